Background: an optimization exercise with open tools, aiming at small area. Do not read the settings as production practice. Only simulation tests tie the RTL to the original design; equivalence was not proved. Runs are listed by start time; runs that overlapped did not see each other's results, and the first one shown may already differ from the original design. The series may have gaps, and a smaller design here may also do less where the tests do not look. The flow treats the clock pin as an ideal source, which a real chip does not have. Power and IR drop assume default switching activity.

<file path="flow/config.mk">
export PLATFORM = sky130hd
export DESIGN_NAME = music_top
export DESIGN_NICKNAME = music_top
export VERILOG_FILES = /design/flow/design.v
export SDC_FILE = /design/flow/constraint.sdc
export NUM_CORES = 4
export LEC_CHECK = 0
export CAP_MARGIN = 20
export CORE_MARGIN = 2
export CORE_UTILIZATION = 40
export SLEW_MARGIN = 20
</file>
<file path="flow/constraint.sdc">
create_clock -name core_clock -period 150.0 [get_ports {clk}]
set_input_delay 30.0000 -clock core_clock [delete_from_list [all_inputs] [get_ports {clk}]]
set_output_delay 30.0000 -clock core_clock [all_outputs]
set_load 0.01 [all_outputs]
</file>
<file path="flow/design.v">
module clock_divider #(parameter n=25)(
    input clk,
    input rst,
    output clk_div,
    output clk_rise
);
    reg [n-1:0] num;
    wire [n-1:0] next_num;
    always @(posedge clk, posedge rst) begin
        if (rst)
            num <= 0;
        else
            num <= next_num;
    end
    assign next_num = num+1;
    assign clk_div = num[n-1];
    assign clk_rise = (num[n-2:0] == {(n-1){1'b1}}) & ~num[n-1];
endmodule
module debounce(pb_debounced, pb ,clk, rst);
    output pb_debounced;
    input pb;
    input clk;
    input rst;
    reg [6:0] shift_reg;
    always @(posedge clk, posedge rst) begin
        if (rst) begin
            shift_reg <= 7'b0;
        end else begin
            shift_reg[6:1] <= shift_reg[5:0];
            shift_reg[0] <= pb;
        end
    end
    assign pb_debounced = shift_reg == 7'b111_1111 ? 1'b1 : 1'b0;
endmodule
module onepulse(signal, clk, rst, op);
    input signal, clk, rst;
    output reg op;
    reg delay;
    always @(posedge clk, posedge rst) begin
        if (rst) begin
            op <= 0;
            delay <= 0;
        end else begin
            if((signal == 1) & (delay == 0)) op <= 1;
            else op <= 0; 
            delay <= signal;
        end
    end
endmodule
module LFSR (
    input clk,
    input rst,
    input [3:0] seed,
    output reg [3:0] random
);
always @(posedge clk, posedge rst) begin
    if (rst)
        random <= seed;
    else begin
        random[2:0] <= random[3:1];
        random[3] <= random[1] ^ random[0]; 
    end
end
endmodule
module KeyboardCtrl#(
   parameter SYSCLK_FREQUENCY_HZ = 100000000
)(
    output reg [7:0] key_in,
    output reg is_extend,
    output reg is_break,
	output reg valid,
    output err,
    input [7:0] rx_data,
    input rx_valid,
    input rst,
    input clk
);
    parameter RESET          = 3'd0;
	parameter SEND_CMD       = 3'd1;
	parameter WAIT_ACK       = 3'd2;
    parameter WAIT_KEYIN     = 3'd3;
	parameter GET_BREAK      = 3'd4;
	parameter GET_EXTEND     = 3'd5;
	parameter RESET_WAIT_BAT = 3'd6;
    parameter CMD_RESET           = 8'hFF; 
    parameter CMD_SET_STATUS_LEDS = 8'hED;
	parameter RSP_ACK             = 8'hFA;
	parameter RSP_BAT_PASS        = 8'hAA;
    parameter BREAK_CODE  = 8'hF0;
    parameter EXTEND_CODE = 8'hE0;
    parameter CAPS_LOCK   = 8'h58;
    parameter NUM_LOCK    = 8'h77;
    parameter SCR_LOCK    = 8'h7E;
	wire busy = 1'b0;
	assign err = 1'b0;
	reg [7:0] tx_data;
	reg tx_valid;
	reg [2:0] state;
	reg [2:0] lock_status;
	always @ (posedge clk, posedge rst)
	  if(rst)
	    key_in <= 0;
	  else if(rx_valid)
	    key_in <= rx_data;
	  else
	    key_in <= key_in;
	always @ (posedge clk, posedge rst)begin
	  if(rst)begin
	    state <= RESET;
        is_extend <= 1'b0;
        is_break <= 1'b1;
		valid <= 1'b0;
		lock_status <= 3'b0;
		tx_data <= 8'h00;
		tx_valid <= 1'b0;
	  end else begin
	    is_extend <= 1'b0;
	    is_break <= 1'b0;
	    valid <= 1'b0;
	    lock_status <= lock_status;
	    tx_data <= tx_data;
	    tx_valid <= 1'b0;
	    case(state)
	      RESET:begin
	          is_extend <= 1'b0;
              is_break <= 1'b1;
		      valid <= 1'b0;
		      lock_status <= 3'b0;
		      tx_data <= CMD_RESET;
		      tx_valid <= 1'b0;
			  state <= SEND_CMD;
	        end
		  SEND_CMD:begin
		      if(busy == 1'b0)begin
			    tx_valid <= 1'b1;
				state <= WAIT_ACK;
			  end else begin
			    tx_valid <= 1'b0;
				state <= SEND_CMD;
		      end
		    end
		  WAIT_ACK:begin
		      if(rx_valid == 1'b1)begin
			    if(rx_data == RSP_ACK && tx_data == CMD_RESET)begin
				  state <= RESET_WAIT_BAT;
				end else if(rx_data == RSP_ACK && tx_data == CMD_SET_STATUS_LEDS)begin
				  tx_data <= {5'b00000, lock_status};
				  state <= SEND_CMD;
				end else begin
				  state <= WAIT_KEYIN;
				end
			  end else if(err == 1'b1)begin
			    state <= RESET;
			  end else begin
			    state <= WAIT_ACK;
			  end
		    end
		  WAIT_KEYIN:begin
		      if(rx_valid == 1'b1 && rx_data == BREAK_CODE)begin
			    state <= GET_BREAK;
			  end else if(rx_valid == 1'b1 && rx_data == EXTEND_CODE)begin
			    state <= GET_EXTEND;
			  end else if(rx_valid == 1'b1)begin
			    state <= WAIT_KEYIN;
				valid <= 1'b1;
			  end else if(err == 1'b1)begin
			    state <= RESET;
			  end else begin
			    state <= WAIT_KEYIN;
			  end
		    end
		  GET_BREAK:begin
		      is_extend <= is_extend;
		      if(rx_valid == 1'b1)begin
			    state <= WAIT_KEYIN;
                valid <= 1'b1;
				is_break <= 1'b1;
			  end else if(err == 1'b1)begin
			    state <= RESET;
			  end else begin
			    state <= GET_BREAK;
			  end
		    end
		  GET_EXTEND:begin
		      if(rx_valid == 1'b1 && rx_data == BREAK_CODE)begin
		        state <= GET_BREAK;
		        is_extend <= 1'b1;
		      end else if(rx_valid == 1'b1)begin
		        state <= WAIT_KEYIN;
                valid <= 1'b1;
		        is_extend <= 1'b1;
			  end else if(err == 1'b1)begin
			    state <= RESET;
		      end else begin
		        state <= GET_EXTEND;
		      end
		    end
		  RESET_WAIT_BAT:begin
		      if(rx_valid == 1'b1 && rx_data == RSP_BAT_PASS)begin
			    state <= WAIT_KEYIN;
			  end else if(rx_valid == 1'b1)begin
			    state <= RESET;
			  end else if(err == 1'b1)begin
			    state <= RESET;
			  end else begin
			    state <= RESET_WAIT_BAT;
			  end
		    end
		  default:begin
		      state <= RESET;
		      valid <= 1'b0;
		    end
		endcase
	  end
	end
endmodule
module KeyboardDecoder(
	input wire rst,
	input wire clk,
	input wire [7:0] kb_data,
	input wire kb_data_valid,
	output reg [511:0] key_down,
	output wire [8:0] last_change,
	output reg key_valid
    );
    parameter [1:0] INIT			= 2'b00;
    parameter [1:0] WAIT_FOR_SIGNAL = 2'b01;
    parameter [1:0] GET_SIGNAL_DOWN = 2'b10;
    parameter [1:0] WAIT_RELEASE    = 2'b11;
	parameter [7:0] IS_INIT			= 8'hAA;
    parameter [7:0] IS_EXTEND		= 8'hE0;
    parameter [7:0] IS_BREAK		= 8'hF0;
    reg [9:0] key;		 
    reg [1:0] state;
    reg been_ready, been_extend, been_break;
    wire [7:0] key_in;
    wire is_extend;
    wire is_break;
    wire valid;
    wire err;
    wire pulse_been_ready;
    wire [511:0] key_decode = 1 << last_change;
    assign last_change = {key[9], key[7:0]};
    KeyboardCtrl inst (
		.key_in(key_in),
		.is_extend(is_extend),
		.is_break(is_break),
		.valid(valid),
		.err(err),
		.rx_data(kb_data),
		.rx_valid(kb_data_valid),
		.rst(rst),
		.clk(clk)
	);
	onepulse op (
		.signal(been_ready),
		.clk(clk),
		.rst(rst),
		.op(pulse_been_ready)
	);
    always @ (posedge clk, posedge rst) begin
    	if (rst) begin
    		state <= INIT;
    		been_ready  <= 1'b0;
    		been_extend <= 1'b0;
    		been_break  <= 1'b0;
    		key <= 10'b0_0_0000_0000;
    	end else begin
    		state <= state;
			been_ready  <= been_ready;
			been_extend <= (is_extend) ? 1'b1 : been_extend;
			been_break  <= (is_break ) ? 1'b1 : been_break;
			key <= key;
    		case (state)
    			INIT : begin
    					if (key_in == IS_INIT) begin
    						state <= WAIT_FOR_SIGNAL;
    						been_ready  <= 1'b0;
							been_extend <= 1'b0;
							been_break  <= 1'b0;
							key <= 10'b0_0_0000_0000;
    					end else begin
    						state <= INIT;
    					end
    				end
    			WAIT_FOR_SIGNAL : begin
    					if (valid == 0) begin
    						state <= WAIT_FOR_SIGNAL;
    						been_ready <= 1'b0;
    					end else begin
    						state <= GET_SIGNAL_DOWN;
    					end
    				end
    			GET_SIGNAL_DOWN : begin
						state <= WAIT_RELEASE;
						key <= {been_extend, been_break, key_in};
						been_ready  <= 1'b1;
    				end
    			WAIT_RELEASE : begin
    					if (valid == 1) begin
    						state <= WAIT_RELEASE;
    					end else begin
    						state <= WAIT_FOR_SIGNAL;
    						been_extend <= 1'b0;
    						been_break  <= 1'b0;
    					end
    				end
    			default : begin
    					state <= INIT;
						been_ready  <= 1'b0;
						been_extend <= 1'b0;
						been_break  <= 1'b0;
						key <= 10'b0_0_0000_0000;
    				end
    		endcase
    	end
    end
    always @ (posedge clk, posedge rst) begin
    	if (rst) begin
    		key_valid <= 1'b0;
    		key_down <= 511'b0;
    	end else if (key_decode[last_change] && pulse_been_ready) begin
    		key_valid <= 1'b1;
    		if (key[8] == 0) begin
    			key_down <= key_down | key_decode;
    		end else begin
    			key_down <= key_down & (~key_decode);
    		end
    	end else begin
    		key_valid <= 1'b0;
			key_down <= key_down;
    	end
    end
endmodule
module play_pause_controller(
    input clk,
    input rst,
    input play_1p,
    output reg play_or_pause
);
    reg play_pause_next;
    always @(posedge clk, posedge rst) begin
        if(rst) begin
            play_or_pause <= 0;
        end else begin
            play_or_pause <= play_pause_next;
        end
    end
    always @(*) begin
        play_pause_next = play_or_pause;
        if(play_1p) begin
            play_pause_next = ~play_or_pause;
        end
    end
endmodule
module speed_controller(
    input clk,
    input rst,
    input [511:0] key_down,
    input [8:0] last_change,
    input key_valid,
    output reg play_en,
    output reg [1:0] speed
);
    parameter [8:0] KEY_CODES_0 = 9'b0_0001_1010;	 
    parameter [8:0] KEY_CODES_1 = 9'b0_0010_0010;	 
    reg [1:0] key_num;
	always @ (*) begin
        case(last_change)
            KEY_CODES_0 : key_num = 2'b00;    
            KEY_CODES_1 : key_num = 2'b01;    
            default : key_num = 2'b11;
        endcase
    end
    parameter N_FAST = 11;
    parameter N_NORMAL = 12;
    wire clkDiv21, clkDiv22, riseDiv21, riseDiv22;
    clock_divider #(.n(N_FAST)) clock_21(.clk(clk), .rst(rst), .clk_div(clkDiv21), .clk_rise(riseDiv21));     
    clock_divider #(.n(N_NORMAL)) clock_22(.clk(clk), .rst(rst), .clk_div(clkDiv22), .clk_rise(riseDiv22));     
    reg [1:0] speed_next;     
    always @(posedge clk, posedge rst) begin
        if(rst) begin
            speed <= 1;
        end else begin
            speed <= speed_next;
        end
    end
    always @(*) begin
        speed_next = speed;
		if(key_valid && key_down[last_change]) begin
            if(key_num != 2'b11) begin
                if (key_num == 2'b00) begin	 
					speed_next = 1;
				end else if (key_num == 2'b01) begin	 
					speed_next = 2;
				end
			end
		end
	end
    always @(*) begin
        if(speed == 1) begin   
            play_en = riseDiv22;
        end else begin     
            play_en = riseDiv21;
        end
    end
endmodule
module loop_width_controller(
    input clk,
    input rst,
    input [511:0] key_down,
    input [8:0] last_change,
    input key_valid,
    output reg [2:0] loop_width
);
    parameter [8:0] KEY_CODES_0 = 9'b0_0111_0010;	 
    parameter [8:0] KEY_CODES_1 = 9'b0_0111_1010;	 
    parameter [8:0] KEY_CODES_2 = 9'b0_0110_1011;	 
    parameter [8:0] KEY_CODES_3 = 9'b0_0111_0011;	 
    parameter [8:0] KEY_CODES_4 = 9'b0_0111_0100;	 
    reg [2:0] key_num;
	always @ (*) begin
        case(last_change)
            KEY_CODES_0 : key_num = 3'b000;    
            KEY_CODES_1 : key_num = 3'b001;    
            KEY_CODES_2 : key_num = 3'b010;    
            KEY_CODES_3 : key_num = 3'b011;    
            KEY_CODES_4 : key_num = 3'b100;    
            default : key_num = 3'b111;
        endcase
    end
    reg [2:0] loop_width_next;
    always @(posedge clk, posedge rst) begin
		if (rst) begin
			loop_width <= 3;     
		end else begin
			loop_width <= loop_width_next;
		end
	end
    always @(*) begin
		loop_width_next = loop_width;
		if(key_valid && key_down[last_change]) begin
            if(key_num != 3'b111) begin
                if (key_num == 3'b000) begin	 
					loop_width_next = 2;
				end else if (key_num == 3'b001) begin	 
					loop_width_next = 3;
				end else if (key_num == 3'b010) begin	 
					loop_width_next = 4;
				end else if (key_num == 3'b011) begin	 
					loop_width_next = 5;
				end else if (key_num == 3'b100) begin	 
					loop_width_next = 6;
				end
			end
		end
	end
endmodule
module volume_octave_controller(
    input clk,
    input rst,
    input [511:0] key_down,
    input [8:0] last_change,
    input key_valid,
    output reg [2:0] volume,
    output reg [2:0] octave
);
    parameter [8:0] KEY_CODES_0 = 9'b0_0001_1100;	 
    parameter [8:0] KEY_CODES_1 = 9'b0_0010_0011;	 
    parameter [8:0] KEY_CODES_2 = 9'b0_0001_1101;	 
    parameter [8:0] KEY_CODES_3 = 9'b0_0001_1011;	 
    reg [2:0] key_num;
    always @ (*) begin
        case(last_change)
            KEY_CODES_0 : key_num = 3'b000;    
            KEY_CODES_1 : key_num = 3'b001;    
            KEY_CODES_2 : key_num = 3'b010;    
            KEY_CODES_3 : key_num = 3'b011;    
            default : key_num = 3'b111;
        endcase
    end
    reg [2:0] volume_next, octave_next;
    always @(posedge clk, posedge rst) begin
        if(rst) begin
            volume <= 3'd3;
            octave <= 3'd2;
        end else begin
            volume <= volume_next;
            octave <= octave_next;
        end
    end
    always @(*) begin
        volume_next = volume;
        octave_next = octave;
        if(key_valid && key_down[last_change]) begin
            if(key_num!=3'b111) begin
                if(key_num == 3'b000) begin    
                    if(volume==1) begin
                        volume_next = 1;
                    end else begin
                        volume_next = volume-1;
                    end
                end else if(key_num == 3'b001) begin   
                    if(volume==5) begin
                        volume_next = 5;
                    end else begin
                        volume_next = volume+1;
                    end
                end else if(key_num == 3'b010) begin   
                    if(octave==3) begin
                        octave_next = 3;
                    end else begin
                        octave_next = octave+1;
                    end
                end else if(key_num == 3'b011) begin   
                    if(octave==1) begin
                        octave_next = 1;
                    end else begin
                        octave_next = octave-1;
                    end
                end
            end
        end
    end
endmodule
module player_control (
	input clk, 
	input rst,
	input en,
	input play_pause,
	input loop_de,
	input [2:0] loop_width,
	input reverse,
	output reg [11:0] ibeat
);
	parameter LEN = 4095;
    reg [11:0] next_ibeat;
	reg [11:0] bound, bound_next;
	always @(posedge clk, posedge rst) begin
		if (rst) begin
			ibeat <= 0;
			bound <= 0;
		end else if (en) begin
            ibeat <= next_ibeat;
			bound <= bound_next;
		end
	end
    always @* begin
		next_ibeat = ibeat;
		bound_next = bound;
		if(play_pause) begin	 
			if(!loop_de) begin
				if(reverse) begin
					next_ibeat = (ibeat > 0) ? (ibeat - 1) : LEN-1;
					bound_next = (ibeat - 1 > 0) ? (ibeat - (ibeat%4)) : 0;
				end else begin
					next_ibeat = (ibeat + 1 < LEN) ? (ibeat + 1) : 0;
					bound_next = (ibeat + 1 < LEN) ? (ibeat + 3 - (ibeat%4)) : 0;
				end
			end else begin
				if(reverse) begin
					if(ibeat > 63 - 4*(loop_width-1) || ibeat != bound) begin
						next_ibeat = (ibeat > 0) ? (ibeat - 1) : LEN-1;
					end else begin
						next_ibeat = ibeat + (4*loop_width-1);
					end
				end else begin
					if(ibeat < 4*(loop_width-1) || ibeat != bound) begin	 
						next_ibeat = (ibeat + 1 < LEN) ? (ibeat + 1) : 0;
					end else begin	 
						next_ibeat = ibeat - (4*loop_width-1);	 
					end
				end
			end
		end
    end
endmodule
module music_example (
    input clk,
    input rst,
	input [11:0] ibeatNum,
	input en,
    input [15:0] switch,
    input left_button_de,
	output reg [31:0] toneL,
    output reg [31:0] toneR,
    output reg [15:0] led
);
    reg [15:0] led_next;
    always @(posedge clk, posedge rst) begin
        if(rst) begin
            led <= 16'b1000_0000_0000_0000;
        end else begin
            led <= led_next;
        end
    end
    always @* begin
        toneR = 32'd1_0000_0000;
        led_next = led;
        if(en) begin    
            if(0<=ibeatNum && ibeatNum<4) begin
                if(switch[15]) begin
                    toneR = 32'd130;
                end
                led_next = 1<<15;
            end else if(4<=ibeatNum && ibeatNum<8) begin
                if(switch[14] && !left_button_de) begin
                    toneR = 32'd311;
                end
                led_next = 1<<14;
            end else if(8<=ibeatNum && ibeatNum<12) begin
                if(switch[13] && !left_button_de) begin
                    toneR = 32'd330;
                end
                led_next = 1<<13;
            end else if(12<=ibeatNum && ibeatNum<16) begin
                if(switch[12] && !left_button_de) begin
                    toneR = 32'd130;
                end
                led_next = 1<<12;
            end else if(16<=ibeatNum && ibeatNum<20) begin
                if(switch[11] && !left_button_de) begin
                    toneR = 32'd147;
                end
                led_next = 1<<11;
            end else if(20<=ibeatNum && ibeatNum<24) begin
                if(switch[10] && !left_button_de) begin
                    toneR = 32'd247;
                end
                led_next = 1<<10;
            end else if(24<=ibeatNum && ibeatNum<28) begin
                if(switch[9]) begin
                    toneR = 32'd175;
                end
                led_next = 1<<9;
            end else if(28<=ibeatNum && ibeatNum<32) begin
                if(switch[8] && !left_button_de) begin
                    toneR = 32'd262;
                end
                led_next = 1<<8;
            end else if(32<=ibeatNum && ibeatNum<36) begin
                if(switch[7] && !left_button_de) begin
                    toneR = 32'd220;
                end
                led_next = 1<<7;
            end else if(36<=ibeatNum && ibeatNum<40) begin
                if(switch[6] && !left_button_de) begin
                    toneR = 32'd147;
                end
                led_next = 1<<6;
            end else if(40<=ibeatNum && ibeatNum<44) begin
                if(switch[5]) begin
                    toneR = 32'd130;
                end
                led_next = 1<<5;
            end else if(44<=ibeatNum && ibeatNum<48) begin
                if(switch[4] && !left_button_de) begin
                    toneR = 32'd130;
                end
                led_next = 1<<4;
            end else if(48<=ibeatNum && ibeatNum<52) begin
                if(switch[3]) begin
                    toneR = 32'd147;
                end
                led_next = 1<<3;
            end else if(52<=ibeatNum && ibeatNum<56) begin
                if(switch[2] && !left_button_de) begin
                    toneR = 32'd130;
                end
                led_next = 1<<2;
            end else if(56<=ibeatNum && ibeatNum<60) begin
                if(switch[1]) begin
                    toneR = 32'd147;
                end
                led_next = 1<<1;
            end else if(60<=ibeatNum && ibeatNum<64) begin
                if(switch[0] && !left_button_de) begin
                    toneR = 32'd262;
                end
                led_next = 1;
            end else begin
                led_next = 65535;
                toneR = 32'd1_0000_0000;
            end
        end
    end
    always @(*) begin
        toneL = toneR;
    end
endmodule
module noise_decider (
    input [11:0] ibeatNum,
    input right_button_de,
    input left_button_de,
    output reg is_noise
);
always @(*) begin
    is_noise = 0;
    if (ibeatNum < 4) begin  
        is_noise = 0;
        if(left_button_de) begin
            is_noise = 1;
        end
    end else if (ibeatNum < 8) begin
        is_noise = 0;
    end else if (ibeatNum < 12) begin
        is_noise = 0;
    end else if (ibeatNum < 16) begin    
        is_noise = 0;
    end else if (ibeatNum < 20) begin
        is_noise = 1;
    end else if (ibeatNum < 24) begin
        is_noise = 0;
    end else if (ibeatNum < 28) begin
        is_noise = 0;
        if(left_button_de) begin
            is_noise = 1;
        end
    end else if (ibeatNum < 32) begin    
        is_noise = 0;
    end else if (ibeatNum < 36) begin
        is_noise = 0;
    end else if (ibeatNum < 40) begin
        is_noise = 0;
    end else if (ibeatNum < 44) begin
        is_noise = 0;
        if(left_button_de) begin
            is_noise = 1;
        end
    end else if (ibeatNum < 48) begin    
        is_noise = 0;
    end else if (ibeatNum < 52) begin
        is_noise = 1;
        if(left_button_de) begin
            is_noise = 1;
        end
    end else if (ibeatNum < 56) begin
        is_noise = 0;
    end else if (ibeatNum < 60) begin
        is_noise = 0;
        if(right_button_de || left_button_de) begin
            is_noise = 1;
        end
    end else if (ibeatNum < 64) begin    
        is_noise = 0;
    end
end
endmodule
module AM_decider (
    input [11:0] ibeatNum,
    output reg is_AM
);
always @(*) begin
    if (ibeatNum < 4)
        is_AM = 0;
    else if (ibeatNum < 8)
        is_AM = 0;
    else if (ibeatNum < 12)
        is_AM = 0;
    else if (ibeatNum < 16)
        is_AM = 0;
    else if (ibeatNum < 20)
        is_AM = 0;
    else if (ibeatNum < 24)
        is_AM = 0;
    else if (ibeatNum < 28)
        is_AM = 0;
    else if (ibeatNum < 32)
        is_AM = 0;
    else if (ibeatNum < 36)
        is_AM = 0;
    else if (ibeatNum < 40)
        is_AM = 0;
    else if (ibeatNum < 44)
        is_AM = 0;
    else if (ibeatNum < 48)
        is_AM = 1;
    else if (ibeatNum < 52)
        is_AM = 0;
    else if (ibeatNum < 56)
        is_AM = 1;
    else if (ibeatNum < 60)
        is_AM = 0;
    else if (ibeatNum < 64)
        is_AM = 0;
    else
        is_AM = 0;
end
endmodule
module AM_gen (
    input clk,
    input rst,
    input [1:0] speed,
    input [2:0] volume,
    input [21:0] note_div_left,
    output reg [15:0] AM_audio
);
reg [15:0] next_AM_audio, AM_audio_abs;
reg [31:0] cnt, global_cnt;
wire [31:0] cnt_max = ((note_div_left >> 1) >> 9) >> 1;  
reg up;
reg [31:0] vol_step;
always @(posedge clk, posedge rst) begin
    if (rst) begin
        cnt <= 0;
        global_cnt <= 0;
        AM_audio <= 1;
        up <= 1;
    end else begin
        cnt <= cnt + 1;
        global_cnt <= global_cnt + 1;
        if (global_cnt < note_div_left) begin
            if (global_cnt < (note_div_left >> 1)) begin
                up <= 1;
            end else begin
                up <= 0;
            end
            if (cnt == cnt_max) begin
                cnt <= 0;
                AM_audio <= next_AM_audio;
            end
        end else begin
            global_cnt <= 0;
            cnt <= 0;
            AM_audio <= 1;
            up <= 1;
        end
    end
end
always @(*) begin
    if (up == 1) begin
        if (AM_audio[15] == 1) begin
            next_AM_audio = (~AM_audio + 1) + vol_step;
        end else begin
            next_AM_audio = ~AM_audio + 1;
        end
    end else begin
        if (AM_audio[15] == 1) begin
            next_AM_audio = (~AM_audio + 1) - vol_step;
        end else begin
            next_AM_audio = ~AM_audio + 1;
        end
    end
end
always @(*) begin
    case (volume)
    3'd1: vol_step = 80;
    3'd2: vol_step = 120;
    3'd3: vol_step = 150;
    3'd4: vol_step = 200;
    3'd5: vol_step = 250;
    default: vol_step = 87;
    endcase
end
endmodule
module note_gen(
    input clk,  
    input rst,  
    input [2:0] volume, 
    input [21:0] note_div_left,  
    input [21:0] note_div_right,
    input is_noise,
    input is_AM,
    input [1:0] speed,
    input [511:0] key_down,
    input [8:0] last_change,
    input key_valid,
    output reg [15:0] audio_left,
    output [15:0] audio_right
);
    parameter [8:0] KEY_CODES_0 = 9'b0_0100_0100;	 
    parameter [8:0] KEY_CODES_1 = 9'b0_0100_1101;	 
    parameter [8:0] KEY_CODES_2 = 9'b0_0101_0100;	 
    reg [2:0] key_num;
	always @ (*) begin
        case(last_change)
            KEY_CODES_0 : key_num = 3'b000;    
            KEY_CODES_1 : key_num = 3'b001;    
            KEY_CODES_2 : key_num = 3'b010;    
            default : key_num = 3'b111;
        endcase
    end
    reg [9:0] square_duty_cycle;
    reg [9:0] square_duty_cycle_next;
    always @(posedge clk, posedge rst) begin
        if(rst) begin
            square_duty_cycle <= 125;
        end else begin
            square_duty_cycle <= square_duty_cycle_next;
        end
    end
    always @(*) begin
        square_duty_cycle_next = square_duty_cycle;
        if(key_valid && key_down[last_change]) begin
            if(key_num != 3'b111) begin
                if (key_num == 3'b000) begin	 
					square_duty_cycle_next = 125;
				end else if (key_num == 3'b001) begin	 
					square_duty_cycle_next = 250;
				end else if (key_num == 3'b010) begin	 
					square_duty_cycle_next = 500;
				end
			end
		end
    end
    wire [3:0] random3, random2, random1, random0;
    LFSR rng3(.clk(clk), .rst(rst), .seed(4'b1010), .random(random3));
    LFSR rng2(.clk(clk), .rst(rst), .seed(4'b1110), .random(random2));
    LFSR rng1(.clk(clk), .rst(rst), .seed(4'b1111), .random(random1));
    LFSR rng0(.clk(clk), .rst(rst), .seed(4'b1100), .random(random0));
    reg [21:0] note_cnt, noise_cnt;
    reg note_clk, noise_clk;
    localparam [31:0] CLK_HZ = 32'd250_000;
    wire [31:0] noise_cnt_max = CLK_HZ / (random0 << 4);
    wire [31:0] noise_cnt_duty = noise_cnt_max * 125/1000;  
    always @(posedge clk, posedge rst) begin
        noise_cnt <= noise_cnt + 1;
        if (rst) begin
            noise_cnt <= 0;
            noise_clk <= 0;
        end
        else begin
            if (noise_cnt < noise_cnt_max) begin
                if (noise_cnt < noise_cnt_duty)
                    noise_clk <= 1; 
                else
                    noise_clk <= 0; 
            end else
                noise_cnt <= 0;
        end
    end
    wire [31:0] note_cnt_duty = note_div_left * square_duty_cycle/1000;
    always @(posedge clk, posedge rst) begin
        note_cnt <= note_cnt + 1;
        if (rst) begin
            note_cnt <= 0;
            note_clk <= 0;
        end
        else begin
            if (note_cnt < note_div_left) begin
                if (note_cnt < note_cnt_duty)
                    note_clk <= 1; 
                else
                    note_clk <= 0; 
            end else
                note_cnt <= 0;
        end
    end
    wire [15:0] AM_audio; 
    AM_gen AMGenInst(
        .clk(clk),
        .rst(rst),
        .speed(speed),
        .volume(volume),
        .note_div_left(note_div_left),
        .AM_audio(AM_audio)
    );
    always @(*) begin
        if(note_div_left == 22'd1) begin
            audio_left = 16'h0000;
        end else if (is_AM) begin
            audio_left = AM_audio;
        end else if (is_noise) begin
            audio_left = (noise_clk == 1'b0) ? 16'hA000 : 16'h6000;
        end else begin
            if(volume==1) begin
                audio_left = (note_clk == 1'b0) ? 16'hF000 : 16'h1000;
            end else if(volume==2) begin
                audio_left = (note_clk == 1'b0) ? 16'hE000 : 16'h2000;
            end else if(volume==3) begin
                audio_left = (note_clk == 1'b0) ? 16'hC000 : 16'h4000;
            end else if(volume==4) begin
                audio_left = (note_clk == 1'b0) ? 16'hB000 : 16'h5000;
            end else if(volume==5) begin
                audio_left = (note_clk == 1'b0) ? 16'hA000 : 16'h6000;
            end else begin
                audio_left = 16'h0000;
            end
        end
    end
    assign audio_right = audio_left;
endmodule
module seven_segment_controller(
    input clk,
    input rst,
    input display_en,
    input [2:0] volume,
    input [2:0] octave,
    input [2:0] loop_width,
    output reg [3:0] DIGIT,
    output reg [6:0] DISPLAY
);
    reg [3:0] value;
    always @(posedge clk, posedge rst) begin
        if (rst) begin
            value <= 10;
            DIGIT <= 4'b1111;
        end else if (display_en) begin
        case(DIGIT)
            4'b1110: begin
                value <= 10;
                DIGIT <= 4'b1101;
            end
            4'b1101: begin
                value <= volume;
                DIGIT <= 4'b1011;
            end
            4'b1011: begin
                value <= octave;
                DIGIT <= 4'b0111;
            end
            4'b0111: begin
                value <= loop_width;
                DIGIT <= 4'b1110;
            end
            default: begin
                value <= 10;
                DIGIT <= 4'b1110;
            end
        endcase
        end
    end
    always @(*) begin
        case(value)  
            4'd0: DISPLAY = 7'b100_0000;
            4'd1: DISPLAY = 7'b111_1001;
            4'd2: DISPLAY = 7'b010_0100;
            4'd3: DISPLAY = 7'b011_0000;
            4'd4: DISPLAY = 7'b001_1001;
            4'd5: DISPLAY = 7'b001_0010;
            4'd6: DISPLAY = 7'b000_0010;
            4'd7: DISPLAY = 7'b111_1000;
            4'd8: DISPLAY = 7'b000_0000;
            4'd9: DISPLAY = 7'b001_0000;
            4'd10: DISPLAY = 7'b011_1111;    
            default: DISPLAY = 7'b111_1111;
        endcase
    end
endmodule
module speaker_control(
    clk,   
    rst,   
    audio_in_left,  
    audio_in_right,  
    audio_mclk,  
    audio_lrck,  
    audio_sck,  
    audio_sdin  
);
    input clk;   
    input rst;   
    input [15:0] audio_in_left;  
    input [15:0] audio_in_right;  
    output audio_mclk;  
    output audio_lrck;  
    output audio_sck;  
    output audio_sdin;  
    reg audio_sdin;
    wire [8:0] clk_cnt_next;
    reg [8:0] clk_cnt;
    reg [15:0] audio_left, audio_right;
    assign clk_cnt_next = clk_cnt + 1'b1;
    always @(posedge clk or posedge rst)
        if (rst == 1'b1)
            clk_cnt <= 9'd0;
        else
            clk_cnt <= clk_cnt_next;
    assign audio_mclk = clk_cnt[1];
    assign audio_lrck = clk_cnt[8];
    assign audio_sck = 1'b1;  
    wire lrck_rise = (clk_cnt == 9'h0FF);
    always @(posedge clk or posedge rst)
        if (rst == 1'b1)
            begin
                audio_left <= 16'd0;
                audio_right <= 16'd0;
            end
        else if (lrck_rise)
            begin
                audio_left <= audio_in_left;
                audio_right <= audio_in_right;
            end
    always @*
        case (clk_cnt[8:4])
            5'b00000: audio_sdin = audio_right[0];
            5'b00001: audio_sdin = audio_left[15];
            5'b00010: audio_sdin = audio_left[14];
            5'b00011: audio_sdin = audio_left[13];
            5'b00100: audio_sdin = audio_left[12];
            5'b00101: audio_sdin = audio_left[11];
            5'b00110: audio_sdin = audio_left[10];
            5'b00111: audio_sdin = audio_left[9];
            5'b01000: audio_sdin = audio_left[8];
            5'b01001: audio_sdin = audio_left[7];
            5'b01010: audio_sdin = audio_left[6];
            5'b01011: audio_sdin = audio_left[5];
            5'b01100: audio_sdin = audio_left[4];
            5'b01101: audio_sdin = audio_left[3];
            5'b01110: audio_sdin = audio_left[2];
            5'b01111: audio_sdin = audio_left[1];
            5'b10000: audio_sdin = audio_left[0];
            5'b10001: audio_sdin = audio_right[15];
            5'b10010: audio_sdin = audio_right[14];
            5'b10011: audio_sdin = audio_right[13];
            5'b10100: audio_sdin = audio_right[12];
            5'b10101: audio_sdin = audio_right[11];
            5'b10110: audio_sdin = audio_right[10];
            5'b10111: audio_sdin = audio_right[9];
            5'b11000: audio_sdin = audio_right[8];
            5'b11001: audio_sdin = audio_right[7];
            5'b11010: audio_sdin = audio_right[6];
            5'b11011: audio_sdin = audio_right[5];
            5'b11100: audio_sdin = audio_right[4];
            5'b11101: audio_sdin = audio_right[3];
            5'b11110: audio_sdin = audio_right[2];
            5'b11111: audio_sdin = audio_right[1];
            default: audio_sdin = 1'b0;
        endcase
endmodule
module music_top(
    input clk,
    input rst,       
    input play,      
    input right_button,
    input left_button,
    input loop,  
    input [7:0] kb_data,     
    input kb_data_valid,     
    input [15:0] sw,
    output [15:0] led,
    output audio_mclk,  
    output audio_lrck,  
    output audio_sck,   
    output audio_sdin,  
    output [6:0] DISPLAY,
    output [3:0] DIGIT
);
    localparam [31:0] CLK_HZ = 32'd250_000;
    localparam [31:0] SIL_MARK = 32'd1_0000_0000;
    wire [15:0] audio_in_left, audio_in_right;
    wire [11:0] ibeatNum;                
    wire [31:0] freqL, freqR;            
    reg [21:0] freq_outL, freq_outR;     
    wire play_en;      
    wire display_clk, display_en;    
    clock_divider #(.n(13)) display(.clk(clk), .rst(rst), .clk_div(display_clk), .clk_rise(display_en));   
    wire [2:0] volume, octave;
    wire play_pause;
    wire play_debounced, loop_debounced, right_button_debounced, left_button_debounced;     
    wire play_1p;
    debounce play_or_pause_de(.clk(clk), .rst(rst), .pb(play), .pb_debounced(play_debounced));
    debounce loop_de(.clk(clk), .rst(rst), .pb(loop), .pb_debounced(loop_debounced));
    debounce rb_de(.clk(clk), .rst(rst), .pb(right_button), .pb_debounced(right_button_debounced));
    debounce lb_de(.clk(clk), .rst(rst), .pb(left_button), .pb_debounced(left_button_debounced));
    onepulse play_or_pause_op(.clk(clk), .rst(rst), .signal(play_debounced), .op(play_1p));
    wire [511:0] key_down;
    wire [8:0] last_change;
    wire key_valid;
    KeyboardDecoder keydecode1(
        .key_down(key_down),
        .last_change(last_change),
        .key_valid(key_valid),
        .kb_data(kb_data),
        .kb_data_valid(kb_data_valid),
        .rst(rst),
        .clk(clk)
    );
    parameter [8:0] KEY_R = 9'b0_0010_1101;  
    reg reverse, reverse_next;
    reg key_num;
    always @(posedge clk, posedge rst) begin
        if(rst) begin
            reverse <= 0;
        end else begin
            reverse <= reverse_next;
        end
    end
    always @(*) begin
        reverse_next = reverse;
        if(key_valid && key_down[last_change]) begin
            if(key_num!=1) begin
                if(key_num==0) begin
                    reverse_next = ~reverse;
                end
            end
        end
    end
    always @(*) begin
        case(last_change)
            KEY_R: key_num=0;
            default: key_num=1;
        endcase
    end
    play_pause_controller playPauseCtrl(
        .clk(clk),
        .rst(rst),
        .play_1p(play_1p),
        .play_or_pause(play_pause)
    );
    wire [1:0] speed;  
    speed_controller speedCtrl(
        .clk(clk),
        .rst(rst),
        .key_down(key_down),
        .last_change(last_change),
        .key_valid(key_valid),
        .play_en(play_en),
        .speed(speed)
    );
    wire [2:0] loop_width;   
    loop_width_controller lwCtrl(
        .clk(clk),
        .rst(rst),
        .key_down(key_down),
        .last_change(last_change),
        .key_valid(key_valid),
        .loop_width(loop_width)
    );
    player_control #(.LEN(64)) playerCtrl(
        .clk(clk),
        .rst(rst),
        .en(play_en),
        .play_pause(play_pause),
        .loop_de(loop_debounced),
        .loop_width(loop_width),
        .reverse(reverse),
        .ibeat(ibeatNum)
    );
    music_example musicExCtrl(
        .clk(clk),
        .rst(rst),
        .ibeatNum(ibeatNum),
        .en(play_pause),
        .switch(sw),
        .left_button_de(left_button_debounced),
        .toneL(freqL),
        .toneR(freqR),
        .led(led)
    );
    volume_octave_controller volOctCtrl(
        .clk(clk),
        .rst(rst),
        .key_down(key_down),
        .last_change(last_change),
        .key_valid(key_valid),
        .volume(volume),
        .octave(octave)
    );
    always @(*) begin
        freq_outL = CLK_HZ / (freqL == SIL_MARK ? CLK_HZ : freqL);
        if(octave==1) begin
            freq_outL = CLK_HZ / (freqL == SIL_MARK ? CLK_HZ : (freqL/2));
        end else if(octave==2) begin
            freq_outL = CLK_HZ / (freqL == SIL_MARK ? CLK_HZ : freqL);
        end else if(octave==3) begin
            freq_outL = CLK_HZ / (freqL == SIL_MARK ? CLK_HZ : (freqL*2));
        end
    end
    always @(*) begin
        freq_outR = CLK_HZ / (freqR == SIL_MARK ? CLK_HZ : freqR);
        if(octave==1) begin
            freq_outR = CLK_HZ / (freqR == SIL_MARK ? CLK_HZ : (freqR/2));
        end else if(octave==2) begin
            freq_outR = CLK_HZ / (freqR == SIL_MARK ? CLK_HZ : freqR);
        end else if(octave==3) begin
            freq_outR = CLK_HZ / (freqR == SIL_MARK ? CLK_HZ : (freqR*2));
        end
    end
    seven_segment_controller sevenSegCtrl(
        .clk(clk),
        .rst(rst),
        .display_en(display_en),
        .volume(volume),
        .octave(octave),
        .loop_width(loop_width),
        .DIGIT(DIGIT),
        .DISPLAY(DISPLAY)
    );
    wire is_noise;
    noise_decider noiseDeciderInst(
        .ibeatNum(ibeatNum),
        .right_button_de(right_button_debounced),
        .left_button_de(left_button_debounced),
        .is_noise(is_noise)
    );
    wire is_AM;
    AM_decider AMDeciderInst(
        .ibeatNum(ibeatNum),
        .is_AM(is_AM)
    );
    note_gen noteGen(
        .clk(clk), 
        .rst(rst), 
        .volume(volume),
        .note_div_left(freq_outL), 
        .note_div_right(freq_outR),
        .is_noise(is_noise),
        .is_AM(is_AM),
        .speed(speed),
        .key_down(key_down),
        .last_change(last_change),
        .key_valid(key_valid),
        .audio_left(audio_in_left),      
        .audio_right(audio_in_right)     
    );
    speaker_control speakerCtrl(
        .clk(clk), 
        .rst(rst), 
        .audio_in_left(audio_in_left),       
        .audio_in_right(audio_in_right),     
        .audio_mclk(audio_mclk),             
        .audio_lrck(audio_lrck),             
        .audio_sck(audio_sck),               
        .audio_sdin(audio_sdin)              
    );
endmodule
</file>
<file path="flow/run.sh">
#!/bin/bash
# synth_recipe.tcl (not shown) runs the flow's synth.tcl, then flattens the netlist and writes it again
# the make line also repeats each setting of config.mk as NAME=value (left out here)
make -C /OpenROAD-flow-scripts/flow DESIGN_CONFIG=/design/flow/config.mk WORK_HOME=/design/flow/orfs CLKGATE_MAP_FILE= SYNTH_SCRIPT=/design/flow/synth_recipe.tcl finish
</file>
==> run_results.csv, run 1 <==
group,metric,value,unit
outcome,status,"complete, no violations",
layout,multi_input_area,0.133,mm2
critical_path,crit_slowest_cell,"o41ai_1",
sta,worst_pin_slew,1.13,ns
placement,gp_congestion,0.914,
layout,nFillCells,40600,
global_route,grt_pass1_wl,779000,um
global_route,grt_start_max_net_pins,223,
critical_path,cpMostUsedCell,"a21oi_1",
critical_path,end_kind,"register",
sta,period_minus_slack,139.72,ns
die,die_x,637,um
synthesis,synth_flop_cell,"dfrtp_1",
sta,finalHoldViolCount,0,
synthesis,synth.avg_cell_area,7.70,um2
sta,rsz0062_at_grt,"false",
critical_path,crit_arrival,140.33,ns
die,die_h,637,um
die,ios,62,
synthesis,netlist_area,0.160,mm2
synthesis,netlist.area_leader.share,12.7,%
layout,drive_gt1_share,8.98,%
clock_tree,clock_sinks,833,
clock_tree,clk_pin_slew,0.06,ns
sta,max-slew-margin-rel,24.1,%
global_route,gr-usage-met1,32.2,%
global_route,grtUsageTotal,22.5,%
global_route,antenna_found_initial,3,
clock_tree,cts-root-buf,"clkbuf_16",
die,dieArea,0.406,mm2
global_route,grt_pass1_vias,146000,
clock_tree,postCtsHoldBufs,0,
clock_tree,clock_latency,0.74,ns
routing,via_count,156000,
critical_path,crit_required,150.61,ns
synthesis,synth_edf_count,0,
synthesis,ys_ff_latch,833,
critical_path,max_stage_delay,0.92,ns
sta,finClkSkew,0.0981,ns
die,core,0.399,mm2
sta,post-route-period-util,93.1,%
clock_tree,clockBufferDepth,3,
sta,setup_viol,0,
synthesis,synthTopCellsByArea,"dfrtp_1, ha_1, a21oi_1, xnor2_1, nor2_1",
placement,portBuffers,60,
routing,wl_per_cell,18.4,um
clock_tree,post_cts_resized,0,
layout,seq_area,0.0209,mm2
global_route,met3_usage,1.26,%
global_route,busiest_layer,"met2",
synthesis,synth_top_area_cell,"dfrtp_1",
clock_tree,cts_max_level,3,
clock_tree,cts_tree,"built",
clock_tree,cts_buffers,90,
critical_path,startpoint_type,"input port",
die,initial_core_util,40.2,%
routing,ant_nets,0,
routing,drt_iter0_drc,12500,
synthesis,yosys_warnings,22,
synthesis,yosysSeqAreaShare,13.0,%
global_route,grt-ovfl-total,0,
critical_path,worstPathMaxFanout,35,
routing,firstDrtPassIters,6,
routing,wirelength,477000,um
routing,drc_errors,0,
critical_path,path_class,"input port to register",
sta,fin_tns_setup,0,ns
die,num_rows,232,
min_path,hold_class,"register to register",
sta,slew_viol_final,0,
run,drv_cap,0,
synthesis,synthCells,20800,
sta,max_freq,0.00716,GHz
synthesis,synth.distinct_cells,210,
routing,via_per_inst,5.99,
layout,area_growth,5.75,%
placement,place.detailed.hpwl,368000,um
synthesis,synthArstFlopShare,100,%
clock_tree,post_cts_buffers,0,
layout,finalNetCount,22400,
global_route,grtUsageMet2,37.5,%
layer usage:
layer | wire length (um) | up-vias
met1 | 231000 | 74100
met3 | 20000 | 507
met5 | 0 | -
li1 | - | 77400
met4 | 8290 | 0
met2 | 217000 | 3663
cell families (layout without fill, tap and decap cells):
kind of cell               after synthesis  after routing  synth area share [%]
AOI/OAI and AO/OA                     7239           7239                  30.6
xor gates and xnor gates              1505           1505                  8.25
adders and majority gates             1799           1799                  15.2
buffers and inverters                 1724           1355                  4.83
DFF                                    833            833                  13.0
muxes                                  680            680                  5.85
other                                    2            275               0.00468
and+or+nand+nor                       7027           7027                  22.3
cell usage after synthesis, types with 57 or more instances:
master / instances
nor2_1: 1901
a21oi_1: 1709
nand2_1: 1686
ha_1: 1539
o21ai_0: 1313
xnor2_1: 920
inv_1: 899
dfrtp_1: 812
a21o_1: 632
xor2_1: 579
a31oi_1: 548
nor3_1: 540
clkbuf_1: 527
nand3_1: 506
o31ai_1: 453
nand2b_1: 349
o21a_1: 300
a211oi_1: 257
mux2i_1: 251
fa_1: 243
and2_1: 232
mux2_2: 232
o211ai_1: 226
nor2b_1: 225
and3_1: 220
nand4_1: 200
or3_1: 185
mux4_2: 175
or2_2: 132
o21bai_1: 125
nor4_1: 122
o21ai_1: 103
o22ai_1: 85
a21boi_0: 84
a21o_2: 74
a211o_1: 70
nor3b_1: 70
o31a_1: 64
o211a_1: 62
and4_1: 61
a2111oi_0: 59
buf_2: 58
o2111ai_1: 58
or4_1: 58
nor3_2: 57
final cells by class:
type / instances / share of cell area, %
diodes: 5 / 0.00738
clock buffers: 115 / 1.46
clock inverters: 53 / 0.522
inverters: 930 / 2.07
multi-input cells: 18500 / 78.5
flip-flops and latches: 833 / 12.3
well taps: 5265 / 3.89
repair buffers: 257 / 1.26
worst max-delay path, delay by kind of cell:
kind	cells	cell delay, ns
AO/OA/AOI/OAI	268	66.06
XOR/XNOR	3	0.57
adder cells (fa/ha/maj)	35	12.25
buffers and inverters	27	5.59
multiplexers	7	2.43
AND/OR/NAND/NOR	115	23.12
stage by stage:
| step | hold slack, ns | cell area [um2] | utilization (%) | cells | setup slack (ns) |
|---|---|---|---|---|---|
| after floorplan | 0.347 | 161000 | - | 21100 | 18.32 |
| after global placement | 0.351 | 166000 | 41.6 | 25800 | 11.72 |
| after detailed placement | 0.355 | 166000 | 41.6 | 25800 | 10.62 |
| after CTS | 0.326 | 169000 | 42.5 | 26000 | 10.83 |
| after global routing | 0.339 | 170000 | 42.5 | 26000 | 0.179 |
| final | 0.339 | 170000 | 42.5 | 26000 | 10.28 |
path summary, 6_finish.rpt:
| path | depth (start not counted) | to | start | slack [ns] |
|---|---|---|---|---|
| max in group asynchronous | 7 | noteGen.AMGenInst.global_cnt[17] | rst | 115.59 |
| setup / recovery | 455 | noteGen.note_clk | sw[3] | 10.28 |
| min in group asynchronous | 2 | display.num[2] | rst | 29.77 |
| setup reg to reg | 451 | noteGen.note_clk | playerCtrl.ibeat[8] | 37.83 |
| hold / removal | 0 | play_or_pause_de.shift_reg[5] | play_or_pause_de.shift_reg[4] | 0.34 |
| hold reg to reg | 0 | play_or_pause_de.shift_reg[5] | play_or_pause_de.shift_reg[4] | 0.34 |
cells in the final DEF (no fill, tap or decap), types with 243 or more instances in the layout:
cell type	count
nor2_1	1880
a21oi_1	1706
nand2_1	1685
ha_1	1539
o21ai_0	1310
xnor2_1	920
inv_1	893
dfrtp_1	807
a21o_1	632
xor2_1	579
a31oi_1	547
nor3_1	533
nand3_1	505
o31ai_1	452
nand2b_1	348
o21a_1	300
conb_1	270
a211oi_1	257
mux2i_1	251
fa_1	243
Power of run 1 is left out: the tool's default activity adds up to more than one toggle a clock period on the data nets, which glitch-free logic cannot reach.
==> run 2, diff against run 1 <==
==> flow/design.v (replaced) <==
module music_top(
    input clk,
    input rst,       
    input play,      
    input right_button,
    input left_button,
    input loop,  
    input [7:0] kb_data,     
    input kb_data_valid,     
    input [15:0] sw,
    output [15:0] led,
    output audio_mclk,  
    output audio_lrck,  
    output audio_sck,   
    output audio_sdin,  
    output [6:0] DISPLAY,
    output [3:0] DIGIT
);
    reg [12:0] tick;
    always @(posedge clk, posedge rst)
        if (rst) tick <= 13'd0;
        else     tick <= tick + 13'd1;
    wire display_en = (tick[11:0] == 12'hFFF) & ~tick[12];
    wire rise_fast  = (tick[9:0]  == 10'h3FF) & ~tick[10];
    wire rise_norm  = (tick[10:0] == 11'h7FF) & ~tick[11];
    wire frame_en   = (tick[8:0]  == 9'h0FF);
    reg [2:0] loop_c, lb_c, rb_c;
    always @(posedge clk, posedge rst)
        if (rst) begin
            loop_c <= 3'd0; lb_c <= 3'd0; rb_c <= 3'd0;
        end else begin
            loop_c <= loop ? ((&loop_c) ? 3'd7 : loop_c + 3'd1) : 3'd0;
            lb_c   <= left_button ? ((&lb_c) ? 3'd7 : lb_c + 3'd1) : 3'd0;
            rb_c   <= right_button ? ((&rb_c) ? 3'd7 : rb_c + 3'd1) : 3'd0;
        end
    wire loop_de  = &loop_c;
    wire left_de  = &lb_c;
    wire right_de = &rb_c;
    reg [3:0] play_c;
    reg play_1p, play_pause;
    always @(posedge clk, posedge rst)
        if (rst) begin
            play_c <= 4'd0; play_1p <= 1'b0; play_pause <= 1'b0;
        end else begin
            play_c <= play ? (play_c[3] ? 4'd8 : play_c + 4'd1) : 4'd0;
            play_1p <= (play_c == 4'd7);
            play_pause <= play_pause ^ play_1p;
        end
    localparam [2:0] K_ACK = 3'd0, K_BAT = 3'd1, K_INA = 3'd2,
                     K_KEY = 3'd3, K_BRK = 3'd4, K_EXT = 3'd5;
    reg [2:0] ks;
    reg [3:0] fid;
    reg [2:0] ktm;
    reg [3:0] code_id;
    always @(*) begin
        case (kb_data)
            8'h2D: code_id = 4'd1;    
            8'h72: code_id = 4'd2;    
            8'h7A: code_id = 4'd3;    
            8'h6B: code_id = 4'd4;    
            8'h73: code_id = 4'd5;    
            8'h74: code_id = 4'd6;    
            8'h1A: code_id = 4'd7;    
            8'h22: code_id = 4'd8;    
            8'h1C: code_id = 4'd9;    
            8'h23: code_id = 4'd10;   
            8'h1D: code_id = 4'd11;   
            8'h1B: code_id = 4'd12;   
            8'h44: code_id = 4'd13;   
            8'h4D: code_id = 4'd14;   
            8'h54: code_id = 4'd15;   
            default: code_id = 4'd0;
        endcase
    end
    always @(posedge clk, posedge rst)
        if (rst) begin
            ks <= K_ACK;
            ktm <= 3'd0;
        end else begin
            if (ktm != 3'd0) ktm <= ktm - 3'd1;
            if (kb_data_valid) begin
                case (ks)
                    K_ACK: ks <= (kb_data == 8'hAA) ? K_KEY : (kb_data == 8'hFA) ? K_BAT : K_INA;
                    K_BAT: ks <= (kb_data == 8'hAA) ? K_KEY : K_ACK;
                    K_INA: ks <= (kb_data == 8'hAA) ? K_KEY : K_INA;
                    K_KEY: begin
                        if (kb_data == 8'hF0) ks <= K_BRK;
                        else if (kb_data == 8'hE0) ks <= K_EXT;
                        else if (code_id != 4'd0) ktm <= 3'd5;
                    end
                    K_BRK: ks <= K_KEY;
                    K_EXT: ks <= (kb_data == 8'hF0) ? K_BRK : K_KEY;
                    default: ks <= K_ACK;
                endcase
            end
        end
    always @(posedge clk)
        if (kb_data_valid) fid <= code_id;
    wire act = (ktm == 3'd1);
    reg reverse, fast;
    reg [2:0] loop_width, volume;
    reg [1:0] octave, duty;    
    always @(posedge clk, posedge rst)
        if (rst) begin
            reverse <= 1'b0; fast <= 1'b0; loop_width <= 3'd3;
            volume <= 3'd3; octave <= 2'd2; duty <= 2'd0;
        end else if (act) begin
            case (fid)
                4'd1: reverse <= ~reverse;
                4'd2, 4'd3, 4'd4, 4'd5, 4'd6: loop_width <= fid[2:0];
                4'd7: fast <= 1'b0;
                4'd8: fast <= 1'b1;
                4'd9: if (volume != 3'd1) volume <= volume - 3'd1;
                4'd10: if (volume != 3'd5) volume <= volume + 3'd1;
                4'd11: if (octave != 2'd3) octave <= octave + 2'd1;
                4'd12: if (octave != 2'd1) octave <= octave - 2'd1;
                4'd13: duty <= 2'd0;
                4'd14: duty <= 2'd1;
                4'd15: duty <= 2'd2;
                default: ;
            endcase
        end
    reg [11:0] ibeat;
    reg [9:0] bound_hi;
    reg bound_lo;
    wire [11:0] bound = {bound_hi, bound_lo, bound_lo};
    wire play_en = fast ? rise_fast : rise_norm;
    wire [11:0] fwd = (ibeat < 12'd63) ? ibeat + 12'd1 : 12'd0;
    wire [11:0] bwd = (ibeat != 12'd0) ? ibeat - 12'd1 : 12'd63;
    wire [11:0] lw4 = {7'd0, loop_width, 2'b00};    
    wire at_bound = (ibeat == bound);
    reg [11:0] next_ibeat;
    always @(*) begin
        if (!loop_de)
            next_ibeat = reverse ? bwd : fwd;
        else if (reverse)
            next_ibeat = (ibeat > 12'd67 - lw4 || !at_bound) ? bwd : ibeat + lw4 - 12'd1;
        else
            next_ibeat = (ibeat < lw4 - 12'd4 || !at_bound) ? fwd : ibeat - lw4 + 12'd1;
    end
    always @(posedge clk, posedge rst)
        if (rst) begin
            ibeat <= 12'd0; bound_hi <= 10'd0; bound_lo <= 1'b0;
        end else if (play_en && play_pause) begin
            ibeat <= next_ibeat;
            if (!loop_de) begin
                if (reverse) begin
                    bound_hi <= ibeat[11:2]; bound_lo <= 1'b0;
                end else if (ibeat < 12'd63) begin
                    bound_hi <= ibeat[11:2]; bound_lo <= 1'b1;
                end else begin
                    bound_hi <= 10'd0; bound_lo <= 1'b0;
                end
            end
        end
    wire in_song = (ibeat[11:6] == 6'd0);
    wire [3:0] step = ibeat[5:2];
    reg [3:0] led_step;
    reg led_all;
    always @(posedge clk, posedge rst)
        if (rst) begin
            led_step <= 4'd0; led_all <= 1'b0;
        end else if (play_pause) begin
            led_step <= step; led_all <= ~in_song;
        end
    genvar gi;
    generate for (gi = 0; gi < 16; gi = gi + 1) begin : g_led
        assign led[15 - gi] = led_all | (led_step == gi);
    end endgenerate
    reg [2:0] tone;        
    reg gated;             
    always @(*) begin
        gated = 1'b1;
        case (step)
            4'd0:  begin tone = 3'd0; gated = 1'b0; end
            4'd1:  tone = 3'd1;
            4'd2:  tone = 3'd2;
            4'd3:  tone = 3'd0;
            4'd4:  tone = 3'd3;
            4'd5:  tone = 3'd4;
            4'd6:  begin tone = 3'd5; gated = 1'b0; end
            4'd7:  tone = 3'd6;
            4'd8:  tone = 3'd7;
            4'd9:  tone = 3'd3;
            4'd10: begin tone = 3'd0; gated = 1'b0; end
            4'd11: tone = 3'd0;
            4'd12: begin tone = 3'd3; gated = 1'b0; end
            4'd13: tone = 3'd0;
            4'd14: begin tone = 3'd3; gated = 1'b0; end
            default: tone = 3'd6;
        endcase
    end
    wire sounding = play_pause & in_song & sw[~step] & ~(gated & left_de);
    reg [11:0] tdiv;
    always @(*) begin
        case ({octave, tone})
            {2'd1, 3'd0}: tdiv = 12'd3846;
            {2'd1, 3'd1}: tdiv = 12'd1612;
            {2'd1, 3'd2}: tdiv = 12'd1515;
            {2'd1, 3'd3}: tdiv = 12'd3424;
            {2'd1, 3'd4}: tdiv = 12'd2032;
            {2'd1, 3'd5}: tdiv = 12'd2873;
            {2'd1, 3'd6}: tdiv = 12'd1908;
            {2'd1, 3'd7}: tdiv = 12'd2272;
            {2'd3, 3'd0}: tdiv = 12'd961;
            {2'd3, 3'd1}: tdiv = 12'd401;
            {2'd3, 3'd2}: tdiv = 12'd378;
            {2'd3, 3'd3}: tdiv = 12'd850;
            {2'd3, 3'd4}: tdiv = 12'd506;
            {2'd3, 3'd5}: tdiv = 12'd714;
            {2'd3, 3'd6}: tdiv = 12'd477;
            {2'd3, 3'd7}: tdiv = 12'd568;
            {2'd2, 3'd0}: tdiv = 12'd1923;
            {2'd2, 3'd1}: tdiv = 12'd803;
            {2'd2, 3'd2}: tdiv = 12'd757;
            {2'd2, 3'd3}: tdiv = 12'd1700;
            {2'd2, 3'd4}: tdiv = 12'd1012;
            {2'd2, 3'd5}: tdiv = 12'd1428;
            {2'd2, 3'd6}: tdiv = 12'd954;
            {2'd2, 3'd7}: tdiv = 12'd1136;
            default: tdiv = 12'd0;
        endcase
    end
    wire [11:0] nd = sounding ? tdiv : 12'd1;
    reg [11:0] pcnt;
    reg note_clk, up;
    reg [1:0] am_c;            
    reg [15:0] am;
    wire run = pcnt < nd;
    wire [11:0] duty_thr = (duty == 2'd0) ? {3'd0, nd[11:3]} :
                           (duty == 2'd1) ? {2'd0, nd[11:2]} : {1'b0, nd[11:1]};
    wire am_hit = nd[11] ? (am_c == 2'd1) : (am_c == 2'd0);
    reg [15:0] vol_step;
    always @(*) begin
        case (volume)
            3'd1: vol_step = 16'd80;
            3'd2: vol_step = 16'd120;
            3'd3: vol_step = 16'd150;
            3'd4: vol_step = 16'd200;
            default: vol_step = 16'd250;
        endcase
    end
    wire [15:0] am_add = am[15] ? (up ? vol_step : -vol_step) : 16'd0;
    wire [15:0] am_next = ~am + 16'd1 + am_add;
    always @(posedge clk, posedge rst)
        if (rst) begin
            pcnt <= 12'd0; note_clk <= 1'b0; up <= 1'b1; am_c <= 2'd0; am <= 16'd1;
        end else if (run) begin
            pcnt <= pcnt + 12'd1;
            note_clk <= pcnt < duty_thr;
            up <= pcnt < {1'b0, nd[11:1]};
            if (am_hit) begin
                am_c <= 2'd0;
                am <= am_next;
            end else
                am_c <= (am_c == 2'd0) ? 2'd1 : 2'd2;
        end else begin
            pcnt <= 12'd0; up <= 1'b1; am_c <= 2'd0; am <= 16'd1;
        end
    reg [3:0] rnd;
    reg [10:0] ncnt;
    reg noise_clk;
    reg [10:0] nduty;
    always @(*) begin
        case (rnd)
            4'd1: nduty = 11'd1953;
            4'd2: nduty = 11'd976;
            4'd3: nduty = 11'd651;
            4'd4: nduty = 11'd488;
            4'd5: nduty = 11'd390;
            4'd6: nduty = 11'd325;
            4'd7: nduty = 11'd279;
            4'd8: nduty = 11'd244;
            4'd9: nduty = 11'd217;
            4'd10: nduty = 11'd195;
            4'd11: nduty = 11'd177;
            4'd12: nduty = 11'd162;
            4'd13: nduty = 11'd150;
            4'd14: nduty = 11'd139;
            default: nduty = 11'd130;
        endcase
    end
    always @(posedge clk, posedge rst)
        if (rst) begin
            rnd <= 4'b1100; ncnt <= 11'd0; noise_clk <= 1'b0;
        end else begin
            rnd <= {rnd[1] ^ rnd[0], rnd[3:1]};
            if (rnd == 4'd15 && ncnt >= 11'd1041)
                ncnt <= 11'd0;
            else begin
                ncnt <= ncnt + 11'd1;
                noise_clk <= ncnt < nduty;
            end
        end
    wire is_am = in_song & (step == 4'd11 || step == 4'd13);
    reg is_noise;
    always @(*) begin
        case (step)
            4'd0, 4'd6, 4'd10: is_noise = left_de;
            4'd4, 4'd12: is_noise = 1'b1;
            4'd14: is_noise = left_de | right_de;
            default: is_noise = 1'b0;
        endcase
    end
    reg [15:0] sample;
    always @(*) begin
        if (!sounding)
            sample = 16'h0000;
        else if (is_am)
            sample = am;
        else if (is_noise)
            sample = noise_clk ? 16'h6000 : 16'hA000;
        else case (volume)
            3'd1: sample = note_clk ? 16'h1000 : 16'hF000;
            3'd2: sample = note_clk ? 16'h2000 : 16'hE000;
            3'd3: sample = note_clk ? 16'h4000 : 16'hC000;
            3'd4: sample = note_clk ? 16'h5000 : 16'hB000;
            default: sample = note_clk ? 16'h6000 : 16'hA000;
        endcase
    end
    reg [15:0] audio;
    always @(posedge clk, posedge rst)
        if (rst) audio <= 16'd0;
        else if (frame_en) audio <= sample;
    assign audio_mclk = tick[1];
    assign audio_lrck = tick[8];
    assign audio_sck = 1'b1;
    assign audio_sdin = audio[4'd0 - tick[7:4]];
    reg [3:0] digit_r;
    reg [2:0] value;
    always @(posedge clk, posedge rst)
        if (rst) begin
            value <= 3'd0; digit_r <= 4'b1111;
        end else if (display_en) begin
            case (digit_r)
                4'b1110: begin value <= 3'd0; digit_r <= 4'b1101; end
                4'b1101: begin value <= volume; digit_r <= 4'b1011; end
                4'b1011: begin value <= {1'b0, octave}; digit_r <= 4'b0111; end
                4'b0111: begin value <= loop_width; digit_r <= 4'b1110; end
                default: begin value <= 3'd0; digit_r <= 4'b1110; end
            endcase
        end
    assign DIGIT = digit_r;
    reg [6:0] seg;
    always @(*) begin
        case (value)
            3'd1: seg = 7'b111_1001;
            3'd2: seg = 7'b010_0100;
            3'd3: seg = 7'b011_0000;
            3'd4: seg = 7'b001_1001;
            3'd5: seg = 7'b001_0010;
            3'd6: seg = 7'b000_0010;
            3'd7: seg = 7'b111_1000;
            default: seg = 7'b011_1111;
        endcase
    end
    assign DISPLAY = seg;
endmodule
==> run 2 against run 1 <==
Cell count is 92% lower. Highest routed layer unchanged. Hold slack better by 0.092 ns. Fmax grew to 4.2 times the previous value. Cell area is 91% lower. First-iteration DRC count is 93% lower. Critical path type unchanged. Critical endpoint is now am[13]. Still clean.
==> run_results.csv, run 2 <==
group,metric,value,unit
routing,firstDrtPassIters,5,
placement,place.detailed.hpwl,25000,um
clock_tree,clk_pin_slew,0.07,ns
routing,drc_errors,0,
layout,stdcell_area,0.0147,mm2
synthesis,yosys_warnings,1,
sta,max-slew-margin-rel,31.7,%
critical_path,startpoint_type,"input port",
synthesis,synthArstFlopShare,97.3,%
critical_path,worstPathMaxFanout,29,
routing,ant_nets,0,
routing,wl_per_cell,17.0,um
critical_path,path_class,"input port to register",
placement,place_area,0.0141,mm2
synthesis,synthTopCellsByArea,"dfrtp_1, ha_1, xnor2_1, o21ai_0, nand2_1",
synthesis,synthTopCellsByCount,"ha_1, dfrtp_1, nand2_1",
sta,setup_ws,116.42,ns
min_path,hold_class,"register to register",
die,core,0.0325,mm2
synthesis,ys_ff_latch,149,
critical_path,regToRegEndpoint,"am[13]",
layout,top_regs,"am x16, audio x16, tick x13",
die,die_h,186,um
synthesis,synth_most_common_cell,"ha_1",
global_route,antenna_found_initial,1,
layout,finalNetCount,1723,
power_and_ir_drop,power.switching,0.0000852,W
layout,seq_area,0.00376,mm2
clock_tree,post_cts_resized,0,
synthesis,synth_top_area_cell,"dfrtp_1",
clock_tree,cts_max_level,4,
power_and_ir_drop,p_int,0.000120,W
global_route,grtUsageTotal,20.4,%
layout,mostFrequentLayoutCells,"ha_1, dfrtp_1, nand2_1",
sta,max_freq,0.0298,GHz
layout,utilization,45.3,%
power_and_ir_drop,p_clk_share,22.0,%
die,initial_core_util,40.6,%
placement,gp_congestion,0.925,
placement,dp_slack,115.98,ns
sta,rsz0062_at_grt,"false",
sta,post-route-period-util,22.4,%
layout,area_growth,11.4,%
power_and_ir_drop,power,0.000205,W
sta,fin_tns_setup,0,ns
sta,period_minus_slack,33.58,ns
power_and_ir_drop,leakage,6.44,nW
critical_path,end_kind,"register",
power_and_ir_drop,p_comb_share,50.0,%
min_path,hold_path_depth,0,
layout,nFillCells,3182,
die,dieArea,0.0344,mm2
layout,layout_commonest_cell,"ha_1",
outcome,status,"complete, no violations",
synthesis,netlist_area,0.0132,mm2
synthesis,synth.distinct_cells,87,
synthesis,synthCells,1533,
routing,drt_iter0_drc,826,
sta,worst_pin_slew,1.01,ns
clock_tree,postCtsHoldBufs,0,
sta,setup_viol,0,
synthesis,synth_edf_count,4,
synthesis,synth_flop_cell,"dfrtp_1",
clock_tree,clock_latency,0.45,ns
min_path,min_from,"rnd[1]",
synthesis,yosysSeqAreaShare,28.6,%
global_route,grt_pass1_wl,56200,um
clock_tree,cts_buffers,17,
routing,wirelength,34000,um
layout,drive_gt1_share,6.56,%
die,die_x,186,um
critical_path,reg2reg_depth,15,
power_and_ir_drop,powerDensity,14.0,mW/mm2
critical_path,worstReg2RegStart,"ibeat[5]",
layout,multi_input_area,0.00866,mm2
critical_path,crit_arrival,33.87,ns
global_route,grt-ovfl-total,0,
placement,portBuffers,60,
die,ios,62,
power_and_ir_drop,peakVddDrop,0.00928,mV
min_path,whs_endpoint,"rnd[0]",
sta,finalHoldViolCount,0,
synthesis,synth.avg_cell_area,8.60,um2
clock_tree,clockBufferDepth,2,
power_and_ir_drop,power_frac_seq,28.1,%
clock_tree,clock_sinks,149,
critical_path,r2r_setup_slack,144.56,ns
run,drv_cap,0,
sta,slew_viol_final,0,
clock_tree,cts_tree,"built",
critical_path,crit_required,150.29,ns
die,num_rows,66,
sta,finClkSkew,0.0114,ns
clock_tree,post_cts_buffers,0,
clock_tree,cts-root-buf,"clkbuf_16",
routing,via_count,11400,
global_route,grt_pass1_vias,10900,
global_route,grt_start_max_net_pins,82,
power_and_ir_drop,p_sw_share,41.6,%
synthesis,netlist.area_leader.share,25.1,%
routing,via_per_inst,5.68,
==> run 2: changes by cell type after synthesis, sizes merged, moves of 855 or more <==
cell and delta:
a21oi -1654, ha -1392, nand2 -1596, nor2 -1808, o21ai -1354, xnor2 -855
==> run 2: final cells by class <==
cell class	count	area share [%]
multi-input cells	1198	59.0
flip-flops and latches	149	25.6
repair buffers	72	4.73
well taps	442	3.77
clock buffers	19	3.02
inverters	105	2.72
clock inverters	13	1.14
diodes	1	0.0170
==> run 2: kinds of logic after synthesis <==
kind of cell	count (synthesis)	share of synthesized area, %
buf+inv	186	5.83
compound gates	420	21.5
fa+ha+maj	149	14.3
simple gates	485	18.9
flops	149	28.6
mux	45	4.39
other cells	2	0.0570
xor+xnor	97	6.45
==> run 2: stage by stage <==
step	cells	hold WS [ns]
floorplan	1533	0.353
global placement	1966	0.426
detailed placement	1966	0.419
CTS	1998	0.434
global route	1998	0.459
finish	1999	0.431
==> run 2: worst max-delay path, stage by stage <==
cell and delay [ns]:
clkdlybuf4s50_1 0.46, mux2i_1 0.06, a22oi_1 0.30, nand3_1 0.18, a211oi_2 0.27, buf_4 0.28
o21ai_0 0.27, ha_1 0.38, nand4_1 0.08, nor2_1 0.21, o2111ai_1 0.17, nor4_2 0.20
a211o_1 0.84, nor3_1 0.15
==> run 2: worst max-delay path by stage <==
| stage | startpoint | endpoint | cells past startpoint |
|---|---|---|---|
| 3_3_place_gp | sw[12] | am[13] | 13 |
| 6_report | sw[12] | am[13] | 14 |
| 4_1_cts | sw[12] | am[13] | 13 |
| 5_1_grt | sw[10] | am[13] | 14 |
| 2_1_floorplan | rst | am[10] | 1 |
| 3_5_place_dp | sw[12] | am[13] | 13 |
==> run 2: per-layer routing <==
layer / global-route usage, % / vias up / part of all wire, %
li1: - / 5608 / -
met1: 27.3 / 5431 / 47
met2: 34.0 / 268 / 46
met3: 3.58 / 44 / 4.9
met4: 5.68 / 0 / 1.6
met5: 0 / - / 0
==> run 2: power by group through the flow <==
| stage | sequential (W) | combinational, W | clock [W] |
|---|---|---|---|
| 2_1_floorplan | 0.0000514 | 0.0000835 | 0 |
| 3_3_place_gp | 0.0000580 | 0.000100 | 0 |
| 3_5_place_dp | 0.0000582 | 0.000101 | 0 |
| 4_1_cts | 0.0000574 | 0.000102 | 0.0000463 |
| 5_1_grt | 0.0000588 | 0.000115 | 0.0000479 |
| 6_report | 0.0000575 | 0.000102 | 0.0000450 |
==> run 3, diff against run 2 <==
--- a/flow/design.v
+++ b/flow/design.v
@@ -17,34 +17,85 @@
     output [3:0] DIGIT
 );
-    reg [12:0] tick;
+    wire [12:0] tick;
+    wire display_en, rise_fast, rise_norm, frame_en;
+    timebase u_tb(.clk(clk), .rst(rst), .tick(tick), .display_en(display_en),
+        .rise_fast(rise_fast), .rise_norm(rise_norm), .frame_en(frame_en));
+    wire loop_de, left_de, right_de, play_pause;
+    buttons u_btn(.clk(clk), .rst(rst), .play(play), .loop(loop), .left_button(left_button),
+        .right_button(right_button), .loop_de(loop_de), .left_de(left_de), .right_de(right_de),
+        .play_pause(play_pause));
+    wire reverse, fast;
+    wire [2:0] loop_width, volume;
+    wire [1:0] octave, duty;
+    keys u_keys(.clk(clk), .rst(rst), .kb_data(kb_data), .kb_data_valid(kb_data_valid),
+        .reverse(reverse), .fast(fast), .loop_width(loop_width), .volume(volume),
+        .octave(octave), .duty(duty));
+    wire [11:0] ibeat;
+    player u_player(.clk(clk), .rst(rst), .en(fast ? rise_fast : rise_norm), .play_pause(play_pause),
+        .loop_de(loop_de), .reverse(reverse), .loop_width(loop_width), .ibeat(ibeat));
+    leds u_leds(.clk(clk), .rst(rst), .play_pause(play_pause), .ibeat(ibeat), .led(led));
+    wire sounding, is_am, is_noise;
+    wire [11:0] nd;
+    tone_sel u_tone(.ibeat(ibeat), .play_pause(play_pause), .sw(sw), .left_de(left_de),
+        .right_de(right_de), .octave(octave), .sounding(sounding), .is_am(is_am),
+        .is_noise(is_noise), .nd(nd));
+    wire note_clk;
+    wire [15:0] am;
+    wave u_wave(.clk(clk), .rst(rst), .nd(nd), .duty(duty), .volume(volume),
+        .note_clk(note_clk), .am(am));
+    wire noise_clk;
+    noise u_noise(.clk(clk), .rst(rst), .noise_clk(noise_clk));
+    audio_out u_audio(.clk(clk), .rst(rst), .tick(tick), .frame_en(frame_en), .sounding(sounding),
+        .is_am(is_am), .is_noise(is_noise), .am(am), .noise_clk(noise_clk), .note_clk(note_clk),
+        .volume(volume), .audio_mclk(audio_mclk), .audio_lrck(audio_lrck), .audio_sck(audio_sck),
+        .audio_sdin(audio_sdin));
+    display u_disp(.clk(clk), .rst(rst), .display_en(display_en), .volume(volume),
+        .octave(octave), .loop_width(loop_width), .DIGIT(DIGIT), .DISPLAY(DISPLAY));
+endmodule
+module timebase(input clk, input rst, output reg [12:0] tick, output display_en,
+                output rise_fast, output rise_norm, output frame_en);
+    integer i;
+    reg [12:0] nxt;
+    reg c;
+    always @(*) begin
+        c = 1'b1;
+        for (i = 0; i < 13; i = i + 1) begin
+            nxt[i] = tick[i] ^ c;
+            c = c & tick[i];
+        end
+    end
     always @(posedge clk, posedge rst)
         if (rst) tick <= 13'd0;
-        else     tick <= tick + 13'd1;
-    wire display_en = (tick[11:0] == 12'hFFF) & ~tick[12];
-    wire rise_fast  = (tick[9:0]  == 10'h3FF) & ~tick[10];
-    wire rise_norm  = (tick[10:0] == 11'h7FF) & ~tick[11];
-    wire frame_en   = (tick[8:0]  == 9'h0FF);
+        else     tick <= nxt;
+    assign display_en = (tick[11:0] == 12'hFFF) & ~tick[12];
+    assign rise_fast  = (tick[9:0]  == 10'h3FF) & ~tick[10];
+    assign rise_norm  = (tick[10:0] == 11'h7FF) & ~tick[11];
+    assign frame_en   = (tick[8:0]  == 9'h0FF);
+endmodule
+module buttons(input clk, input rst, input play, input loop, input left_button,
+               input right_button, output loop_de, output left_de, output right_de,
+               output reg play_pause);
     reg [2:0] loop_c, lb_c, rb_c;
-    always @(posedge clk, posedge rst)
-        if (rst) begin
-            loop_c <= 3'd0; lb_c <= 3'd0; rb_c <= 3'd0;
-        end else begin
-            loop_c <= loop ? ((&loop_c) ? 3'd7 : loop_c + 3'd1) : 3'd0;
-            lb_c   <= left_button ? ((&lb_c) ? 3'd7 : lb_c + 3'd1) : 3'd0;
-            rb_c   <= right_button ? ((&rb_c) ? 3'd7 : rb_c + 3'd1) : 3'd0;
-        end
-    wire loop_de  = &loop_c;
-    wire left_de  = &lb_c;
-    wire right_de = &rb_c;
     reg [3:0] play_c;
-    reg play_1p, play_pause;
+    reg play_1p;
     always @(posedge clk, posedge rst)
         if (rst) begin
+            loop_c <= 3'd0; lb_c <= 3'd0; rb_c <= 3'd0;
             play_c <= 4'd0; play_1p <= 1'b0; play_pause <= 1'b0;
         end else begin
-            play_c <= play ? (play_c[3] ? 4'd8 : play_c + 4'd1) : 4'd0;
+            loop_c <= loop ? {loop_c[1] & loop_c[0] | loop_c[2], loop_c[1] ^ loop_c[0] | (&loop_c), ~loop_c[0] | (&loop_c)} : 3'd0;
+            lb_c <= left_button ? {lb_c[1] & lb_c[0] | lb_c[2], lb_c[1] ^ lb_c[0] | (&lb_c), ~lb_c[0] | (&lb_c)} : 3'd0;
+            rb_c <= right_button ? {rb_c[1] & rb_c[0] | rb_c[2], rb_c[1] ^ rb_c[0] | (&rb_c), ~rb_c[0] | (&rb_c)} : 3'd0;
+            play_c <= play ? (play_c[3] ? 4'd8 : {&play_c[2:0], play_c[2] ^ (&play_c[1:0]), play_c[1] ^ play_c[0], ~play_c[0]}) : 4'd0;
             play_1p <= (play_c == 4'd7);
             play_pause <= play_pause ^ play_1p;
         end
+    assign loop_de  = &loop_c;
+    assign left_de  = &lb_c;
+    assign right_de = &rb_c;
+endmodule
+module keys(input clk, input rst, input [7:0] kb_data, input kb_data_valid,
+            output reg reverse, output reg fast, output reg [2:0] loop_width,
+            output reg [2:0] volume, output reg [1:0] octave, output reg [1:0] duty);
     localparam [2:0] K_ACK = 3'd0, K_BAT = 3'd1, K_INA = 3'd2,
                      K_KEY = 3'd3, K_BRK = 3'd4, K_EXT = 3'd5;
@@ -78,5 +129,11 @@
             ktm <= 3'd0;
         end else begin
-            if (ktm != 3'd0) ktm <= ktm - 3'd1;
+            case (ktm)
+                3'd5: ktm <= 3'd4;
+                3'd4: ktm <= 3'd3;
+                3'd3: ktm <= 3'd2;
+                3'd2: ktm <= 3'd1;
+                default: ktm <= 3'd0;
+            endcase
             if (kb_data_valid) begin
                 case (ks)
@@ -98,7 +155,4 @@
         if (kb_data_valid) fid <= code_id;
     wire act = (ktm == 3'd1);
-    reg reverse, fast;
-    reg [2:0] loop_width, volume;
-    reg [1:0] octave, duty;    
     always @(posedge clk, posedge rst)
         if (rst) begin
@@ -111,8 +165,18 @@
                 4'd7: fast <= 1'b0;
                 4'd8: fast <= 1'b1;
-                4'd9: if (volume != 3'd1) volume <= volume - 3'd1;
-                4'd10: if (volume != 3'd5) volume <= volume + 3'd1;
-                4'd11: if (octave != 2'd3) octave <= octave + 2'd1;
-                4'd12: if (octave != 2'd1) octave <= octave - 2'd1;
+                4'd9: case (volume)
+                    3'd5: volume <= 3'd4;
+                    3'd4: volume <= 3'd3;
+                    3'd3: volume <= 3'd2;
+                    default: volume <= 3'd1;
+                endcase
+                4'd10: case (volume)
+                    3'd1: volume <= 3'd2;
+                    3'd2: volume <= 3'd3;
+                    3'd3: volume <= 3'd4;
+                    default: volume <= 3'd5;
+                endcase
+                4'd11: octave <= (octave == 2'd1) ? 2'd2 : 2'd3;
+                4'd12: octave <= (octave == 2'd3) ? 2'd2 : 2'd1;
                 4'd13: duty <= 2'd0;
                 4'd14: duty <= 2'd1;
@@ -121,31 +185,58 @@
             endcase
         end
-    reg [11:0] ibeat;
+endmodule
+module player(input clk, input rst, input en, input play_pause, input loop_de,
+              input reverse, input [2:0] loop_width, output reg [11:0] ibeat);
     reg [9:0] bound_hi;
     reg bound_lo;
     wire [11:0] bound = {bound_hi, bound_lo, bound_lo};
-    wire play_en = fast ? rise_fast : rise_norm;
-    wire [11:0] fwd = (ibeat < 12'd63) ? ibeat + 12'd1 : 12'd0;
-    wire [11:0] bwd = (ibeat != 12'd0) ? ibeat - 12'd1 : 12'd63;
-    wire [11:0] lw4 = {7'd0, loop_width, 2'b00};    
+    reg [4:0] jump;        
+    reg [11:0] rlim;       
+    reg [11:0] flim;       
+    always @(*) begin
+        case (loop_width)
+            3'd2: begin jump = 5'd7;  rlim = 12'd59; flim = 12'd4;  end
+            3'd3: begin jump = 5'd11; rlim = 12'd55; flim = 12'd8;  end
+            3'd4: begin jump = 5'd15; rlim = 12'd51; flim = 12'd12; end
+            3'd5: begin jump = 5'd19; rlim = 12'd47; flim = 12'd16; end
+            default: begin jump = 5'd23; rlim = 12'd43; flim = 12'd20; end
+        endcase
+    end
+    integer i;
+    reg r_gt, f_lt;        
+    always @(*) begin
+        r_gt = 1'b0; f_lt = 1'b0;
+        for (i = 0; i < 12; i = i + 1) begin
+            r_gt = (ibeat[i] & ~rlim[i]) | (ibeat[i] & r_gt) | (~rlim[i] & r_gt);
+            f_lt = (~ibeat[i] & flim[i]) | (~ibeat[i] & f_lt) | (flim[i] & f_lt);
+        end
+    end
     wire at_bound = (ibeat == bound);
-    reg [11:0] next_ibeat;
+    wire do_jump = loop_de & at_bound & (reverse ? ~r_gt : ~f_lt);
+    wire [11:0] delta = reverse ? (do_jump ? {7'd0, jump} : 12'hFFF)
+                                : (do_jump ? ~{7'd0, jump} : 12'd1);
+    reg [11:0] moved;
+    reg c;
     always @(*) begin
-        if (!loop_de)
-            next_ibeat = reverse ? bwd : fwd;
-        else if (reverse)
-            next_ibeat = (ibeat > 12'd67 - lw4 || !at_bound) ? bwd : ibeat + lw4 - 12'd1;
-        else
-            next_ibeat = (ibeat < lw4 - 12'd4 || !at_bound) ? fwd : ibeat - lw4 + 12'd1;
+        c = ~reverse & do_jump;
+        for (i = 0; i < 12; i = i + 1) begin
+            moved[i] = ibeat[i] ^ delta[i] ^ c;
+            c = (ibeat[i] & delta[i]) | (c & (ibeat[i] ^ delta[i]));
+        end
     end
+    wire beat_hi = (ibeat[11:6] != 6'd0) | (&ibeat[5:0]);    
+    wire beat_zero = (ibeat == 12'd0);
+    wire [11:0] next_ibeat = do_jump ? moved :
+                             reverse ? (beat_zero ? 12'd63 : moved) :
+                                       (beat_hi ? 12'd0 : moved);
     always @(posedge clk, posedge rst)
         if (rst) begin
             ibeat <= 12'd0; bound_hi <= 10'd0; bound_lo <= 1'b0;
-        end else if (play_en && play_pause) begin
+        end else if (en && play_pause) begin
             ibeat <= next_ibeat;
             if (!loop_de) begin
                 if (reverse) begin
                     bound_hi <= ibeat[11:2]; bound_lo <= 1'b0;
-                end else if (ibeat < 12'd63) begin
+                end else if (!beat_hi) begin
                     bound_hi <= ibeat[11:2]; bound_lo <= 1'b1;
                 end else begin
@@ -154,6 +245,6 @@
             end
         end
-    wire in_song = (ibeat[11:6] == 6'd0);
-    wire [3:0] step = ibeat[5:2];
+endmodule
+module leds(input clk, input rst, input play_pause, input [11:0] ibeat, output [15:0] led);
     reg [3:0] led_step;
     reg led_all;
@@ -162,5 +253,5 @@
             led_step <= 4'd0; led_all <= 1'b0;
         end else if (play_pause) begin
-            led_step <= step; led_all <= ~in_song;
+            led_step <= ibeat[5:2]; led_all <= (ibeat[11:6] != 6'd0);
         end
     genvar gi;
@@ -168,4 +259,10 @@
         assign led[15 - gi] = led_all | (led_step == gi);
     end endgenerate
+endmodule
+module tone_sel(input [11:0] ibeat, input play_pause, input [15:0] sw, input left_de,
+                input right_de, input [1:0] octave, output sounding, output is_am,
+                output reg is_noise, output [11:0] nd);
+    wire [3:0] step = ibeat[5:2];
+    wire in_song = (ibeat[11:6] == 6'd0);
     reg [2:0] tone;        
     reg gated;             
@@ -191,5 +288,5 @@
         endcase
     end
-    wire sounding = play_pause & in_song & sw[~step] & ~(gated & left_de);
+    assign sounding = play_pause & in_song & sw[~step] & ~(gated & left_de);
     reg [11:0] tdiv;
     always @(*) begin
@@ -222,12 +319,36 @@
         endcase
     end
-    wire [11:0] nd = sounding ? tdiv : 12'd1;
+    assign nd = sounding ? tdiv : 12'd1;
+    assign is_am = (step == 4'd11) | (step == 4'd13);
+    always @(*) begin
+        case (step)
+            4'd0, 4'd6, 4'd10: is_noise = left_de;
+            4'd4, 4'd12: is_noise = 1'b1;
+            4'd14: is_noise = left_de | right_de;
+            default: is_noise = 1'b0;
+        endcase
+    end
+endmodule
+module wave(input clk, input rst, input [11:0] nd, input [1:0] duty, input [2:0] volume,
+            output reg note_clk, output reg [15:0] am);
     reg [11:0] pcnt;
-    reg note_clk, up;
+    reg up;
     reg [1:0] am_c;            
-    reg [15:0] am;
-    wire run = pcnt < nd;
     wire [11:0] duty_thr = (duty == 2'd0) ? {3'd0, nd[11:3]} :
                            (duty == 2'd1) ? {2'd0, nd[11:2]} : {1'b0, nd[11:1]};
+    wire [11:0] half = {1'b0, nd[11:1]};
+    integer i;
+    reg run, lt_duty, lt_half, c;
+    reg [11:0] pinc;
+    always @(*) begin
+        run = 1'b0; lt_duty = 1'b0; lt_half = 1'b0; c = 1'b1;
+        for (i = 0; i < 12; i = i + 1) begin
+            run = (~pcnt[i] & nd[i]) | (~pcnt[i] & run) | (nd[i] & run);
+            lt_duty = (~pcnt[i] & duty_thr[i]) | (~pcnt[i] & lt_duty) | (duty_thr[i] & lt_duty);
+            lt_half = (~pcnt[i] & half[i]) | (~pcnt[i] & lt_half) | (half[i] & lt_half);
+            pinc[i] = pcnt[i] ^ c;
+            c = c & pcnt[i];
+        end
+    end
     wire am_hit = nd[11] ? (am_c == 2'd1) : (am_c == 2'd0);
     reg [15:0] vol_step;
@@ -241,13 +362,31 @@
         endcase
     end
-    wire [15:0] am_add = am[15] ? (up ? vol_step : -vol_step) : 16'd0;
-    wire [15:0] am_next = ~am + 16'd1 + am_add;
+    reg [15:0] vol_neg;
+    always @(*) begin
+        case (volume)
+            3'd1: vol_neg = 16'hFFB0;
+            3'd2: vol_neg = 16'hFF88;
+            3'd3: vol_neg = 16'hFF6A;
+            3'd4: vol_neg = 16'hFF38;
+            default: vol_neg = 16'hFF06;
+        endcase
+    end
+    wire [15:0] am_add = am[15] ? (up ? vol_step : vol_neg) : 16'd0;
+    reg [15:0] am_next;
+    reg ac;
+    always @(*) begin
+        ac = 1'b1;
+        for (i = 0; i < 16; i = i + 1) begin
+            am_next[i] = ~am[i] ^ am_add[i] ^ ac;
+            ac = (~am[i] & am_add[i]) | (ac & (~am[i] ^ am_add[i]));
+        end
+    end
     always @(posedge clk, posedge rst)
         if (rst) begin
             pcnt <= 12'd0; note_clk <= 1'b0; up <= 1'b1; am_c <= 2'd0; am <= 16'd1;
         end else if (run) begin
-            pcnt <= pcnt + 12'd1;
-            note_clk <= pcnt < duty_thr;
-            up <= pcnt < {1'b0, nd[11:1]};
+            pcnt <= pinc;
+            note_clk <= lt_duty;
+            up <= lt_half;
             if (am_hit) begin
                 am_c <= 2'd0;
@@ -258,49 +397,58 @@
             pcnt <= 12'd0; up <= 1'b1; am_c <= 2'd0; am <= 16'd1;
         end
+endmodule
+module noise(input clk, input rst, output reg noise_clk);
     reg [3:0] rnd;
-    reg [10:0] ncnt;
-    reg noise_clk;
-    reg [10:0] nduty;
+    reg [6:0] nq;
+    reg nfirst;
+    reg [6:0] nthr;       
     always @(*) begin
         case (rnd)
-            4'd1: nduty = 11'd1953;
-            4'd2: nduty = 11'd976;
-            4'd3: nduty = 11'd651;
-            4'd4: nduty = 11'd488;
-            4'd5: nduty = 11'd390;
-            4'd6: nduty = 11'd325;
-            4'd7: nduty = 11'd279;
-            4'd8: nduty = 11'd244;
-            4'd9: nduty = 11'd217;
-            4'd10: nduty = 11'd195;
-            4'd11: nduty = 11'd177;
-            4'd12: nduty = 11'd162;
-            4'd13: nduty = 11'd150;
-            4'd14: nduty = 11'd139;
-            default: nduty = 11'd130;
+            4'd1: nthr = 7'd127;
+            4'd2: nthr = nfirst ? 7'd66 : 7'd65;
+            4'd3: nthr = 7'd44;
+            4'd4: nthr = 7'd33;
+            4'd5: nthr = 7'd26;
+            4'd6: nthr = 7'd22;
+            4'd7: nthr = nfirst ? 7'd20 : 7'd19;
+            4'd8: nthr = 7'd17;
+            4'd9: nthr = 7'd15;
+            4'd10: nthr = 7'd13;
+            4'd11: nthr = 7'd12;
+            4'd12: nthr = 7'd11;
+            4'd13: nthr = 7'd10;
+            4'd14: nthr = 7'd9;
+            default: nthr = nfirst ? 7'd9 : 7'd8;
         endcase
     end
+    integer i;
+    reg lt, c;
+    reg [6:0] qinc;
+    always @(*) begin
+        lt = 1'b0; c = 1'b1;
+        for (i = 0; i < 7; i = i + 1) begin
+            lt = (~nq[i] & nthr[i]) | (~nq[i] & lt) | (nthr[i] & lt);
+            qinc[i] = nq[i] ^ c;
+            c = c & nq[i];
+        end
+    end
+    wire rnd15 = &rnd;
     always @(posedge clk, posedge rst)
         if (rst) begin
-            rnd <= 4'b1100; ncnt <= 11'd0; noise_clk <= 1'b0;
+            rnd <= 4'b1100; nq <= 7'd0; nfirst <= 1'b1; noise_clk <= 1'b0;
         end else begin
             rnd <= {rnd[1] ^ rnd[0], rnd[3:1]};
-            if (rnd == 4'd15 && ncnt >= 11'd1041)
-                ncnt <= 11'd0;
-            else begin
-                ncnt <= ncnt + 11'd1;
-                noise_clk <= ncnt < nduty;
+            if (rnd15 && nq == 7'd69) begin
+                nq <= 7'd0; nfirst <= 1'b0;
+            end else begin
+                if (rnd15) nq <= qinc;
+                noise_clk <= lt;
             end
         end
-    wire is_am = in_song & (step == 4'd11 || step == 4'd13);
-    reg is_noise;
-    always @(*) begin
-        case (step)
-            4'd0, 4'd6, 4'd10: is_noise = left_de;
-            4'd4, 4'd12: is_noise = 1'b1;
-            4'd14: is_noise = left_de | right_de;
-            default: is_noise = 1'b0;
-        endcase
-    end
+endmodule
+module audio_out(input clk, input rst, input [12:0] tick, input frame_en, input sounding,
+                 input is_am, input is_noise, input [15:0] am, input noise_clk, input note_clk,
+                 input [2:0] volume, output audio_mclk, output audio_lrck, output audio_sck,
+                 output audio_sdin);
     reg [15:0] sample;
     always @(*) begin
@@ -326,33 +474,35 @@
     assign audio_lrck = tick[8];
     assign audio_sck = 1'b1;
-    assign audio_sdin = audio[4'd0 - tick[7:4]];
-    reg [3:0] digit_r;
+    wire [15:0] audio_rev = {audio[1], audio[2], audio[3], audio[4], audio[5], audio[6],
+                             audio[7], audio[8], audio[9], audio[10], audio[11], audio[12],
+                             audio[13], audio[14], audio[15], audio[0]};
+    assign audio_sdin = audio_rev[tick[7:4]];
+endmodule
+module display(input clk, input rst, input display_en, input [2:0] volume, input [1:0] octave,
+               input [2:0] loop_width, output reg [3:0] DIGIT, output reg [6:0] DISPLAY);
     reg [2:0] value;
     always @(posedge clk, posedge rst)
         if (rst) begin
-            value <= 3'd0; digit_r <= 4'b1111;
+            value <= 3'd0; DIGIT <= 4'b1111;
         end else if (display_en) begin
-            case (digit_r)
-                4'b1110: begin value <= 3'd0; digit_r <= 4'b1101; end
-                4'b1101: begin value <= volume; digit_r <= 4'b1011; end
-                4'b1011: begin value <= {1'b0, octave}; digit_r <= 4'b0111; end
-                4'b0111: begin value <= loop_width; digit_r <= 4'b1110; end
-                default: begin value <= 3'd0; digit_r <= 4'b1110; end
+            case (DIGIT)
+                4'b1110: begin value <= 3'd0; DIGIT <= 4'b1101; end
+                4'b1101: begin value <= volume; DIGIT <= 4'b1011; end
+                4'b1011: begin value <= {1'b0, octave}; DIGIT <= 4'b0111; end
+                4'b0111: begin value <= loop_width; DIGIT <= 4'b1110; end
+                default: begin value <= 3'd0; DIGIT <= 4'b1110; end
             endcase
         end
-    assign DIGIT = digit_r;
-    reg [6:0] seg;
     always @(*) begin
         case (value)
-            3'd1: seg = 7'b111_1001;
-            3'd2: seg = 7'b010_0100;
-            3'd3: seg = 7'b011_0000;
-            3'd4: seg = 7'b001_1001;
-            3'd5: seg = 7'b001_0010;
-            3'd6: seg = 7'b000_0010;
-            3'd7: seg = 7'b111_1000;
-            default: seg = 7'b011_1111;
+            3'd1: DISPLAY = 7'b111_1001;
+            3'd2: DISPLAY = 7'b010_0100;
+            3'd3: DISPLAY = 7'b011_0000;
+            3'd4: DISPLAY = 7'b001_1001;
+            3'd5: DISPLAY = 7'b001_0010;
+            3'd6: DISPLAY = 7'b000_0010;
+            3'd7: DISPLAY = 7'b111_1000;
+            default: DISPLAY = 7'b011_1111;
         endcase
     end
-    assign DISPLAY = seg;
 endmodule
--- a/flow/config.mk
+++ b/flow/config.mk
@@ -6,4 +6,5 @@
 export NUM_CORES = 4
 export LEC_CHECK = 0
+export ABC_AREA = 1
 export CAP_MARGIN = 20
 export CORE_MARGIN = 2
==> run 3 against run 2 <==
Clock power decreased by 9.6%. Critical path depth up 4. Die area is 22% lower. Utilization rose by 1.1 points. Via count decreased by 22%. Synthesized cell count is 11% lower.
==> run_results.csv, run 3 <==
group,metric,value,unit
synthesis,synth_xor_area_share,1.28,%
synthesis,synth_top_area_cell,"dfrtp_1",
sta,rsz0062_at_grt,"false",
routing,firstDrtPassIters,9,
synthesis,synth_adder_area_share,11.3,%
synthesis,synthArstFlopShare,97.3,%
die,die_x,164,um
clock_tree,postCtsHoldBufs,0,
synthesis,synth_most_common_cell,"nand2_1",
die,die_h,164,um
placement,place.detailed.hpwl,18300,um
clock_tree,cts_tree,"built",
routing,via_count,8867,
critical_path,crit_required,150.31,ns
die,core,0.0252,mm2
synthesis,synth_simple_gate_area_share,26.1,%
layout,area_growth,13.8,%
synthesis,synth_compound_area_share,14.4,%
synthesis,synth_edf_count,4,
routing,wirelength,24400,um
power_and_ir_drop,peakVddDrop,0.00836,mV
sta,finClkSkew,0.0114,ns
critical_path,path_class,"input port to register",
layout,layout_commonest_cell,"nand2_1",
sta,holdWs,0.392,ns
synthesis,synth_flop_cell,"dfrtp_1",
routing,drt_iter0_drc,568,
critical_path,cp_top_family,"simple AND/OR/NAND/NOR gates",
layout,finalNetCount,1528,
routing,via_per_inst,5.03,
clock_tree,cts_max_level,4,
layout,mostFrequentLayoutCells,"nand2_1, inv_1, dfrtp_1",
synthesis,yosysSeqAreaShare,36.0,%
placement,place_area,0.0111,mm2
synthesis,synth_top_family_by_area,"simple AND/OR/NAND/NOR gates",
die,ios,62,
routing,wl_per_cell,13.8,um
sta,finalHoldViolCount,0,
routing,ant_nets,0,
die,num_rows,58,
global_route,grt_pass1_vias,8747,
global_route,grtUsageTotal,19.2,%
global_route,antenna_found_initial,0,
synthesis,synthCells,1366,
power_and_ir_drop,powerDensity,12.9,mW/mm2
clock_tree,clk_pin_slew,0.06,ns
placement,gp_congestion,0.875,
critical_path,critPathBufInv,5,
critical_path,crit_arrival,32.79,ns
clock_tree,clock_latency,0.43,ns
layout,utilization,46.3,%
clock_tree,post_cts_resized,0,
clock_tree,cts-root-buf,"clkbuf_16",
clock_tree,cts_buffers,17,
power_and_ir_drop,leakage,5.60,nW
sta,worst_pin_slew,0.981,ns
placement,portBuffers,60,
sta,setup_viol,0,
layout,drive_gt1_share,7.96,%
critical_path,crit_slowest_cell,"inv_1",
critical_path,r2r_setup_slack,143.30,ns
clock_tree,clock_sinks,146,
synthesis,ys_ff_latch,146,
layout,diodes,0,
sta,slew_viol_final,0,
synthesis,yosys_warnings,10,
synthesis,netlist.area_leader.share,31.3,%
critical_path,startpoint_type,"input port",
outcome,status,"complete, no violations",
critical_path,end_kind,"register",
global_route,grt_start_max_net_pins,86,
layout,stdcell_area,0.0117,mm2
sta,max-slew-margin-rel,34.1,%
synthesis,synth.distinct_cells,62,
sta,period_minus_slack,32.49,ns
global_route,grt_pass1_wl,41800,um
synthesis,netlist_area,0.0102,mm2
synthesis,synthTopCellsByArea,"dfrtp_1, nand2_1, inv_1, ha_1, o21ai_0",
synthesis,synth.avg_cell_area,7.50,um2
die,dieArea,0.0269,mm2
sta,post-route-period-util,21.7,%
critical_path,cpMostUsedCell,"nand2_1",
sta,fin_tns_setup,0,ns
synthesis,synthTopCellsByCount,"nand2_1, inv_1, dfrtp_1",
critical_path,max_stage_delay,0.47,ns
run,drv_cap,0,
synthesis,yosys-mux-area-fraction,0.208,%
min_path,hold_class,"register to register",
critical_path,path_cells,"clkdlybuf4s50_1 > inv_1 > nand2_1 > nand3_1 > nand2_1 > nand2_1 > nand2_1 > nor2_2 > nor2_4 > inv_1 > nor3_4 > inv_2 > nand2_1 > nand2_1 > inv_1 > nand2_1 > o21ai_0 > nor2_1",
layout,top_regs,"u_audio.audio x16, u_wave.am x16, u_tb.tick x13",
clock_tree,post_cts_buffers,0,
sta,max_freq,0.0308,GHz
critical_path,worstPathMaxFanout,21,
global_route,grt-ovfl-total,0,
die,initial_core_util,40.7,%
routing,drc_errors,0,
clock_tree,clockBufferDepth,2,
## run 3: changes by cell type in the layout (fill, tap and decap cells not counted), sizes merged, moves of 18 or more
cell    before  now
inv        109  249
nand2      115  317
nand2b      23    0
and3        23    1
xnor2       67    3
mux2i       25    1
xor2        30   12
nor2b       32    0
fa           2   24
o21ai       93  125
a21oi       86   44
ha         147   54
nor2       111  145
a21o        23    0
## run 3: cell families after synthesis
kind of cell / Yosys count
compound gates: 252
xor+xnor: 15
fa+ha+maj: 78
buf+inv: 271
flops: 146
mux: 2
other cells: 1
simple gates: 601
## run 3: metal layers
metal | GRT usage [%] | share of wire [%] | up-vias
met1 | 26.3 | 49 | 4113
met3 | 3.23 | 4.1 | 27
met2 | 31.6 | 46 | 165
li1 | - | - | 4562
met4 | 5.18 | 1.3 | 0
met5 | 0 | 0 | -
## run 3: worst paths after layout
kind,from,end,cells past startpoint
max,sw[12],u_wave.am[14],18
min,u_noise.rnd[3],u_noise.rnd[2],0
max reg2reg,u_keys.volume[0],u_wave.am[15],29
min reg2reg,u_noise.rnd[3],u_noise.rnd[2],0
max in group asynchronous,rst,u_tb.tick[8],3
min in group asynchronous,rst,u_keys.ks[1],2
## run 3: layout make-up
type | count | area (um2)
tap | 330 | 413
inverter | 243 | 920
timing repair buffer | 62 | 616
clock buffer | 18 | 439
multi-input combinational | 949 | 5470
clock inverter | 14 | 119
fill | 2527 | 13500
sequential | 146 | 3690
## run 3: where the power goes
group	switching, W	internal [W]	leakage, nW
sequential	0.00000507	0.0000451	1.82
combinational	0.0000365	0.0000231	3.51
clock	0.0000186	0.0000221	0.271
## run 3: per-stage QoR
step / worst slack (ns) / total power, W / instances
2_1_floorplan: 116.21 / 0.0000952 / 1366
4_1_cts: 117.54 / 0.000152 / 1762
3_3_place_gp: 117.18 / 0.000109 / 1730
3_5_place_dp: 117.08 / 0.000110 / 1730
6_report: 117.51 / 0.000151 / 1762
5_1_grt: 117.18 / 0.000163 / 1762
==> run 4, diff against run 3 <==
--- a/flow/design.v
+++ b/flow/design.v
@@ -98,9 +98,9 @@
             output reg reverse, output reg fast, output reg [2:0] loop_width,
             output reg [2:0] volume, output reg [1:0] octave, output reg [1:0] duty);
-    localparam [2:0] K_ACK = 3'd0, K_BAT = 3'd1, K_INA = 3'd2,
-                     K_KEY = 3'd3, K_BRK = 3'd4, K_EXT = 3'd5;
-    reg [2:0] ks;
+    localparam [3:0] K_ACK = 4'd0, K_BAT = 4'd1, K_INA = 4'd2,
+                     K_KEY = 4'd3, K_BRK = 4'd4, K_EXT = 4'd5,
+                     K_T5 = 4'd6, K_T4 = 4'd7, K_T3 = 4'd8, K_T2 = 4'd9, K_T1 = 4'd10;
+    reg [3:0] ks;
     reg [3:0] fid;
-    reg [2:0] ktm;
     reg [3:0] code_id;
     always @(*) begin
@@ -125,34 +125,26 @@
     end
     always @(posedge clk, posedge rst)
-        if (rst) begin
-            ks <= K_ACK;
-            ktm <= 3'd0;
-        end else begin
-            case (ktm)
-                3'd5: ktm <= 3'd4;
-                3'd4: ktm <= 3'd3;
-                3'd3: ktm <= 3'd2;
-                3'd2: ktm <= 3'd1;
-                default: ktm <= 3'd0;
-            endcase
-            if (kb_data_valid) begin
-                case (ks)
-                    K_ACK: ks <= (kb_data == 8'hAA) ? K_KEY : (kb_data == 8'hFA) ? K_BAT : K_INA;
-                    K_BAT: ks <= (kb_data == 8'hAA) ? K_KEY : K_ACK;
-                    K_INA: ks <= (kb_data == 8'hAA) ? K_KEY : K_INA;
-                    K_KEY: begin
-                        if (kb_data == 8'hF0) ks <= K_BRK;
-                        else if (kb_data == 8'hE0) ks <= K_EXT;
-                        else if (code_id != 4'd0) ktm <= 3'd5;
-                    end
-                    K_BRK: ks <= K_KEY;
-                    K_EXT: ks <= (kb_data == 8'hF0) ? K_BRK : K_KEY;
-                    default: ks <= K_ACK;
-                endcase
+        if (rst) ks <= K_ACK;
+        else case (ks)
+            K_ACK: if (kb_data_valid) ks <= (kb_data == 8'hAA) ? K_KEY : (kb_data == 8'hFA) ? K_BAT : K_INA;
+            K_BAT: if (kb_data_valid) ks <= (kb_data == 8'hAA) ? K_KEY : K_ACK;
+            K_INA: if (kb_data_valid && kb_data == 8'hAA) ks <= K_KEY;
+            K_KEY: if (kb_data_valid) begin
+                if (kb_data == 8'hF0) ks <= K_BRK;
+                else if (kb_data == 8'hE0) ks <= K_EXT;
+                else if (code_id != 4'd0) ks <= K_T5;
             end
-        end
+            K_BRK: if (kb_data_valid) ks <= K_KEY;
+            K_EXT: if (kb_data_valid) ks <= (kb_data == 8'hF0) ? K_BRK : K_KEY;
+            K_T5: ks <= K_T4;
+            K_T4: ks <= K_T3;
+            K_T3: ks <= K_T2;
+            K_T2: ks <= K_T1;
+            K_T1: ks <= K_KEY;
+            default: ks <= K_ACK;
+        endcase
     always @(posedge clk)
         if (kb_data_valid) fid <= code_id;
-    wire act = (ktm == 3'd1);
+    wire act = (ks == K_T1);
     always @(posedge clk, posedge rst)
         if (rst) begin
@@ -382,11 +374,15 @@
         end
     end
+    always @(posedge clk)
+        if (run) begin
+            note_clk <= lt_duty;
+            up <= lt_half;
+        end else
+            up <= 1'b1;
     always @(posedge clk, posedge rst)
         if (rst) begin
-            pcnt <= 12'd0; note_clk <= 1'b0; up <= 1'b1; am_c <= 2'd0; am <= 16'd1;
+            pcnt <= 12'd0; am_c <= 2'd0; am <= 16'd1;
         end else if (run) begin
             pcnt <= pinc;
-            note_clk <= lt_duty;
-            up <= lt_half;
             if (am_hit) begin
                 am_c <= 2'd0;
@@ -395,5 +391,5 @@
                 am_c <= (am_c == 2'd0) ? 2'd1 : 2'd2;
         end else begin
-            pcnt <= 12'd0; up <= 1'b1; am_c <= 2'd0; am <= 16'd1;
+            pcnt <= 12'd0; am_c <= 2'd0; am <= 16'd1;
         end
 endmodule
@@ -436,14 +432,14 @@
     always @(posedge clk, posedge rst)
         if (rst) begin
-            rnd <= 4'b1100; nq <= 7'd0; nfirst <= 1'b1; noise_clk <= 1'b0;
+            rnd <= 4'b1100; nq <= 7'd0; nfirst <= 1'b1;
         end else begin
             rnd <= {rnd[1] ^ rnd[0], rnd[3:1]};
             if (rnd15 && nq == 7'd69) begin
                 nq <= 7'd0; nfirst <= 1'b0;
-            end else begin
-                if (rnd15) nq <= qinc;
-                noise_clk <= lt;
-            end
+            end else if (rnd15)
+                nq <= qinc;
         end
+    always @(posedge clk)
+        if (!(rnd15 && nq == 7'd69)) noise_clk <= lt;
 endmodule
 module audio_out(input clk, input rst, input [12:0] tick, input frame_en, input sounding,
@@ -468,7 +464,10 @@
     end
     reg [15:0] audio;
+    reg audio_ok;
+    always @(posedge clk)
+        if (frame_en) audio <= sample;
     always @(posedge clk, posedge rst)
-        if (rst) audio <= 16'd0;
-        else if (frame_en) audio <= sample;
+        if (rst) audio_ok <= 1'b0;
+        else if (frame_en) audio_ok <= 1'b1;
     assign audio_mclk = tick[1];
     assign audio_lrck = tick[8];
@@ -477,5 +476,5 @@
                              audio[7], audio[8], audio[9], audio[10], audio[11], audio[12],
                              audio[13], audio[14], audio[15], audio[0]};
-    assign audio_sdin = audio_rev[tick[7:4]];
+    assign audio_sdin = audio_ok & audio_rev[tick[7:4]];
 endmodule
 module display(input clk, input rst, input display_en, input [2:0] volume, input [1:0] octave,
==> flow/flow/run.sh (new file) <==
#!/bin/bash
# Own layout flow: the standard ORFS flow (standard.sh) with
#  - a different ABC mapping script for the area-oriented synthesis
#    (flow/abc_area.script: repeated &dch/&nf area mapping),
#  - port buffers made with the smallest buffer cell (buf_1),
#  - clock tree built from clkbuf_4 cells, without dummy loads.
# Registers, floorplan, power grid, tap cells, placement, routing and
# finishing are the standard flow's.  Every tool's output is kept in
# orfs/logs (ORFS's per-step logs) and in flow_make.log here.
set -euo pipefail
W=$(pwd)
S="$W/scripts_mod"
rm -rf "$S"
mkdir -p "$S"
cp -r "$FLOW_HOME/scripts/." "$S/"
cp "$W/flow/abc_area.script" "$S/abc_area.script"
bash "$W/standard.sh" \
  "SCRIPTS_DIR=$S" \
  "BUFFER_PORTS_ARGS=-buffer_cell sky130_fd_sc_hd__buf_1" \
  "CTS_ARGS=$(cat "$W/flow/cts_args")" \
  finish > "$W/flow_make.log" 2>&1
==> flow/flow/abc_area.script (new file) <==
&get -n
&st
&dch -f
&nf -R 1000 -p
&st
&dch -f
&nf -R 1000 -p
&st
&dch -f
&nf -R 1000 -p
&put
==> flow/flow/cts_args (new file) <==
-sink_clustering_enable -repair_clock_nets -dont_use_dummy_load -buf_list sky130_fd_sc_hd__clkbuf_8
==> flow/standard.sh (new file) <==
#!/bin/bash
# synth_recipe.tcl (not shown) runs the flow's synth.tcl, then flattens the netlist and writes it again
# the make line also repeats each setting of config.mk as NAME=value (left out here)
make -C /OpenROAD-flow-scripts/flow DESIGN_CONFIG=/design/flow/config.mk WORK_HOME=/design/flow/orfs CLKGATE_MAP_FILE= SYNTH_SCRIPT=/design/flow/synth_recipe.tcl "${@:-finish}"
removed: flow/run.sh
==> run 4 against run 3 <==
Global-route usage is 1.3 points lower. Cell count is 23% lower. Still clean on timing, DRC and antenna. Synthesized cell count is 28% lower. Largest cell class unchanged. Critical path type unchanged. Total power is 15% lower.
==> run_results.csv, run 4 <==
group,metric,value,unit
outcome,status,"complete, no violations",
global_route,grt_start_max_net_pins,80,
sta,finClkSkew,0.0368,ns
critical_path,reg2reg_depth,22,
synthesis,synth_simple_gate_area_share,19.9,%
die,die_h,155,um
synthesis,synth.distinct_cells,70,
layout,top_regs,"u_audio.audio x16, u_wave.am x16, u_tb.tick x13",
synthesis,synth_top_area_cell,"dfrtp_1",
power_and_ir_drop,peakVddDrop,0.00635,mV
synthesis,synth.avg_cell_area,9.35,um2
clock_tree,clk_pin_slew,0.07,ns
critical_path,path_class,"input port to register",
die,dieArea,0.0241,mm2
critical_path,cp_top_family,"adder cells",
global_route,antenna_found_initial,0,
clock_tree,clock_sinks,145,
placement,dp_slack,115.80,ns
global_route,grt_pass1_vias,6975,
global_route,grtUsageTotal,17.9,%
critical_path,end_kind,"register",
critical_path,worstPathMaxFanout,18,
sta,setup_viol,0,
layout,diodes,0,
synthesis,synth_xor_area_share,1.34,%
sta,max_freq,0.0296,GHz
critical_path,startpoint_type,"input port",
sta,post-route-period-util,22.5,%
placement,portBuffers,60,
global_route,grt_pass1_wl,35300,um
synthesis,netlist_area,0.00916,mm2
die,initial_core_util,40.6,%
synthesis,synthTopCellsByCount,"nor2_1, nand2_1, dfrtp_1",
sta,rsz0062_at_grt,"false",
placement,gp_congestion,0.869,
synthesis,yosys-mux-area-fraction,2.47,%
synthesis,synthArstFlopShare,84.1,%
layout,mostFrequentLayoutCells,"nor2_1, nand2_1, dfrtp_1",
sta,setup_ws,116.22,ns
sta,max-slew-margin-rel,48.1,%
clock_tree,cts_tree,"built",
power_and_ir_drop,leakage,4.24,nW
synthesis,synth_edf_count,22,
sta,worst_pin_slew,0.779,ns
critical_path,crit_slowest_cell,"or3b_1",
routing,drt_iter0_drc,467,
sta,period_minus_slack,33.78,ns
min_path,hold_class,"register to register",
sta,finalHoldViolCount,0,
layout,layout_commonest_cell,"nor2_1",
synthesis,yosys_warnings,10,
routing,firstDrtPassIters,5,
layout,area_growth,9.76,%
critical_path,path_cells,"buf_1 > mux4_2 > a22o_1 > nor2_1 > a211oi_2 > buf_4 > or3b_1 > a222oi_1 > clkinv_1 > maj3_1 > maj3_1 > maj3_1 > maj3_1 > a21oi_1 > o21ai_0 > o221ai_1 > a21oi_1 > a211oi_1",
routing,via_count,7491,
critical_path,cp.depth,18,
layout,nFillCells,2246,
die,die_x,155,um
clock_tree,cts_max_level,4,
critical_path,crit_required,150.26,ns
clock_tree,post_cts_buffers,0,
routing,drc_errors,0,
power_and_ir_drop,powerDensity,12.7,mW/mm2
critical_path,cpMostUsedCell,"maj3_1",
sta,holdWs,0.423,ns
synthesis,synth_most_common_cell,"nor2_1",
synthesis,yosysSeqAreaShare,40.9,%
die,core,0.0226,mm2
clock_tree,clock_latency,0.45,ns
synthesis,synth_top_family_by_area,"compound AO/OA/AOI/OAI gates",
layout,drive_gt1_share,4.51,%
sta,slew_viol_final,0,
synthesis,synthTopCellsByArea,"dfrtp_1, edfxtp_1, ha_1, nor2_1, fa_1",
critical_path,r2r_setup_slack,142.87,ns
routing,ant_nets,0,
min_path,hold_path_depth,0,
critical_path,critPathBufInv,3,
synthesis,synth_flop_cell,"dfrtp_1",
synthesis,synth_adder_area_share,12.6,%
critical_path,max_stage_delay,0.47,ns
synthesis,synth_compound_area_share,20.3,%
routing,wirelength,20500,um
synthesis,netlist.area_leader.share,29.8,%
global_route,grt-ovfl-total,0,
layout,utilization,44.6,%
clock_tree,postCtsHoldBufs,0,
power_and_ir_drop,power,0.000128,W
clock_tree,cts-root-buf,"clkbuf_8",
layout,finalNetCount,1173,
clock_tree,clockBufferDepth,2,
die,num_rows,55,
synthesis,synthCells,980,
sta,fin_tns_setup,0,ns
run,drv_cap,0,
synthesis,ys_ff_latch,145,
routing,via_per_inst,5.55,
clock_tree,cts_buffers,17,
routing,wl_per_cell,15.2,um
clock_tree,post_cts_resized,0,
critical_path,crit_arrival,34.04,ns
die,ios,62,
placement,place.detailed.hpwl,15000,um
run 4: cell types whose count changed after synthesis, sizes merged, moves of 18 or more:
| cell | before | now |
|---|---|---|
| dfrtp | 128 | 109 |
| nand2 | 317 | 111 |
| inv | 242 | 0 |
| a211oi | 1 | 22 |
| clkinv | 1 | 55 |
| nand3 | 58 | 17 |
| nor2b | 0 | 37 |
| edfxtp | 4 | 22 |
| nand4 | 25 | 7 |
| o21ai | 125 | 59 |
run 4: logic make-up (layout without fill, tap and decap cells):
logic type / after synthesis / after routing
adders and majority gates: 79 / 79
other: 1 / 1
buffers and inverters: 56 / 141
xor gates and xnor gates: 14 / 14
AOI/OAI and AO/OA: 280 / 280
and+or+nand+nor: 389 / 389
DFF: 145 / 145
muxes: 16 / 16
run 4: metrics by stage:
step | area, um2 | instances
2_1_floorplan | 9160 | 980
3_3_place_gp | 9820 | 1333
3_5_place_dp | 9820 | 1333
4_1_cts | 10100 | 1350
5_1_grt | 10100 | 1350
6_report | 10100 | 1350
run 4: area by class of cell:
type / count / area [um2] / share of cell area, %
Multi-Input combinational cell: 779 / 5210 / 51.8
Sequential cell: 145 / 3750 / 37.3
Tap cell: 285 / 357 / 3.55
Timing Repair Buffer: 69 / 297 / 2.95
Clock buffer: 17 / 234 / 2.33
Inverter: 55 / 209 / 2.08
run 4: layer usage:
metal  global-route usage [%]  wire length, um  vias to the layer above
met5                        0                0                        -
met4                     5.02              244                        0
met3                     2.70              787                       21
met2                     27.6             9000                      164
met1                     26.2            10400                     3551
li1                         -                -                     3755
run 4: final timing paths:
| kind | startpoint | to |
|---|---|---|
| max in group asynchronous | rst | u_tb.tick[11] |
| max reg2reg | u_keys.volume[1] | u_wave.am[15] |
| max | sw[9] | u_wave.note_clk |
| min reg2reg | u_noise.rnd[3] | u_noise.rnd[2] |
| min | u_noise.rnd[3] | u_noise.rnd[2] |
| min in group asynchronous | rst | u_keys.ks[1] |
run 4: power by group:
group | leakage [nW] | internal (W) | switching (W) | total, W
registers | 1.84 | 0.0000459 | 0.00000741 | 0.0000533
clock network | 0.122 | 0.00000999 | 0.0000130 | 0.0000230
logic | 2.28 | 0.0000223 | 0.0000295 | 0.0000518
total | 4.24 | 0.0000782 | 0.0000499 | 0.000128
==> run 5, diff against run 4 <==
--- a/flow/flow/run.sh
+++ b/flow/flow/run.sh
@@ -17,4 +17,5 @@
 bash "$W/standard.sh" \
   "SCRIPTS_DIR=$S" \
+  "ADDER_MAP_FILE=" \
   "BUFFER_PORTS_ARGS=-buffer_cell sky130_fd_sc_hd__buf_1" \
   "CTS_ARGS=$(cat "$W/flow/cts_args")" \
==> flow/flow/abc_area.script (replaced) <==
&get -n
&st
&deepsyn -T 30
&dch -f
&nf -R 1000 -p
&st
&dch -f
&nf -R 1000 -p
&put
==> run 5 against run 4 <==
Worst setup slack better by 0.27 ns. Via count down 1.4%. Global-route usage up 0.46 points. Wire length down 4.8%. Critical endpoint is now u_wave.am[11].
==> run_results.csv, run 5 <==
group,metric,value,unit
outcome,status,"complete, no violations",
routing,wl_per_cell,15.0,um
routing,via_per_inst,5.70,
sta,finalHoldViolCount,0,
routing,wirelength,19500,um
critical_path,crit_slowest_cell,"a21o_1",
layout,drive_gt1_share,3.70,%
global_route,grt_pass1_wl,33000,um
clock_tree,post_cts_resized,0,
clock_tree,clk_pin_slew,0.06,ns
synthesis,synth_most_common_cell,"nor2_1",
clock_tree,clock_sinks,145,
synthesis,yosys_warnings,10,
global_route,grt_pass1_vias,6714,
sta,worst_pin_slew,0.926,ns
die,core,0.0204,mm2
synthesis,netlist_area,0.00837,mm2
layout,nFillCells,2012,
power_and_ir_drop,p_sw_share,36.5,%
synthesis,synthTopCellsByCount,"nor2_1, dfrtp_1, nand2_1",
power_and_ir_drop,leakage,3.84,nW
global_route,grt_start_max_net_pins,63,
global_route,antenna_found_initial,0,
run,drv_cap,0,
min_path,min_from,"u_btn.play_c[3]",
critical_path,worstReg2RegStart,"u_player.ibeat[3]",
critical_path,worstPathMaxFanout,30,
global_route,grtUsageTotal,18.4,%
critical_path,reg2reg_depth,25,
layout,layout_commonest_cell,"nor2_1",
critical_path,max_stage_delay,0.73,ns
clock_tree,cts_max_level,4,
power_and_ir_drop,power.switching,0.0000405,W
die,initial_core_util,41.1,%
synthesis,yosysSeqAreaShare,44.8,%
die,num_rows,52,
layout,diodes,0,
layout,multi_input_area,0.00451,mm2
placement,place.detailed.hpwl,14100,um
layout,area_growth,9.91,%
sta,max-slew-margin-rel,38.3,%
synthesis,netlist.area_leader.share,32.6,%
placement,portBuffers,60,
power_and_ir_drop,peakVddDrop,0.00659,mV
placement,gp_congestion,0.834,
sta,slew_viol_final,0,
critical_path,path_cells,"buf_1 > o22ai_1 > o21ai_0 > nand4b_1 > nor2_1 > o21ai_0 > buf_4 > nor2_1 > a31oi_1 > o22ai_1 > a21oi_1 > a221oi_1 > o21ai_0 > o21ai_0 > a21oi_1 > a221oi_1 > nor2_1 > a221oi_1 > nor3_1 > a21o_1 > clkinv_1 > o21ai_0 > a21oi_1",
critical_path,cpMostUsedCell,"o21ai_0",
synthesis,synth_edf_count,22,
synthesis,synthTopCellsByArea,"dfrtp_1, edfxtp_1, nor2_1, a21oi_1, dfstp_2",
critical_path,path_class,"input port to register",
clock_tree,postCtsHoldBufs,0,
min_path,whs_endpoint,"u_btn.play_1p",
clock_tree,clockBufferDepth,2,
routing,drc_errors,0,
sta,period_minus_slack,33.51,ns
critical_path,r2r_setup_slack,144.25,ns
routing,drt_iter0_drc,500,
sta,setup_viol,0,
routing,firstDrtPassIters,6,
global_route,grt-ovfl-total,0,
critical_path,crit_required,150.31,ns
routing,ant_nets,0,
clock_tree,post_cts_buffers,0,
synthesis,synth.distinct_cells,61,
die,ios,62,
power_and_ir_drop,p_comb_share,33.2,%
sta,holdWs,0.436,ns
critical_path,crit_arrival,33.82,ns
synthesis,synthCells,945,
power_and_ir_drop,p_int,0.0000706,W
synthesis,ys_ff_latch,145,
sta,finClkSkew,0.0330,ns
critical_path,cp_top_family,"compound AO/OA/AOI/OAI gates",
clock_tree,cts-root-buf,"clkbuf_8",
sta,fin_tns_setup,0,ns
sta,max_freq,0.0298,GHz
critical_path,critPathBufInv,3,
sta,post-route-period-util,22.3,%
power_and_ir_drop,power_frac_seq,46.6,%
min_path,hold_class,"register to register",
clock_tree,clock_latency,0.46,ns
die,dieArea,0.0221,mm2
power_and_ir_drop,p_clk_share,20.1,%
synthesis,synth.avg_cell_area,8.86,um2
clock_tree,cts_tree,"built",
critical_path,end_kind,"register",
critical_path,regToRegEndpoint,"u_wave.am[11]",
layout,seq_area,0.00375,mm2
layout,mostFrequentLayoutCells,"nor2_1, dfrtp_1, nand2_1",
die,die_x,149,um
synthesis,synth_top_area_cell,"dfrtp_1",
clock_tree,cts_buffers,17,
power_and_ir_drop,powerDensity,12.1,mW/mm2
synthesis,synth_flop_cell,"dfrtp_1",
die,die_h,149,um
layout,top_regs,"u_audio.audio x16, u_wave.am x16, u_tb.tick x13",
critical_path,cp.depth,23,
sta,rsz0062_at_grt,"false",
routing,via_count,7385,
min_path,hold_path_depth,1,
synthesis,synthArstFlopShare,84.1,%
layout,finalNetCount,1059,
critical_path,startpoint_type,"input port",
-- run 5: changes by cell type in the layout (fill, tap and decap cells not counted), moves of 16 or more --
cell      before  now
clkinv_1      54   27
nand2_1      111   86
xor2_1         5   22
a21oi_1       60   76
ha_1          51    0
fa_1          24    0
a211oi_1      21    5
nor3_1        15   33
-- run 5: through the flow --
step	total power [W]	std cells	cell area (um2)	utilization [%]	worst slack (ns)
CTS	0.000112	1296	9200	45.2	116.49
global placement	0.0000889	1279	8970	44.0	116.09
detailed placement	0.0000891	1279	8970	44.0	116.06
finish	0.000111	1296	9200	45.2	116.49
floorplan	0.0000801	945	8370	-	116.53
global route	0.000120	1296	9200	45.2	115.94
-- run 5: per-layer routing --
metal / vias up / track usage (%) / share of wire [%]
li1: 3675 / - / -
met4: 0 / 4.62 / 1.5
met5: - / 0 / 0
met1: 3515 / 25.5 / 48
met3: 27 / 3.65 / 4.2
met2: 168 / 29.6 / 46
-- run 5: how the worst max path moves through the flow --
stage	slack, ns	to	start
after detailed placement	116.06	u_wave.am[11]	sw[3]
after CTS	116.49	u_wave.am[11]	sw[3]
after global placement	116.09	u_wave.am[11]	sw[3]
after floorplan	116.53	u_wave.am[11]	sw[3]
final	116.49	u_wave.am[11]	sw[15]
after global routing	115.94	u_wave.am[11]	sw[3]
-- run 5: worst reg2reg max path, cell delays in order (launching register included) --
cell,delay [ns]
dfrtp_1,0.61
clkinv_1,0.41
nand2_1,0.22
o22ai_1,0.12
nor2_1,0.26
nor2_1,0.10
a21oi_1,0.37
a21oi_1,0.12
o21ai_0,0.16
buf_4,0.21
nor2_1,0.12
a31oi_1,0.45
o22ai_1,0.16
a21oi_1,0.14
a221oi_1,0.06
o21ai_0,0.16
o21ai_0,0.11
a21oi_1,0.15
a221oi_1,0.06
nor2_1,0.13
a221oi_1,0.06
nor3_1,0.28
a21o_1,0.73
clkinv_1,0.25
o21ai_0,0.13
a21oi_1,0.06
-- run 5: cell families after synthesis --
logic type	Yosys count	synth area share [%]
AOI/OAI and AO/OA	299	23.1
DFF	145	44.8
xor gates and xnor gates	45	4.71
muxes	10	1.54
other	1	0.0448
buffers and inverters	29	1.34
adders and majority gates	2	0.239
and+or+nand+nor	414	24.2
-- run 5: power groups by stage --
| stage | combinational [W] | clock [W] | sequential [W] |
|---|---|---|---|
| floorplan | 0.0000299 | 0 | 0.0000502 |
| detailed placement | 0.0000367 | 0 | 0.0000524 |
| finish | 0.0000369 | 0.0000224 | 0.0000518 |
| CTS | 0.0000370 | 0.0000234 | 0.0000517 |
| global route | 0.0000426 | 0.0000249 | 0.0000527 |
| global placement | 0.0000365 | 0 | 0.0000524 |
-- run 5: cell type report --
class,instances,share of cell area [%]
tap,270,3.67
inverter,28,1.17
timing repair buffer,65,2.85
sequential,145,40.7
clock buffer,17,2.54
multi-input combinational,771,49.0
==> run 6, diff against run 5 <==
==> flow/flow/cts_args (replaced) <==
-sink_clustering_enable -repair_clock_nets -dont_use_dummy_load -buf_list {sky130_fd_sc_hd__clkbuf_4 sky130_fd_sc_hd__clkbuf_8}
==> run 6 against run 5 <==
Still clean on timing, DRC and antenna. Worst setup slack is the same. Sequential power hardly changed. Area after synthesis did not move. Critical path type unchanged. Largest cell class unchanged. Largest power group unchanged. Highest routed layer unchanged.
==> run_results.csv, run 6 <==
group,metric,value,unit
synthesis,synth_edf_count,22,
clock_tree,cts_buffers,17,
routing,drt_iter0_drc,500,
routing,firstDrtPassIters,6,
synthesis,yosys_warnings,10,
synthesis,synth_flop_cell,"dfrtp_1",
layout,drive_gt1_share,3.70,%
sta,rsz0062_at_grt,"false",
power_and_ir_drop,leakage,3.84,nW
critical_path,path_class,"input port to register",
layout,mostFrequentLayoutCells,"nor2_1, dfrtp_1, nand2_1",
sta,setup_viol,0,
clock_tree,cts_max_level,4,
clock_tree,cts_tree,"built",
global_route,grt_pass1_wl,33000,um
power_and_ir_drop,peakVddDrop,0.00659,mV
routing,ant_nets,0,
sta,worst_pin_slew,0.926,ns
placement,portBuffers,60,
synthesis,synth.avg_cell_area,8.86,um2
sta,finClkSkew,0.0330,ns
critical_path,crit_required,150.31,ns
global_route,antenna_found_initial,0,
die,dieArea,0.0221,mm2
layout,layout_commonest_cell,"nor2_1",
synthesis,synthCells,945,
layout,diodes,0,
clock_tree,post_cts_resized,0,
clock_tree,cts-root-buf,"clkbuf_8",
critical_path,startpoint_type,"input port",
synthesis,synth_top_area_cell,"dfrtp_1",
synthesis,netlist_area,0.00837,mm2
die,initial_core_util,41.1,%
synthesis,ys_ff_latch,145,
sta,slew_viol_final,0,
sta,max_freq,0.0298,GHz
global_route,grtUsageTotal,18.4,%
synthesis,netlist.area_leader.share,32.6,%
sta,fin_tns_setup,0,ns
synthesis,synth_most_common_cell,"nor2_1",
clock_tree,postCtsHoldBufs,0,
outcome,status,"complete, no violations",
layout,utilization,45.2,%
run,drv_cap,0,
synthesis,yosysSeqAreaShare,44.8,%
routing,via_per_inst,5.70,
die,die_x,149,um
sta,finalHoldViolCount,0,
routing,drc_errors,0,
placement,place.detailed.hpwl,14100,um
routing,wirelength,19500,um
die,die_h,149,um
clock_tree,clock_latency,0.46,ns
critical_path,end_kind,"register",
global_route,grt-ovfl-total,0,
placement,gp_congestion,0.834,
power_and_ir_drop,powerDensity,12.1,mW/mm2
synthesis,synthTopCellsByArea,"dfrtp_1, edfxtp_1, nor2_1, a21oi_1, dfstp_2",
layout,nFillCells,2012,
clock_tree,clock_sinks,145,
sta,max-slew-margin-rel,38.3,%
sta,holdWs,0.436,ns
sta,post-route-period-util,22.3,%
synthesis,synthTopCellsByCount,"nor2_1, dfrtp_1, nand2_1",
clock_tree,clk_pin_slew,0.06,ns
layout,finalNetCount,1059,
routing,wl_per_cell,15.0,um
critical_path,worstPathMaxFanout,30,
synthesis,synth.distinct_cells,61,
die,core,0.0204,mm2
layout,top_regs,"u_audio.audio x16, u_wave.am x16, u_tb.tick x13",
synthesis,synthArstFlopShare,84.1,%
min_path,hold_class,"register to register",
layout,area_growth,9.91,%
sta,setup_ws,116.49,ns
clock_tree,post_cts_buffers,0,
global_route,grt_pass1_vias,6714,
routing,via_count,7385,
die,num_rows,52,
global_route,grt_start_max_net_pins,63,
sta,period_minus_slack,33.51,ns
critical_path,crit_arrival,33.82,ns
clock_tree,clockBufferDepth,2,
critical_path,r2r_setup_slack,144.25,ns
die,ios,62,
placement,dp_slack,116.06,ns
-- run 6: cell counts after synthesis --
Identical to the previous run, type by type.
-- run 6: path summary, 6_finish.rpt --
path / start / end / depth (start not counted)
max: sw[15] / u_wave.am[11] / 23
min: u_btn.play_c[3] / u_btn.play_1p / 1
max reg2reg: u_player.ibeat[3] / u_wave.am[11] / 25
min reg2reg: u_btn.play_c[3] / u_btn.play_1p / 1
max in group asynchronous: rst / u_wave.pcnt[2] / 3
min in group asynchronous: rst / u_noise.nq[6] / 2
-- run 6: cell families (layout without fill, tap and decap cells) --
| logic type | after synthesis | after routing | share of synthesized area, % |
|---|---|---|---|
| AO/OA/AOI/OAI | 299 | 299 | 23.1 |
| XOR/XNOR | 45 | 45 | 4.71 |
| adder cells (fa/ha/maj) | 2 | 2 | 0.239 |
| buffers and inverters | 29 | 110 | 1.34 |
| flip-flops | 145 | 145 | 44.8 |
| multiplexers | 10 | 10 | 1.54 |
| other | 1 | 1 | 0.0448 |
| AND/OR/NAND/NOR | 414 | 414 | 24.2 |
-- run 6: where the power goes --
part           switching [W]  internal [W]  leakage (nW)  total [W]
clock network      0.0000124    0.00000996         0.122  0.0000224
logic              0.0000211     0.0000158          1.86  0.0000369
registers         0.00000702     0.0000448          1.86  0.0000518
total              0.0000405     0.0000706          3.84   0.000111
-- run 6: worst max-delay path: stages --
cell,delay [ns]
buf_1,0.07
o22ai_1,0.16
o21ai_0,0.11
nand4b_1,0.11
nor2_1,0.05
o21ai_0,0.07
buf_4,0.21
nor2_1,0.12
a31oi_1,0.45
o22ai_1,0.16
a21oi_1,0.14
a221oi_1,0.06
o21ai_0,0.16
o21ai_0,0.11
a21oi_1,0.15
a221oi_1,0.06
nor2_1,0.13
a221oi_1,0.06
nor3_1,0.28
a21o_1,0.73
clkinv_1,0.23
o21ai_0,0.13
a21oi_1,0.06
-- run 6: per-stage QoR --
step / area, um2 / std cells / power (W)
after detailed placement: 8970 / 1279 / 0.0000891
after CTS: 9200 / 1296 / 0.000112
after global placement: 8970 / 1279 / 0.0000889
final: 9200 / 1296 / 0.000111
after global routing: 9200 / 1296 / 0.000120
after floorplan: 8370 / 945 / 0.0000801
-- run 6: final cells by class --
cell class                      instances  area, um2  share of cell area, %
Tap cell                              270        338                   3.67
Inverter                               28        108                   1.17
Multi-Input combinational cell        771       4510                   49.0
Clock buffer                           17        234                   2.54
Timing Repair Buffer                   65        263                   2.85
Sequential cell                       145       3750                   40.7
-- run 6: routing by layer --
metal	vias up	GRT usage, %	routed length, um
met5	-	0	0
met4	0	4.62	299
met3	27	3.65	810
met2	168	29.6	8930
met1	3515	25.5	9450
li1	3675	-	-
==> run 7, diff against run 6 <==
--- a/flow/design.v
+++ b/flow/design.v
@@ -98,40 +98,24 @@
             output reg reverse, output reg fast, output reg [2:0] loop_width,
             output reg [2:0] volume, output reg [1:0] octave, output reg [1:0] duty);
-    localparam [3:0] K_ACK = 4'd0, K_BAT = 4'd1, K_INA = 4'd2,
-                     K_KEY = 4'd3, K_BRK = 4'd4, K_EXT = 4'd5,
-                     K_T5 = 4'd6, K_T4 = 4'd7, K_T3 = 4'd8, K_T2 = 4'd9, K_T1 = 4'd10;
+    localparam [3:0] K_PRE = 4'd0, K_KEY = 4'd1, K_BRK = 4'd2, K_EXT = 4'd3,
+                     K_T1 = 4'd9, K_T2 = 4'd10, K_T3 = 4'd11, K_T4 = 4'd12, K_T5 = 4'd13;
     reg [3:0] ks;
-    reg [3:0] fid;
-    reg [3:0] code_id;
+    reg [4:0] fid;
+    reg is_fkey;
     always @(*) begin
         case (kb_data)
-            8'h2D: code_id = 4'd1;    
-            8'h72: code_id = 4'd2;    
-            8'h7A: code_id = 4'd3;    
-            8'h6B: code_id = 4'd4;    
-            8'h73: code_id = 4'd5;    
-            8'h74: code_id = 4'd6;    
-            8'h1A: code_id = 4'd7;    
-            8'h22: code_id = 4'd8;    
-            8'h1C: code_id = 4'd9;    
-            8'h23: code_id = 4'd10;   
-            8'h1D: code_id = 4'd11;   
-            8'h1B: code_id = 4'd12;   
-            8'h44: code_id = 4'd13;   
-            8'h4D: code_id = 4'd14;   
-            8'h54: code_id = 4'd15;   
-            default: code_id = 4'd0;
+            8'h2D, 8'h72, 8'h7A, 8'h6B, 8'h73, 8'h74, 8'h1A, 8'h22,
+            8'h1C, 8'h23, 8'h1D, 8'h1B, 8'h44, 8'h4D, 8'h54: is_fkey = 1'b1;
+            default: is_fkey = 1'b0;
         endcase
     end
     always @(posedge clk, posedge rst)
-        if (rst) ks <= K_ACK;
+        if (rst) ks <= K_PRE;
         else case (ks)
-            K_ACK: if (kb_data_valid) ks <= (kb_data == 8'hAA) ? K_KEY : (kb_data == 8'hFA) ? K_BAT : K_INA;
-            K_BAT: if (kb_data_valid) ks <= (kb_data == 8'hAA) ? K_KEY : K_ACK;
-            K_INA: if (kb_data_valid && kb_data == 8'hAA) ks <= K_KEY;
+            K_PRE: if (kb_data_valid && kb_data == 8'hAA) ks <= K_KEY;
             K_KEY: if (kb_data_valid) begin
                 if (kb_data == 8'hF0) ks <= K_BRK;
                 else if (kb_data == 8'hE0) ks <= K_EXT;
-                else if (code_id != 4'd0) ks <= K_T5;
+                else if (is_fkey) ks <= K_T5;
             end
             K_BRK: if (kb_data_valid) ks <= K_KEY;
@@ -142,9 +126,24 @@
             K_T2: ks <= K_T1;
             K_T1: ks <= K_KEY;
-            default: ks <= K_ACK;
+            default: ks <= K_PRE;
         endcase
     always @(posedge clk)
-        if (kb_data_valid) fid <= code_id;
+        if (kb_data_valid) fid <= {kb_data[5:3], kb_data[1:0]};
     wire act = (ks == K_T1);
+    wire kR = fid[4] & ~fid[3] & ~fid[1];
+    wire k2 = fid[3] & ~fid[2] & fid[1] & ~fid[0];
+    wire k3 = fid[4] & fid[3] & fid[2];
+    wire k4 = ~fid[3] & fid[2] & fid[1];
+    wire k5 = fid[4] & fid[3] & fid[0];
+    wire k6 = fid[4] & fid[3] & ~fid[1];
+    wire kZ = ~fid[4] & fid[1] & ~fid[0];
+    wire kX = fid[4] & ~fid[3] & ~fid[0];
+    wire kA = fid[2] & ~fid[1] & ~fid[0];
+    wire kD = ~fid[3] & ~fid[2] & fid[0];
+    wire kW = fid[3] & ~fid[1] & fid[0];
+    wire kS = ~fid[4] & fid[1] & fid[0];
+    wire kO = ~fid[4] & ~fid[3] & ~fid[2];
+    wire kP = ~fid[4] & ~fid[3] & fid[2];
+    wire kB = ~fid[4] & fid[3] & ~fid[2];
     always @(posedge clk, posedge rst)
         if (rst) begin
@@ -152,28 +151,29 @@
             volume <= 3'd3; octave <= 2'd2; duty <= 2'd0;
         end else if (act) begin
-            case (fid)
-                4'd1: reverse <= ~reverse;
-                4'd2, 4'd3, 4'd4, 4'd5, 4'd6: loop_width <= fid[2:0];
-                4'd7: fast <= 1'b0;
-                4'd8: fast <= 1'b1;
-                4'd9: case (volume)
-                    3'd5: volume <= 3'd4;
-                    3'd4: volume <= 3'd3;
-                    3'd3: volume <= 3'd2;
-                    default: volume <= 3'd1;
-                endcase
-                4'd10: case (volume)
-                    3'd1: volume <= 3'd2;
-                    3'd2: volume <= 3'd3;
-                    3'd3: volume <= 3'd4;
-                    default: volume <= 3'd5;
-                endcase
-                4'd11: octave <= (octave == 2'd1) ? 2'd2 : 2'd3;
-                4'd12: octave <= (octave == 2'd3) ? 2'd2 : 2'd1;
-                4'd13: duty <= 2'd0;
-                4'd14: duty <= 2'd1;
-                4'd15: duty <= 2'd2;
-                default: ;
+            if (kR) reverse <= ~reverse;
+            if (k2) loop_width <= 3'd2;
+            if (k3) loop_width <= 3'd3;
+            if (k4) loop_width <= 3'd4;
+            if (k5) loop_width <= 3'd5;
+            if (k6) loop_width <= 3'd6;
+            if (kZ) fast <= 1'b0;
+            if (kX) fast <= 1'b1;
+            if (kA) case (volume)
+                3'd5: volume <= 3'd4;
+                3'd4: volume <= 3'd3;
+                3'd3: volume <= 3'd2;
+                default: volume <= 3'd1;
             endcase
+            if (kD) case (volume)
+                3'd1: volume <= 3'd2;
+                3'd2: volume <= 3'd3;
+                3'd3: volume <= 3'd4;
+                default: volume <= 3'd5;
+            endcase
+            if (kW) octave <= (octave == 2'd1) ? 2'd2 : 2'd3;
+            if (kS) octave <= (octave == 2'd3) ? 2'd2 : 2'd1;
+            if (kO) duty <= 2'd0;
+            if (kP) duty <= 2'd1;
+            if (kB) duty <= 2'd2;
         end
 endmodule
--- a/flow/flow/run.sh
+++ b/flow/flow/run.sh
@@ -2,7 +2,9 @@
 # Own layout flow: the standard ORFS flow (standard.sh) with
 #  - a different ABC mapping script for the area-oriented synthesis
-#    (flow/abc_area.script: repeated &dch/&nf area mapping),
+#    (flow/abc_area.script: &deepsyn, then repeated &dch/&nf area mapping),
+#    and arithmetic left to ABC (no separate half/full adder mapping),
 #  - port buffers made with the smallest buffer cell (buf_1),
-#  - clock tree built from clkbuf_4 cells, without dummy loads.
+#  - a clock tree of small buffers, without dummy loads, whose buffers are
+#    then sized up where the flip-flop clock slew needs it (flow/cts_post.tcl).
 # Registers, floorplan, power grid, tap cells, placement, routing and
 # finishing are the standard flow's.  Every tool's output is kept in
@@ -20,3 +22,4 @@
   "BUFFER_PORTS_ARGS=-buffer_cell sky130_fd_sc_hd__buf_1" \
   "CTS_ARGS=$(cat "$W/flow/cts_args")" \
+  "POST_CTS_TCL=$W/flow/cts_post.tcl" \
   finish > "$W/flow_make.log" 2>&1
==> flow/flow/cts_args (replaced) <==
-sink_clustering_enable -repair_clock_nets -dont_use_dummy_load -root_buf sky130_fd_sc_hd__clkbuf_4 -buf_list sky130_fd_sc_hd__clkbuf_2
==> flow/flow/cts_post.tcl (new file) <==
set clk_sizes {sky130_fd_sc_hd__clkbuf_1 sky130_fd_sc_hd__clkbuf_2 sky130_fd_sc_hd__clkbuf_4 sky130_fd_sc_hd__clkbuf_8 sky130_fd_sc_hd__clkbuf_16}
set clk_slew_lim 0.115
estimate_parasitics -placement
for {set iter 0} {$iter < 8} {incr iter} {
  set changed 0
  foreach inst [[ord::get_db_block] getInsts] {
    set idx [lsearch $clk_sizes [[$inst getMaster] getName]]
    if {$idx < 0 || $idx == [expr {[llength $clk_sizes] - 1}]} continue
    set net [[$inst findITerm X] getNet]
    if {$net == "NULL"} continue
    set w 0
    foreach it [$net getITerms] {
      if {[$it isInputSignal] || [[$it getMTerm] getName] == "CLK"} {
        set s [get_property [get_pins "[[$it getInst] getName]/[[$it getMTerm] getName]"] slew_max]
        if {$s > $w} {set w $s}
      }
    }
    if {$w > $clk_slew_lim} {
      replace_cell [$inst getName] [lindex $clk_sizes [expr {$idx + 1}]]
      incr changed
    }
  }
  estimate_parasitics -placement
  puts "clock buffer sizing pass $iter: $changed resized"
  if {$changed == 0} break
}
detailed_placement
check_placement -verbose
estimate_parasitics -placement
==> run 7 against run 6 <==
Critical path type unchanged. Critical path depth decreased by 2. Clock skew grew 0.0041 ns. Die area down 0.34%. Count of clock-buffer cells in the layout stayed put. Fmax fell by 2.4%.
==> run_results.csv, run 7 <==
group,metric,value,unit
outcome,status,"complete, no violations",
critical_path,crit_required,150.30,ns
synthesis,synth_edf_count,23,
global_route,antenna_found_initial,0,
layout,mostFrequentLayoutCells,"nor2_1, dfrtp_1, nand2_1",
run,drv_cap,0,
die,die_x,148,um
global_route,grt_pass1_vias,6761,
clock_tree,clock_sinks,146,
min_path,hold_class,"register to register",
critical_path,startpoint_type,"input port",
critical_path,crit_arrival,34.65,ns
synthesis,ys_ff_latch,146,
routing,ant_nets,0,
global_route,grt_start_max_net_pins,66,
sta,max-slew-margin-rel,36.8,%
synthesis,synth_top_area_cell,"dfrtp_1",
sta,worst_pin_slew,0.945,ns
global_route,grt_pass1_wl,33200,um
layout,top_regs,"u_audio.audio x16, u_wave.am x16, u_tb.tick x13",
die,die_h,148,um
synthesis,yosys_warnings,10,
synthesis,netlist_area,0.00835,mm2
synthesis,synthTopCellsByCount,"nor2_1, dfrtp_1, nand2_1",
die,dieArea,0.0220,mm2
layout,diodes,0,
die,num_rows,52,
power_and_ir_drop,peakVddDrop,0.00447,mV
sta,max_freq,0.0291,GHz
critical_path,end_kind,"register",
placement,place.detailed.hpwl,14000,um
synthesis,synth_most_common_cell,"nor2_1",
synthesis,yosysSeqAreaShare,45.3,%
layout,stdcell_area,0.00909,mm2
synthesis,synth_flop_cell,"dfrtp_1",
synthesis,synthTopCellsByArea,"dfrtp_1, edfxtp_1, nor2_1, a21oi_1, dfstp_2",
routing,drc_errors,0,
sta,rsz0062_at_grt,"false",
clock_tree,cts_tree,"built",
routing,wl_per_cell,15.3,um
sta,setup_viol,0,
routing,firstDrtPassIters,7,
routing,wirelength,19500,um
die,core,0.0204,mm2
layout,area_growth,8.97,%
layout,layout_commonest_cell,"nor2_1",
sta,post-route-period-util,22.9,%
clock_tree,clk_pin_slew,0.10,ns
power_and_ir_drop,powerDensity,11.4,mW/mm2
routing,via_per_inst,5.67,
synthesis,synth.distinct_cells,63,
global_route,grtUsageTotal,18.5,%
layout,finalNetCount,1039,
die,ios,62,
sta,finClkSkew,0.0371,ns
sta,fin_tns_setup,0,ns
layout,nFillCells,2040,
placement,portBuffers,60,
placement,place_area,0.00893,mm2
die,initial_core_util,41.0,%
routing,via_count,7234,
power_and_ir_drop,leakage,3.71,nW
critical_path,worstPathMaxFanout,28,
sta,period_minus_slack,34.35,ns
synthesis,netlist.area_leader.share,32.7,%
routing,drt_iter0_drc,402,
sta,finalHoldViolCount,0,
synthesis,synth.avg_cell_area,9.00,um2
placement,gp_congestion,0.915,
clock_tree,clock_latency,0.37,ns
synthesis,synthCells,927,
critical_path,path_class,"input port to register",
global_route,grt-ovfl-total,0,
synthesis,synthArstFlopShare,83.6,%
sta,slew_viol_final,0,
layout,drive_gt1_share,3.88,%
==> run 7: changes by cell type after synthesis, moves of 7 or more <==
cell | before | now
clkinv_1 | 28 | 38
maj3_1 | 2 | 9
nand2b_1 | 23 | 14
o22ai_1 | 28 | 13
xor2_1 | 22 | 14
==> run 7: final cells by class <==
class                           instances  area (um2)  area share (%)
Multi-Input combinational cell        742        4420            48.6
Sequential cell                       146        3780            41.6
Tap cell                              270         338            3.71
Timing Repair Buffer                   63         248            2.72
Clock buffer                           17         168            1.84
Inverter                               38         145            1.60
==> run 7: worst paths after layout <==
check | startpoint | slack, ns | cells after the start | endpoint
setup / recovery | sw[9] | 115.65 | 21 | u_wave.am[14]
hold / removal | u_noise.rnd[3] | 0.41 | 0 | u_noise.rnd[2]
setup reg to reg | u_player.ibeat[5] | 143.67 | 24 | u_wave.am[14]
hold reg to reg | u_noise.rnd[3] | 0.41 | 0 | u_noise.rnd[2]
max in group asynchronous | rst | 118.94 | 3 | u_leds.led_all
min in group asynchronous | rst | 29.75 | 2 | u_btn.play_c[3]
==> run 7: cells by family after synthesis <==
logic type / Yosys count / share of synthesized area (%)
AND/OR/NAND/NOR: 402 / 23.4
AO/OA/AOI/OAI: 281 / 22.4
flip-flops: 146 / 45.3
XOR/XNOR: 41 / 4.30
buffers and inverters: 39 / 1.80
adder cells (fa/ha/maj): 9 / 1.08
multiplexers: 8 / 1.72
other: 1 / 0.0449
==> run 7: layer usage <==
layer / part of all wire (%) / wire length [um] / track usage (%)
met5: 0 / 0 / 0
met2: 43 / 8460 / 27.3
met1: 48 / 9290 / 26.3
met3: 6.2 / 1200 / 4.69
met4: 2.6 / 504 / 6.86
==> run 7: metrics by stage <==
stage               total power [W]  hold slack (ns)  util (%)  cells  worst slack [ns]
floorplan                 0.0000761            0.379         -    927            116.28
global placement          0.0000845            0.397      43.8   1259            115.42
detailed placement        0.0000848            0.398      43.8   1259            115.32
global route               0.000112            0.426      44.7   1276            115.17
finish                     0.000103            0.410      44.7   1276            115.65
==> run 7: critical path, cell delays in order <==
cell,delay [ns]
buf_1,0.08
o21ai_0,0.09
o31ai_1,0.46
a31oi_1,0.14
or3_1,0.61
nor2_1,0.36
clkinv_1,0.18
o22ai_1,0.18
o2bb2ai_1,0.09
maj3_1,0.35
a21oi_1,0.11
nor2_1,0.06
a221oi_1,0.22
a2bb2oi_1,0.20
nor2_1,0.06
a221o_1,0.25
o221ai_1,0.08
nand2_1,0.59
clkinv_1,0.27
o21ai_0,0.12
a21oi_1,0.12
==> run 7: power by group <==
part	leakage, nW	internal (W)	switching, W	total [W]
clock	0.0958	0.00000721	0.0000120	0.0000192
combinational	1.75	0.0000141	0.0000188	0.0000329
sequential	1.87	0.0000445	0.00000687	0.0000514
==> run 8, diff against run 7 <==
--- a/flow/design.v
+++ b/flow/design.v
@@ -77,17 +77,24 @@
                output reg play_pause);
     reg [2:0] loop_c, lb_c, rb_c;
+    localparam [3:0] P8 = 4'b1000, P0 = 4'b1001, C8 = 4'b1111;
     reg [3:0] play_c;
-    reg play_1p;
     always @(posedge clk, posedge rst)
         if (rst) begin
             loop_c <= 3'd0; lb_c <= 3'd0; rb_c <= 3'd0;
-            play_c <= 4'd0; play_1p <= 1'b0; play_pause <= 1'b0;
+            play_c <= 4'd0; play_pause <= 1'b0;
         end else begin
             loop_c <= loop ? {loop_c[1] & loop_c[0] | loop_c[2], loop_c[1] ^ loop_c[0] | (&loop_c), ~loop_c[0] | (&loop_c)} : 3'd0;
             lb_c <= left_button ? {lb_c[1] & lb_c[0] | lb_c[2], lb_c[1] ^ lb_c[0] | (&lb_c), ~lb_c[0] | (&lb_c)} : 3'd0;
             rb_c <= right_button ? {rb_c[1] & rb_c[0] | rb_c[2], rb_c[1] ^ rb_c[0] | (&rb_c), ~rb_c[0] | (&rb_c)} : 3'd0;
-            play_c <= play ? (play_c[3] ? 4'd8 : {&play_c[2:0], play_c[2] ^ (&play_c[1:0]), play_c[1] ^ play_c[0], ~play_c[0]}) : 4'd0;
-            play_1p <= (play_c == 4'd7);
-            play_pause <= play_pause ^ play_1p;
+            if (play) begin
+                if (!play_c[3])
+                    play_c <= {&play_c[2:0], play_c[2] ^ (&play_c[1:0]), play_c[1] ^ play_c[0], ~play_c[0]};
+                else if (play_c == P0)
+                    play_c <= 4'd1;
+                else
+                    play_c <= C8;
+            end else
+                play_c <= (play_c == 4'd7) ? P0 : 4'd0;
+            play_pause <= play_pause ^ (play_c[3] & ~play_c[2]);
         end
     assign loop_de  = &loop_c;
@@ -447,27 +454,28 @@
                  input [2:0] volume, output audio_mclk, output audio_lrck, output audio_sck,
                  output audio_sdin);
-    reg [15:0] sample;
+    reg [3:0] top;
     always @(*) begin
-        if (!sounding)
-            sample = 16'h0000;
-        else if (is_am)
-            sample = am;
+        if (is_am)
+            top = am[15:12];
         else if (is_noise)
-            sample = noise_clk ? 16'h6000 : 16'hA000;
+            top = noise_clk ? 4'h6 : 4'hA;
         else case (volume)
-            3'd1: sample = note_clk ? 16'h1000 : 16'hF000;
-            3'd2: sample = note_clk ? 16'h2000 : 16'hE000;
-            3'd3: sample = note_clk ? 16'h4000 : 16'hC000;
-            3'd4: sample = note_clk ? 16'h5000 : 16'hB000;
-            default: sample = note_clk ? 16'h6000 : 16'hA000;
+            3'd1: top = note_clk ? 4'h1 : 4'hF;
+            3'd2: top = note_clk ? 4'h2 : 4'hE;
+            3'd3: top = note_clk ? 4'h4 : 4'hC;
+            3'd4: top = note_clk ? 4'h5 : 4'hB;
+            default: top = note_clk ? 4'h6 : 4'hA;
         endcase
     end
     reg [15:0] audio;
-    reg audio_ok;
+    reg am_cap, snd_cap;
     always @(posedge clk)
-        if (frame_en) audio <= sample;
+        if (frame_en) audio <= {top, am[11:0]};
     always @(posedge clk, posedge rst)
-        if (rst) audio_ok <= 1'b0;
-        else if (frame_en) audio_ok <= 1'b1;
+        if (rst) begin
+            am_cap <= 1'b0; snd_cap <= 1'b0;
+        end else if (frame_en) begin
+            am_cap <= sounding & is_am; snd_cap <= sounding;
+        end
     assign audio_mclk = tick[1];
     assign audio_lrck = tick[8];
@@ -476,5 +484,6 @@
                              audio[7], audio[8], audio[9], audio[10], audio[11], audio[12],
                              audio[13], audio[14], audio[15], audio[0]};
-    assign audio_sdin = audio_ok & audio_rev[tick[7:4]];
+    wire low_bit = ~(tick[6] | tick[5] | tick[4]) | tick[7] | (tick[6] & (tick[5] | tick[4]));    
+    assign audio_sdin = (low_bit ? am_cap : snd_cap) & audio_rev[tick[7:4]];
 endmodule
 module display(input clk, input rst, input display_en, input [2:0] volume, input [1:0] octave,
==> run 8 against run 7 <==
Sequential cell count is the same. Wire length grew 4.9%. Via count grew 1.8%. Count of clock-buffer cells in the layout is the same. Critical endpoint is now u_wave.am[5]. Largest cell class unchanged.
==> run_results.csv, run 8 <==
group,metric,value,unit
critical_path,crit_required,150.24,ns
power_and_ir_drop,peakVddDrop,0.00468,mV
synthesis,netlist_area,0.00837,mm2
global_route,grt-ovfl-total,0,
routing,via_count,7363,
synthesis,synth_adder_area_share,0.479,%
critical_path,crit_arrival,34.23,ns
critical_path,crit_slowest_cell,"o21ai_1",
sta,setup_viol,0,
synthesis,synthTopCellsByArea,"dfrtp_1, edfxtp_1, nor2_1, nand2_1, dfstp_2",
power_and_ir_drop,leakage,3.58,nW
clock_tree,cts_tree,"built",
power_and_ir_drop,p_int,0.0000787,W
sta,period_minus_slack,33.99,ns
sta,worst_pin_slew,0.910,ns
sta,max_freq,0.0294,GHz
critical_path,path_class,"input port to register",
layout,finalNetCount,1058,
layout,nFillCells,2006,
sta,finalHoldViolCount,0,
min_path,hold_class,"register to register",
critical_path,cp.depth,19,
layout,mostFrequentLayoutCells,"nor2_1, nand2_1, dfrtp_1",
placement,dp_slack,115.35,ns
power_and_ir_drop,power.switching,0.0000561,W
placement,portBuffers,60,
die,core,0.0204,mm2
layout,area_growth,9.02,%
synthesis,synthArstFlopShare,83.6,%
sta,holdWs,0.420,ns
critical_path,worstReg2RegStart,"u_player.ibeat[3]",
critical_path,end_kind,"register",
critical_path,crit_start,"sw[5]",
critical_path,max_stage_delay,0.70,ns
clock_tree,clock_latency,0.38,ns
power_and_ir_drop,p_comb_share,42.7,%
critical_path,reg2reg_depth,20,
synthesis,synth_top_area_cell,"dfrtp_1",
routing,wl_per_cell,15.8,um
power_and_ir_drop,powerDensity,14.8,mW/mm2
global_route,grtUsageTotal,19.3,%
placement,place.detailed.hpwl,14800,um
critical_path,crit_end,"u_wave.am[5]",
global_route,grt_start_max_net_pins,73,
clock_tree,clk_pin_slew,0.09,ns
routing,firstDrtPassIters,5,
die,num_rows,52,
sta,rsz0062_at_grt,"false",
synthesis,synth_xor_area_share,4.71,%
die,initial_core_util,41.1,%
layout,drive_gt1_share,3.61,%
layout,layout_commonest_cell,"nor2_1",
routing,drc_errors,0,
synthesis,yosys-mux-area-fraction,0.912,%
critical_path,path_cells,"buf_1 > a222oi_1 > and4b_1 > nor4_1 > buf_4 > o21ai_0 > a2111o_1 > a221oi_1 > nor2_1 > a221oi_1 > o21ai_0 > a21oi_1 > nor2_1 > a221oi_1 > nor2_1 > a21o_1 > o21ai_1 > nand2_1 > o41ai_1",
die,die_h,149,um
synthesis,synth_compound_area_share,22.9,%
sta,finClkSkew,0.0533,ns
critical_path,startpoint_type,"input port",
run,drv_cap,0,
synthesis,yosysSeqAreaShare,45.2,%
global_route,antenna_found_initial,0,
synthesis,synthTopCellsByCount,"nor2_1, nand2_1, dfrtp_1",
synthesis,ys_ff_latch,146,
synthesis,synthCells,944,
die,die_x,149,um
synthesis,synth_most_common_cell,"nor2_1",
synthesis,netlist.area_leader.share,32.6,%
sta,post-route-period-util,22.7,%
clock_tree,clock_sinks,146,
synthesis,synth.avg_cell_area,8.86,um2
synthesis,synth.distinct_cells,64,
placement,gp_congestion,0.958,
routing,ant_nets,0,
sta,fin_tns_setup,0,ns
critical_path,critPathBufInv,2,
sta,slew_viol_final,0,
critical_path,r2r_setup_slack,143.67,ns
die,ios,62,
sta,setup_ws,116.01,ns
synthesis,synth_flop_cell,"dfrtp_1",
outcome,status,"complete, no violations",
global_route,grt_pass1_vias,6883,
power_and_ir_drop,p_sw_share,41.6,%
die,dieArea,0.0221,mm2
synthesis,synth_top_family_by_area,"simple AND/OR/NAND/NOR gates",
layout,diodes,0,
routing,wirelength,20400,um
layout,top_regs,"u_audio.audio x16, u_wave.am x16, u_tb.tick x13",
sta,max-slew-margin-rel,39.3,%
synthesis,yosys_warnings,10,
critical_path,regToRegEndpoint,"u_wave.am[5]",
critical_path,worstPathMaxFanout,25,
routing,via_per_inst,5.69,
power_and_ir_drop,p_clk_share,14.0,%
synthesis,synth_simple_gate_area_share,24.0,%
routing,drt_iter0_drc,505,
synthesis,synth_edf_count,23,
global_route,grt_pass1_wl,34700,um
power_and_ir_drop,power_frac_seq,43.3,%
critical_path,cp_top_family,"compound AO/OA/AOI/OAI gates",
## run 8: how the worst min path moves through the flow
stage / from / to / cells after the start / slack (ns)
final: u_wave.am_c[1] / u_wave.am_c[0] / 1 / 0.42
after floorplan: u_wave.am_c[1] / u_wave.am_c[0] / 1 / 0.40
after global placement: u_wave.am_c[1] / u_wave.am_c[0] / 1 / 0.42
after detailed placement: u_wave.am_c[1] / u_wave.am_c[0] / 1 / 0.42
after global routing: u_wave.am_c[1] / u_wave.am_c[0] / 1 / 0.45
## run 8: per-layer routing
metal	part of all wire (%)	global-route usage [%]
met5	0	0
met4	1.8	6.19
met3	5.3	3.56
met2	45	30.1
met1	48	27.4
## run 8: worst register-to-register path, stage by stage (launching register included)
cell and delay, ns:
dfrtp_1 0.79, clkinv_1 0.51, nor2_1 0.64, a222oi_1 0.17
and4b_1 0.30, nor4_1 0.29, buf_4 0.23, o21ai_0 0.20
a2111o_1 0.49, a221oi_1 0.27, nor2_1 0.08, a221oi_1 0.23
o21ai_0 0.13, a21oi_1 0.13, nor2_1 0.06, a221oi_1 0.21
nor2_1 0.09, a21o_1 0.45, o21ai_1 0.71, nand2_1 0.13
o41ai_1 0.09
## run 8: cells by family (layout without fill, tap and decap cells)
| logic type | Yosys count | count (layout) |
|---|---|---|
| AO/OA/AOI/OAI | 287 | 287 |
| XOR/XNOR | 45 | 45 |
| adder cells (fa/ha/maj) | 4 | 4 |
| buffers and inverters | 38 | 119 |
| flip-flops | 146 | 146 |
| multiplexers | 6 | 6 |
| other | 1 | 1 |
| AND/OR/NAND/NOR | 417 | 417 |
## run 8: area by class of cell
cell class              count  area (um2)  share of cell area, %
clock buffers              17         159                   1.74
inverters                  37         141                   1.55
multi-input cells         760        4440                   48.7
flip-flops and latches    146        3780                   41.4
well taps                 270         338                   3.70
repair buffers             65         263                   2.88
## run 8: per-stage QoR
step / area (um2) / utilization, % / instances / power (W)
after detailed placement: 8960 / 44.0 / 1278 / 0.000116
after global placement: 8960 / 44.0 / 1278 / 0.000116
after global routing: 9120 / 44.8 / 1295 / 0.000147
after floorplan: 8370 / - / 944 / 0.000101
final: 9120 / 44.8 / 1295 / 0.000135
## run 8: power groups by stage
stage	sequential (W)	clock, W	combinational (W)
finish	0.0000583	0.0000189	0.0000576
global route	0.0000595	0.0000212	0.0000658
detailed placement	0.0000589	0	0.0000571
global placement	0.0000587	0	0.0000570
floorplan	0.0000552	0	0.0000456
==> run 9, diff against run 8 <==
--- a/flow/config.mk
+++ b/flow/config.mk
@@ -11,2 +11,3 @@
 export CORE_UTILIZATION = 40
 export SLEW_MARGIN = 20
+export SYNTH_HIERARCHICAL = 1
==> run 9 against run 8 <==
First-iteration DRC count is 15% lower. Clock skew down 0.025 ns. Worst setup slack got worse by 0.13 ns. Clock power about the same. Combinational power shrank about 50%. Register-to-register slack improved by 0.46 ns. Hold slack improved by 0.0063 ns. Die area is 0.99% lower. Fmax decreased by 0.38%. Cell count fell by 2.2%. Non-clock buffer count is 1 higher.
==> run_results.csv, run 9 <==
group,metric,value,unit
synthesis,synthTopCellsByCount,"dfrtp_1, nor2_1, nand2_1",
placement,portBuffers,60,
layout,layout_commonest_cell,"dfrtp_1",
critical_path,crit_arrival,34.42,ns
routing,drt_iter0_drc,428,
run,drv_cap,0,
synthesis,synthTopCellsByArea,"dfrtp_1, edfxtp_1, o21ai_0, a21oi_1, dfstp_2",
power_and_ir_drop,peakVddDrop,0.00511,mV
placement,gp_congestion,0.872,
critical_path,end_kind,"register",
global_route,antenna_found_initial,0,
sta,worst_pin_slew,0.912,ns
die,dieArea,0.0219,mm2
min_path,hold_class,"register to register",
power_and_ir_drop,leakage,3.56,nW
global_route,grt_start_max_net_pins,31,
critical_path,crit_start,"sw[6]",
sta,period_minus_slack,34.12,ns
synthesis,synth.avg_cell_area,9.03,um2
min_path,hold_path_depth,0,
synthesis,yosys_warnings,16,
global_route,grt_pass1_vias,6466,
power_and_ir_drop,powerDensity,10.8,mW/mm2
synthesis,synthArstFlopShare,83.6,%
die,num_rows,52,
routing,firstDrtPassIters,7,
layout,diodes,0,
global_route,grt_pass1_wl,32100,um
layout,finalNetCount,1030,
sta,fin_tns_setup,0,ns
sta,rsz0062_at_grt,"false",
die,ios,62,
synthesis,synth_edf_count,23,
sta,setup_ws,115.88,ns
critical_path,crit_required,150.30,ns
synthesis,synth_most_common_cell,"dfrtp_1",
clock_tree,clock_latency,0.37,ns
placement,dpl.cell_count,1250,
synthesis,synth.distinct_cells,58,
routing,via_count,7106,
synthesis,synth_flop_cell,"dfrtp_1",
critical_path,worstPathMaxFanout,20,
routing,wl_per_cell,14.9,um
sta,finalHoldViolCount,0,
layout,fin_cells,1267,
synthesis,netlist.area_leader.share,32.9,%
critical_path,path_class,"input port to register",
outcome,status,"complete, no violations",
die,die_h,148,um
critical_path,startpoint_type,"input port",
routing,drc_errors,0,
die,core,0.0203,mm2
min_path,min_from,"u_noise.rnd[3]",
synthesis,synth_top_area_cell,"dfrtp_1",
global_route,grt-ovfl-total,0,
sta,setup_viol,0,
global_route,grtUsageTotal,18.0,%
sta,slew_viol_final,0,
die,initial_core_util,40.8,%
placement,dp_slack,115.51,ns
routing,ant_nets,0,
layout,top_regs,"u_audio.audio x16, u_wave.am x16, u_tb.tick x13",
layout,drive_gt1_share,3.71,%
routing,via_per_inst,5.61,
synthesis,yosysSeqAreaShare,45.6,%
layout,mostFrequentLayoutCells,"dfrtp_1, nor2_1, nand2_1",
synthesis,ys_ff_latch,146,
sta,max-slew-margin-rel,38.8,%
layout,area_growth,9.03,%
clock_tree,clk_pin_slew,0.10,ns
sta,max_freq,0.0293,GHz
sta,holdWs,0.427,ns
critical_path,worstReg2RegStart,"u_player.ibeat[5]",
sta,post-route-period-util,22.7,%
clock_tree,cts_tree,"built",
placement,place.detailed.hpwl,14100,um
synthesis,synthCells,917,
sta,finClkSkew,0.0281,ns
routing,wirelength,18900,um
synthesis,netlist_area,0.00828,mm2
power_and_ir_drop,power,0.0000974,W
die,die_x,148,um
critical_path,reg2reg_depth,25,
clock_tree,clock_sinks,146,
==> run 9: cell count changes after synthesis, moves of 10 or more <==
cell      change
o22ai_1      -11
mux2i_1      +10
clkinv_1     +24
nor2_1       -26
nor3_1       -10
nor2b_1      +13
o21ai_0      +10
nand2_1      -29
==> run 9: metrics by stage <==
stage / area (um2) / util, %
after floorplan: 8280 / -
final: 9030 / 44.5
after detailed placement: 8870 / 43.7
after global placement: 8870 / 43.7
after global routing: 9030 / 44.5
==> run 9: power breakdown <==
| group | switching (W) | total [W] | internal, W |
|---|---|---|---|
| registers | 0.00000556 | 0.0000499 | 0.0000443 |
| clock network | 0.0000118 | 0.0000187 | 0.00000693 |
| logic | 0.0000157 | 0.0000288 | 0.0000131 |
==> run 9: cell type report <==
class,count,area [um2]
clock buffers,17,161
inverters,61,230
well taps,270,338
multi-input cells,707,4250
flip-flops and latches,146,3780
fillers,2034,11300
repair buffers,66,270
==> run 9: modules after synthesis (local to each module, per instance), a selection <==
module    flip-flops and latches  area (um2)  times used  cells
wave                          32        2050           1    242
player                        23        1310           1    147
keys                          21        1080           1    115
noise                         13         658           1     72
buttons                       14         568           1     53
tone_sel                       0         539           1     99
display                        7         367           1     41
leds                           5         359           1     36
==> run 9: worst paths after layout <==
check / to / slack (ns)
worst max-delay path: u_wave.am[6] / 115.88
worst min-delay path: u_noise.rnd[2] / 0.43
worst max register to register: u_wave.am[6] / 144.13
worst min register to register: u_noise.rnd[2] / 0.43
max in group asynchronous: u_player.ibeat[6] / 119.44
min in group asynchronous: u_audio.am_cap / 29.84
==> run 9: routing by layer <==
layer | vias to the layer above | part of all wire, % | GRT usage, %
li1 | 3540 | - | -
met1 | 3393 | 51 | 26.5
met2 | 161 | 44 | 27.3
met3 | 12 | 4.7 | 3.64
met4 | 0 | 0.91 | 4.43
met5 | - | 0 | 0
==> run 9: worst max-delay path: stages <==
cell	delay, ns
buf_1	0.20
nand3_1	0.11
a31oi_1	0.19
a21oi_1	0.05
nand2_1	0.07
and3_1	0.34
nand2_1	0.17
o21a_1	0.22
nor3_1	0.28
clkinv_1	0.11
maj3_1	0.34
a21oi_1	0.13
o22ai_1	0.09
a21oi_1	0.12
o221ai_1	0.13
o221ai_1	0.08
o221ai_1	0.13
o221ai_1	0.09
o221ai_1	0.14
o221ai_1	0.12
o21ai_1	0.10
buf_4	0.21
o21ai_0	0.72
a22o_1	0.25
==> run 9: cell families (layout without fill, tap and decap cells) <==
logic type               Yosys count  in the layout  synth area share (%)
AND/OR/NAND/NOR                  343            343                  20.4
AO/OA/AOI/OAI                    294            294                  23.1
flip-flops                       146            146                  45.6
buffers and inverters             64            144                  3.04
XOR/XNOR                          45             45                  4.76
multiplexers                      19             19                  2.40
adder cells (fa/ha/maj)            5              5                 0.604
other                              1              1                0.0453
==> run 10, diff against run 9 <==
--- a/flow/design.v
+++ b/flow/design.v
@@ -105,6 +105,6 @@
             output reg reverse, output reg fast, output reg [2:0] loop_width,
             output reg [2:0] volume, output reg [1:0] octave, output reg [1:0] duty);
-    localparam [3:0] K_PRE = 4'd0, K_KEY = 4'd1, K_BRK = 4'd2, K_EXT = 4'd3,
-                     K_T1 = 4'd9, K_T2 = 4'd10, K_T3 = 4'd11, K_T4 = 4'd12, K_T5 = 4'd13;
+    localparam [3:0] K_PRE = 4'b0000, K_KEY = 4'b0011, K_BRK = 4'b0001, K_EXT = 4'b0010,
+                     K_T5 = 4'b1000, K_T4 = 4'b1100, K_T3 = 4'b1110, K_T2 = 4'b1111, K_T1 = 4'b0111;
     reg [3:0] ks;
     reg [4:0] fid;
@@ -488,18 +488,26 @@
 endmodule
 module display(input clk, input rst, input display_en, input [2:0] volume, input [1:0] octave,
-               input [2:0] loop_width, output reg [3:0] DIGIT, output reg [6:0] DISPLAY);
+               input [2:0] loop_width, output [3:0] DIGIT, output reg [6:0] DISPLAY);
     reg [2:0] value;
+    reg [1:0] idx;
+    reg started;
     always @(posedge clk, posedge rst)
         if (rst) begin
-            value <= 3'd0; DIGIT <= 4'b1111;
+            value <= 3'd0; idx <= 2'd0; started <= 1'b0;
         end else if (display_en) begin
-            case (DIGIT)
-                4'b1110: begin value <= 3'd0; DIGIT <= 4'b1101; end
-                4'b1101: begin value <= volume; DIGIT <= 4'b1011; end
-                4'b1011: begin value <= {1'b0, octave}; DIGIT <= 4'b0111; end
-                4'b0111: begin value <= loop_width; DIGIT <= 4'b1110; end
-                default: begin value <= 3'd0; DIGIT <= 4'b1110; end
-            endcase
+            started <= 1'b1;
+            if (started) begin
+                idx <= idx + 2'd1;
+                case (idx)
+                    2'd0: value <= 3'd0;
+                    2'd1: value <= volume;
+                    2'd2: value <= {1'b0, octave};
+                    default: value <= loop_width;
+                endcase
+            end else
+                value <= 3'd0;
         end
+    assign DIGIT = {~(started & (idx == 2'd3)), ~(started & (idx == 2'd2)),
+                    ~(started & (idx == 2'd1)), ~(started & (idx == 2'd0))};
     always @(*) begin
         case (value)
@@ -510,5 +518,5 @@
             3'd5: DISPLAY = 7'b001_0010;
             3'd6: DISPLAY = 7'b000_0010;
-            3'd7: DISPLAY = 7'b111_1000;
+            3'd7: DISPLAY = 7'b001_0010;    
             default: DISPLAY = 7'b011_1111;
         endcase
--- a/flow/config.mk
+++ b/flow/config.mk
@@ -10,4 +10,5 @@
 export CORE_MARGIN = 2
 export CORE_UTILIZATION = 40
+export GPL_TIMING_DRIVEN = 0
 export SLEW_MARGIN = 20
 export SYNTH_HIERARCHICAL = 1
==> run 10 against run 9 <==
Area after synthesis fell by 0.45%. Largest power group unchanged. Largest cell class unchanged. Critical path depth up 1. Sequential power increased by 5.4%. Still clean on timing, DRC and antenna. Total power grew 11%. Critical path type unchanged. Die area fell by 0.44%. Sequential cell count down 1. Cell count shrank 0.71%.
==> run_results.csv, run 10 <==
group,metric,value,unit
routing,wirelength,18700,um
synthesis,synth.distinct_cells,61,
critical_path,crit_start,"sw[6]",
power_and_ir_drop,power,0.000108,W
min_path,hold_class,"register to register",
die,dieArea,0.0218,mm2
power_and_ir_drop,p_comb_share,33.8,%
clock_tree,clock_latency,0.37,ns
layout,finalNetCount,1021,
power_and_ir_drop,peakVddDrop,0.00489,mV
die,core,0.0202,mm2
sta,worst_pin_slew,0.917,ns
global_route,grt_pass1_wl,32000,um
die,die_x,148,um
critical_path,worstReg2RegStart,"u_player.ibeat[4]",
sta,setup_viol,0,
outcome,status,"complete, no violations",
critical_path,end_kind,"register",
die,initial_core_util,40.7,%
critical_path,worstPathMaxFanout,14,
routing,ant_nets,0,
critical_path,crit_end,"u_wave.am[3]",
power_and_ir_drop,powerDensity,12.0,mW/mm2
synthesis,yosysSeqAreaShare,45.5,%
power_and_ir_drop,p_clk_share,17.5,%
placement,place.detailed.hpwl,13800,um
clock_tree,clock_sinks,145,
synthesis,ys_ff_latch,145,
global_route,antenna_found_initial,0,
sta,fin_tns_setup,0,ns
layout,area_growth,9.26,%
critical_path,crit_required,150.28,ns
synthesis,synthTopCellsByArea,"dfrtp_1, edfxtp_1, a21oi_1, nand2_1, xnor2_1",
critical_path,regToRegEndpoint,"u_wave.am[3]",
global_route,grt_pass1_vias,6430,
clock_tree,clk_pin_slew,0.10,ns
synthesis,synth.avg_cell_area,9.07,um2
routing,firstDrtPassIters,5,
synthesis,netlist.area_leader.share,34.0,%
power_and_ir_drop,p_sw_share,36.2,%
sta,post-route-period-util,22.9,%
die,ios,62,
synthesis,yosys_warnings,16,
synthesis,synth_flop_cell,"dfrtp_1",
global_route,grt_start_max_net_pins,31,
placement,gp_congestion,0.852,
clock_tree,cts_tree,"built",
routing,drt_iter0_drc,601,
critical_path,reg2reg_depth,26,
layout,layout_commonest_cell,"dfrtp_1",
layout,mostFrequentLayoutCells,"dfrtp_1, nand2_1, nor2_1",
synthesis,synth_edf_count,23,
run,drv_cap,0,
sta,period_minus_slack,34.31,ns
power_and_ir_drop,power_frac_seq,48.7,%
placement,portBuffers,60,
power_and_ir_drop,power.switching,0.0000391,W
sta,rsz0062_at_grt,"false",
critical_path,startpoint_type,"input port",
routing,wl_per_cell,14.9,um
synthesis,synth_top_area_cell,"dfrtp_1",
routing,via_per_inst,5.54,
die,num_rows,52,
sta,slew_viol_final,0,
layout,diodes,0,
sta,max_freq,0.0291,GHz
routing,drc_errors,0,
sta,max-slew-margin-rel,38.9,%
global_route,grtUsageTotal,18.0,%
sta,holdWs,0.418,ns
synthesis,synthCells,909,
sta,finalHoldViolCount,0,
die,die_h,148,um
power_and_ir_drop,p_int,0.0000689,W
sta,finClkSkew,0.0295,ns
critical_path,r2r_setup_slack,143.82,ns
layout,top_regs,"u_audio.audio x16, u_wave.am x16, u_tb.tick x13",
critical_path,max_stage_delay,0.56,ns
global_route,grt-ovfl-total,0,
critical_path,crit_slowest_cell,"o21ai_1",
critical_path,cpMostUsedCell,"o221ai_1",
routing,via_count,6967,
synthesis,synthArstFlopShare,83.4,%
synthesis,synthTopCellsByCount,"dfrtp_1, nand2_1, nor2_1",
layout,drive_gt1_share,3.85,%
power_and_ir_drop,leakage,3.53,nW
synthesis,synth_most_common_cell,"dfrtp_1",
critical_path,path_class,"input port to register",
synthesis,netlist_area,0.00824,mm2
critical_path,crit_arrival,34.59,ns
==> run 10: power groups by stage <==
stage / combinational (W) / clock [W] / sequential [W]
after detailed placement: 0.0000367 / 0 / 0.0000533
after global placement: 0.0000354 / 0 / 0.0000532
final: 0.0000365 / 0.0000189 / 0.0000526
after global routing: 0.0000413 / 0.0000215 / 0.0000537
after floorplan: 0.0000289 / 0 / 0.0000510
==> run 10: worst max-delay path, delay by kind of cell <==
kind            cells  cell delay [ns]
compound gates     15             2.51
fa+ha+maj           1             0.33
buf+inv             3             0.48
simple gates        6             1.30
==> run 10: cell type report <==
type,instances,area [um2]
fillers,2005,11200
multi-input cells,695,4230
flip-flops and latches,145,3750
well taps,270,338
repair buffers,62,248
inverters,65,245
clock buffers,17,164
plain buffers,4,30.0
==> run 10: routing by layer <==
| metal | up-vias | share of wire [%] | track usage, % |
|---|---|---|---|
| met3 | 14 | 4.3 | 3.40 |
| met4 | 0 | 1.1 | 4.47 |
| li1 | 3519 | - | - |
| met1 | 3287 | 51 | 26.6 |
| met5 | - | 0 | 0 |
| met2 | 147 | 44 | 27.2 |
==> run 10: kinds of logic after synthesis <==
family / Yosys count / synth area share, %
flops: 145 / 45.5
simple gates: 329 / 19.4
buf+inv: 69 / 3.32
fa+ha+maj: 5 / 0.607
mux: 22 / 3.08
compound gates: 293 / 23.3
xor+xnor: 45 / 4.78
other cells: 1 / 0.0455
==> run 10: worst min path at each step <==
stage               slack (ns)            from  depth (start not counted)             end
floorplan                 0.39  u_noise.rnd[3]                          0  u_noise.rnd[2]
global placement          0.40  u_noise.rnd[3]                          0  u_noise.rnd[2]
detailed placement        0.40  u_noise.rnd[3]                          0  u_noise.rnd[2]
global route              0.43  u_noise.rnd[3]                          0  u_noise.rnd[2]
finish                    0.42  u_noise.rnd[3]                          0  u_noise.rnd[2]
==> run 10: modules after synthesis, one instance, submodules excluded <==
module / cells / times used / flip-flops and latches
wave: 242 / 1 / 32
player: 147 / 1 / 23
keys: 111 / 1 / 21
audio_out: 68 / 1 / 18
noise: 72 / 1 / 13
buttons: 53 / 1 / 14
tone_sel: 99 / 1 / 0
timebase: 43 / 1 / 13
leds: 36 / 1 / 5
display: 37 / 1 / 6
music_top: 1 / 1 / 0
==> run 10: stage by stage <==
| step | setup slack, ns | utilization (%) | cells | area [um2] |
|---|---|---|---|---|
| final | 115.69 | 44.5 | 1258 | 9010 |
| after global routing | 115.28 | 44.5 | 1258 | 9010 |
| after detailed placement | 115.06 | 43.7 | 1241 | 8840 |
| after global placement | 114.27 | 43.5 | 1239 | 8810 |
| after floorplan | 115.97 | - | 909 | 8240 |
==> run 11, diff against run 10 <==
--- a/flow/flow/run.sh
+++ b/flow/flow/run.sh
@@ -20,4 +20,5 @@
   "SCRIPTS_DIR=$S" \
   "ADDER_MAP_FILE=" \
+  "SYNTH_INSBUF=0" \
   "BUFFER_PORTS_ARGS=-buffer_cell sky130_fd_sc_hd__buf_1" \
   "CTS_ARGS=$(cat "$W/flow/cts_args")" \
--- a/flow/config.mk
+++ b/flow/config.mk
@@ -7,8 +7,8 @@
 export LEC_CHECK = 0
 export ABC_AREA = 1
-export CAP_MARGIN = 20
+export CAP_MARGIN = 5
 export CORE_MARGIN = 2
 export CORE_UTILIZATION = 40
 export GPL_TIMING_DRIVEN = 0
-export SLEW_MARGIN = 20
+export SLEW_MARGIN = 5
 export SYNTH_HIERARCHICAL = 1
==> run 11 against run 10 <==
Clock power hardly changed. Fmax is 6.8% lower. Register-to-register slack worse by 2.3 ns. Wire length is 1.6% higher. Sequential share of layout area is 0.14 points higher. Combinational power is 9.6% higher. Synthesized cell count is 0.22% higher. Clock skew is 0.0068 ns higher. Largest power group unchanged.
==> run_results.csv, run 11 <==
group,metric,value,unit
outcome,status,"complete, no violations",
critical_path,startpoint_type,"input port",
layout,mostFrequentLayoutCells,"dfrtp_1, nand2_1, nor2_1",
sta,rsz0062_at_grt,"false",
critical_path,path_class,"input port to register",
synthesis,synthCells,911,
layout,top_regs,"u_audio.audio x16, u_wave.am x16, u_tb.tick x13",
placement,portBuffers,60,
routing,drc_errors,0,
sta,max_freq,0.0272,GHz
die,die_h,147,um
synthesis,yosys_warnings,16,
routing,drt_iter0_drc,458,
critical_path,end_kind,"register",
global_route,grt_pass1_vias,6581,
power_and_ir_drop,peakVddDrop,0.00647,mV
die,dieArea,0.0218,mm2
global_route,grt_pass1_wl,32300,um
synthesis,synth.distinct_cells,64,
synthesis,synth_edf_count,23,
routing,wirelength,19000,um
sta,setup_ws,113.21,ns
layout,area_growth,8.99,%
global_route,grt-ovfl-total,0,
routing,firstDrtPassIters,5,
sta,post-route-period-util,24.5,%
synthesis,synth_top_area_cell,"dfrtp_1",
sta,period_minus_slack,36.79,ns
critical_path,crit_arrival,37.08,ns
die,core,0.0202,mm2
routing,wl_per_cell,15.1,um
synthesis,netlist_area,0.00824,mm2
sta,slew_viol_final,0,
sta,finClkSkew,0.0364,ns
power_and_ir_drop,powerDensity,12.4,mW/mm2
critical_path,max_stage_delay,0.88,ns
global_route,grtUsageTotal,18.2,%
clock_tree,cts_tree,"built",
layout,multi_input_area,0.00426,mm2
synthesis,synth_flop_cell,"dfrtp_1",
routing,ant_nets,0,
synthesis,synthTopCellsByArea,"dfrtp_1, edfxtp_1, nand2_1, nor2_1, o21ai_0",
run,drv_cap,0,
sta,worst_pin_slew,1.05,ns
die,num_rows,52,
synthesis,synthTopCellsByCount,"dfrtp_1, nand2_1, nor2_1",
die,die_x,147,um
layout,drive_gt1_share,2.93,%
synthesis,ys_ff_latch,145,
die,initial_core_util,40.7,%
synthesis,synth.avg_cell_area,9.04,um2
layout,diodes,0,
sta,fin_tns_setup,0,ns
die,ios,62,
synthesis,yosysSeqAreaShare,45.5,%
global_route,grt_start_max_net_pins,31,
clock_tree,clock_latency,0.37,ns
sta,finalHoldViolCount,0,
global_route,antenna_found_initial,0,
critical_path,crit_slowest_cell,"o21ai_0",
layout,layout_commonest_cell,"dfrtp_1",
layout,seq_area,0.00375,mm2
synthesis,synth_most_common_cell,"dfrtp_1",
min_path,hold_class,"register to register",
power_and_ir_drop,leakage,3.56,nW
critical_path,worstPathMaxFanout,8,
placement,place.detailed.hpwl,14100,um
placement,dp_slack,112.88,ns
routing,via_per_inst,5.46,
synthesis,synthArstFlopShare,83.4,%
placement,gp_congestion,0.841,
clock_tree,clk_pin_slew,0.11,ns
critical_path,cpMostUsedCell,"o21ai_0",
sta,max-slew-margin-rel,29.7,%
sta,setup_viol,0,
critical_path,crit_required,150.29,ns
routing,via_count,6880,
layout,finalNetCount,1022,
clock_tree,clock_sinks,145,
layout,nFillCells,2018,
synthesis,netlist.area_leader.share,34.0,%
run 11: changes by cell type in the layout (fill, tap and decap cells not counted), moves of 8 or more:
cell | before | now
nor2_1 | 86 | 94
a21oi_1 | 72 | 63
o221ai_1 | 15 | 6
and2_0 | 5 | 13
run 11: stage by stage:
stage | cells | util [%] | hold slack, ns | total power, W | cell area (um2)
floorplan | 911 | - | 0.386 | 0.0000827 | 8240
global placement | 1241 | 43.5 | 0.400 | 0.0000918 | 8800
detailed placement | 1242 | 43.6 | 0.399 | 0.0000930 | 8810
global route | 1259 | 44.4 | 0.429 | 0.000120 | 8980
finish | 1259 | 44.4 | 0.426 | 0.000111 | 8980
run 11: final timing paths:
path | start | end | slack, ns | depth (start not counted)
max in group asynchronous | rst | u_wave.pcnt[0] | 119.42 | 2
max | sw[13] | u_wave.am[7] | 113.21 | 27
max reg2reg | u_player.ibeat[4] | u_wave.am[7] | 141.47 | 28
min reg2reg | u_wave.am_c[1] | u_wave.am_c[0] | 0.43 | 1
min in group asynchronous | rst | u_audio.snd_cap | 29.77 | 2
min | u_wave.am_c[1] | u_wave.am_c[0] | 0.43 | 1
run 11: report_power, final:
part | internal [W] | switching, W
logic | 0.0000185 | 0.0000215
clock network | 0.00000706 | 0.0000120
registers | 0.0000452 | 0.00000695
run 11: final cells by class:
cell class / instances / share of cell area, %
inverter: 61 / 2.55
timing repair buffer: 61 / 2.63
sequential: 145 / 41.8
multi-input combinational: 705 / 47.5
tap: 270 / 3.76
clock buffer: 17 / 1.83
run 11: worst max-delay path: cells and delay by family:
family | cells | cell delay [ns]
simple gates | 7 | 1.33
buf+inv | 1 | 0.17
compound gates | 14 | 4.02
mux | 1 | 0.45
fa+ha+maj | 4 | 1.08
run 11: metal layers:
| metal | GRT usage, % | part of all wire [%] | vias up |
|---|---|---|---|
| li1 | - | - | 3480 |
| met1 | 25.5 | 49 | 3225 |
| met2 | 27.4 | 43 | 144 |
| met3 | 4.75 | 5.8 | 31 |
| met4 | 6.73 | 2.3 | 0 |
| met5 | 0 | 0 | - |
run 11: logic make-up (layout without fill, tap and decap cells):
family / after synthesis / count (layout) / synth area share [%]
flops: 145 / 145 / 45.5
simple gates: 341 / 341 / 19.9
mux: 20 / 20 / 2.54
xor+xnor: 46 / 46 / 4.89
buf+inv: 61 / 139 / 2.78
fa+ha+maj: 10 / 10 / 1.22
other cells: 1 / 1 / 0.0455
compound gates: 287 / 287 / 23.1
run 11: Yosys stat by module (local to each module, per instance), excerpt:
module / times used / cells
keys: 1 / 111
timebase: 1 / 43
audio_out: 1 / 65
noise: 1 / 72
display: 1 / 36
tone_sel: 1 / 104
music_top: 1 / 1
leds: 1 / 36
player: 1 / 147
==> run 12, diff against run 11 <==
--- a/flow/design.v
+++ b/flow/design.v
@@ -81,10 +81,10 @@
     always @(posedge clk, posedge rst)
         if (rst) begin
-            loop_c <= 3'd0; lb_c <= 3'd0; rb_c <= 3'd0;
+            loop_c <= 3'b110; lb_c <= 3'b110; rb_c <= 3'b110;
             play_c <= 4'd0; play_pause <= 1'b0;
         end else begin
-            loop_c <= loop ? {loop_c[1] & loop_c[0] | loop_c[2], loop_c[1] ^ loop_c[0] | (&loop_c), ~loop_c[0] | (&loop_c)} : 3'd0;
-            lb_c <= left_button ? {lb_c[1] & lb_c[0] | lb_c[2], lb_c[1] ^ lb_c[0] | (&lb_c), ~lb_c[0] | (&lb_c)} : 3'd0;
-            rb_c <= right_button ? {rb_c[1] & rb_c[0] | rb_c[2], rb_c[1] ^ rb_c[0] | (&rb_c), ~rb_c[0] | (&rb_c)} : 3'd0;
+            loop_c <= loop ? {loop_c[1:0], loop_c[0] ? (loop_c[1] | loop_c[2]) : ~loop_c[2]} : 3'b110;
+            lb_c <= left_button ? {lb_c[1:0], lb_c[0] ? (lb_c[1] | lb_c[2]) : ~lb_c[2]} : 3'b110;
+            rb_c <= right_button ? {rb_c[1:0], rb_c[0] ? (rb_c[1] | rb_c[2]) : ~rb_c[2]} : 3'b110;
             if (play) begin
                 if (!play_c[3])
==> run 12 against run 11 <==
Synthesized cell count shrank 0.77%. Via count grew 0.77%. Sequential power increased by 0.8%. Wire length fell by 1.4%. Fmax is 6.6% higher. Critical path depth fell by 4. Still clean on timing, DRC and antenna. Cell area decreased by 0.13%. Clock skew rose by 0.0029 ns. Count of clock-buffer cells in the layout did not move. Area after synthesis decreased by 0.44%.
==> run_results.csv, run 12 <==
group,metric,value,unit
outcome,status,"complete, no violations",
synthesis,netlist_area,0.00820,mm2
routing,drc_errors,0,
power_and_ir_drop,leakage,3.51,nW
sta,post-route-period-util,23.0,%
placement,dpl.cell_count,1234,
run,drv_cap,0,
synthesis,synthArstFlopShare,83.4,%
layout,top_regs,"u_audio.audio x16, u_wave.am x16, u_tb.tick x13",
routing,via_per_inst,5.54,
synthesis,synth_top_area_cell,"dfrtp_1",
sta,period_minus_slack,34.51,ns
die,core,0.0202,mm2
layout,drive_gt1_share,3.77,%
global_route,grt_start_max_net_pins,31,
critical_path,cpMostUsedCell,"o221ai_1",
power_and_ir_drop,powerDensity,12.0,mW/mm2
layout,finalNetCount,1015,
layout,mostFrequentLayoutCells,"dfrtp_1, nand2_1, nor2_1",
placement,place.detailed.hpwl,13700,um
critical_path,crit_required,150.32,ns
synthesis,synth_most_common_cell,"dfrtp_1",
global_route,grt_pass1_wl,31300,um
layout,fin_cells,1252,
synthesis,yosys_warnings,16,
sta,fin_tns_setup,0,ns
synthesis,netlist.area_leader.share,32.3,%
die,num_rows,52,
die,die_h,147,um
global_route,grt-ovfl-total,0,
clock_tree,clk_pin_slew,0.11,ns
routing,drt_iter0_drc,480,
placement,place_area,0.00877,mm2
synthesis,synthTopCellsByCount,"dfrtp_1, nand2_1, nor2_1",
sta,max-slew-margin-rel,33.2,%
critical_path,critPathBufInv,2,
die,dieArea,0.0217,mm2
global_route,antenna_found_initial,0,
critical_path,startpoint_type,"input port",
sta,slew_viol_final,0,
critical_path,cp_top_family,"compound AO/OA/AOI/OAI gates",
critical_path,crit_arrival,34.83,ns
routing,via_count,6933,
critical_path,worstPathMaxFanout,20,
critical_path,crit_slowest_cell,"o21ai_0",
routing,wirelength,18700,um
routing,firstDrtPassIters,5,
global_route,grt_pass1_vias,6344,
critical_path,max_stage_delay,0.88,ns
synthesis,synth.distinct_cells,60,
clock_tree,clock_latency,0.37,ns
routing,ant_nets,0,
sta,setup_viol,0,
synthesis,ys_ff_latch,145,
synthesis,synth_flop_cell,"dfrtp_1",
layout,layout_commonest_cell,"dfrtp_1",
die,ios,62,
min_path,hold_class,"register to register",
sta,worst_pin_slew,0.991,ns
layout,area_growth,9.34,%
die,die_x,147,um
layout,utilization,44.5,%
synthesis,synth.avg_cell_area,9.07,um2
placement,portBuffers,60,
synthesis,synth_edf_count,23,
critical_path,r2r_setup_slack,143.58,ns
critical_path,path_class,"input port to register",
sta,finalHoldViolCount,0,
power_and_ir_drop,peakVddDrop,0.00444,mV
synthesis,yosysSeqAreaShare,45.8,%
routing,wl_per_cell,15.0,um
placement,gp_congestion,0.837,
layout,nFillCells,1968,
global_route,grtUsageTotal,17.7,%
die,initial_core_util,40.7,%
sta,max_freq,0.0290,GHz
clock_tree,cts_tree,"built",
sta,rsz0062_at_grt,"false",
critical_path,path_cells,"buf_1 > nand3_1 > a31oi_1 > a21oi_1 > nand2_1 > and3_1 > nand2_1 > o21a_1 > nor3_1 > clkinv_1 > maj3_1 > a21oi_1 > o22ai_1 > a21oi_1 > o221ai_1 > o221ai_1 > o221ai_1 > o221ai_1 > o221ai_1 > o221ai_1 > o21ai_2 > o21ai_0 > a22o_1",
layout,stdcell_area,0.00897,mm2
sta,finClkSkew,0.0393,ns
clock_tree,clock_sinks,145,
synthesis,synthCells,904,
layout,diodes,0,
critical_path,end_kind,"register",
synthesis,synthTopCellsByArea,"dfrtp_1, edfxtp_1, dfstp_2, a21oi_1, nand2_1",
## run 12: worst paths after layout
check                                   from             end  depth (start not counted)
setup / recovery                       sw[6]    u_wave.am[6]                         23
max in group asynchronous                rst  u_wave.pcnt[6]                          3
min in group asynchronous                rst  u_audio.am_cap                          2
hold reg to reg               u_noise.rnd[3]  u_noise.rnd[2]                          0
setup reg to reg           u_player.ibeat[4]    u_wave.am[6]                         24
hold / removal                u_noise.rnd[3]  u_noise.rnd[2]                          0
## run 12: cells by family (layout without fill, tap and decap cells)
kind of cell	Yosys count	after routing	share of synthesized area [%]
AOI/OAI and AO/OA	286	286	22.7
xor gates and xnor gates	45	45	4.81
adders and majority gates	5	5	0.610
buffers and inverters	61	139	2.79
DFF	145	145	45.8
muxes	22	22	3.10
other	1	1	0.0457
and+or+nand+nor	339	339	20.1
## run 12: stage by stage
step	power (W)	hold slack, ns	worst slack (ns)
after global placement	0.0000886	0.402	114.30
after global routing	0.000116	0.420	114.98
after detailed placement	0.0000895	0.402	115.07
final	0.000108	0.409	115.49
after floorplan	0.0000798	0.386	115.97
## run 12: where the power goes
part	internal [W]	switching, W
clock	0.00000722	0.0000121
sequential	0.0000452	0.00000734
combinational	0.0000162	0.0000197
total	0.0000687	0.0000392
## run 12: layout make-up
class	count	area (um2)	area share, %
Clock buffer	17	168	1.87
Inverter	61	229	2.55
Multi-Input combinational cell	698	4220	47.1
Sequential cell	145	3760	41.9
Tap cell	270	338	3.77
Timing Repair Buffer	61	253	2.82
## run 12: modules after synthesis (local to each module, per instance)
module     flops+latches  cells inside  copies in the design
tone_sel               0            99                     1
timebase              13            43                     1
audio_out             18            65                     1
player                23           147                     1
display                6            36                     1
music_top              0             1                     1
buttons               14            52                     1
wave                  32           242                     1
noise                 13            72                     1
keys                  21           111                     1
leds                   5            36                     1
## run 12: per-layer routing
layer | track usage (%) | part of all wire (%)
met4 | 3.41 | 0.69
met3 | 3.70 | 4.4
met2 | 27.2 | 45
met1 | 26.1 | 50
met5 | 0 | 0

-- separate check: timing with driven ports --
In the flow no input, the clock included, has a driving cell. The finished layouts below were timed again as built, in two steps. Step 1 assumes that a clkbuf_16 drives the clock port and a buf_2 every other input. Step 2 adds t to the input delays and takes it off the output delays; t is the mean of the earliest and latest rising clock arrival at the registers after step 1. Input paths then give back, and output paths get back, about the clock's delay inside the block. Slacks: ideal ports / drivers / drivers and shift; pairs: ideal ports / drivers.
run	t, ns	setup slack, ns	slew at the worst register clock pin (ns)	worst slew at a driven data input, ns	cell pins on the clock port's net
run 1	0.752	10.277 / 10.314 / 9.562	0.09 / 0.09	0.05	1
run 2	0.490	116.416 / 116.443 / 115.953	0.07 / 0.07	0.04	1
run 3	0.473	117.514 / 117.530 / 117.058	0.07 / 0.07	0.04	1
run 4	0.473	116.220 / 116.218 / 115.746	0.09 / 0.09	0.04	1
run 5	0.479	116.488 / 116.503 / 116.025	0.09 / 0.09	0.04	1
run 6	0.479	116.488 / 116.503 / 116.025	0.09 / 0.09	0.04	1
run 7	0.400	115.649 / 115.668 / 115.268	0.11 / 0.11	0.03	1
run 8	0.394	116.010 / 116.031 / 115.637	0.11 / 0.11	0.04	1
run 9	0.397	115.880 / 115.890 / 115.493	0.11 / 0.11	0.04	1
run 10	0.402	115.694 / 115.719 / 115.317	0.10 / 0.10	0.04	1
run 11	0.397	113.209 / 113.225 / 112.828	0.11 / 0.11	0.06	1
run 12	0.398	115.491 / 115.508 / 115.110	0.11 / 0.11	0.04	1
After both steps every run listed still meets setup and hold. For run 1, which loses most, drivers alone change the setup slack by +0.037 ns; drivers and shift together by -0.715 ns.
